Background: an optimization exercise with open tools, aiming at small area. Do not read the settings as production practice.
Where RTL was checked, it was by simulation tests only, not by an equivalence proof against the original.
The runs stand in the order in which they began. Some may have run side by side, so a run need not build on the results above it, and the first need not be the original design.
Not every run is shown, and edits may drop behaviour that the tests do not exercise.
Function not checked in runs 1 to 4: the RTL went through the layout flow alone.
Power is estimated from default activity; no workload was simulated.

--- design/flow/config.mk ---
export PLATFORM = sky130hd
export DESIGN_NAME = top_module
export DESIGN_NICKNAME = top_module
export VERILOG_FILES = /design/flow/design.v
export SDC_FILE = /design/flow/constraint.sdc
export NUM_CORES = 4
export LEC_CHECK = 0
export CAP_MARGIN = 20
export CORE_MARGIN = 2
export CORE_UTILIZATION = 40
export PLACE_DENSITY = 0.6
export SLEW_MARGIN = 20
--- design/flow/constraint.sdc ---
create_clock -name core_clock -period 10.0 [get_ports {clk}]
set_input_delay 2.0000 -clock core_clock [delete_from_list [all_inputs] [get_ports {clk}]]
set_output_delay 2.0000 -clock core_clock [all_outputs]
set_load 0.01 [all_outputs]
--- design/flow/design.v ---
module top_module (
    input wire clk,
    input wire reset,
    input wire rx,
    input wire mode_switch,
    input wire btn_up,
    input wire btn_down,
    output wire pwm_fan,
    output wire in1,
    output wire in2,
    output wire in3,
    output wire [3:0] an,
    output wire [6:0] seg,
    output wire dp
);
    localparam [6:0] U_S0 = 7'b0011010, U_S52 = 7'b0000001, U_END = 7'b1001101;
    reg rx1, rx2;
    reg busy;
    reg [6:0] cnt;
    reg [9:0] sh;       
    reg [7:0] tdf;
    always @(posedge clk or posedge reset)
        if (reset) begin rx1 <= 1'b1; rx2 <= 1'b1; end
        else begin rx1 <= rx; rx2 <= rx1; end
    wire utick = (cnt == U_END);
    always @(posedge clk)
        cnt <= busy ? {cnt[5:0], ~(cnt[0] ^ cnt[6]) ^ utick} : U_S52;
    always @(posedge clk or posedge reset)
        if (reset) busy <= 1'b0;
        else busy <= busy ? ~(utick & sh[0]) : ~rx2;
    always @(posedge clk)
        if (!busy) sh <= 10'b1000000000;
        else if (utick & ~sh[0]) sh <= {rx2, sh[9:1]};
    wire dv = ~busy & (cnt == U_S0);
    always @(posedge clk or posedge reset)
        if (reset) tdf <= 8'd0;
        else if (dv) tdf <= sh[9:2];
    localparam [16:0] C_LIM = 17'b01001010111000001;    
    reg [6:0] usp;
    reg [16:0] count;
    wire up = btn_up & (usp != 7'd99);
    wire dn = ~up & btn_down & (usp != 7'd0);
    wire active = mode_switch & (up | dn);
    wire lim = (count == C_LIM);
    always @(posedge clk)
        count <= (active & ~lim & ~reset) ? {count[15:0], ~(count[16] ^ count[2])} : 17'd0;
    always @(posedge clk or posedge reset)
        if (reset) usp <= 7'd24;
        else if (active & lim) usp <= up ? usp + 7'd1 : usp - 7'd1;
    wire [7:0] csp = mode_switch ? {1'b0, usp} : 8'd24;
    wire [8:0] dd = {1'b0, csp} - {1'b0, tdf};
    wire [7:0] d = dd[7:0];
    wire fan_en = dd[8];
    reg [7:0] e1, e2;
    reg [11:0] fr, fr2;
    reg [13:0] ctl;
    always @(posedge clk or posedge reset)
        if (reset) e1 <= 8'd0;
        else e1 <= d;
    always @(posedge clk) begin
        e2 <= e1;
        fr <= {2'b0, d, 2'b0} - {3'b0, e1, 1'b0} + {4'b0, e2};
    end
    always @(posedge clk or posedge reset)
        if (reset) begin fr2 <= 12'd0; ctl <= 14'd0; end
        else begin fr2 <= fr; ctl <= ctl + {{2{fr2[11]}}, fr2}; end
    reg [15:0] pc;
    reg pwm;
    always @(posedge clk or posedge reset)
        if (reset) pc <= 16'd0;
        else pc <= pc + 16'd1;
    always @(posedge clk) pwm <= (pc[15:2] < ctl);
    assign pwm_fan = fan_en & pwm;
    assign in1 = ~(tdf < {1'b0, usp});
    assign in2 = (tdf > {1'b0, usp});
    assign in3 = ~in2;
    localparam [9:0] R_S0 = 10'b0111010011, R_END = 10'b1011101001;
    reg [9:0] rc;
    reg [1:0] sel;
    reg [3:0] sd;
    wire rtick = (rc == R_END);
    always @(posedge clk or posedge reset)
        if (reset) rc <= R_S0;
        else rc <= {rc[8:0], ~(rc[2] ^ rc[9]) ^ rtick};
    wire [1:0] sel_n = sel + {1'b0, rtick};
    always @(posedge clk or posedge reset)
        if (reset) sel <= 2'd0;
        else sel <= sel_n;
    wire [7:0] tin = mode_switch ? {1'b0, usp} : tdf;
    wire [3:0] tens = (tin / 8'd10) % 8'd10;
    wire [3:0] ones = tin % 8'd10;
    always @(posedge clk)
        sd <= (sel_n == 2'd0) ? tens : (sel_n == 2'd1) ? ones : 4'd0;
    assign an = (sel == 2'd0) ? 4'b0111 : (sel == 2'd1) ? 4'b1011 : (sel == 2'd2) ? 4'b1101 : 4'b1110;
    assign dp = (sel != 2'd1);
    reg [6:0] sg;
    always @(*)
        case (sd)
            4'd0: sg = 7'b1000000;
            4'd1: sg = 7'b1111001;
            4'd2: sg = 7'b0100100;
            4'd3: sg = 7'b0110000;
            4'd4: sg = 7'b0011001;
            4'd5: sg = 7'b0010010;
            4'd6: sg = 7'b0000010;
            4'd7: sg = 7'b1111000;
            4'd8: sg = 7'b0000000;
            4'd9: sg = 7'b0010000;
            default: sg = 7'b1111111;
        endcase
    assign seg = sg;
endmodule
--- design/flow/run.sh ---
#!/bin/bash
# synth_recipe.tcl (not shown) runs the flow's synth.tcl, then flattens the netlist and writes it again
# the make line also repeats each setting of config.mk as NAME=value (left out here)
make -C /OpenROAD-flow-scripts/flow DESIGN_CONFIG=/design/flow/config.mk WORK_HOME=/design/flow/orfs CLKGATE_MAP_FILE= SYNTH_SCRIPT=/design/flow/synth_recipe.tcl finish
==> results.sh, run 1 <==
export IMPL_routed_wl_mm=14.2
export IMPL_die_y_um=144
export IMPL_synthArstFlopShare_pct=56.3
export IMPL_status="finished clean"
export IMPL_syn_avg_cell_area_um2=9.94
export IMPL_skew_ps=11.3
export IMPL_cts_root_buffer="clkbuf_16"
export IMPL_top_level_ports=22
export IMPL_setup_tns_ps=0
export IMPL_synth_distinct_cells=80
export IMPL_ir_worst_vdd_mv=0.112
export IMPL_synth_edf_count=0
export IMPL_syn_to_final_growth_pct=13.5
export IMPL_grt_antenna_before_repair=0
export IMPL_power_density_nw_per_um2=184
export IMPL_n_fill_cell=1822
export IMPL_critical_path_max_fanout=25
export IMPL_cts_sinks=142
export IMPL_cp_cell_sequence="clkdlybuf4s50_1, buf_4, clkinv_1, nor2_1, ha_1, nand2_1, nand2_1, a21oi_1, o21bai_1, a21oi_1, inv_1, a21oi_1, o21a_1, clkdlybuf4s50_1"
export IMPL_viasPerCell=4.97
export IMPL_ctsHoldBuffers=0
export IMPL_maxSlewViolCount=0
export IMPL_max_stage_delay_ps=550
export IMPL_leakagePower_nw=4.09
export IMPL_clock_fmax_mhz=142
export IMPL_rsz0062_at_grt="no"
export IMPL_cts_resized=0
export IMPL_post_route_min_period_ps=7020
export IMPL_start_kind="input pin"
export IMPL_slowest_stage="clkdlybuf4s50_1"
export IMPL_required_ps=8000
export IMPL_start_util_pct=40.4
export IMPL_port_buffers=21
export IMPL_grt_usage_pct=15.0
export IMPL_syn_inst=783
export IMPL_drive_above_1_share_pct=9.44
export IMPL_crit_family="buffers and inverters"
export IMPL_hold_viol=0
export IMPL_worst_skew_pair_late_latency_ps=420
export IMPL_rows=51
export IMPL_nNetsFinal=881
export IMPL_core_area_um2=19300
export IMPL_crit_type="in -> out"
export IMPL_cp_common_cell="a21oi_1"
export IMPL_min_period_over_period_pct=70.2
export IMPL_hold_class="reg -> reg"
export IMPL_cts_htree_levels=4
export IMPL_p_total_mw=1.63
export IMPL_grt_ovfl_total=0
export IMPL_grt_pass1_wl_mm=25.0
export IMPL_grt_max_degree=81
export IMPL_clk_path_buf_depth=2
export IMPL_die_w_um=144
export IMPL_layout_common_cells="inv_1 (70), dfrtp_1 (70), ha_1 (67)"
export IMPL_post_cts_buffers=0
export IMPL_clkTransAtPathRegs_ps=60
export IMPL_tritoncts="built"
export IMPL_synth_nets=861
export IMPL_synth_area_um2=7780
export IMPL_gp_congestion=0.874
export IMPL_diodes=0
export IMPL_firstDrtPassIters=4
export IMPL_fin_ws_ps=2980
export IMPL_relSlewSlack_pct=29.4
export IMPL_numCtsBuffers=17
export IMPL_grt_pass1_vias=5340
export IMPL_synth_flop_cell="dfrtp_1"
export IMPL_fp_dieArea_um2=20600
export IMPL_synth_seq_area_share_pct=41.8
export IMPL_critPathCaptureType="output pin"
export IMPL_cp_data_arrival_time_ps=5020
export IMPL_dr_first_iter_drc_count=197
export IMPL_hold_ws_ps=325
export IMPL_ant_nets=0
export IMPL_route_vias_total=5372
export IMPL_setup_violations=0
export IMPL_yosys_warnings=1
export IMPL_dp_slack_ps=3010
export IMPL_wire_per_inst_um=13.1
export IMPL_place_hpwl_mm=10.1
export IMPL_cp_num_buf_inv=5
export IMPL_cap_violations=0
export IMPL_worst_pin_slew_ps=1050
export IMPL_drc=0
export IMPL_yosys_register_bits=142
==> Yosys cell counts (4+ instances only) <==
cell type	n	area, um^2
dfstp_2	10	263
dfrtp_1	70	1750
or2_2	4	25.0
buf_2	9	45.0
dfxtp_1	62	1240
nor2_1	34	128
a32oi_1	5	43.8
nand3_1	15	75.1
o21ai_1	4	20.0
a21o_1	20	150
nor4b_1	4	35.0
xnor2_1	37	324
a31oi_1	9	56.3
fa_1	5	100
inv_1	71	267
or3_1	4	25.0
and2_1	26	163
nand3b_1	5	37.5
nand2_1	42	158
xor2_1	18	158
o211ai_1	5	37.5
and3_1	10	62.6
o21ai_0	31	155
a21oi_1	40	200
ha_1	67	838
o21a_1	4	30.0
nand4_1	9	56.3
a211oi_1	4	30.0
o21bai_1	5	37.5
a21boi_0	4	30.0
mux2_2	12	135
nor2b_1	25	156
clkbuf_1	10	37.5
mux2i_1	14	140
nor3_1	16	80.1
nand2b_1	10	62.6
==> state kept, by name, indices dropped and copies added, names as in the netlist <==
| name | cells |
|---|---|
| rx1 | 1 |
| ctl | 14 |
| e2 | 8 |
| sh | 10 |
| pwm | 1 |
| busy | 1 |
| rc | 10 |
| count | 17 |
| sel | 2 |
| tdf | 8 |
| seg | 7 |
| cnt | 7 |
| e1 | 8 |
| pc | 16 |
| fr2 | 12 |
| usp | 7 |
| rx2 | 1 |
| fr | 12 |
==> worst register-to-register path, delay by kind of cell, from the launching register on <==
family	cells	cell delay [ps]
buffers and inverters	1	190
adders and majority gates	2	550
DFF	1	660
AOI/OAI and AO/OA	7	1550
and+or+nand+nor	6	1460
==> path summary, 6_finish.rpt <==
kind                                   from      end  slack [ps]  cells after the start
worst max-delay path            mode_switch  pwm_fan        2980                     14
min in group asynchronous             reset   tdf[0]        2190                      3
worst max register to register       tdf[7]   seg[0]        5480                     16
worst min register to register        e2[0]    fr[0]         330                      0
max in group asynchronous             reset   ctl[2]        7280                      3
worst min-delay path                  e2[0]    fr[0]         330                      0
==> power by group <==
| group | internal, mW | switching, mW | total (mW) |
|---|---|---|---|
| Sequential | 0.631 | 0.0265 | 0.657 |
| Clock | 0.363 | 0.262 | 0.625 |
| Combinational | 0.166 | 0.178 | 0.344 |
| Total | 1.16 | 0.467 | 1.63 |
==> metrics by stage <==
stage               utilization (%)  std cells  area (um^2)
CTS                            45.8       1081         8830
global placement               42.7       1049         8230
global route                   45.9       1081         8840
finish                         45.9       1081         8840
detailed placement             42.7       1049         8240
floorplan                         -        783         7780
==> cell type report <==
class | count | area [um^2] | area share [%]
Clock buffer | 20 | 489 | 5.54
Clock inverter | 12 | 108 | 1.22
Inverter | 73 | 275 | 3.12
Multi-Input combinational cell | 545 | 4140 | 46.9
Sequential cell | 142 | 3260 | 36.8
Tap cell | 265 | 332 | 3.75
Timing Repair Buffer | 24 | 236 | 2.68
==> kinds of logic (layout without fill, tap and decap cells) <==
logic type                 Yosys count  count (layout)  share of synthesized area [%]
adders and majority gates           74              74                           12.3
muxes                               28              28                           4.02
and+or+nand+nor                    220             220                           15.7
AOI/OAI and AO/OA                  168             168                           14.9
buffers and inverters               96             129                           5.06
xor gates and xnor gates            55              55                           6.19
DFF                                142             142                           41.8
==> routing by layer <==
metal	global-route usage [%]	routed length (um)	vias to the layer above
met5	0	0	-
met4	5.06	182	0
met3	2.93	295	15
met2	25.1	6850	45
met1	19.5	6880	2534
li1	-	-	2778
==> inputs of run 2 (changes only) <==
--- a/design/flow/config.mk
+++ b/design/flow/config.mk
@@ -5,8 +5,10 @@
 export SDC_FILE = /design/flow/constraint.sdc
 export NUM_CORES = 4
 export LEC_CHECK = 0
+export ABC_AREA = 1
 export CAP_MARGIN = 20
 export CORE_MARGIN = 2
 export CORE_UTILIZATION = 40
+export CTS_BUF_LIST = sky130_fd_sc_hd__clkbuf_8
 export PLACE_DENSITY = 0.6
 export SLEW_MARGIN = 20
==> run 2 against run 1 <==
Net effect: routed wire length down 14%; global-route usage down 1.3 points; clock power is 23% lower; clock-buffer cell count down 2; flip-flop and latch count stayed put; largest cell class unchanged; sequential share of layout area grew 2.6 points; register-to-register slack better by 830 ps; via count fell by 4.4%; cell count is 4.4% higher; critical endpoint unchanged; synthesized cell count grew 8.8%; non-clock buffer count down 2; still clean.
==> results.sh, run 2 <==
export IMPL_reg_largest_list="count (17), pc (16), ctl (14)"
export IMPL_place_hpwl_mm=9.08
export IMPL_top_level_ports=22
export IMPL_layout_common_cells="inv_1 (163), nand2_1 (116), dfrtp_1 (70)"
export IMPL_hold_viol=0
export IMPL_syn_avg_cell_area_um2=8.66
export IMPL_syn_to_final_growth_pct=12.0
export IMPL_internal_power_mw=1.10
export IMPL_core_area_um2=18000
export IMPL_reg2reg_depth=18
export IMPL_yosys_register_bits=142
export IMPL_ctsHoldBuffers=0
export IMPL_setup_tns_ps=0
export IMPL_required_ps=8000
export IMPL_grt_max_degree=62
export IMPL_grt_pass1_wl_mm=22.1
export IMPL_worst_pin_slew_ps=931
export IMPL_drc=0
export IMPL_cts_htree_levels=4
export IMPL_power_density_nw_per_um2=194
export IMPL_ir_worst_vdd_mv=0.154
export IMPL_synth_flop_cell="dfrtp_1"
export IMPL_rsz0062_at_grt="no"
export IMPL_post_cts_buffers=0
export IMPL_cp_startpoint="mode_switch"
export IMPL_status="finished clean"
export IMPL_gp_congestion=0.801
export IMPL_clk_path_buf_depth=2
export IMPL_ant_nets=0
export IMPL_min_from="fr[7]"
export IMPL_grt_antenna_before_repair=0
export IMPL_final_cells=1129
export IMPL_yosys_warnings=1
export IMPL_leakagePower_nw=4.11
export IMPL_port_buffers=21
export IMPL_diodes=0
export IMPL_largest_reg_flops=17
export IMPL_grt_pass1_vias=5072
export IMPL_clkTransAtPathRegs_ps=80
export IMPL_rows=49
export IMPL_critPathCaptureType="output pin"
export IMPL_viasPerCell=4.55
export IMPL_skew_ps=15.2
export IMPL_clock_power_share_pct=29.9
export IMPL_synth_nets=930
export IMPL_netlist_top_cell_by_area="dfrtp_1"
export IMPL_synth_edf_count=0
export IMPL_die_w_um=140
export IMPL_post_route_min_period_ps=6760
export IMPL_synth_area_um2=7370
export IMPL_firstDrtPassIters=4
export IMPL_synth_area_leaders="dfrtp_1 (24%), dfxtp_1 (17%), ha_1 (11%), inv_1 (8.3%), nand2_1 (5.9%)"
export IMPL_p_sw_mw=0.506
export IMPL_wire_per_inst_um=10.8
export IMPL_start_kind="input pin"
export IMPL_n_fill_cell=1749
export IMPL_comb_power_share_pct=27.3
export IMPL_synthArstFlopShare_pct=56.3
export IMPL_drive_above_1_share_pct=9.67
export IMPL_fp_dieArea_um2=19500
export IMPL_cap_violations=0
export IMPL_worst_skew_pair_late_latency_ps=440
export IMPL_tritoncts="built"
export IMPL_min_period_over_period_pct=67.6
export IMPL_maxSlewViolCount=0
export IMPL_dr_first_iter_drc_count=162
export IMPL_swShare_pct=31.5
export IMPL_setup_violations=0
export IMPL_clock_fmax_mhz=148
export IMPL_largest_register="count"
export IMPL_relSlewSlack_pct=37.7
export IMPL_synth_most_common_cell="inv_1"
export IMPL_dp_cells=1097
export IMPL_syn_inst=852
export IMPL_design_area_um2=8260
export IMPL_nNetsFinal=965
export IMPL_holdPathStages=0
export IMPL_route_vias_total=5138
export IMPL_start_util_pct=40.9
export IMPL_hold_class="reg -> reg"
export IMPL_r2r_start="usp[0]"
export IMPL_critical_path_max_fanout=13
export IMPL_pwr_share_seq_pct=42.8
export IMPL_synth_seq_area_share_pct=44.1
export IMPL_cts_root_buffer="clkbuf_8"
export IMPL_placed_area_um2=7850
export IMPL_synth_top_area_share_pct=23.8
export IMPL_synthTopCellsByCount="inv_1 (163), nand2_1 (116), dfrtp_1 (70), ha_1 (67), dfxtp_1 (62)"
export IMPL_grt_ovfl_total=0
export IMPL_cts_sinks=142
export IMPL_grt_usage_pct=13.7
export IMPL_routed_wl_mm=12.2
export IMPL_layout_commonest_cell="inv_1"
export IMPL_cts_resized=0
export IMPL_cp_data_arrival_time_ps=4760
export IMPL_die_y_um=140
export IMPL_crit_type="in -> out"
export IMPL_synth_distinct_cells=46
export IMPL_numCtsBuffers=17
[run 2: changes by cell type in the layout (fill, tap and decap cells not counted), sizes merged, moves of 25 or more]
cell | previous run | this run
inv | 80 | 171
nand2 | 42 | 142
nand3 | 15 | 45
nor2 | 35 | 60
nor2b | 25 | 0
xnor2 | 37 | 11
xor2 | 18 | 44
[run 2: critical path, stage by stage]
cell,delay [ps]
clkdlybuf4s50_1,790
nand2_1,140
ha_1,350
a21oi_1,190
inv_1,60
a31oi_1,210
o21ai_0,160
a21oi_1,160
o21a_1,150
clkdlybuf4s50_1,540
[run 2: through the flow]
step	hold WS, ps	worst slack, ps	util, %	power (mW)
finish	328	3240	45.8	1.60
global route	335	3000	45.8	1.74
CTS	331	3200	45.8	1.63
detailed placement	315	3200	43.5	1.14
global placement	311	3230	43.5	1.13
floorplan	310	4590	-	1.05
[run 2: area by class of cell]
| class | instances | area [um^2] | area share, % |
|---|---|---|---|
| Clock buffer | 18 | 248 | 3.00 |
| Sequential cell | 142 | 3260 | 39.4 |
| Inverter | 169 | 636 | 7.69 |
| Tap cell | 229 | 287 | 3.47 |
| Multi-Input combinational cell | 535 | 3450 | 41.8 |
| Clock inverter | 14 | 168 | 2.03 |
| Timing Repair Buffer | 22 | 218 | 2.64 |
[run 2: final timing paths]
kind / endpoint / slack [ps]
worst max-delay path: pwm_fan / 3240
worst min-delay path: fr2[7] / 330
worst max register to register: fr[9] / 6310
worst min register to register: fr2[7] / 330
max in group asynchronous: e1[3] / 7030
min in group asynchronous: usp[6] / 1910
[run 2: kinds of logic after synthesis]
logic type | Yosys count | share of synthesized area [%]
AO/OA/AOI/OAI | 134 | 10.4
XOR/XNOR | 55 | 6.53
adder cells (fa/ha/maj) | 72 | 12.7
buffers and inverters | 175 | 9.06
flip-flops | 142 | 44.1
multiplexers | 1 | 0.136
AND/OR/NAND/NOR | 273 | 17.0
[run 2: power groups by stage]
stage	logic [mW]	registers, mW	clock network (mW)
3_5_place_dp	0.442	0.701	0
2_1_floorplan	0.354	0.695	0
5_1_grt	0.516	0.698	0.522
4_1_cts	0.446	0.689	0.498
6_report	0.437	0.687	0.480
3_3_place_gp	0.429	0.699	0
[run 2: layer usage]
layer / part of all wire, % / wire length (um) / global-route usage, % / vias up
met5: 0 / 0 / 0 / -
met4: 1.0 / 124 / 4.11 / 0
met3: 2.3 / 286 / 3.61 / 12
met2: 46 / 5610 / 23.0 / 31
met1: 51 / 6190 / 17.5 / 2311
li1: - / - / - / 2784
==> inputs of run 3 (changes only) <==
--- a/design/flow/design.v
+++ b/design/flow/design.v
@@ -51,19 +51,20 @@
     wire [8:0] dd = {1'b0, csp} - {1'b0, tdf};
     wire [7:0] d = dd[7:0];
     wire fan_en = dd[8];
-    reg [7:0] e1, e2;
-    reg [11:0] fr, fr2;
+    reg [7:0] e1, e2, e3, e4;
+    reg f1, g;
     reg [13:0] ctl;
     always @(posedge clk or posedge reset)
-        if (reset) e1 <= 8'd0;
-        else e1 <= d;
+        if (reset) begin e1 <= 8'd0; e3 <= 8'd0; f1 <= 1'b1; g <= 1'b0; end
+        else begin e1 <= d; e3 <= e2; f1 <= 1'b0; g <= f1; end
     always @(posedge clk) begin
         e2 <= e1;
-        fr <= {2'b0, d, 2'b0} - {3'b0, e1, 1'b0} + {4'b0, e2};
+        e4 <= e3;
     end
+    wire [7:0] e2x = e2 | {3'b000, g, g, 3'b000};
     always @(posedge clk or posedge reset)
-        if (reset) begin fr2 <= 12'd0; ctl <= 14'd0; end
-        else begin fr2 <= fr; ctl <= ctl + {{2{fr2[11]}}, fr2}; end
+        if (reset) ctl <= 14'd0;
+        else ctl <= ctl + {4'b0, e2x, 2'b0} - {5'b0, e3, 1'b0} + {6'b0, e4};
     reg [15:0] pc;
     reg pwm;
     always @(posedge clk or posedge reset)
--- a/design/flow/config.mk
+++ b/design/flow/config.mk
@@ -9,6 +9,8 @@
 export CAP_MARGIN = 20
 export CORE_MARGIN = 2
 export CORE_UTILIZATION = 40
-export CTS_BUF_LIST = sky130_fd_sc_hd__clkbuf_8
+export CTS_BUF_LIST = sky130_fd_sc_hd__clkbuf_4 sky130_fd_sc_hd__clkbuf_8
+export CTS_CLUSTER_DIAMETER = 30
+export CTS_CLUSTER_SIZE = 8
 export PLACE_DENSITY = 0.6
 export SLEW_MARGIN = 20
==> run 3 against run 2 <==
Net effect: routed wire length shrank 5.7%; via count decreased by 6.7%; flip-flop and latch count fell by 6; largest power group unchanged; critical path type unchanged; still clean; synthesized area shrank 4.3%; global-route usage rose by 0.42 points; highest routed layer unchanged; maximum frequency fell by 2.2%; design area shrank 3.9%; largest cell class unchanged.
==> results.sh, run 3 <==
export IMPL_firstDrtPassIters=4
export IMPL_route_vias_total=4796
export IMPL_syn_to_final_growth_pct=12.5
export IMPL_skew_ps=16.7
export IMPL_viasPerCell=4.49
export IMPL_grt_usage_pct=14.2
export IMPL_cp_cell_sequence="clkdlybuf4s50_1, nand2_1, ha_1, fa_1, o21ai_0, a21oi_1, o21bai_1, a21oi_1, o21a_1, clkdlybuf4s50_1"
export IMPL_routed_wl_mm=11.5
export IMPL_required_ps=8000
export IMPL_n_fill_cell=1712
export IMPL_synth_area_um2=7060
export IMPL_tritoncts="built"
export IMPL_synth_distinct_cells=47
export IMPL_layout_commonest_cell="inv_1"
export IMPL_grt_pass1_wl_mm=21.1
export IMPL_yosys_warnings=1
export IMPL_netlist_top_cell_by_area="dfrtp_1"
export IMPL_final_util_pct=45.9
export IMPL_grt_ovfl_total=0
export IMPL_largest_reg_flops=17
export IMPL_ctsHoldBuffers=0
export IMPL_grt_max_degree=79
export IMPL_dr_first_iter_drc_count=146
export IMPL_synthArstFlopShare_pct=57.4
export IMPL_diodes=0
export IMPL_largest_register="count"
export IMPL_grt_antenna_before_repair=0
export IMPL_hold_ws_ps=347
export IMPL_dp_cells=1037
export IMPL_cts_resized=0
export IMPL_hold_class="reg -> reg"
export IMPL_setup_violations=0
export IMPL_post_route_min_period_ps=6920
export IMPL_rows=48
export IMPL_synth_top_area_share_pct=23.8
export IMPL_design_area_um2=7940
export IMPL_p_total_mw=1.63
export IMPL_rsz0062_at_grt="no"
export IMPL_min_period_over_period_pct=69.2
export IMPL_start_kind="input pin"
export IMPL_synth_edf_count=0
export IMPL_wire_per_inst_um=10.8
export IMPL_core_area_um2=17300
export IMPL_die_w_um=137
export IMPL_numCtsBuffers=17
export IMPL_synth_nets=878
export IMPL_ant_nets=0
export IMPL_critical_path_max_fanout=15
export IMPL_maxSlewViolCount=0
export IMPL_relSlewSlack_pct=42.4
export IMPL_layout_common_cells="inv_1 (162), nand2_1 (101), dfrtp_1 (67)"
export IMPL_port_buffers=21
export IMPL_top_level_ports=22
export IMPL_final_cells=1069
export IMPL_dp_slack_ps=3110
export IMPL_drive_above_1_share_pct=10.1
export IMPL_synth_seq_area_share_pct=44.3
export IMPL_reg_largest_list="count (17), pc (16), ctl (14)"
export IMPL_synthTopCellsByCount="inv_1 (163), nand2_1 (101), dfrtp_1 (67), nor2_1 (63), ha_1 (59)"
export IMPL_post_cts_buffers=0
export IMPL_critPathCaptureType="output pin"
export IMPL_die_y_um=137
export IMPL_clkTransAtPathRegs_ps=80
export IMPL_status="finished clean"
export IMPL_worst_pin_slew_ps=861
export IMPL_drc=0
export IMPL_slowest_stage="clkdlybuf4s50_1"
export IMPL_leakagePower_nw=3.93
export IMPL_cts_root_buffer="clkbuf_8"
export IMPL_worst_skew_pair_late_latency_ps=450
export IMPL_clock_fmax_mhz=145
export IMPL_max_stage_delay_ps=770
export IMPL_cts_htree_levels=4
export IMPL_grt_pass1_vias=4716
export IMPL_start_util_pct=40.8
export IMPL_setup_tns_ps=0
export IMPL_synth_flop_cell="dfrtp_1"
export IMPL_hold_viol=0
export IMPL_syn_avg_cell_area_um2=8.87
export IMPL_syn_inst=796
export IMPL_gp_congestion=0.840
export IMPL_crit_type="in -> out"
export IMPL_nNetsFinal=913
export IMPL_synth_area_leaders="dfrtp_1 (24%), dfxtp_1 (16%), ha_1 (10%), inv_1 (8.7%), nand2_1 (5.4%)"
export IMPL_clk_path_buf_depth=2
export IMPL_fp_dieArea_um2=18700
export IMPL_place_hpwl_mm=8.64
export IMPL_cp_data_arrival_time_ps=4920
export IMPL_synth_most_common_cell="inv_1"
export IMPL_cts_sinks=136
export IMPL_power_density_nw_per_um2=205
export IMPL_fin_ws_ps=3080
export IMPL_ir_worst_vdd_mv=0.110
export IMPL_yosys_register_bits=136
export IMPL_placed_area_um2=7530
export IMPL_cap_violations=0
## run 3: cell count changes in the layout (fill, tap and decap cells not counted), moves of 4 or more
cell        previous run  this run
xor2_1                44        32
o21ai_0               43        33
a21oi_1               59        47
ha_1                  67        59
nand3_1               43        38
fa_1                   5        17
clkinvlp_4             5         1
nand2_1              116       101
nor2_1                56        63
inv_8                  0         8
dfxtp_1               62        58
## run 3: routing by layer
layer	global-route usage, %	vias up	share of wire [%]
met3	3.59	6	2.2
met1	18.7	2190	50
li1	-	2573	-
met5	0	-	0
met4	4.75	0	0.93
met2	22.7	27	47
## run 3: worst max-delay path, delay by kind of cell
family | cells | cell delay [ps]
compound gates | 5 | 900
buf+inv | 2 | 1240
fa+ha+maj | 2 | 640
simple gates | 1 | 140
## run 3: kinds of logic (layout without fill, tap and decap cells)
family	after synthesis	after routing	share of synthesized area, %
and+or+nand+nor	262	262	17.4
xor gates and xnor gates	44	44	5.46
adders and majority gates	76	76	15.3
buffers and inverters	175	223	9.46
other	1	1	0.0531
AOI/OAI and AO/OA	102	102	8.10
DFF	136	136	44.3
## run 3: final timing paths
kind	start	to	slack, ps	depth (start not counted)
setup / recovery	mode_switch	pwm_fan	3080	10
min in group asynchronous	reset	e1[7]	2100	3
max in group asynchronous	reset	ctl[12]	7430	3
setup reg to reg	tdf[7]	seg[3]	6130	29
hold reg to reg	e1[7]	e2[7]	350	0
hold / removal	e1[7]	e2[7]	350	0
## run 3: report_power, final
group	internal (mW)	switching [mW]
Combinational	0.244	0.309
Sequential	0.606	0.0211
Clock	0.193	0.260
## run 3: final cells by class
| class | count | area [um^2] | area share (%) |
|---|---|---|---|
| Multi-Input combinational cell | 485 | 3260 | 41.1 |
| Sequential cell | 136 | 3130 | 39.4 |
| Inverter | 168 | 632 | 7.96 |
| Tap cell | 225 | 282 | 3.55 |
| Clock buffer | 17 | 234 | 2.95 |
| Timing Repair Buffer | 23 | 229 | 2.88 |
| Clock inverter | 15 | 173 | 2.17 |
==> inputs of run 4 (changes only) <==
--- a/design/flow/config.mk
+++ b/design/flow/config.mk
@@ -9,8 +9,6 @@
 export CAP_MARGIN = 20
 export CORE_MARGIN = 2
 export CORE_UTILIZATION = 40
-export CTS_BUF_LIST = sky130_fd_sc_hd__clkbuf_4 sky130_fd_sc_hd__clkbuf_8
-export CTS_CLUSTER_DIAMETER = 30
-export CTS_CLUSTER_SIZE = 8
+export CTS_BUF_LIST = sky130_fd_sc_hd__clkbuf_8
 export PLACE_DENSITY = 0.6
 export SLEW_MARGIN = 20
==> run 4 against run 3 <==
Net effect: hold slack is the same; sequential share of layout area unchanged; flip-flop and latch count unchanged; synthesized area unchanged; clock-buffer cell count unchanged; global-route usage did not move; routed wire length unchanged; largest cell class unchanged.
==> results.sh, run 4 <==
export IMPL_status="finished clean"
export IMPL_worst_pin_slew_ps=861
export IMPL_final_util_pct=45.9
export IMPL_synth_nets=878
export IMPL_viasPerCell=4.49
export IMPL_cts_htree_levels=4
export IMPL_synthXorXnorAreaFrac_pct=5.46
export IMPL_clock_power_share_pct=27.7
export IMPL_cts_resized=0
export IMPL_cp_data_arrival_time_ps=4920
export IMPL_cts_root_buffer="clkbuf_8"
export IMPL_syn_to_final_growth_pct=12.5
export IMPL_gp_congestion=0.840
export IMPL_grt_pass1_wl_mm=21.1
export IMPL_skew_ps=16.7
export IMPL_worst_skew_pair_late_latency_ps=450
export IMPL_reg_largest_list="count (17), pc (16), ctl (14)"
export IMPL_grt_ovfl_total=0
export IMPL_grt_antenna_before_repair=0
export IMPL_setup_violations=0
export IMPL_diodes=0
export IMPL_synth_most_common_cell="inv_1"
export IMPL_fin_ws_ps=3080
export IMPL_synthTopCellsByCount="inv_1 (163), nand2_1 (101), dfrtp_1 (67), nor2_1 (63), ha_1 (59)"
export IMPL_rr_endpoint="seg[3]"
export IMPL_syn_avg_cell_area_um2=8.87
export IMPL_comb_power_share_pct=33.8
export IMPL_cap_violations=0
export IMPL_power_density_nw_per_um2=205
export IMPL_largest_reg_flops=17
export IMPL_setup_tns_ps=0
export IMPL_clkTransAtPathRegs_ps=80
export IMPL_holdPathStages=0
export IMPL_start_util_pct=40.8
export IMPL_nNetsFinal=913
export IMPL_synth_distinct_cells=47
export IMPL_relSlewSlack_pct=42.4
export IMPL_numCtsBuffers=17
export IMPL_route_vias_total=4796
export IMPL_dp_slack_ps=3110
export IMPL_synth_area_um2=7060
export IMPL_synthArstFlopShare_pct=57.4
export IMPL_min_delay_worst_endpoint="e2[7]"
export IMPL_critical_path_max_fanout=15
export IMPL_start_kind="input pin"
export IMPL_die_y_um=137
export IMPL_crit_type="in -> out"
export IMPL_yosys_area_share_simple_pct=17.4
export IMPL_largest_register="count"
export IMPL_hold_class="reg -> reg"
export IMPL_grt_pass1_vias=4716
export IMPL_hold_viol=0
export IMPL_required_ps=8000
export IMPL_cts_sinks=136
export IMPL_routed_wl_mm=11.5
export IMPL_synthMuxAreaShare_pct=0
export IMPL_post_route_min_period_ps=6920
export IMPL_tritoncts="built"
export IMPL_ant_nets=0
export IMPL_reg2reg_depth=29
export IMPL_port_buffers=21
export IMPL_rsz0062_at_grt="no"
export IMPL_yosys_register_bits=136
export IMPL_fp_dieArea_um2=18700
export IMPL_rows=48
export IMPL_synth_seq_area_share_pct=44.3
export IMPL_maxSlewViolCount=0
export IMPL_grt_max_degree=79
export IMPL_layout_common_cells="inv_1 (162), nand2_1 (101), dfrtp_1 (67)"
export IMPL_post_cts_buffers=0
export IMPL_drive_above_1_share_pct=10.1
export IMPL_critPathCaptureType="output pin"
export IMPL_p_sw_mw=0.589
export IMPL_netlist_top_cell_by_area="dfrtp_1"
export IMPL_r2r_start="tdf[7]"
export IMPL_dp_cells=1037
export IMPL_leakagePower_nw=3.93
export IMPL_grt_usage_pct=14.2
export IMPL_min_from="e1[7]"
export IMPL_swShare_pct=36.1
export IMPL_place_hpwl_mm=8.64
export IMPL_ctsHoldBuffers=0
export IMPL_pwr_share_seq_pct=38.4
export IMPL_syn_inst=796
export IMPL_synth_edf_count=0
export IMPL_cp_startpoint="mode_switch"
export IMPL_firstDrtPassIters=4
export IMPL_internal_power_mw=1.04
export IMPL_min_period_over_period_pct=69.2
export IMPL_core_area_um2=17300
export IMPL_die_w_um=137
export IMPL_synth_top_family_by_area="simple AND/OR/NAND/NOR gates"
export IMPL_yosys_warnings=1
export IMPL_synth_compound_area_share_pct=8.10
export IMPL_ir_worst_vdd_mv=0.110
export IMPL_synth_top_area_share_pct=23.8
export IMPL_r2r_setup_slack_ps=6130
export IMPL_clock_fmax_mhz=145
export IMPL_wire_per_inst_um=10.8
export IMPL_synthAdderAreaFrac_pct=15.3
export IMPL_synth_flop_cell="dfrtp_1"
export IMPL_dr_first_iter_drc_count=146
export IMPL_drc=0
export IMPL_synth_area_leaders="dfrtp_1 (24%), dfxtp_1 (16%), ha_1 (10%), inv_1 (8.7%), nand2_1 (5.4%)"
export IMPL_top_level_ports=22
export IMPL_clk_path_buf_depth=2
export IMPL_layout_commonest_cell="inv_1"
export IMPL_final_cells=1069
## run 4: cell counts after synthesis
Identical to the previous run, type by type.
## run 4: cell families (layout without fill, tap and decap cells)
family | Yosys count | count (layout)
buffers and inverters | 175 | 223
AOI/OAI and AO/OA | 102 | 102
and+or+nand+nor | 262 | 262
other | 1 | 1
adders and majority gates | 76 | 76
xor gates and xnor gates | 44 | 44
DFF | 136 | 136
## run 4: area by class of cell
type | count | area (um^2)
well taps | 225 | 282
clock buffers | 17 | 234
flip-flops and latches | 136 | 3130
clock inverters | 15 | 173
repair buffers | 23 | 229
multi-input cells | 485 | 3260
fillers | 1712 | 9360
inverters | 168 | 632
## run 4: metal layers
layer | vias up | global-route usage (%) | share of wire [%]
met4 | 0 | 4.75 | 0.93
li1 | 2573 | - | -
met2 | 27 | 22.7 | 47
met1 | 2190 | 18.7 | 50
met3 | 6 | 3.59 | 2.2
met5 | - | 0 | 0
## run 4: stage by stage
stage | area [um^2] | hold WS [ps] | power (mW)
after floorplan | 7060 | 324 | 1.09
after global placement | 7530 | 326 | 1.19
after detailed placement | 7530 | 329 | 1.20
after CTS | 7940 | 349 | 1.67
after global routing | 7940 | 355 | 1.79
final | 7940 | 347 | 1.63
## run 4: worst max-delay path, cell delays in order
cell,delay [ps]
clkdlybuf4s50_1,770
nand2_1,140
ha_1,230
fa_1,410
o21ai_0,310
a21oi_1,110
o21bai_1,210
a21oi_1,90
o21a_1,180
clkdlybuf4s50_1,470
## run 4: worst max path at each step
| stage | endpoint | slack [ps] | depth (start not counted) |
|---|---|---|---|
| floorplan | pwm_fan | 4440 | 9 |
| global placement | pwm_fan | 3160 | 10 |
| detailed placement | pwm_fan | 3110 | 10 |
| CTS | pwm_fan | 3100 | 10 |
| global route | pwm_fan | 2840 | 12 |
| finish | pwm_fan | 3080 | 10 |
## run 4: power groups by stage
stage	sequential, mW	combinational, mW	clock, mW
4_1_cts	0.628	0.564	0.473
5_1_grt	0.634	0.659	0.495
3_3_place_gp	0.639	0.547	0
3_5_place_dp	0.640	0.561	0
6_report	0.627	0.552	0.453
2_1_floorplan	0.638	0.451	0
==> inputs of run 5 (changes only) <==
--- a/design/flow/design.v
+++ b/design/flow/design.v
@@ -13,28 +13,41 @@
     output wire [6:0] seg,
     output wire dp
 );
+    function [16:0] rca16(input [15:0] a, input [15:0] b, input ci);
+        integer i;
+        reg c;
+        reg [15:0] s;
+        begin
+            c = ci;
+            for (i = 0; i < 16; i = i + 1) begin
+                s[i] = a[i] ^ b[i] ^ c;
+                c = (a[i] & b[i]) | (a[i] & c) | (b[i] & c);
+            end
+            rca16 = {c, s};
+        end
+    endfunction
     localparam [6:0] U_S0 = 7'b0011010, U_S52 = 7'b0000001, U_END = 7'b1001101;
-    reg rx1, rx2;
+    reg rx1, nrx2;      
     reg busy;
     reg [6:0] cnt;
     reg [9:0] sh;       
-    reg [7:0] tdf;
+    reg [7:0] ntdf;     
     always @(posedge clk or posedge reset)
-        if (reset) begin rx1 <= 1'b1; rx2 <= 1'b1; end
-        else begin rx1 <= rx; rx2 <= rx1; end
+        if (reset) begin rx1 <= 1'b1; nrx2 <= 1'b0; end
+        else begin rx1 <= rx; nrx2 <= ~rx1; end
     wire utick = (cnt == U_END);
     always @(posedge clk)
         cnt <= busy ? {cnt[5:0], ~(cnt[0] ^ cnt[6]) ^ utick} : U_S52;
     always @(posedge clk or posedge reset)
         if (reset) busy <= 1'b0;
-        else busy <= busy ? ~(utick & sh[0]) : ~rx2;
+        else busy <= busy ? ~(utick & sh[0]) : nrx2;
     always @(posedge clk)
         if (!busy) sh <= 10'b1000000000;
-        else if (utick & ~sh[0]) sh <= {rx2, sh[9:1]};
+        else if (utick & ~sh[0]) sh <= {nrx2, sh[9:1]};
     wire dv = ~busy & (cnt == U_S0);
     always @(posedge clk or posedge reset)
-        if (reset) tdf <= 8'd0;
-        else if (dv) tdf <= sh[9:2];
+        if (reset) ntdf <= 8'hff;
+        else if (dv) ntdf <= sh[9:2];
     localparam [16:0] C_LIM = 17'b01001010111000001;    
     reg [6:0] usp;
     reg [16:0] count;
@@ -44,13 +57,19 @@
     wire lim = (count == C_LIM);
     always @(posedge clk)
         count <= (active & ~lim & ~reset) ? {count[15:0], ~(count[16] ^ count[2])} : 17'd0;
+    wire [16:0] usp_n = rca16({9'd0, usp}, {16{dn}}, up);
     always @(posedge clk or posedge reset)
         if (reset) usp <= 7'd24;
-        else if (active & lim) usp <= up ? usp + 7'd1 : usp - 7'd1;
+        else if (active & lim) usp <= usp_n[6:0];
     wire [7:0] csp = mode_switch ? {1'b0, usp} : 8'd24;
-    wire [8:0] dd = {1'b0, csp} - {1'b0, tdf};
-    wire [7:0] d = dd[7:0];
-    wire fan_en = dd[8];
+    wire [16:0] dsum = rca16({8'd0, csp}, {8'd0, ntdf}, 1'b1);    
+    wire [7:0] d = dsum[7:0];
+    wire fan_en = ~dsum[8];                                        
+    wire [16:0] c_gt = rca16({9'd0, usp}, {8'd0, ntdf}, 1'b1);     
+    wire [16:0] c_ge = rca16({9'd0, usp}, {8'd0, ntdf}, 1'b0);     
+    assign in2 = ~c_gt[8];
+    assign in3 = c_gt[8];
+    assign in1 = ~c_ge[8];
     reg [7:0] e1, e2, e3, e4;
     reg f1, g;
     reg [13:0] ctl;
@@ -62,19 +81,21 @@
         e4 <= e3;
     end
     wire [7:0] e2x = e2 | {3'b000, g, g, 3'b000};
+    wire [16:0] pa = rca16({6'd0, e2x, 2'b00}, {8'd0, e4}, 1'b0);
+    wire [16:0] pb = rca16(pa[15:0], {7'h7f, ~e3, 1'b1}, 1'b1);    
+    wire [16:0] pc_ = rca16({2'b00, ctl}, pb[15:0], 1'b0);
     always @(posedge clk or posedge reset)
         if (reset) ctl <= 14'd0;
-        else ctl <= ctl + {4'b0, e2x, 2'b0} - {5'b0, e3, 1'b0} + {6'b0, e4};
+        else ctl <= pc_[13:0];
     reg [15:0] pc;
     reg pwm;
+    wire [16:0] pc_inc = rca16(pc, 16'd0, 1'b1);
+    wire [16:0] c_lt = rca16({2'b00, ctl}, {2'b11, ~pc[15:2]}, 1'b0);   
     always @(posedge clk or posedge reset)
         if (reset) pc <= 16'd0;
-        else pc <= pc + 16'd1;
-    always @(posedge clk) pwm <= (pc[15:2] < ctl);
+        else pc <= pc_inc[15:0];
+    always @(posedge clk) pwm <= c_lt[16];
     assign pwm_fan = fan_en & pwm;
-    assign in1 = ~(tdf < {1'b0, usp});
-    assign in2 = (tdf > {1'b0, usp});
-    assign in3 = ~in2;
     localparam [9:0] R_S0 = 10'b0111010011, R_END = 10'b1011101001;
     reg [9:0] rc;
     reg [1:0] sel;
@@ -83,13 +104,26 @@
     always @(posedge clk or posedge reset)
         if (reset) rc <= R_S0;
         else rc <= {rc[8:0], ~(rc[2] ^ rc[9]) ^ rtick};
-    wire [1:0] sel_n = sel + {1'b0, rtick};
+    wire [1:0] sel_n = {sel[1] ^ (sel[0] & rtick), sel[0] ^ rtick};
     always @(posedge clk or posedge reset)
         if (reset) sel <= 2'd0;
         else sel <= sel_n;
-    wire [7:0] tin = mode_switch ? {1'b0, usp} : tdf;
-    wire [3:0] tens = (tin / 8'd10) % 8'd10;
-    wire [3:0] ones = tin % 8'd10;
+    function [3:0] a3(input [3:0] x);    
+        a3 = {x[3] | x[2] & x[0] | x[2] & x[1],
+              x[3] & x[0] | x[2] & ~x[1] & ~x[0],
+              x[3] & ~x[0] | ~x[2] & x[1] | x[1] & x[0],
+              x[3] & ~x[0] | ~x[3] & ~x[2] & x[0] | x[2] & x[1] & ~x[0]};
+    endfunction
+    wire [7:0] tin = mode_switch ? {1'b0, usp} : ~ntdf;
+    wire [3:0] b1 = a3({1'b0, tin[7:5]});
+    wire [3:0] b2 = a3({b1[2:0], tin[4]});
+    wire [3:0] b3 = a3({b2[2:0], tin[3]});
+    wire [3:0] b4 = a3({b3[2:0], tin[2]});
+    wire [3:0] b5 = a3({b4[2:0], tin[1]});
+    wire [3:0] t1 = a3({1'b0, b1[3], b2[3], b3[3]});
+    wire [3:0] t2 = a3({t1[2:0], b4[3]});
+    wire [3:0] ones = {b5[2:0], tin[0]};
+    wire [3:0] tens = {t2[2:0], b5[3]};
     always @(posedge clk)
         sd <= (sel_n == 2'd0) ? tens : (sel_n == 2'd1) ? ones : 4'd0;
     assign an = (sel == 2'd0) ? 4'b0111 : (sel == 2'd1) ? 4'b1011 : (sel == 2'd2) ? 4'b1101 : 4'b1110;
==> run 5 against run 4 <==
Net effect: cell count is 12% lower; hold slack got worse by 13 ps; die area shrank 9.5%; non-clock buffer count shrank 1; combinational power shrank 62%; clock-buffer cell count is 1 higher; global-route usage decreased by 0.34 points; clock power rose by 8.4%; first-iteration DRC count increased by 30%; highest routed layer unchanged; maximum frequency down 12%.
==> results.sh, run 5 <==
export IMPL_status="finished clean"
export IMPL_min_delay_worst_endpoint="e2[2]"
export IMPL_min_period_over_period_pct=79.0
export IMPL_yosys_register_bits=136
export IMPL_reg2reg_depth=15
export IMPL_start_kind="input pin"
export IMPL_crit_type="in -> out"
export IMPL_synth_nets=745
export IMPL_grt_pass1_vias=4377
export IMPL_grt_max_degree=79
export IMPL_cts_root_buffer="clkbuf_8"
export IMPL_p_total_mw=1.36
export IMPL_route_vias_total=4221
export IMPL_holdPathStages=0
export IMPL_n_fill_cell=1446
export IMPL_cts_htree_levels=4
export IMPL_largest_reg_flops=17
export IMPL_numCtsBuffers=17
export IMPL_drc=0
export IMPL_clkTransAtPathRegs_ps=70
export IMPL_place_hpwl_mm=7.37
export IMPL_core_area_um2=15700
export IMPL_synth_flop_cell="dfrtp_1"
export IMPL_leakagePower_nw=3.56
export IMPL_dr_first_iter_drc_count=190
export IMPL_critical_path_max_fanout=15
export IMPL_skew_ps=11.9
export IMPL_top_level_ports=22
export IMPL_post_route_min_period_ps=7900
export IMPL_clk_path_buf_depth=2
export IMPL_ant_nets=0
export IMPL_synth_area_leaders="dfrtp_1 (24%), dfxtp_1 (18%), fa_1 (11%), inv_1 (8.2%), dfstp_2 (7.4%)"
export IMPL_post_cts_buffers=0
export IMPL_grt_usage_pct=13.8
export IMPL_synth_distinct_cells=43
export IMPL_required_ps=8000
export IMPL_start_util_pct=40.5
export IMPL_rows=46
export IMPL_diodes=0
export IMPL_final_util_pct=46.2
export IMPL_synth_seq_area_share_pct=49.2
export IMPL_power_density_nw_per_um2=187
export IMPL_comb_power_share_pct=15.5
export IMPL_clock_power_share_pct=36.2
export IMPL_grt_antenna_before_repair=0
export IMPL_synthTopCellsByCount="inv_1 (140), nand2_1 (125), dfrtp_1 (60), dfxtp_1 (58), nor2_1 (54)"
export IMPL_tritoncts="built"
export IMPL_relSlewSlack_pct=36.3
export IMPL_multi_input_area_um2=2650
export IMPL_rr_endpoint="ctl[12]"
export IMPL_cap_violations=0
export IMPL_viasPerCell=4.50
export IMPL_pwr_share_seq_pct=48.3
export IMPL_nNetsFinal=779
export IMPL_placed_area_um2=6820
export IMPL_cts_sinks=136
export IMPL_r2r_start="e2[0]"
export IMPL_worst_skew_pair_late_latency_ps=430
export IMPL_syn_avg_cell_area_um2=9.45
export IMPL_hold_class="reg -> reg"
export IMPL_clock_fmax_mhz=127
export IMPL_hold_viol=0
export IMPL_design_area_um2=7260
export IMPL_min_from="e1[2]"
export IMPL_synth_area_um2=6370
export IMPL_critPathCaptureType="output pin"
export IMPL_synth_edf_count=0
export IMPL_drive_above_1_share_pct=11.4
export IMPL_setup_tns_ps=0
export IMPL_fp_dieArea_um2=17000
export IMPL_layout_commonest_cell="inv_1"
export IMPL_layout_common_cells="inv_1 (139), nand2_1 (125), dfrtp_1 (60)"
export IMPL_cp_data_arrival_time_ps=5900
export IMPL_syn_to_final_growth_pct=14.0
export IMPL_r2r_setup_slack_ps=4580
export IMPL_ir_worst_vdd_mv=0.115
export IMPL_yosys_warnings=1
export IMPL_synthArstFlopShare_pct=57.4
export IMPL_regArea_um2=3140
export IMPL_p_sw_mw=0.370
export IMPL_die_w_um=130
export IMPL_wire_per_inst_um=10.6
export IMPL_rsz0062_at_grt="no"
export IMPL_synth_most_common_cell="inv_1"
export IMPL_port_buffers=21
export IMPL_swShare_pct=27.3
export IMPL_grt_ovfl_total=0
export IMPL_routed_wl_mm=9.96
export IMPL_firstDrtPassIters=4
export IMPL_largest_register="count"
export IMPL_netlist_top_cell_by_area="dfrtp_1"
export IMPL_die_y_um=130
export IMPL_reg_largest_list="count (17), pc (16), ctl (14)"
export IMPL_synth_top_area_share_pct=23.6
export IMPL_worst_pin_slew_ps=955
export IMPL_syn_inst=674
export IMPL_internal_power_mw=0.986
export IMPL_maxSlewViolCount=0
export IMPL_ctsHoldBuffers=0
export IMPL_gp_congestion=0.844
export IMPL_grt_pass1_wl_mm=18.6
export IMPL_setup_violations=0
export IMPL_cts_resized=0
==> run 5: cells by family after synthesis <==
group	count (synthesis)	share of synthesized area (%)
DFF	136	49.2
and+or+nand+nor	245	16.8
adders and majority gates	65	17.0
xor gates and xnor gates	8	1.10
muxes	5	0.884
other	1	0.0589
AOI/OAI and AO/OA	62	5.81
buffers and inverters	152	9.15
==> run 5: through the flow <==
stage | cells | hold WS (ps) | setup WS, ps
after CTS | 937 | 335 | 2070
after floorplan | 674 | 324 | 3400
after detailed placement | 905 | 327 | 2060
after global placement | 905 | 326 | 2120
final | 937 | 334 | 2100
after global routing | 937 | 345 | 1860
==> run 5: worst max-delay path by stage <==
| stage | start | endpoint | slack [ps] | cells past startpoint |
|---|---|---|---|---|
| 2_1_floorplan | mode_switch | pwm_fan | 3400 | 14 |
| 3_3_place_gp | mode_switch | pwm_fan | 2120 | 15 |
| 3_5_place_dp | mode_switch | pwm_fan | 2060 | 15 |
| 4_1_cts | mode_switch | pwm_fan | 2070 | 15 |
| 5_1_grt | mode_switch | pwm_fan | 1860 | 15 |
| 6_report | mode_switch | pwm_fan | 2100 | 15 |
==> run 5: cell type report <==
class | instances | share of cell area [%]
Sequential cell | 136 | 43.2
Clock inverter | 14 | 2.67
Timing Repair Buffer | 22 | 3.00
Multi-Input combinational cell | 386 | 36.5
Clock buffer | 18 | 3.41
Tap cell | 216 | 3.72
Inverter | 145 | 7.51
==> run 5: routing by layer <==
layer / GRT usage (%) / part of all wire, % / up-vias
li1: - / - / 2133
met1: 15.9 / 45 / 1993
met2: 23.8 / 49 / 76
met3: 4.51 / 4.1 / 19
met4: 5.57 / 2.1 / 0
met5: 0 / 0 / -
==> run 5: critical path, cell delays in order <==
cell             delay (ps)
clkdlybuf4s50_1         680
nand2_1                 220
ha_1                    160
inv_1                    40
fa_1                    370
fa_1                    370
inv_1                    80
fa_1                    180
fa_1                    160
inv_1                    50
fa_1                    370
fa_1                    380
ha_1                    200
nor2_1                  100
clkdlybuf4s50_1         540
==> run 5: power groups by stage <==
stage | Sequential (mW) | Clock [mW] | Combinational (mW)
floorplan | 0.661 | 0 | 0.158
global placement | 0.663 | 0 | 0.203
detailed placement | 0.666 | 0 | 0.215
CTS | 0.656 | 0.509 | 0.216
global route | 0.665 | 0.532 | 0.256
finish | 0.655 | 0.491 | 0.210
==> inputs of run 6 (changes only) <==
--- a/design/flow/config.mk
+++ b/design/flow/config.mk
@@ -8,7 +8,7 @@
 export ABC_AREA = 1
 export CAP_MARGIN = 20
 export CORE_MARGIN = 2
-export CORE_UTILIZATION = 40
-export CTS_BUF_LIST = sky130_fd_sc_hd__clkbuf_8
-export PLACE_DENSITY = 0.6
+export CORE_UTILIZATION = 65
+export CTS_BUF_LIST = sky130_fd_sc_hd__clkbuf_4
+export PLACE_DENSITY = 0.75
 export SLEW_MARGIN = 20
==> run 6 against run 5 <==
Net effect: combinational power is essentially flat; critical endpoint unchanged; via count is 1.5% lower; routed wire length up 2.4%; global-route usage increased by 8.1 points.
==> results.sh, run 6 <==
export IMPL_start_util_pct=66.1
export IMPL_rsz0062_at_grt="no"
export IMPL_die_w_um=103
export IMPL_top_level_ports=22
export IMPL_synthTopCellsByCount="inv_1 (140), nand2_1 (125), dfrtp_1 (60), dfxtp_1 (58), nor2_1 (54)"
export IMPL_nNetsFinal=779
export IMPL_layout_common_cells="inv_1 (139), nand2_1 (125), dfrtp_1 (60)"
export IMPL_relSlewSlack_pct=39.5
export IMPL_required_ps=8000
export IMPL_min_period_over_period_pct=80.8
export IMPL_cts_root_buffer="clkbuf_4"
export IMPL_synth_distinct_cells=43
export IMPL_yosys_register_bits=136
export IMPL_multi_input_area_um2=2650
export IMPL_cts_htree_levels=4
export IMPL_cap_violations=0
export IMPL_core_area_um2=9640
export IMPL_hold_ws_ps=340
export IMPL_place_hpwl_mm=7.70
export IMPL_drc=0
export IMPL_firstDrtPassIters=4
export IMPL_reg_largest_list="count (17), pc (16), ctl (14)"
export IMPL_start_kind="input pin"
export IMPL_rows=36
export IMPL_clock_fmax_mhz=124
export IMPL_crit_type="in -> out"
export IMPL_comb_power_share_pct=17.2
export IMPL_worst_skew_pair_late_latency_ps=540
export IMPL_clkTransAtPathRegs_ps=110
export IMPL_synth_area_um2=6370
export IMPL_cp_data_arrival_time_ps=6080
export IMPL_largest_register="count"
export IMPL_yosys_warnings=1
export IMPL_grt_usage_pct=21.9
export IMPL_swShare_pct=28.5
export IMPL_grt_antenna_before_repair=0
export IMPL_syn_avg_cell_area_um2=9.45
export IMPL_numCtsBuffers=17
export IMPL_fp_dieArea_um2=10600
export IMPL_synth_flop_cell="dfrtp_1"
export IMPL_ant_nets=0
export IMPL_synthArstFlopShare_pct=57.4
export IMPL_power_density_nw_per_um2=176
export IMPL_grt_pass1_vias=4060
export IMPL_maxSlewViolCount=0
export IMPL_skew_ps=20.0
export IMPL_cts_resized=0
export IMPL_synth_most_common_cell="inv_1"
export IMPL_rr_endpoint="ctl[12]"
export IMPL_gp_congestion=0.912
export IMPL_syn_to_final_growth_pct=10.0
export IMPL_post_route_min_period_ps=8080
export IMPL_holdPathStages=0
export IMPL_p_sw_mw=0.351
export IMPL_layout_commonest_cell="inv_1"
export IMPL_grt_pass1_wl_mm=17.7
export IMPL_netlist_top_cell_by_area="dfrtp_1"
export IMPL_synth_seq_area_share_pct=49.2
export IMPL_clk_path_buf_depth=2
export IMPL_setup_tns_ps=0
export IMPL_grt_max_degree=73
export IMPL_internal_power_mw=0.882
export IMPL_ctsHoldBuffers=0
export IMPL_hold_class="reg -> reg"
export IMPL_min_from="e1[3]"
export IMPL_die_y_um=103
export IMPL_setup_violations=0
export IMPL_reg2reg_depth=15
export IMPL_synth_top_area_share_pct=23.6
export IMPL_port_buffers=21
export IMPL_status="finished clean"
export IMPL_tritoncts="built"
export IMPL_viasPerCell=4.87
export IMPL_diodes=0
export IMPL_routed_wl_mm=10.2
export IMPL_hold_viol=0
export IMPL_wire_per_inst_um=11.9
export IMPL_dr_first_iter_drc_count=164
export IMPL_syn_inst=674
export IMPL_pwr_share_seq_pct=53.1
export IMPL_route_vias_total=4156
export IMPL_post_cts_buffers=0
export IMPL_clock_power_share_pct=29.7
export IMPL_regArea_um2=3140
export IMPL_r2r_setup_slack_ps=4420
export IMPL_synth_nets=745
export IMPL_grt_ovfl_total=0
export IMPL_min_delay_worst_endpoint="e2[3]"
export IMPL_r2r_start="e2[0]"
export IMPL_n_fill_cell=718
export IMPL_synth_edf_count=0
export IMPL_drive_above_1_share_pct=11.0
export IMPL_critical_path_max_fanout=15
export IMPL_cts_sinks=136
export IMPL_critPathCaptureType="output pin"
export IMPL_worst_pin_slew_ps=908
export IMPL_ir_worst_vdd_mv=0.154
export IMPL_largest_reg_flops=17
export IMPL_leakagePower_nw=3.49
export IMPL_synth_area_leaders="dfrtp_1 (24%), dfxtp_1 (18%), fa_1 (11%), inv_1 (8.2%), dfstp_2 (7.4%)"
[run 6: cell count changes in the layout (fill, tap and decap cells not counted), sizes merged]
| cell | previous run | this run |
|---|---|---|
| clkinvlp | 0 | 2 |
| bufinv | 4 | 3 |
| clkbuf | 18 | 19 |
| clkinv | 7 | 6 |
| inv | 148 | 147 |
[run 6: cell families after synthesis]
group	Yosys count	synth area share (%)
buffers and inverters	152	9.15
and+or+nand+nor	245	16.8
other	1	0.0589
muxes	5	0.884
DFF	136	49.2
AOI/OAI and AO/OA	62	5.81
xor gates and xnor gates	8	1.10
adders and majority gates	65	17.0
[run 6: cell type report]
class	instances	share of cell area, %
multi-input combinational	386	37.8
sequential	136	44.7
inverter	145	7.78
clock inverter	13	2.14
timing repair buffer	22	3.11
clock buffer	19	2.03
tap	133	2.37
[run 6: critical path, cell delays in order]
cell,delay (ps)
clkdlybuf4s50_1,720
nand2_1,240
ha_1,160
inv_1,40
fa_1,370
fa_1,380
inv_1,80
fa_1,180
fa_1,180
inv_1,50
fa_1,390
fa_1,390
ha_1,220
nor2_1,110
clkdlybuf4s50_1,550
[run 6: how the worst max path moves through the flow]
| stage | from | to |
|---|---|---|
| floorplan | mode_switch | pwm_fan |
| global placement | mode_switch | pwm_fan |
| detailed placement | mode_switch | pwm_fan |
| CTS | mode_switch | pwm_fan |
| global route | mode_switch | pwm_fan |
| finish | mode_switch | pwm_fan |
[run 6: power groups by stage]
stage	Sequential [mW]	Clock, mW	Combinational [mW]
floorplan	0.661	0	0.158
global placement	0.663	0	0.202
detailed placement	0.666	0	0.215
CTS	0.655	0.377	0.217
global route	0.663	0.405	0.258
finish	0.655	0.366	0.212
[run 6: routing by layer]
metal  wire, um  GRT usage [%]  up-vias
met3        307           6.71       13
met4        155           7.29        0
met2       5100           36.6       44
met1       4640           27.5     1953
met5          0              0        -
li1           -              -     2146
[run 6: metrics by stage]
stage	utilization [%]	cells	instance area (um^2)	total power [mW]	worst slack, ps
floorplan	-	674	6370	0.819	3400
global route	72.7	854	7010	1.33	1730
detailed placement	69.7	822	6720	0.881	1940
CTS	72.7	854	7010	1.25	1930
finish	72.7	854	7010	1.23	1920
global placement	69.7	822	6720	0.865	2080
==> inputs of run 7 (changes only) <==
--- a/design/flow/design.v
+++ b/design/flow/design.v
@@ -71,21 +71,19 @@
     assign in3 = c_gt[8];
     assign in1 = ~c_ge[8];
     reg [7:0] e1, e2, e3, e4;
-    reg f1, g;
     reg [13:0] ctl;
+    always @(posedge clk) begin
+        e1 <= d;
+        e2 <= e1;
+    end
     always @(posedge clk or posedge reset)
-        if (reset) begin e1 <= 8'd0; e3 <= 8'd0; f1 <= 1'b1; g <= 1'b0; end
-        else begin e1 <= d; e3 <= e2; f1 <= 1'b0; g <= f1; end
-    always @(posedge clk) begin
-        e2 <= e1;
-        e4 <= e3;
-    end
-    wire [7:0] e2x = e2 | {3'b000, g, g, 3'b000};
-    wire [16:0] pa = rca16({6'd0, e2x, 2'b00}, {8'd0, e4}, 1'b0);
-    wire [16:0] pb = rca16(pa[15:0], {7'h7f, ~e3, 1'b1}, 1'b1);    
+        if (reset) begin e3 <= 8'd24; e4 <= 8'd24; end
+        else begin e3 <= e2; e4 <= e3; end
+    wire [16:0] pa = rca16({8'd0, e4}, {7'h7f, ~e3, 1'b1}, 1'b1);   
+    wire [16:0] pb = rca16(pa[15:0], {6'd0, e2, 2'b00}, 1'b0);      
     wire [16:0] pc_ = rca16({2'b00, ctl}, pb[15:0], 1'b0);
     always @(posedge clk or posedge reset)
-        if (reset) ctl <= 14'd0;
+        if (reset) ctl <= 14'h3fd0;     
         else ctl <= pc_[13:0];
     reg [15:0] pc;
     reg pwm;
@@ -108,40 +106,31 @@
     always @(posedge clk or posedge reset)
         if (reset) sel <= 2'd0;
         else sel <= sel_n;
-    function [3:0] a3(input [3:0] x);    
-        a3 = {x[3] | x[2] & x[0] | x[2] & x[1],
-              x[3] & x[0] | x[2] & ~x[1] & ~x[0],
-              x[3] & ~x[0] | ~x[2] & x[1] | x[1] & x[0],
-              x[3] & ~x[0] | ~x[3] & ~x[2] & x[0] | x[2] & x[1] & ~x[0]};
+    function [3:0] d5(input [2:0] r, input b);    
+        d5 = {r[2] | b & r[1] | r[0] & r[1],
+              b & r[2] | ~b & ~r[0] & r[1],
+              b & r[0] & ~r[2] | ~b & r[0] & ~r[1],
+              r[2] | (b ^ r[1])};
     endfunction
     wire [7:0] tin = mode_switch ? {1'b0, usp} : ~ntdf;
-    wire [3:0] b1 = a3({1'b0, tin[7:5]});
-    wire [3:0] b2 = a3({b1[2:0], tin[4]});
-    wire [3:0] b3 = a3({b2[2:0], tin[3]});
-    wire [3:0] b4 = a3({b3[2:0], tin[2]});
-    wire [3:0] b5 = a3({b4[2:0], tin[1]});
-    wire [3:0] t1 = a3({1'b0, b1[3], b2[3], b3[3]});
-    wire [3:0] t2 = a3({t1[2:0], b4[3]});
-    wire [3:0] ones = {b5[2:0], tin[0]};
-    wire [3:0] tens = {t2[2:0], b5[3]};
+    wire [3:0] s1 = d5({1'b0, tin[7:6]}, tin[5]);
+    wire [3:0] s2 = d5(s1[2:0], tin[4]);
+    wire [3:0] s3 = d5(s2[2:0], tin[3]);
+    wire [3:0] s4 = d5(s3[2:0], tin[2]);
+    wire [3:0] s5 = d5(s4[2:0], tin[1]);
+    wire [4:0] q = {s1[3], s2[3], s3[3], s4[3], s5[3]};    
+    wire [3:0] u1 = d5({1'b0, q[4:3]}, q[2]);
+    wire [3:0] u2 = d5(u1[2:0], q[1]);
     always @(posedge clk)
-        sd <= (sel_n == 2'd0) ? tens : (sel_n == 2'd1) ? ones : 4'd0;
-    assign an = (sel == 2'd0) ? 4'b0111 : (sel == 2'd1) ? 4'b1011 : (sel == 2'd2) ? 4'b1101 : 4'b1110;
-    assign dp = (sel != 2'd1);
-    reg [6:0] sg;
-    always @(*)
-        case (sd)
-            4'd0: sg = 7'b1000000;
-            4'd1: sg = 7'b1111001;
-            4'd2: sg = 7'b0100100;
-            4'd3: sg = 7'b0110000;
-            4'd4: sg = 7'b0011001;
-            4'd5: sg = 7'b0010010;
-            4'd6: sg = 7'b0000010;
-            4'd7: sg = 7'b1111000;
-            4'd8: sg = 7'b0000000;
-            4'd9: sg = 7'b0010000;
-            default: sg = 7'b1111111;
-        endcase
-    assign seg = sg;
+        sd <= (sel_n == 2'd0) ? {u2[2:0], q[0]} : (sel_n == 2'd1) ? {s5[2:0], tin[0]} : 4'd0;
+    assign an = {sel[1] | sel[0], sel[1] | ~sel[0], ~sel[1] | sel[0], ~(sel[1] & sel[0])};
+    assign dp = sel[1] | ~sel[0];
+    wire l = sd[0], c0 = sd[1], c1 = sd[2], c2 = sd[3];
+    assign seg[0] = l & ~c0 & ~c1 | ~l & ~c0 & c1;
+    assign seg[1] = ~l & c0 & c1 | l & ~c0 & c1;
+    assign seg[2] = ~l & c0 & ~c1 & ~c2;
+    assign seg[3] = ~l & ~c0 & c1 | l & ~c0 & ~c1 | l & c0 & c1;
+    assign seg[4] = ~c0 & c1 | l;
+    assign seg[5] = l & ~c1 & ~c2 | c0 & ~c1 & ~c2 | l & c0 & ~c2;
+    assign seg[6] = ~c0 & ~c1 | l & c0 & c1;
 endmodule
--- a/design/flow/config.mk
+++ b/design/flow/config.mk
@@ -6,9 +6,9 @@
 export NUM_CORES = 4
 export LEC_CHECK = 0
 export ABC_AREA = 1
-export CAP_MARGIN = 20
+export CAP_MARGIN = 0
 export CORE_MARGIN = 2
 export CORE_UTILIZATION = 65
 export CTS_BUF_LIST = sky130_fd_sc_hd__clkbuf_4
 export PLACE_DENSITY = 0.75
-export SLEW_MARGIN = 20
+export SLEW_MARGIN = 0
==> run 7 against run 6 <==
Net effect: core utilization rose by 1.5 points; power is 3.1% higher; sequential power is 2% lower; global-route usage down 0.081 points; die area fell by 0.99%; non-clock buffer count is 1 higher; combinational power is about 20% higher; sequential share of layout area down 0.84 points; clock skew is 5.1 ps lower; hold slack barely moved; register-to-register slack lost 860 ps.
==> results.sh, run 7 <==
export IMPL_fin_ws_ps=2260
export IMPL_clkTransAtPathRegs_ps=110
export IMPL_critPathCaptureType="output pin"
export IMPL_syn_inst=643
export IMPL_yosys_register_bits=131
export IMPL_n_fill_cell=684
export IMPL_synth_distinct_cells=41
export IMPL_ctsHoldBuffers=0
export IMPL_highest_layer="met4"
export IMPL_core_area_um2=9330
export IMPL_drc=0
export IMPL_fp_dieArea_um2=10500
export IMPL_wl_met2_mm=5.00
export IMPL_max_stage_delay_ps=550
export IMPL_die_y_um=102
export IMPL_hold_viol=0
export IMPL_drive_above_1_share_pct=15.7
export IMPL_wire_per_inst_um=12.0
export IMPL_relSlewSlack_pct=38.6
export IMPL_rows=35
export IMPL_place_hpwl_mm=7.30
export IMPL_worst_skew_pair_late_latency_ps=520
export IMPL_skew_ps=14.9
export IMPL_tritoncts="built"
export IMPL_routed_wl_mm=9.82
export IMPL_synth_edf_count=0
export IMPL_synth_most_common_cell="inv_1"
export IMPL_synthArstFlopShare_pct=58.0
export IMPL_grt_pass1_vias=4086
export IMPL_grt_pass1_wl_mm=17.7
export IMPL_cts_root_buffer="clkbuf_4"
export IMPL_numCtsBuffers=17
export IMPL_power_density_nw_per_um2=184
export IMPL_start_util_pct=67.6
export IMPL_syn_avg_cell_area_um2=9.81
export IMPL_reg2reg_depth=19
export IMPL_r2r_setup_slack_ps=3560
export IMPL_cts_resized=0
export IMPL_holdPathStages=0
export IMPL_grt_usage_pct=21.9
export IMPL_synth_flop_cell="dfxtp_1"
export IMPL_rsz0062_at_grt="no"
export IMPL_diodes=0
export IMPL_viasPerCell=4.88
export IMPL_grt_antenna_before_repair=0
export IMPL_regArea_um2=3040
export IMPL_grt_max_degree=77
export IMPL_post_cts_buffers=0
export IMPL_route_vias_total=3988
export IMPL_cp_cell_sequence="clkdlybuf4s50_1, buf_4, nand2_1, ha_1, inv_1, fa_1, fa_1, inv_1, fa_1, fa_1, inv_1, fa_1, fa_1, ha_1, nor2_1, clkdlybuf4s50_1"
export IMPL_dr_first_iter_drc_count=143
export IMPL_min_delay_worst_endpoint="e2[0]"
export IMPL_maxSlewViolCount=0
export IMPL_worst_pin_slew_ps=921
export IMPL_syn_to_final_growth_pct=9.86
export IMPL_layout_common_cells="inv_1 (153), nand2_1 (94), dfxtp_1 (55)"
export IMPL_grt_ovfl_total=0
export IMPL_cts_htree_levels=4
export IMPL_gp_congestion=0.855
export IMPL_synth_seq_area_share_pct=48.2
export IMPL_firstDrtPassIters=4
export IMPL_cp_data_arrival_time_ps=5740
export IMPL_leakagePower_nw=3.35
export IMPL_min_from="e1[0]"
export IMPL_clk_path_buf_depth=2
export IMPL_synth_nets=713
export IMPL_synth_area_leaders="dfrtp_1 (18%), dfxtp_1 (17%), dfstp_2 (13%), fa_1 (12%), inv_1 (9.2%)"
export IMPL_wl_met3_um=321
export IMPL_reg_largest_list="count (17), pc (16), ctl (14)"
export IMPL_setup_violations=0
export IMPL_port_buffers=21
export IMPL_met1Wirelength_mm=4.41
export IMPL_slowest_stage="clkdlybuf4s50_1"
export IMPL_status="finished clean"
export IMPL_ir_worst_vdd_mv=0.142
export IMPL_layout_commonest_cell="inv_1"
export IMPL_synth_top_area_share_pct=18.3
export IMPL_cts_sinks=131
export IMPL_critical_path_max_fanout=18
export IMPL_r2r_start="e4[1]"
export IMPL_top_level_ports=22
export IMPL_multi_input_area_um2=2590
export IMPL_synth_area_um2=6310
export IMPL_crit_type="in -> out"
export IMPL_min_period_over_period_pct=77.4
export IMPL_cp_common_cell="fa_1"
export IMPL_netlist_top_cell_by_area="dfrtp_1"
export IMPL_dp_slack_ps=2260
export IMPL_rr_endpoint="ctl[13]"
export IMPL_synthTopCellsByCount="inv_1 (154), nand2_1 (94), dfxtp_1 (55), dfrtp_1 (46), fa_1 (37)"
export IMPL_yosys_warnings=1
export IMPL_nNetsFinal=746
export IMPL_largest_reg_flops=17
export IMPL_setup_tns_ps=0
export IMPL_start_kind="input pin"
export IMPL_clock_fmax_mhz=129
export IMPL_required_ps=8000
export IMPL_hold_class="reg -> reg"
export IMPL_die_w_um=102
export IMPL_post_route_min_period_ps=7740
export IMPL_largest_register="count"
export IMPL_ant_nets=0
export IMPL_cap_violations=0
[run 7: changes by cell type after synthesis, moves of 5 or more]
cell,before,now
dfrtp_1,60,46
dfstp_2,18,30
inv_1,140,154
mux2_2,5,0
nand2_1,125,94
nand3_1,32,19
nor2_1,54,35
nor2_4,0,10
o21ai_0,26,31
o21ai_2,2,7
[run 7: how the worst max path moves through the flow]
stage	start	to	slack, ps
2_1_floorplan	mode_switch	pwm_fan	3200
3_3_place_gp	mode_switch	pwm_fan	2300
3_5_place_dp	mode_switch	pwm_fan	2260
4_1_cts	mode_switch	pwm_fan	2260
5_1_grt	mode_switch	pwm_fan	2050
6_report	mode_switch	pwm_fan	2260
[run 7: area by class of cell]
class                      instances  share of cell area [%]
sequential                       131                    43.9
multi-input combinational        343                    37.4
inverter                         160                    8.67
timing repair buffer              23                    3.25
clock inverter                    15                    2.60
tap                              129                    2.33
clock buffer                      17                    1.84
[run 7: metal layers]
layer,vias to the layer above,global-route usage [%]
li1,2032,-
met1,1898,27.5
met2,48,37.1
met3,10,6.44
met4,0,6.36
met5,-,0
[run 7: logic make-up after synthesis]
group / count (synthesis) / share of synthesized area (%)
flops: 131 / 48.2
compound gates: 74 / 7.06
fa+ha+maj: 64 / 17.1
simple gates: 198 / 16.0
buf+inv: 169 / 10.7
xor+xnor: 7 / 0.972
[run 7: worst max-delay path, delay by kind of cell]
kind / cells / cell delay, ps
buffers and inverters: 6 / 1350
AND/OR/NAND/NOR: 2 / 250
adder cells (fa/ha/maj): 8 / 2140
[run 7: metrics by stage]
stage	instances	cell area, um^2	utilization (%)	hold WS (ps)	power [mW]
6_report	818	6930	74.3	340	1.27
5_1_grt	818	6930	74.3	344	1.36
4_1_cts	818	6930	74.3	340	1.29
3_5_place_dp	786	6620	71.0	312	0.912
3_3_place_gp	786	6620	71.0	310	0.895
2_1_floorplan	643	6310	-	310	0.844
[run 7: power breakdown]
| group | internal [mW] | leakage (nW) | switching [mW] |
|---|---|---|---|
| clock network | 0.175 | 0.160 | 0.198 |
| logic | 0.105 | 1.84 | 0.149 |
| registers | 0.608 | 1.35 | 0.0359 |
==> inputs of run 8 (changes only) <==
--- a/design/flow/config.mk
+++ b/design/flow/config.mk
@@ -8,7 +8,7 @@
 export ABC_AREA = 1
 export CAP_MARGIN = 0
 export CORE_MARGIN = 2
-export CORE_UTILIZATION = 65
+export CORE_UTILIZATION = 75
 export CTS_BUF_LIST = sky130_fd_sc_hd__clkbuf_4
-export PLACE_DENSITY = 0.75
+export PLACE_DENSITY = 0.85
 export SLEW_MARGIN = 0
==> run 8 against run 7 <==
Net effect: register-to-register slack lost 140 ps; critical path depth shrank 1; hold slack worse by 12 ps.
==> results.sh, run 8 <==
export IMPL_largest_reg_flops=17
export IMPL_numCtsBuffers=17
export IMPL_die_w_um=95.7
export IMPL_worst_pin_slew_ps=1050
export IMPL_critical_path_max_fanout=18
export IMPL_viasPerCell=5.30
export IMPL_synth_area_leaders="dfrtp_1 (18%), dfxtp_1 (17%), dfstp_2 (13%), fa_1 (12%), inv_1 (9.2%)"
export IMPL_core_area_um2=8180
export IMPL_reg_largest_list="count (17), pc (16), ctl (14)"
export IMPL_synth_seq_area_share_pct=48.2
export IMPL_yosys_register_bits=131
export IMPL_ir_worst_vdd_mv=0.162
export IMPL_hold_viol=0
export IMPL_post_route_min_period_ps=8310
export IMPL_synthTopCellsByCount="inv_1 (154), nand2_1 (94), dfxtp_1 (55), dfrtp_1 (46), fa_1 (37)"
export IMPL_crit_type="in -> out"
export IMPL_maxSlewViolCount=0
export IMPL_rsz0062_at_grt="no"
export IMPL_min_period_over_period_pct=83.1
export IMPL_syn_avg_cell_area_um2=9.81
export IMPL_fp_dieArea_um2=9160
export IMPL_dr_first_iter_drc_count=243
export IMPL_grt_pass1_wl_mm=19.0
export IMPL_drc=0
export IMPL_n_fill_cell=433
export IMPL_grt_antenna_before_repair=0
export IMPL_worst_skew_pair_late_latency_ps=530
export IMPL_cts_resized=0
export IMPL_hold_class="reg -> reg"
export IMPL_grt_pass1_vias=4274
export IMPL_drive_above_1_share_pct=15.7
export IMPL_clock_fmax_mhz=120
export IMPL_tritoncts="built"
export IMPL_relSlewSlack_pct=29.5
export IMPL_grt_ovfl_total=0
export IMPL_netlist_top_cell_by_area="dfrtp_1"
export IMPL_grt_max_degree=77
export IMPL_synth_nets=713
export IMPL_setup_violations=0
export IMPL_diodes=0
export IMPL_power_density_nw_per_um2=191
export IMPL_start_util_pct=77.1
export IMPL_status="finished clean"
export IMPL_clkTransAtPathRegs_ps=100
export IMPL_synth_top_area_share_pct=18.3
export IMPL_largest_register="count"
export IMPL_nNetsFinal=745
export IMPL_synth_most_common_cell="inv_1"
export IMPL_synth_edf_count=0
export IMPL_syn_inst=643
export IMPL_cts_root_buffer="clkbuf_4"
export IMPL_port_buffers=21
export IMPL_yosys_warnings=1
export IMPL_synth_area_um2=6310
export IMPL_cp_data_arrival_time_ps=6310
export IMPL_layout_commonest_cell="inv_1"
export IMPL_post_cts_buffers=0
export IMPL_rows=33
export IMPL_cts_sinks=131
export IMPL_leakagePower_nw=3.35
export IMPL_gp_congestion=0.887
export IMPL_top_level_ports=22
export IMPL_wire_per_inst_um=14.3
export IMPL_layout_common_cells="inv_1 (153), nand2_1 (94), dfxtp_1 (55)"
export IMPL_synth_flop_cell="dfxtp_1"
export IMPL_grt_usage_pct=27.9
export IMPL_start_kind="input pin"
export IMPL_synthArstFlopShare_pct=58.0
export IMPL_syn_to_final_growth_pct=9.66
export IMPL_ctsHoldBuffers=0
export IMPL_cts_htree_levels=4
export IMPL_synth_distinct_cells=41
export IMPL_routed_wl_mm=11.4
export IMPL_ant_nets=0
export IMPL_route_vias_total=4205
export IMPL_place_hpwl_mm=8.04
export IMPL_firstDrtPassIters=5
export IMPL_die_y_um=95.7
export IMPL_setup_tns_ps=0
export IMPL_cap_violations=0
export IMPL_final_cells=793
export IMPL_required_ps=8000
export IMPL_clk_path_buf_depth=2
export IMPL_critPathCaptureType="output pin"
export IMPL_skew_ps=23.2
export IMPL_dp_cells=761
run 8: cell counts after synthesis:
No cell type changed its count.
run 8: final timing paths:
check / startpoint / end / slack [ps] / depth (start not counted)
max: mode_switch / pwm_fan / 1690 / 15
min: e1[5] / e2[5] / 330 / 0
max reg2reg: e4[1] / ctl[13] / 3420 / 19
min reg2reg: e1[5] / e2[5] / 330 / 0
max in group asynchronous: reset / pc[0] / 7250 / 3
min in group asynchronous: reset / usp[5] / 2120 / 3
run 8: per-layer routing:
layer	global-route usage [%]	part of all wire [%]	wire, um	up-vias
li1	-	-	-	2029
met2	48.6	53	6030	114
met5	0	0	0	-
met4	15.6	3.4	385	0
met1	32.2	40	4530	2018
met3	5.87	3.7	415	44
run 8: cell families (layout without fill, tap and decap cells):
kind of cell	count (synthesis)	count (layout)	synth area share [%]
XOR/XNOR	7	7	0.972
buffers and inverters	169	214	10.7
AO/OA/AOI/OAI	74	74	7.06
adder cells (fa/ha/maj)	64	64	17.1
flip-flops	131	131	48.2
AND/OR/NAND/NOR	198	198	16.0
run 8: metrics by stage:
| step | instance area, um^2 | utilization (%) | total power, mW | setup WS [ps] | hold WS (ps) |
|---|---|---|---|---|---|
| 2_1_floorplan | 6310 | - | 0.844 | 3200 | 310 |
| 3_3_place_gp | 6580 | 80.5 | 0.893 | 1830 | 311 |
| 3_5_place_dp | 6580 | 80.5 | 0.925 | 1720 | 312 |
| 4_1_cts | 6920 | 84.6 | 1.33 | 1720 | 323 |
| 5_1_grt | 6920 | 84.6 | 1.40 | 1500 | 338 |
| 6_report | 6920 | 84.6 | 1.32 | 1690 | 328 |
run 8: critical path, cell delays in order:
cell,delay (ps)
clkdlybuf4s50_1,940
nand2_1,290
ha_1,180
inv_1,50
fa_1,380
fa_1,380
inv_1,80
fa_1,180
fa_1,160
inv_1,50
fa_1,380
fa_1,390
ha_1,200
nor2_1,110
clkdlybuf4s50_1,540
run 8: final cells by class:
| cell class | count | area, um^2 | share of cell area [%] |
|---|---|---|---|
| flip-flops and latches | 131 | 3040 | 44.0 |
| clock buffers | 20 | 150 | 2.17 |
| well taps | 105 | 131 | 1.90 |
| repair buffers | 22 | 218 | 3.15 |
| clock inverters | 12 | 183 | 2.64 |
| inverters | 160 | 601 | 8.68 |
| multi-input cells | 343 | 2590 | 37.5 |
run 8: report_power, final:
group	switching (mW)	internal, mW
clock	0.197	0.208
combinational	0.162	0.111
sequential	0.0357	0.608
total	0.394	0.927
==> inputs of run 9 (changes only) <==
==> design/flow/flow/run.sh (new file) <==
#!/bin/bash
# Own layout flow: the standard ORFS flow (standard.sh) with three changes
#  - synthesis maps the logic with a stronger ABC area script (flow/abc_area.script);
#    the registers, their names and cells are those of the standard synthesis
#  - port buffers are sky130_fd_sc_hd__buf_1
#  - clock tree synthesis inserts no dummy loads
# Each tool's output is in orfs/logs/ (ORFS keeps one log per step); make's own
# output is in flow_make.log.
set -euo pipefail
W=$(pwd)
rm -rf "$W/scripts_own"
cp -r "$FLOW_HOME/scripts" "$W/scripts_own"
cp "$W/flow/abc_area.script" "$W/scripts_own/abc_area.script"
export SCRIPTS_DIR="$W/scripts_own"
export BUFFER_PORTS_ARGS="-buffer_cell sky130_fd_sc_hd__buf_1"
export CTS_ARGS="-sink_clustering_enable -repair_clock_nets -buf_list sky130_fd_sc_hd__clkbuf_4 -dont_use_dummy_load"
bash "$W/standard.sh" > "$W/flow_make.log" 2>&1
==> design/flow/flow/abc_area.script (new file) <==
strash
&get -n
&dch -f
&nf -R 1000
&put
strash
&get -n
&dch -f
&nf -R 1000
&put
strash
&get -n
&dch -f
&nf -R 1000
&put
strash
&get -n
&dch -f
&nf -R 1000
&put
strash
&get -n
&dch -f
&nf -R 1000
&put
strash
&get -n
&dch -f
&nf -R 1000
&put
topo
stime -c
dnsize -c
==> design/flow/standard.sh (new file) <==
#!/bin/bash
# synth_recipe.tcl (not shown) runs the flow's synth.tcl, then flattens the netlist and writes it again
# the make line also repeats each setting of config.mk as NAME=value (left out here)
make -C /OpenROAD-flow-scripts/flow DESIGN_CONFIG=/design/flow/config.mk WORK_HOME=/design/flow/orfs CLKGATE_MAP_FILE= SYNTH_SCRIPT=/design/flow/synth_recipe.tcl "${@:-finish}"
--- a/design/flow/config.mk
+++ b/design/flow/config.mk
@@ -8,7 +8,7 @@
 export ABC_AREA = 1
 export CAP_MARGIN = 0
 export CORE_MARGIN = 2
-export CORE_UTILIZATION = 75
+export CORE_UTILIZATION = 65
 export CTS_BUF_LIST = sky130_fd_sc_hd__clkbuf_4
-export PLACE_DENSITY = 0.85
+export PLACE_DENSITY = 0.75
 export SLEW_MARGIN = 0
removed: design/flow/run.sh
==> run 9 against run 8 <==
Net effect: hold slack better by 2.9 ps; power down 16%; synthesized area down 8.4%; die area up 5.5%; combinational power down about 10%; via count down 18%; clock skew up 24 ps; synthesized cell count down 23%.
==> results.sh, run 9 <==
export IMPL_status="finished clean"
export IMPL_fp_dieArea_um2=9660
export IMPL_rows=34
export IMPL_syn_inst=498
export IMPL_ir_worst_vdd_mv=0.0986
export IMPL_synth_most_common_cell="clkinv_1"
export IMPL_start_kind="input pin"
export IMPL_route_vias_total=3440
export IMPL_synth_distinct_cells=42
export IMPL_cp_num_buf_inv=5
export IMPL_grt_max_degree=77
export IMPL_cp_cell_sequence="buf_1, nand2_1, ha_1, clkinv_1, fa_1, fa_1, clkinv_1, fa_1, fa_1, clkinv_1, fa_1, fa_1, ha_1, nor2b_1, buf_1"
export IMPL_drc=0
export IMPL_clkTransAtPathRegs_ps=90
export IMPL_cap_violations=0
export IMPL_post_cts_buffers=0
export IMPL_viasPerCell=5.33
export IMPL_critPathCaptureType="output pin"
export IMPL_start_util_pct=66.6
export IMPL_yosys_register_bits=131
export IMPL_final_util_pct=70.6
export IMPL_drive_above_1_share_pct=9.31
export IMPL_cp_common_cell="fa_1"
export IMPL_slowest_stage="fa_1"
export IMPL_post_route_min_period_ps=7170
export IMPL_grt_pass1_vias=3513
export IMPL_numCtsBuffers=17
export IMPL_grt_usage_pct=20.0
export IMPL_gp_congestion=0.922
export IMPL_worst_pin_slew_ps=1180
export IMPL_crit_family="adder cells"
export IMPL_cts_root_buffer="clkbuf_4"
export IMPL_ctsHoldBuffers=0
export IMPL_grt_use_met3_pct=4.37
export IMPL_syn_to_final_growth_pct=6.04
export IMPL_multi_input_area_um2=2460
export IMPL_dp_slack_ps=2850
export IMPL_synthTopCellsByCount="clkinv_1 (71), dfxtp_1 (55), nor2_1 (48), dfrtp_1 (46), fa_1 (37)"
export IMPL_required_ps=8000
export IMPL_firstDrtPassIters=4
export IMPL_synth_nets=568
export IMPL_power_density_nw_per_um2=182
export IMPL_synth_area_leaders="dfrtp_1 (20%), dfxtp_1 (19%), dfstp_2 (14%), fa_1 (13%), ha_1 (5.8%)"
export IMPL_n_fill_cell=650
export IMPL_wire_per_inst_um=12.9
export IMPL_clk_path_buf_depth=2
export IMPL_ant_nets=0
export IMPL_routed_wl_mm=8.29
export IMPL_met2_usage_pct=33.2
export IMPL_skew_ps=46.7
export IMPL_cts_sinks=131
export IMPL_die_w_um=98.3
export IMPL_layout_commonest_cell="clkinv_1"
export IMPL_syn_avg_cell_area_um2=11.6
export IMPL_maxSlewViolCount=0
export IMPL_largest_reg_flops=17
export IMPL_leakagePower_nw=2.61
export IMPL_hold_viol=0
export IMPL_grt_ovfl_total=0
export IMPL_setup_tns_ps=0
export IMPL_max_stage_delay_ps=390
export IMPL_rsz0062_at_grt="no"
export IMPL_cts_htree_levels=4
export IMPL_cp_data_arrival_time_ps=5170
export IMPL_p_total_mw=1.12
export IMPL_hold_class="reg -> reg"
export IMPL_setup_violations=0
export IMPL_synthArstFlopShare_pct=58.0
export IMPL_nNetsFinal=609
export IMPL_layout_common_cells="clkinv_1 (70), dfxtp_1 (55), nor2_1 (48)"
export IMPL_synth_top_area_share_pct=19.9
export IMPL_worst_skew_pair_late_latency_ps=490
export IMPL_critical_path_max_fanout=13
export IMPL_relSlewSlack_pct=20.5
export IMPL_fin_ws_ps=2830
export IMPL_diodes=0
export IMPL_die_y_um=98.3
export IMPL_core_area_um2=8680
export IMPL_grt_pass1_wl_mm=15.4
export IMPL_yosys_warnings=1
export IMPL_synth_edf_count=0
export IMPL_synth_flop_cell="dfxtp_1"
export IMPL_clock_fmax_mhz=139
export IMPL_regArea_um2=3040
export IMPL_dr_first_iter_drc_count=103
export IMPL_crit_type="in -> out"
export IMPL_synth_seq_area_share_pct=52.6
export IMPL_largest_register="count"
export IMPL_reg_largest_list="count (17), pc (16), ctl (14)"
export IMPL_grt_busiest_layer="met2"
export IMPL_cts_resized=0
export IMPL_tritoncts="built"
export IMPL_place_hpwl_mm=6.26
export IMPL_grt_util_met1_pct=25.8
export IMPL_netlist_top_cell_by_area="dfrtp_1"
export IMPL_grt_antenna_before_repair=0
export IMPL_port_buffers=21
export IMPL_synth_area_um2=5780
export IMPL_min_period_over_period_pct=71.7
export IMPL_top_level_ports=22
run 9: kinds of logic (layout without fill, tap and decap cells):
family                   Yosys count  count (layout)  synth area share [%]
buffers and inverters             72             111                  4.74
flip-flops                       131             131                  52.6
multiplexers                      11              11                  2.12
adder cells (fa/ha/maj)           79              79                  21.3
AO/OA/AOI/OAI                     54              54                  5.63
XOR/XNOR                           9               9                  1.36
AND/OR/NAND/NOR                  142             142                  12.3
run 9: per-layer routing:
layer  vias up  share of wire (%)  wire, um
met1      1687                 46      3800
met4         0                1.6       134
met5         -                  0         0
met3        12                2.2       184
met2        34                 50      4170
li1       1707                  -         -
run 9: through the flow:
step                      hold WS [ps]  cells  instance area, um^2
after global routing               331    645                 6130
after global placement             310    628                 6000
after floorplan                    310    498                 5780
after detailed placement           312    628                 6000
after CTS                          328    645                 6130
final                              331    645                 6130
run 9: path summary, 6_finish.rpt:
| path | slack (ps) | depth (start not counted) | start | end |
|---|---|---|---|---|
| min in group asynchronous | 1820 | 3 | reset | nrx2 |
| max in group asynchronous | 7550 | 3 | reset | ctl[5] |
| worst max register to register | 3560 | 19 | e4[1] | ctl[13] |
| worst max-delay path | 2830 | 15 | mode_switch | pwm_fan |
| worst min-delay path | 330 | 0 | e1[5] | e2[5] |
| worst min register to register | 330 | 0 | e1[5] | e2[5] |
run 9: report_power, final:
group          switching, mW  internal, mW
clock                  0.144        0.0778
sequential            0.0382         0.611
combinational          0.136         0.108
total                  0.318         0.797
run 9: layout make-up:
| type | instances | share of cell area, % |
|---|---|---|
| Clock buffer | 17 | 2.08 |
| Inverter | 71 | 4.35 |
| Multi-Input combinational cell | 295 | 40.2 |
| Sequential cell | 131 | 49.6 |
| Tap cell | 108 | 2.21 |
| Timing Repair Buffer | 23 | 1.53 |
run 9: worst reg2reg max path, stage by stage (launching register included):
cell      delay, ps
dfrtp_1         370
clkinv_1         40
ha_1            130
clkinv_1         70
fa_1            380
fa_1            410
fa_1            400
fa_1            470
fa_1            420
fa_1            390
fa_1            400
fa_1            520
clkinv_1         70
fa_1            420
fa_1            390
fa_1            390
fa_1            380
fa_1            380
xor2_1          180
xnor2_1         150
==> inputs of run 10 (changes only) <==
==> design/flow/flow/run.sh (replaced) <==
#!/bin/bash
# Own layout flow: the standard ORFS flow (standard.sh) with these changes
#  - synthesis maps the logic with a stronger ABC area script (flow/abc_area.script);
#    the registers, their names and cells are those of the standard synthesis
#  - after synthesis, flow/polarity.py re-chooses the polarity of full adders, majority
#    gates and xor gates to need fewer inverters; the result is used only if a SAT proof
#    (yosys, flip-flops cut by flow/combcut.py) shows its logic equals the synthesised one
#  - port buffers are sky130_fd_sc_hd__buf_1
#  - clock tree synthesis inserts no dummy loads
# Logs: flow_synth.log (synthesis), polarity.log, polarity_eq.log, flow_make.log (the rest);
# ORFS also keeps one log per step in orfs/logs/.
set -euo pipefail
W=$(pwd)
rm -rf "$W/scripts_own"
cp -r "$FLOW_HOME/scripts" "$W/scripts_own"
cp "$W/flow/abc_area.script" "$W/scripts_own/abc_area.script"
export SCRIPTS_DIR="$W/scripts_own"
export BUFFER_PORTS_ARGS="-buffer_cell sky130_fd_sc_hd__buf_1"
export CTS_ARGS="-sink_clustering_enable -repair_clock_nets -buf_list sky130_fd_sc_hd__clkbuf_4 -dont_use_dummy_load"
R="$W/orfs/results/sky130hd/top_module/base"
YOSYS="$FLOW_HOME/../tools/install/yosys/bin/yosys"
LIB="$FLOW_HOME/platforms/sky130hd/lib/sky130_fd_sc_hd__tt_025C_1v80.lib"

bash "$W/standard.sh" "$R/1_2_yosys.v" > "$W/flow_synth.log" 2>&1
cp "$R/1_2_yosys.v" "$W/synth_orig.v"
ok=0
if python3 "$W/flow/polarity.py" "$W/synth_orig.v" "$W/synth_pol.v" > "$W/polarity.log" 2>&1 \
   && python3 "$W/flow/combcut.py" "$W/synth_orig.v" "$W/eq_gold.v" gold >> "$W/polarity.log" 2>&1 \
   && python3 "$W/flow/combcut.py" "$W/synth_pol.v" "$W/eq_gate.v" gate >> "$W/polarity.log" 2>&1; then
  cat > "$W/eq.ys" <<EOS
read_liberty -ignore_miss_func $LIB
read_verilog $W/eq_gold.v
read_verilog $W/eq_gate.v
flatten
opt_clean
miter -equiv -flatten -make_assert gold gate m
hierarchy -top m
sat -verify -prove-asserts m
EOS
  if "$YOSYS" -s "$W/eq.ys" > "$W/polarity_eq.log" 2>&1 && grep -q "SAT proof finished - no model found: SUCCESS" "$W/polarity_eq.log"; then
    ok=1
  fi
fi
if [[ $ok == 1 ]]; then
  cp "$W/synth_pol.v" "$R/1_2_yosys.v"
  echo "polarity: using the re-polarised netlist" >> "$W/polarity.log"
else
  echo "polarity: keeping the synthesised netlist" >> "$W/polarity.log"
fi
touch "$R/1_2_yosys.v"
bash "$W/standard.sh" > "$W/flow_make.log" 2>&1
==> design/flow/flow/combcut.py (new file) <==
#!/usr/bin/env python3
"""Cut every flip-flop out of a flat sky130hd netlist: its Q net becomes an input (ffqN) and
its D net an output (ffdN), so two netlists with the same registers can be compared as
combinational logic. usage: combcut.py IN.v OUT.v MODULE"""
import re,sys
src,dst,modname=sys.argv[1],sys.argv[2],sys.argv[3]
txt=open(src).read()
ins=[];outs=[]
def repl(m):
    typ,name,body=m.group(1),m.group(2),m.group(3)
    if '__df' not in typ and '__edf' not in typ: return m.group(0)
    pins=dict((a,b.strip()) for a,b in re.findall(r'\.(\w+)\(((?:\\\S+\s)|[^()]*?)\)',body))
    k=len(ins)
    ins.append(pins['Q']); outs.append(('ffd%d'%k,pins['D']))
    return ''
txt=re.sub(r'^\s*(sky130_fd_sc_hd__\w+)\s+(\\\S+\s|\S+)\s*\((.*?)\);',repl,txt,flags=re.M|re.S)
# add ports
hdr_end=txt.index(');')
mh=re.match(r'(\s*/\*.*?\*/\s*)?module (\w+)\((.*?)\);',txt,re.S)
ports=mh.group(3)
newports=ports+', '+', '.join('ffq%d'%i for i in range(len(ins)))+', '+', '.join(o for o,_ in outs)
txt=txt[:mh.start(2)]+modname+'('+newports+');'+txt[mh.end():]
decl='\n'.join('  input ffq%d;'%i for i in range(len(ins)))+'\n'+'\n'.join('  output %s;'%o for o,_ in outs)+'\n'
decl+='\n'.join('  assign %s = ffq%d;'%(q if not q.startswith('\\') else q+' ',i) for i,q in enumerate(ins))+'\n'
decl+='\n'.join('  assign %s = %s;'%(o,d if not d.startswith('\\') else d+' ') for o,d in outs)+'\n'
txt=txt.replace('endmodule',decl+'endmodule')
open(dst,'w').write(txt)
print(len(ins),'flops cut')
==> design/flow/flow/polarity.py (new file) <==
#!/usr/bin/env python3
"""Re-choose the polarity of self-dual cells (fa, maj3) and xor/xnor cells in a flat
Yosys netlist of sky130hd cells so that fewer inverters are needed.

A full adder and a majority gate are self-dual: f(~a,~b,~c) = ~f(a,b,c). An xor2/xnor2
absorbs an inverted input by switching to the other cell. Every inverter in the netlist is
removed, each net is written as (source signal, inversion), each flippable cell is given a
polarity, and one inverter is added per source signal whose other polarity some pin still
needs. The polarities are chosen by local search to minimise the inverters added. The
netlist keeps every register, port and register output net name.

usage: polarity.py IN.v OUT.v
"""
import re, sys, random

INV_RE = re.compile(r'sky130_fd_sc_hd__(clk)?inv(lp)?_\d+$')
FLIP = {'fa': (('A', 'B', 'CIN'), ('COUT', 'SUM')), 'maj3': (('A', 'B', 'C'), ('X',))}
PAR = {'xor2': ('X', 0), 'xnor2': ('Y', 1)}
OUTPINS = {'X', 'Y', 'Q', 'Q_N', 'SUM', 'COUT', 'HI', 'LO'}


def kind(t):
    m = re.match(r'sky130_fd_sc_hd__([a-z0-9]+?)_(\d+)$', t)
    return m.group(1) if m else t


def parse(path):
    txt = open(path).read()
    head_end = txt.index('  sky130_fd_sc_hd__')
    head = txt[:head_end]
    body = txt[head_end:]
    tail_i = body.rindex('endmodule')
    tail = body[tail_i:]
    body = body[:tail_i]
    if re.search(r'^\s*assign\b', body, re.M) or re.search(r'^\s*assign\b', head, re.M):
        raise SystemExit('netlist has assign statements: not handled')
    cells = []
    for m in re.finditer(r'^\s*(sky130_fd_sc_hd__\w+)\s+(\\\S+\s|\S+)\s*\((.*?)\);', body, re.M | re.S):
        typ, name, conns = m.group(1), m.group(2), m.group(3)
        pins = {}
        for pm in re.finditer(r'\.(\w+)\(((?:\\\S+\s)|[^()]*?)\)', conns):
            pins[pm.group(1)] = pm.group(2).strip() if not pm.group(2).startswith('\\') else pm.group(2)
        cells.append([typ, name, pins])
    rebuilt = sum(1 for _ in re.finditer(r'^\s*sky130_fd_sc_hd__', body, re.M))
    if rebuilt != len(cells):
        raise SystemExit('parse mismatch')
    return head, cells, tail


def norm(n):
    return n.strip()


def main(src, dst):
    head, cells, tail = parse(src)
    ports_out = set()
    for m in re.finditer(r'^\s*output\s+(\[(\d+):(\d+)\]\s*)?(\S+);', head, re.M):
        if m.group(1):
            hi, lo = int(m.group(2)), int(m.group(3))
            for i in range(min(hi, lo), max(hi, lo) + 1):
                ports_out.add('%s[%d]' % (m.group(4), i))
        else:
            ports_out.add(m.group(4))
    # literal of every net: (base, parity)
    invs = {}
    for c in cells:
        if INV_RE.match(c[0]):
            invs[norm(c[2]['Y'])] = norm(c[2]['A'])
    lit = {}

    def L(n):
        n = norm(n)
        if n in lit:
            return lit[n]
        if n in invs:
            b, p = L(invs[n])
            r = (b, p ^ 1)
        else:
            r = (n, 0)
        lit[n] = r
        return r
    # output port nets driven by inverters: keep that net name for the literal
    keep_name = {}
    for c in cells:
        if INV_RE.match(c[0]):
            y = norm(c[2]['Y'])
            if y in ports_out:
                l = L(y)
                if l in keep_name:
                    raise SystemExit('two output ports on one literal')
                keep_name[l] = y
    others = [c for c in cells if not INV_RE.match(c[0])]
    driver = {}
    for i, c in enumerate(others):
        for p, n in c[2].items():
            if p in OUTPINS:
                driver[norm(n)] = i
    var = {}   # cell index -> variable index
    for i, c in enumerate(others):
        k = kind(c[0])
        if k in FLIP or k in PAR:
            var[i] = len(var)
    fixed0 = set()
    for i, c in enumerate(others):
        if i in var:
            for p, n in c[2].items():
                if p in OUTPINS and norm(n) in ports_out:
                    fixed0.add(var[i])
    # loads: for every base, list of (required parity, load var or None); parity-cell inputs need nothing
    loads = {}
    for i, c in enumerate(others):
        k = kind(c[0])
        for p, n in c[2].items():
            if p in OUTPINS or p == 'CLK':
                continue
            n = norm(n)
            if re.match(r"^\d+'[bh]", n):
                continue
            b, r = L(n)
            if k in PAR:
                continue
            v = var.get(i) if k in FLIP else None
            loads.setdefault(b, []).append((r, v))
    for pn in ports_out:
        if pn in lit or pn in invs or pn in driver:
            b, r = L(pn)
            loads.setdefault(b, []).append((r, None))
    base_var = {}
    for b, i in driver.items():
        if i in var:
            base_var[b] = var[i]
    nv = len(var)
    dep = [[] for _ in range(nv)]
    for b, ls in loads.items():
        vs = set(v for _, v in ls if v is not None)
        if b in base_var:
            vs.add(base_var[b])
        for v in vs:
            dep[v].append(b)

    def bcost(b, x):
        q = x[base_var[b]] if b in base_var else 0
        need = set(r ^ (x[v] if v is not None else 0) for r, v in loads[b])
        return 1 if (q ^ 1) in need else 0

    def total(x):
        return sum(bcost(b, x) for b in loads)
    for b in base_var:
        loads.setdefault(b, [])
    best = None
    rnd = random.Random(1)
    for restart in range(30):
        x = [0] * nv if restart == 0 else [rnd.randint(0, 1) for _ in range(nv)]
        for v in fixed0:
            x[v] = 0
        improved = True
        while improved:
            improved = False
            order = list(range(nv))
            rnd.shuffle(order)
            for v in order:
                if v in fixed0:
                    continue
                bs = set(dep[v])
                before = sum(bcost(b, x) for b in bs)
                x[v] ^= 1
                after = sum(bcost(b, x) for b in bs)
                if after < before:
                    improved = True
                else:
                    x[v] ^= 1
        t = total(x)
        if best is None or t < best[0]:
            best = (t, x[:])
    t, x = best
    n_inv_before = sum(1 for c in cells if INV_RE.match(c[0]))
    # names
    name = {}
    fresh = [0]

    def N(b, r):
        if (b, r) in name:
            return name[(b, r)]
        if (b, r) in keep_name:
            nm = keep_name[(b, r)]
        elif r == 0:
            nm = b
        else:
            fresh[0] += 1
            nm = '_pol%d_' % fresh[0]
        name[(b, r)] = nm
        return nm
    for pn in ports_out:
        if pn in lit or pn in invs or pn in driver:
            N(*L(pn))
    out = []
    newwires = []
    for i, c in enumerate(others):
        typ, inst, pins = c
        k = kind(typ)
        np = {}
        if k in FLIP:
            p = x[var[i]]
            for pn, n in pins.items():
                nn = norm(n)
                if pn in OUTPINS:
                    np[pn] = N(nn, p)
                else:
                    if re.match(r"^\d+'[bh]", nn):
                        raise SystemExit('constant on flippable cell')
                    b, r = L(nn)
                    np[pn] = N(b, r ^ p)
        elif k in PAR:
            outpin, k0 = PAR[k]
            q = x[var[i]]
            par = k0 ^ q
            for pn, n in pins.items():
                nn = norm(n)
                if pn == outpin:
                    continue
                b, r = L(nn)
                qb = x[base_var[b]] if b in base_var else 0
                par ^= r ^ qb
                np[pn] = N(b, qb)
            if par:
                typ = 'sky130_fd_sc_hd__xnor2_1'; np['Y'] = N(norm(pins[outpin]), q)
            else:
                typ = 'sky130_fd_sc_hd__xor2_1'; np['X'] = N(norm(pins[outpin]), q)
        else:
            for pn, n in pins.items():
                nn = norm(n)
                if pn in OUTPINS:
                    np[pn] = N(nn, 0)
                elif pn == 'CLK' or re.match(r"^\d+'[bh]", nn):
                    np[pn] = nn
                else:
                    b, r = L(nn)
                    np[pn] = N(b, r)
        out.append((typ, inst, np))
    # inverters for every base whose other polarity is used
    used = {}
    for typ, inst, np in out:
        for pn, n in np.items():
            if pn not in OUTPINS:
                used[n] = True
    for pn in ports_out:
        used[pn] = True
    k = 0
    for (b, r), nm in list(name.items()):
        q = x[base_var[b]] if b in base_var else 0
        if r != q and nm in used:
            k += 1
            out.append(('sky130_fd_sc_hd__inv_1', '_polinv%d_' % k, {'A': N(b, q), 'Y': nm}))
    for (b, r), nm in name.items():
        if nm.startswith('_pol'):
            newwires.append(nm)

    def fmt(n):
        return n if not n.startswith('\\') else n + ' '
    lines = [head.rstrip('\n')]
    for w in newwires:
        lines.append('  wire %s;' % w)
    for typ, inst, np in out:
        lines.append('  %s %s (' % (typ, inst.strip() + (' ' if inst.startswith('\\') else '')))
        items = sorted(np.items())
        lines.append(',\n'.join('    .%s(%s)' % (p, fmt(n)) for p, n in items))
        lines.append('  );')
    lines.append(tail)
    open(dst, 'w').write('\n'.join(lines))
    sys.stderr.write('polarity: %d inverters before, %d after (%d flippable cells, %d flipped)\n'
                     % (n_inv_before, k, nv, sum(x)))


if __name__ == '__main__':
    main(sys.argv[1], sys.argv[2])
==> run 10 against run 9 <==
Net effect: sequential share of layout area up 0.77 points; still clean; routed wire length rose by 1.5%; global-route usage grew 0.32 points; register-to-register slack gained 110 ps; critical path type unchanged; sequential power rose by 2%; critical endpoint unchanged; setup slack lost 270 ps.
==> results.sh, run 10 <==
export IMPL_status="finished clean"
export IMPL_final_cells=620
export IMPL_place_hpwl_mm=6.19
export IMPL_cts_htree_levels=4
export IMPL_setup_violations=0
export IMPL_start_util_pct=66.1
export IMPL_required_ps=8000
export IMPL_leakagePower_nw=2.73
export IMPL_min_period_over_period_pct=74.4
export IMPL_slowest_stage="fa_1"
export IMPL_die_y_um=97.5
export IMPL_grt_pass1_wl_mm=15.5
export IMPL_port_buffers=21
export IMPL_cp_common_cell="fa_1"
export IMPL_drc=0
export IMPL_comb_power_share_pct=18.4
export IMPL_cp_num_buf_inv=3
export IMPL_pwr_share_seq_pct=60.9
export IMPL_clock_power_share_pct=20.7
export IMPL_wire_per_inst_um=13.6
export IMPL_max_stage_delay_ps=410
export IMPL_design_area_um2=6030
export IMPL_gp_congestion=0.812
export IMPL_skew_ps=42.5
export IMPL_diodes=0
export IMPL_fin_ws_ps=2560
export IMPL_viasPerCell=5.45
export IMPL_final_util_pct=70.2
export IMPL_critPathCaptureType="output pin"
export IMPL_ctsHoldBuffers=0
export IMPL_synth_nets=543
export IMPL_cts_root_buffer="clkbuf_4"
export IMPL_dp_slack_ps=2550
export IMPL_tritoncts="built"
export IMPL_fp_dieArea_um2=9510
export IMPL_highest_layer="met4"
export IMPL_multi_input_area_um2=2460
export IMPL_crit_family="adder cells"
export IMPL_syn_inst=473
export IMPL_layout_common_cells="dfxtp_1 (55), nor2_1 (48), dfrtp_1 (46)"
export IMPL_rows=34
export IMPL_die_w_um=97.5
export IMPL_route_vias_total=3379
export IMPL_cp_cell_sequence="buf_1, nand2_1, ha_1, inv_1, fa_1, fa_1, fa_1, fa_1, fa_1, fa_1, ha_1, nor2b_1, buf_1"
export IMPL_setup_tns_ps=0
export IMPL_internal_power_mw=0.787
export IMPL_cts_resized=0
export IMPL_regArea_um2=3040
export IMPL_grt_max_degree=77
export IMPL_routed_wl_mm=8.42
export IMPL_placed_area_um2=5910
export IMPL_largest_register="count"
export IMPL_worst_skew_pair_late_latency_ps=500
export IMPL_nNetsFinal=584
export IMPL_yosys_warnings=1
export IMPL_worst_pin_slew_ps=1190
export IMPL_synth_area_um2=5680
export IMPL_largest_reg_flops=17
export IMPL_cts_sinks=131
export IMPL_start_kind="input pin"
export IMPL_relSlewSlack_pct=19.8
export IMPL_firstDrtPassIters=5
export IMPL_cap_violations=0
export IMPL_p_total_mw=1.09
export IMPL_crit_type="in -> out"
export IMPL_power_density_nw_per_um2=181
export IMPL_dr_first_iter_drc_count=128
export IMPL_ir_worst_vdd_mv=0.123
export IMPL_maxSlewViolCount=0
export IMPL_n_fill_cell=629
export IMPL_critical_path_max_fanout=13
export IMPL_post_cts_buffers=0
export IMPL_ant_nets=0
export IMPL_dp_cells=603
export IMPL_clock_fmax_mhz=134
export IMPL_reg_largest_list="count (17), pc (16), ctl (14)"
export IMPL_met1Wirelength_mm=3.73
export IMPL_hold_viol=0
export IMPL_grt_antenna_before_repair=0
export IMPL_swShare_pct=27.8
export IMPL_cp_data_arrival_time_ps=5440
export IMPL_numCtsBuffers=17
export IMPL_clk_path_buf_depth=2
export IMPL_drive_above_1_share_pct=9.77
export IMPL_grt_usage_pct=20.4
export IMPL_core_area_um2=8590
export IMPL_top_level_ports=22
export IMPL_post_route_min_period_ps=7440
export IMPL_layout_commonest_cell="dfxtp_1"
export IMPL_clkTransAtPathRegs_ps=80
export IMPL_grt_ovfl_total=0
export IMPL_hold_ws_ps=320
export IMPL_grt_pass1_vias=3569
export IMPL_wl_met3_um=307
export IMPL_syn_avg_cell_area_um2=12.0
export IMPL_rsz0062_at_grt="no"
export IMPL_wl_met2_mm=4.20
export IMPL_syn_to_final_growth_pct=6.14
export IMPL_p_sw_mw=0.303
export IMPL_hold_class="reg -> reg"
## run 10: cell types whose count changed in the layout (fill, tap and decap cells not counted), sizes merged
cell / before / now
xor2: 5 / 4
inv: 1 / 46
xnor2: 4 / 5
clkinv: 70 / 0
## run 10: area by class of cell
class,count,share of cell area [%]
flip-flops and latches,131,50.4
multi-input cells,295,40.8
inverters,46,2.86
well taps,108,2.24
clock buffers,17,2.12
repair buffers,23,1.56
## run 10: power by group through the flow
stage,combinational [mW],sequential [mW],clock (mW)
5_1_grt,0.241,0.677,0.258
6_report,0.201,0.664,0.225
3_5_place_dp,0.205,0.676,0
4_1_cts,0.208,0.665,0.236
2_1_floorplan,0.162,0.662,0
3_3_place_gp,0.189,0.672,0
## run 10: metal layers
layer / vias up / track usage [%]
met4: 0 / 8.65
li1: 1641 / -
met2: 65 / 33.3
met1: 1649 / 25.7
met5: - / 0
met3: 24 / 5.61
## run 10: path summary, 6_finish.rpt
path / from / to / slack, ps / depth (start not counted)
min in group asynchronous: reset / usp[1] / 1800 / 3
max in group asynchronous: reset / e4[5] / 7580 / 3
worst max register to register: e3[0] / ctl[13] / 3670 / 17
worst min-delay path: e1[3] / e2[3] / 320 / 0
worst max-delay path: mode_switch / pwm_fan / 2560 / 13
worst min register to register: e1[3] / e2[3] / 320 / 0
==> inputs of run 11 (changes only) <==
--- a/design/flow/flow/run.sh
+++ b/design/flow/flow/run.sh
@@ -16,7 +16,7 @@
 cp "$W/flow/abc_area.script" "$W/scripts_own/abc_area.script"
 export SCRIPTS_DIR="$W/scripts_own"
 export BUFFER_PORTS_ARGS="-buffer_cell sky130_fd_sc_hd__buf_1"
-export CTS_ARGS="-sink_clustering_enable -repair_clock_nets -buf_list sky130_fd_sc_hd__clkbuf_4 -dont_use_dummy_load"
+export CTS_ARGS="-repair_clock_nets -buf_list sky130_fd_sc_hd__clkbuf_4 -dont_use_dummy_load"
 R="$W/orfs/results/sky130hd/top_module/base"
 YOSYS="$FLOW_HOME/../tools/install/yosys/bin/yosys"
 LIB="$FLOW_HOME/platforms/sky130hd/lib/sky130_fd_sc_hd__tt_025C_1v80.lib"
==> run 11 against run 10 <==
Net effect: largest power group unchanged; routed wire length is the same; maximum frequency unchanged; design area unchanged; non-clock buffer count stayed put; die area is the same; sequential share of layout area is the same; combinational power is essentially flat; setup slack did not move; hold slack did not move.
==> results.sh, run 11 <==
export IMPL_critPathCaptureType="output pin"
export IMPL_rsz0062_at_grt="no"
export IMPL_wire_per_inst_um=13.6
export IMPL_cts_sinks=131
export IMPL_grt_antenna_before_repair=0
export IMPL_syn_avg_cell_area_um2=12.0
export IMPL_clk_path_buf_depth=2
export IMPL_drive_above_1_share_pct=9.77
export IMPL_ir_worst_vdd_mv=0.123
export IMPL_status="finished clean"
export IMPL_syn_inst=473
export IMPL_cp_cell_sequence="buf_1, nand2_1, ha_1, inv_1, fa_1, fa_1, fa_1, fa_1, fa_1, fa_1, ha_1, nor2b_1, buf_1"
export IMPL_clock_fmax_mhz=134
export IMPL_crit_family="adder cells"
export IMPL_layout_commonest_cell="dfxtp_1"
export IMPL_largest_register="count"
export IMPL_diodes=0
export IMPL_synth_area_um2=5680
export IMPL_post_cts_buffers=0
export IMPL_routed_wl_mm=8.42
export IMPL_grt_pass1_vias=3569
export IMPL_cp_common_cell="fa_1"
export IMPL_worst_skew_pair_late_latency_ps=500
export IMPL_place_hpwl_mm=6.19
export IMPL_required_ps=8000
export IMPL_synth_nets=543
export IMPL_cp_data_arrival_time_ps=5440
export IMPL_min_period_over_period_pct=74.4
export IMPL_critical_path_max_fanout=13
export IMPL_grt_pass1_wl_mm=15.5
export IMPL_start_util_pct=66.1
export IMPL_grt_usage_pct=20.4
export IMPL_yosys_warnings=1
export IMPL_clkTransAtPathRegs_ps=80
export IMPL_layout_common_cells="dfxtp_1 (55), nor2_1 (48), dfrtp_1 (46)"
export IMPL_relSlewSlack_pct=19.8
export IMPL_hold_class="reg -> reg"
export IMPL_fp_dieArea_um2=9510
export IMPL_port_buffers=21
export IMPL_r2r_setup_slack_ps=3670
export IMPL_viasPerCell=5.45
export IMPL_die_y_um=97.5
export IMPL_drc=0
export IMPL_maxSlewViolCount=0
export IMPL_crit_type="in -> out"
export IMPL_setup_tns_ps=0
export IMPL_tritoncts="built"
export IMPL_cts_resized=0
export IMPL_slowest_stage="fa_1"
export IMPL_numCtsBuffers=17
export IMPL_grt_max_degree=77
export IMPL_ctsHoldBuffers=0
export IMPL_max_stage_delay_ps=410
export IMPL_cp_num_buf_inv=3
export IMPL_leakagePower_nw=2.73
export IMPL_largest_reg_flops=17
export IMPL_worst_pin_slew_ps=1190
export IMPL_post_route_min_period_ps=7440
export IMPL_rows=34
export IMPL_cap_violations=0
export IMPL_dr_first_iter_drc_count=128
export IMPL_skew_ps=42.5
export IMPL_nNetsFinal=584
export IMPL_syn_to_final_growth_pct=6.14
export IMPL_top_level_ports=22
export IMPL_n_fill_cell=629
export IMPL_hold_viol=0
export IMPL_setup_violations=0
export IMPL_firstDrtPassIters=5
export IMPL_reg_largest_list="count (17), pc (16), ctl (14)"
export IMPL_die_w_um=97.5
export IMPL_core_area_um2=8590
export IMPL_cts_htree_levels=4
export IMPL_gp_congestion=0.812
export IMPL_hold_ws_ps=320
export IMPL_grt_ovfl_total=0
export IMPL_cts_root_buffer="clkbuf_4"
export IMPL_route_vias_total=3379
export IMPL_start_kind="input pin"
export IMPL_ant_nets=0
export IMPL_power_density_nw_per_um2=181
run 11: report_power, final:
part	leakage (nW)	internal, mW	switching, mW	total, mW
combinational	1.30	0.0974	0.104	0.201
clock	0.0782	0.0778	0.148	0.225
sequential	1.35	0.612	0.0520	0.664
total	2.73	0.787	0.303	1.09
run 11: worst paths after layout:
check,end,cells after the start,startpoint
worst max-delay path,pwm_fan,13,mode_switch
worst min-delay path,e2[3],0,e1[3]
worst max register to register,ctl[13],17,e3[0]
worst min register to register,e2[3],0,e1[3]
max in group asynchronous,e4[5],3,reset
min in group asynchronous,usp[1],3,reset
run 11: stage by stage:
| step | power, mW | utilization (%) | cell area (um^2) | setup slack (ps) | instances |
|---|---|---|---|---|---|
| 2_1_floorplan | 0.824 | - | 5680 | 3150 | 473 |
| 5_1_grt | 1.18 | 70.2 | 6030 | 2360 | 620 |
| 6_report | 1.09 | 70.2 | 6030 | 2560 | 620 |
| 3_3_place_gp | 0.861 | 68.7 | 5910 | 2680 | 603 |
| 4_1_cts | 1.11 | 70.2 | 6030 | 2550 | 620 |
| 3_5_place_dp | 0.881 | 68.7 | 5910 | 2550 | 603 |
run 11: area by class of cell:
type / instances / area (um^2) / area share (%)
flip-flops and latches: 131 / 3040 / 50.4
multi-input cells: 295 / 2460 / 40.8
inverters: 46 / 173 / 2.86
well taps: 108 / 135 / 2.24
clock buffers: 17 / 128 / 2.12
repair buffers: 23 / 93.8 / 1.56
run 11: layer usage:
metal | part of all wire [%] | GRT usage [%] | wire length [um] | vias to the layer above
met3 | 3.6 | 5.61 | 307 | 24
li1 | - | - | - | 1641
met1 | 44 | 25.7 | 3730 | 1649
met5 | 0 | 0 | 0 | -
met2 | 50 | 33.3 | 4200 | 65
met4 | 2.0 | 8.65 | 171 | 0
==> inputs of run 12 (changes only) <==
--- a/design/flow/flow/run.sh
+++ b/design/flow/flow/run.sh
@@ -16,7 +16,7 @@
 cp "$W/flow/abc_area.script" "$W/scripts_own/abc_area.script"
 export SCRIPTS_DIR="$W/scripts_own"
 export BUFFER_PORTS_ARGS="-buffer_cell sky130_fd_sc_hd__buf_1"
-export CTS_ARGS="-repair_clock_nets -buf_list sky130_fd_sc_hd__clkbuf_4 -dont_use_dummy_load"
+export CTS_ARGS="-sink_clustering_enable -repair_clock_nets -buf_list sky130_fd_sc_hd__clkbuf_4 -dont_use_dummy_load -sink_clustering_size 30"
 R="$W/orfs/results/sky130hd/top_module/base"
 YOSYS="$FLOW_HOME/../tools/install/yosys/bin/yosys"
 LIB="$FLOW_HOME/platforms/sky130hd/lib/sky130_fd_sc_hd__tt_025C_1v80.lib"
==> run 12 against run 11 <==
Net effect: setup slack did not move; highest routed layer unchanged; clock-buffer cell count stayed put; non-clock buffer count is the same; synthesized cell count stayed put; via count is the same; sequential power about the same; flip-flop and latch count stayed put; core utilization did not move; maximum frequency unchanged; global-route usage did not move; critical path type unchanged.
==> results.sh, run 12 <==
export IMPL_synth_area_um2=5680
export IMPL_tritoncts="built"
export IMPL_dp_cells=603
export IMPL_dr_first_iter_drc_count=128
export IMPL_r2r_setup_slack_ps=3670
export IMPL_critical_path_max_fanout=13
export IMPL_routed_wl_mm=8.42
export IMPL_ctsHoldBuffers=0
export IMPL_viasPerCell=5.45
export IMPL_relSlewSlack_pct=19.8
export IMPL_grt_usage_pct=20.4
export IMPL_cap_violations=0
export IMPL_grt_pass1_vias=3569
export IMPL_route_vias_total=3379
export IMPL_cts_htree_levels=4
export IMPL_nNetsFinal=584
export IMPL_worst_pin_slew_ps=1190
export IMPL_fp_dieArea_um2=9510
export IMPL_power_density_nw_per_um2=181
export IMPL_r2r_start="e3[0]"
export IMPL_p_total_mw=1.09
export IMPL_layout_commonest_cell="dfxtp_1"
export IMPL_clk_path_buf_depth=2
export IMPL_wl_met3_um=307
export IMPL_reg_largest_list="count (17), pc (16), ctl (14)"
export IMPL_min_period_over_period_pct=74.4
export IMPL_highest_layer="met4"
export IMPL_holdPathStages=0
export IMPL_grt_ovfl_total=0
export IMPL_setup_tns_ps=0
export IMPL_cts_sinks=131
export IMPL_place_hpwl_mm=6.19
export IMPL_grt_pass1_wl_mm=15.5
export IMPL_maxSlewViolCount=0
export IMPL_drive_above_1_share_pct=9.77
export IMPL_hold_ws_ps=320
export IMPL_min_delay_worst_endpoint="e2[3]"
export IMPL_required_ps=8000
export IMPL_cp_startpoint="mode_switch"
export IMPL_port_buffers=21
export IMPL_diodes=0
export IMPL_syn_avg_cell_area_um2=12.0
export IMPL_die_w_um=97.5
export IMPL_syn_to_final_growth_pct=6.14
export IMPL_reg2reg_depth=17
export IMPL_leakagePower_nw=2.73
export IMPL_wl_met2_mm=4.20
export IMPL_layout_common_cells="dfxtp_1 (55), nor2_1 (48), dfrtp_1 (46)"
export IMPL_clock_fmax_mhz=134
export IMPL_hold_viol=0
export IMPL_setup_violations=0
export IMPL_critPathCaptureType="output pin"
export IMPL_post_cts_buffers=0
export IMPL_cts_resized=0
export IMPL_skew_ps=42.5
export IMPL_die_y_um=97.5
export IMPL_top_level_ports=22
export IMPL_met1Wirelength_mm=3.73
export IMPL_gp_congestion=0.812
export IMPL_start_kind="input pin"
export IMPL_numCtsBuffers=17
export IMPL_rows=34
export IMPL_status="finished clean"
export IMPL_min_from="e1[3]"
export IMPL_firstDrtPassIters=5
export IMPL_ir_worst_vdd_mv=0.123
export IMPL_drc=0
export IMPL_hold_class="reg -> reg"
export IMPL_crit_type="in -> out"
export IMPL_rsz0062_at_grt="no"
export IMPL_grt_antenna_before_repair=0
export IMPL_final_util_pct=70.2
export IMPL_cp_data_arrival_time_ps=5440
export IMPL_ant_nets=0
export IMPL_worst_skew_pair_late_latency_ps=500
export IMPL_rr_endpoint="ctl[13]"
export IMPL_yosys_warnings=1
export IMPL_wire_per_inst_um=13.6
export IMPL_clkTransAtPathRegs_ps=80
export IMPL_cts_root_buffer="clkbuf_4"
export IMPL_largest_register="count"
export IMPL_core_area_um2=8590
export IMPL_grt_max_degree=77
export IMPL_post_route_min_period_ps=7440
export IMPL_start_util_pct=66.1
export IMPL_final_cells=620
export IMPL_synth_nets=543
export IMPL_syn_inst=473
export IMPL_largest_reg_flops=17
run 12: power breakdown:
| part | total, mW | leakage (nW) | internal, mW | switching (mW) |
|---|---|---|---|---|
| Sequential | 0.664 | 1.35 | 0.612 | 0.0520 |
| Combinational | 0.201 | 1.30 | 0.0974 | 0.104 |
| Clock | 0.225 | 0.0782 | 0.0778 | 0.148 |
| Total | 1.09 | 2.73 | 0.787 | 0.303 |
run 12: worst max path at each step:
stage | slack, ps | to
floorplan | 3150 | pwm_fan
global placement | 2680 | pwm_fan
detailed placement | 2550 | pwm_fan
CTS | 2550 | pwm_fan
global route | 2360 | pwm_fan
finish | 2560 | pwm_fan
run 12: routing by layer:
| metal | vias up | track usage [%] |
|---|---|---|
| li1 | 1641 | - |
| met2 | 65 | 33.3 |
| met5 | - | 0 |
| met3 | 24 | 5.61 |
| met1 | 1649 | 25.7 |
| met4 | 0 | 8.65 |
run 12: cell type report:
cell class / instances / area [um^2]
timing repair buffer: 23 / 93.8
fill: 629 / 2560
clock buffer: 17 / 128
tap: 108 / 135
inverter: 46 / 173
sequential: 131 / 3040
multi-input combinational: 295 / 2460
run 12: worst max-delay path, stage by stage:
cell,delay [ps]
buf_1,220
nand2_1,180
ha_1,160
inv_1,50
fa_1,390
fa_1,410
fa_1,400
fa_1,390
fa_1,400
fa_1,380
ha_1,200
nor2b_1,110
buf_1,160
run 12: per-stage QoR:
step	instance area, um^2	worst slack [ps]
floorplan	5680	3150
global placement	5910	2680
detailed placement	5910	2550
CTS	6030	2550
global route	6030	2360
finish	6030	2560
==> inputs of run 13 (changes only) <==
--- a/design/flow/flow/run.sh
+++ b/design/flow/flow/run.sh
@@ -16,7 +16,7 @@
 cp "$W/flow/abc_area.script" "$W/scripts_own/abc_area.script"
 export SCRIPTS_DIR="$W/scripts_own"
 export BUFFER_PORTS_ARGS="-buffer_cell sky130_fd_sc_hd__buf_1"
-export CTS_ARGS="-sink_clustering_enable -repair_clock_nets -buf_list sky130_fd_sc_hd__clkbuf_4 -dont_use_dummy_load -sink_clustering_size 30"
+export CTS_ARGS="-sink_clustering_enable -repair_clock_nets -buf_list sky130_fd_sc_hd__clkbuf_4 -dont_use_dummy_load -sink_clustering_size 25 -sink_clustering_max_diameter 100"
 R="$W/orfs/results/sky130hd/top_module/base"
 YOSYS="$FLOW_HOME/../tools/install/yosys/bin/yosys"
 LIB="$FLOW_HOME/platforms/sky130hd/lib/sky130_fd_sc_hd__tt_025C_1v80.lib"
==> run 13 against run 12 <==
Net effect: still clean on timing, DRC and antenna; via count is the same; flip-flop and latch count is the same; clock skew is the same; synthesized cell count is the same; clock-buffer cell count is the same; critical endpoint unchanged; largest cell class unchanged; highest routed layer unchanged.
==> results.sh, run 13 <==
export IMPL_min_period_over_period_pct=74.4
export IMPL_ctsHoldBuffers=0
export IMPL_dp_cells=603
export IMPL_cp_startpoint="mode_switch"
export IMPL_die_y_um=97.5
export IMPL_yosys_warnings=1
export IMPL_place_hpwl_mm=6.19
export IMPL_ant_nets=0
export IMPL_rows=34
export IMPL_final_cells=620
export IMPL_largest_reg_flops=17
export IMPL_nNetsFinal=584
export IMPL_grt_antenna_before_repair=0
export IMPL_layout_common_cells="dfxtp_1 (55), nor2_1 (48), dfrtp_1 (46)"
export IMPL_core_area_um2=8590
export IMPL_rsz0062_at_grt="no"
export IMPL_required_ps=8000
export IMPL_syn_inst=473
export IMPL_placed_area_um2=5910
export IMPL_drive_above_1_share_pct=9.77
export IMPL_top_level_ports=22
export IMPL_slowest_stage="fa_1"
export IMPL_start_kind="input pin"
export IMPL_clock_fmax_mhz=134
export IMPL_cts_sinks=131
export IMPL_grt_usage_pct=20.4
export IMPL_dp_slack_ps=2550
export IMPL_cp_cell_sequence="buf_1, nand2_1, ha_1, inv_1, fa_1, fa_1, fa_1, fa_1, fa_1, fa_1, ha_1, nor2b_1, buf_1"
export IMPL_start_util_pct=66.1
export IMPL_cp_num_buf_inv=3
export IMPL_tritoncts="built"
export IMPL_design_area_um2=6030
export IMPL_diodes=0
export IMPL_r2r_setup_slack_ps=3670
export IMPL_fin_ws_ps=2560
export IMPL_post_route_min_period_ps=7440
export IMPL_fp_dieArea_um2=9510
export IMPL_r2r_start="e3[0]"
export IMPL_setup_violations=0
export IMPL_cp_data_arrival_time_ps=5440
export IMPL_p_total_mw=1.09
export IMPL_routed_wl_mm=8.42
export IMPL_syn_to_final_growth_pct=6.14
export IMPL_grt_pass1_wl_mm=15.5
export IMPL_critPathCaptureType="output pin"
export IMPL_clk_path_buf_depth=2
export IMPL_dr_first_iter_drc_count=128
export IMPL_largest_register="count"
export IMPL_gp_congestion=0.812
export IMPL_synth_nets=543
export IMPL_grt_pass1_vias=3569
export IMPL_hold_ws_ps=320
export IMPL_clkTransAtPathRegs_ps=80
export IMPL_wire_per_inst_um=13.6
export IMPL_cts_root_buffer="clkbuf_4"
export IMPL_max_stage_delay_ps=410
export IMPL_ir_worst_vdd_mv=0.123
export IMPL_worst_pin_slew_ps=1190
export IMPL_synth_area_um2=5680
export IMPL_crit_family="adder cells"
export IMPL_layout_commonest_cell="dfxtp_1"
export IMPL_post_cts_buffers=0
export IMPL_maxSlewViolCount=0
export IMPL_cp_common_cell="fa_1"
export IMPL_numCtsBuffers=17
export IMPL_min_from="e1[3]"
export IMPL_cts_resized=0
export IMPL_crit_type="in -> out"
export IMPL_cts_htree_levels=4
export IMPL_relSlewSlack_pct=19.8
export IMPL_port_buffers=21
export IMPL_cap_violations=0
export IMPL_grt_ovfl_total=0
export IMPL_worst_skew_pair_late_latency_ps=500
export IMPL_power_density_nw_per_um2=181
export IMPL_syn_avg_cell_area_um2=12.0
export IMPL_setup_tns_ps=0
export IMPL_leakagePower_nw=2.73
export IMPL_route_vias_total=3379
export IMPL_die_w_um=97.5
export IMPL_final_util_pct=70.2
export IMPL_hold_class="reg -> reg"
export IMPL_reg_largest_list="count (17), pc (16), ctl (14)"
export IMPL_drc=0
export IMPL_skew_ps=42.5
export IMPL_firstDrtPassIters=5
export IMPL_viasPerCell=5.45
export IMPL_critical_path_max_fanout=13
export IMPL_hold_viol=0
export IMPL_status="finished clean"
export IMPL_grt_max_degree=77
-- run 13: cell type report --
cell class / instances / area, um^2
inverters: 46 / 173
fillers: 629 / 2560
well taps: 108 / 135
multi-input cells: 295 / 2460
flip-flops and latches: 131 / 3040
repair buffers: 23 / 93.8
clock buffers: 17 / 128
-- run 13: routing by layer --
| metal | up-vias | wire [um] | global-route usage (%) |
|---|---|---|---|
| met5 | - | 0 | 0 |
| met1 | 1649 | 3730 | 25.7 |
| li1 | 1641 | - | - |
| met3 | 24 | 307 | 5.61 |
| met2 | 65 | 4200 | 33.3 |
| met4 | 0 | 171 | 8.65 |
-- run 13: final timing paths --
check	cells after the start	to
max	13	pwm_fan
min	0	e2[3]
max reg2reg	17	ctl[13]
min reg2reg	0	e2[3]
max in group asynchronous	3	e4[5]
min in group asynchronous	3	usp[1]
-- run 13: report_power, final --
part | leakage, nW | switching, mW | internal, mW | total [mW]
Sequential | 1.35 | 0.0520 | 0.612 | 0.664
Clock | 0.0782 | 0.148 | 0.0778 | 0.225
Combinational | 1.30 | 0.104 | 0.0974 | 0.201
Total | 2.73 | 0.303 | 0.787 | 1.09
==> inputs of run 14 (changes only) <==
--- a/design/flow/flow/run.sh
+++ b/design/flow/flow/run.sh
@@ -16,7 +16,7 @@
 cp "$W/flow/abc_area.script" "$W/scripts_own/abc_area.script"
 export SCRIPTS_DIR="$W/scripts_own"
 export BUFFER_PORTS_ARGS="-buffer_cell sky130_fd_sc_hd__buf_1"
-export CTS_ARGS="-sink_clustering_enable -repair_clock_nets -buf_list sky130_fd_sc_hd__clkbuf_4 -dont_use_dummy_load -sink_clustering_size 25 -sink_clustering_max_diameter 100"
+export CTS_ARGS="-sink_clustering_enable -repair_clock_nets -buf_list sky130_fd_sc_hd__clkbuf_8 -dont_use_dummy_load -sink_clustering_size 30 -sink_clustering_max_diameter 200"
 R="$W/orfs/results/sky130hd/top_module/base"
 YOSYS="$FLOW_HOME/../tools/install/yosys/bin/yosys"
 LIB="$FLOW_HOME/platforms/sky130hd/lib/sky130_fd_sc_hd__tt_025C_1v80.lib"
==> run 14 against run 13 <==
Net effect: still clean; routed wire length increased by 1.1%; clock power is 37% higher; design area is 1.8% higher; non-clock buffer count unchanged; highest routed layer unchanged.
==> results.sh, run 14 <==
export IMPL_dr_first_iter_drc_count=120
export IMPL_hold_ws_ps=318
export IMPL_setup_violations=0
export IMPL_cp_common_cell="fa_1"
export IMPL_cts_htree_levels=4
export IMPL_layout_commonest_cell="dfxtp_1"
export IMPL_min_period_over_period_pct=74.3
export IMPL_power_density_nw_per_um2=191
export IMPL_drc=0
export IMPL_wire_per_inst_um=13.7
export IMPL_max_stage_delay_ps=410
export IMPL_die_y_um=97.5
export IMPL_dp_cells=603
export IMPL_ctsHoldBuffers=0
export IMPL_route_vias_total=3422
export IMPL_routed_wl_mm=8.51
export IMPL_start_util_pct=66.1
export IMPL_maxSlewViolCount=0
export IMPL_grt_antenna_before_repair=0
export IMPL_diodes=0
export IMPL_cts_sinks=131
export IMPL_rsz0062_at_grt="no"
export IMPL_start_kind="input pin"
export IMPL_worst_pin_slew_ps=1170
export IMPL_post_route_min_period_ps=7430
export IMPL_holdPathStages=0
export IMPL_cts_root_buffer="clkbuf_8"
export IMPL_top_level_ports=22
export IMPL_reg_largest_list="count (17), pc (16), ctl (14)"
export IMPL_critical_path_max_fanout=13
export IMPL_synth_area_um2=5680
export IMPL_fp_dieArea_um2=9510
export IMPL_hold_viol=0
export IMPL_skew_ps=24.8
export IMPL_reg2reg_depth=18
export IMPL_syn_inst=473
export IMPL_r2r_setup_slack_ps=3680
export IMPL_cp_cell_sequence="buf_1, nand2_1, ha_1, inv_1, fa_1, fa_1, fa_1, fa_1, fa_1, fa_1, ha_1, nor2b_1, buf_1"
export IMPL_tritoncts="built"
export IMPL_grt_pass1_vias=3609
export IMPL_grt_ovfl_total=0
export IMPL_hold_class="reg -> reg"
export IMPL_grt_pass1_wl_mm=15.7
export IMPL_post_cts_buffers=0
export IMPL_status="finished clean"
export IMPL_largest_register="count"
export IMPL_worst_skew_pair_late_latency_ps=410
export IMPL_drive_above_1_share_pct=9.77
export IMPL_relSlewSlack_pct=21.6
export IMPL_slowest_stage="fa_1"
export IMPL_ant_nets=0
export IMPL_ir_worst_vdd_mv=0.153
export IMPL_clkTransAtPathRegs_ps=60
export IMPL_crit_type="in -> out"
export IMPL_port_buffers=21
export IMPL_firstDrtPassIters=5
export IMPL_layout_common_cells="dfxtp_1 (55), nor2_1 (48), dfrtp_1 (46)"
export IMPL_core_area_um2=8590
export IMPL_nNetsFinal=584
export IMPL_synth_nets=543
export IMPL_grt_max_degree=77
export IMPL_syn_avg_cell_area_um2=12.0
export IMPL_syn_to_final_growth_pct=8.01
export IMPL_die_w_um=97.5
export IMPL_viasPerCell=5.52
export IMPL_leakagePower_nw=2.77
export IMPL_critPathCaptureType="output pin"
export IMPL_gp_congestion=0.812
export IMPL_largest_reg_flops=17
export IMPL_cts_resized=0
export IMPL_rows=34
export IMPL_clock_fmax_mhz=135
export IMPL_yosys_warnings=1
export IMPL_clk_path_buf_depth=2
export IMPL_setup_tns_ps=0
export IMPL_required_ps=8000
export IMPL_place_hpwl_mm=6.19
export IMPL_cap_violations=0
export IMPL_final_cells=620
export IMPL_numCtsBuffers=17
export IMPL_cp_data_arrival_time_ps=5430
export IMPL_grt_usage_pct=20.6
## run 14: cell count changes in the layout (fill, tap and decap cells not counted)
cell / change
clkbuf_8: +17
clkbuf_4: -17
## run 14: area by class of cell
type / count / area (um^2)
Multi-Input combinational cell: 295 / 2460
Inverter: 46 / 173
Tap cell: 108 / 135
Sequential cell: 131 / 3040
Fill cell: 623 / 2450
Timing Repair Buffer: 23 / 93.8
Clock buffer: 17 / 234
## run 14: path summary, 6_finish.rpt
| kind | startpoint | end |
|---|---|---|
| max | mode_switch | pwm_fan |
| min | e1[3] | e2[3] |
| max in group asynchronous | reset | e3[2] |
| max reg2reg | e4[1] | ctl[13] |
| min reg2reg | e1[3] | e2[3] |
| min in group asynchronous | reset | usp[1] |
## run 14: power breakdown
| part | switching [mW] | internal [mW] | leakage, nW | total (mW) |
|---|---|---|---|---|
| clock | 0.158 | 0.149 | 0.122 | 0.308 |
| sequential | 0.0520 | 0.613 | 1.35 | 0.665 |
| combinational | 0.104 | 0.0975 | 1.30 | 0.201 |
| total | 0.314 | 0.860 | 2.77 | 1.17 |
## run 14: worst max-delay path, delay by kind of cell
kind | cells | cell delay (ps)
fa+ha+maj | 8 | 2730
buf+inv | 3 | 430
simple gates | 2 | 280
## run 14: routing by layer
metal / vias up / wire length [um] / track usage [%]
met5: - / 0 / 0
met4: 0 / 141 / 8.87
met3: 13 / 269 / 5.25
met2: 61 / 4310 / 33.6
met1: 1704 / 3790 / 26.3
li1: 1644 / - / -
## run 14: metrics by stage
step / util (%) / power, mW / setup WS (ps) / cell area (um^2)
2_1_floorplan: - / 0.824 / 3150 / 5680
3_3_place_gp: 68.7 / 0.861 / 2680 / 5910
5_1_grt: 71.4 / 1.26 / 2380 / 6140
6_report: 71.4 / 1.17 / 2570 / 6140
3_5_place_dp: 68.7 / 0.881 / 2550 / 5910
4_1_cts: 71.4 / 1.19 / 2570 / 6140
==> inputs of run 15 (changes only) <==
--- a/design/flow/flow/run.sh
+++ b/design/flow/flow/run.sh
@@ -16,7 +16,7 @@
 cp "$W/flow/abc_area.script" "$W/scripts_own/abc_area.script"
 export SCRIPTS_DIR="$W/scripts_own"
 export BUFFER_PORTS_ARGS="-buffer_cell sky130_fd_sc_hd__buf_1"
-export CTS_ARGS="-sink_clustering_enable -repair_clock_nets -buf_list sky130_fd_sc_hd__clkbuf_8 -dont_use_dummy_load -sink_clustering_size 30 -sink_clustering_max_diameter 200"
+export CTS_ARGS="-sink_clustering_enable -repair_clock_nets -buf_list sky130_fd_sc_hd__clkbuf_4 -dont_use_dummy_load -sink_buffer_max_cap_derate 1.0"
 R="$W/orfs/results/sky130hd/top_module/base"
 YOSYS="$FLOW_HOME/../tools/install/yosys/bin/yosys"
 LIB="$FLOW_HOME/platforms/sky130hd/lib/sky130_fd_sc_hd__tt_025C_1v80.lib"
==> run 15 against run 14 <==
Net effect: sequential share of layout area increased by 0.87 points; largest power group unchanged; still clean; clock power decreased by 27%; via count decreased by 1.3%; critical endpoint unchanged.
==> results.sh, run 15 <==
export IMPL_grt_antenna_before_repair=0
export IMPL_dr_first_iter_drc_count=128
export IMPL_grt_pass1_wl_mm=15.5
export IMPL_layout_commonest_cell="dfxtp_1"
export IMPL_skew_ps=42.5
export IMPL_die_w_um=97.5
export IMPL_drive_above_1_share_pct=9.77
export IMPL_cap_violations=0
export IMPL_firstDrtPassIters=5
export IMPL_synth_nets=543
export IMPL_hold_viol=0
export IMPL_worst_skew_pair_late_latency_ps=500
export IMPL_clock_power_share_pct=20.7
export IMPL_crit_type="in -> out"
export IMPL_wire_per_inst_um=13.6
export IMPL_post_route_min_period_ps=7440
export IMPL_grt_max_degree=77
export IMPL_port_buffers=21
export IMPL_nNetsFinal=584
export IMPL_critical_path_max_fanout=13
export IMPL_ir_worst_vdd_mv=0.123
export IMPL_cts_sinks=131
export IMPL_slowest_stage="fa_1"
export IMPL_setup_tns_ps=0
export IMPL_setup_violations=0
export IMPL_syn_inst=473
export IMPL_power_density_nw_per_um2=181
export IMPL_status="finished clean"
export IMPL_diodes=0
export IMPL_start_kind="input pin"
export IMPL_swShare_pct=27.8
export IMPL_worst_pin_slew_ps=1190
export IMPL_n_fill_cell=629
export IMPL_final_util_pct=70.2
export IMPL_cts_root_buffer="clkbuf_4"
export IMPL_cts_htree_levels=4
export IMPL_clk_path_buf_depth=2
export IMPL_cts_resized=0
export IMPL_die_y_um=97.5
export IMPL_rows=34
export IMPL_top_level_ports=22
export IMPL_cp_common_cell="fa_1"
export IMPL_grt_usage_pct=20.4
export IMPL_gp_congestion=0.812
export IMPL_reg_largest_list="count (17), pc (16), ctl (14)"
export IMPL_p_sw_mw=0.303
export IMPL_comb_power_share_pct=18.4
export IMPL_route_vias_total=3379
export IMPL_rsz0062_at_grt="no"
export IMPL_ant_nets=0
export IMPL_hold_class="reg -> reg"
export IMPL_pwr_share_seq_pct=60.9
export IMPL_routed_wl_mm=8.42
export IMPL_post_cts_buffers=0
export IMPL_layout_common_cells="dfxtp_1 (55), nor2_1 (48), dfrtp_1 (46)"
export IMPL_clock_fmax_mhz=134
export IMPL_ctsHoldBuffers=0
export IMPL_largest_reg_flops=17
export IMPL_grt_ovfl_total=0
export IMPL_syn_to_final_growth_pct=6.14
export IMPL_synth_area_um2=5680
export IMPL_min_period_over_period_pct=74.4
export IMPL_viasPerCell=5.45
export IMPL_max_stage_delay_ps=410
export IMPL_maxSlewViolCount=0
export IMPL_internal_power_mw=0.787
export IMPL_tritoncts="built"
export IMPL_relSlewSlack_pct=19.8
export IMPL_drc=0
export IMPL_cp_cell_sequence="buf_1, nand2_1, ha_1, inv_1, fa_1, fa_1, fa_1, fa_1, fa_1, fa_1, ha_1, nor2b_1, buf_1"
export IMPL_grt_pass1_vias=3569
export IMPL_leakagePower_nw=2.73
export IMPL_required_ps=8000
export IMPL_yosys_warnings=1
export IMPL_largest_register="count"
export IMPL_core_area_um2=8590
export IMPL_clkTransAtPathRegs_ps=80
export IMPL_numCtsBuffers=17
export IMPL_syn_avg_cell_area_um2=12.0
export IMPL_critPathCaptureType="output pin"
export IMPL_fp_dieArea_um2=9510
export IMPL_place_hpwl_mm=6.19
export IMPL_cp_data_arrival_time_ps=5440
export IMPL_start_util_pct=66.1
-- run 15: cell types whose count changed in the layout (fill, tap and decap cells not counted) --
| cell | change |
|---|---|
| clkbuf_4 | +17 |
| clkbuf_8 | -17 |
-- run 15: layout make-up --
type	count	area, um^2	share of cell area (%)
Multi-Input combinational cell	295	2460	40.8
Tap cell	108	135	2.24
Sequential cell	131	3040	50.4
Clock buffer	17	128	2.12
Inverter	46	173	2.86
Timing Repair Buffer	23	93.8	1.56
-- run 15: metal layers --
metal	vias to the layer above	track usage [%]	wire (um)
met5	-	0	0
met4	0	8.65	171
met3	24	5.61	307
met2	65	33.3	4200
met1	1649	25.7	3730
li1	1641	-	-
-- run 15: worst max-delay path, delay by kind of cell --
family        cells  cell delay, ps
simple gates      2             290
buf+inv           3             430
fa+ha+maj         8            2730
-- run 15: stage by stage --
step                hold WS [ps]  cell area [um^2]  total power [mW]  std cells  setup WS [ps]
global placement             310              5910             0.861        603           2680
detailed placement           312              5910             0.881        603           2550
global route                 331              6030              1.18        620           2360
CTS                          324              6030              1.11        620           2550
floorplan                    310              5680             0.824        473           3150
finish                       320              6030              1.09        620           2560
-- run 15: worst paths after layout --
path	from	end	slack (ps)	cells after the start
worst max-delay path	mode_switch	pwm_fan	2560	13
worst min-delay path	e1[3]	e2[3]	320	0
worst max register to register	e3[0]	ctl[13]	3670	17
worst min register to register	e1[3]	e2[3]	320	0
max in group asynchronous	reset	e4[5]	7580	3
min in group asynchronous	reset	usp[1]	1800	3
-- run 15: power by group through the flow --
stage               sequential, mW  clock [mW]  combinational (mW)
floorplan                    0.662           0               0.162
global placement             0.672           0               0.189
detailed placement           0.676           0               0.205
CTS                          0.665       0.236               0.208
global route                 0.677       0.258               0.241
finish                       0.664       0.225               0.201
==> inputs of run 16 (changes only) <==
--- a/design/flow/design.v
+++ b/design/flow/design.v
@@ -55,8 +55,11 @@
     wire dn = ~up & btn_down & (usp != 7'd0);
     wire active = mode_switch & (up | dn);
     wire lim = (count == C_LIM);
+    localparam [16:0] C_INV = 17'b01010101010101010;
+    reg [16:0] count_s;
+    always @(*) count = count_s ^ C_INV;
     always @(posedge clk)
-        count <= (active & ~lim & ~reset) ? {count[15:0], ~(count[16] ^ count[2])} : 17'd0;
+        count_s <= ((active & ~lim & ~reset) ? {count[15:0], ~(count[16] ^ count[2])} : 17'd0) ^ C_INV;
     wire [16:0] usp_n = rca16({9'd0, usp}, {16{dn}}, up);
     always @(posedge clk or posedge reset)
         if (reset) usp <= 7'd24;
@@ -77,13 +80,13 @@
         e2 <= e1;
     end
     always @(posedge clk or posedge reset)
-        if (reset) begin e3 <= 8'd24; e4 <= 8'd24; end
+        if (reset) begin e3 <= 8'd48; e4 <= 8'd0; end
         else begin e3 <= e2; e4 <= e3; end
     wire [16:0] pa = rca16({8'd0, e4}, {7'h7f, ~e3, 1'b1}, 1'b1);   
     wire [16:0] pb = rca16(pa[15:0], {6'd0, e2, 2'b00}, 1'b0);      
     wire [16:0] pc_ = rca16({2'b00, ctl}, pb[15:0], 1'b0);
     always @(posedge clk or posedge reset)
-        if (reset) ctl <= 14'h3fd0;     
+        if (reset) ctl <= 14'd0;
         else ctl <= pc_[13:0];
     reg [15:0] pc;
     reg pwm;
--- a/design/flow/flow/run.sh
+++ b/design/flow/flow/run.sh
@@ -16,7 +16,7 @@
 cp "$W/flow/abc_area.script" "$W/scripts_own/abc_area.script"
 export SCRIPTS_DIR="$W/scripts_own"
 export BUFFER_PORTS_ARGS="-buffer_cell sky130_fd_sc_hd__buf_1"
-export CTS_ARGS="-sink_clustering_enable -repair_clock_nets -buf_list sky130_fd_sc_hd__clkbuf_4 -dont_use_dummy_load -sink_buffer_max_cap_derate 1.0"
+export CTS_ARGS="-sink_clustering_enable -repair_clock_nets -buf_list sky130_fd_sc_hd__clkbuf_4 -dont_use_dummy_load"
 R="$W/orfs/results/sky130hd/top_module/base"
 YOSYS="$FLOW_HOME/../tools/install/yosys/bin/yosys"
 LIB="$FLOW_HOME/platforms/sky130hd/lib/sky130_fd_sc_hd__tt_025C_1v80.lib"
==> run 16 against run 15 <==
Net effect: design area down 0.85%; combinational power grew 36%; largest cell class unchanged; first-iteration DRC count is 11% higher.
==> results.sh, run 16 <==
export IMPL_largest_reg_flops=17
export IMPL_p_sw_mw=0.350
export IMPL_fp_dieArea_um2=9440
export IMPL_grt_pass1_wl_mm=15.9
export IMPL_internal_power_mw=0.819
export IMPL_diodes=0
export IMPL_ant_nets=0
export IMPL_clock_fmax_mhz=136
export IMPL_syn_inst=473
export IMPL_comb_power_share_pct=23.4
export IMPL_drive_above_1_share_pct=7.44
export IMPL_cp_common_cell="fa_1"
export IMPL_top_level_ports=22
export IMPL_die_y_um=97.2
export IMPL_layout_common_cells="dfrtp_1 (57), dfxtp_1 (55), nor2_1 (51)"
export IMPL_cts_htree_levels=4
export IMPL_synth_nets=543
export IMPL_nNetsFinal=583
export IMPL_p_total_mw=1.17
export IMPL_grt_ovfl_total=0
export IMPL_crit_type="in -> out"
export IMPL_layout_commonest_cell="dfrtp_1"
export IMPL_ir_worst_vdd_mv=0.113
export IMPL_design_area_um2=5980
export IMPL_dr_first_iter_drc_count=142
export IMPL_grt_pass1_vias=3467
export IMPL_skew_ps=40.1
export IMPL_tritoncts="built"
export IMPL_viasPerCell=5.46
export IMPL_setup_violations=0
export IMPL_swShare_pct=29.9
export IMPL_worst_pin_slew_ps=946
export IMPL_grt_usage_pct=20.9
export IMPL_min_period_over_period_pct=73.4
export IMPL_post_route_min_period_ps=7340
export IMPL_firstDrtPassIters=6
export IMPL_grt_antenna_before_repair=0
export IMPL_clk_path_buf_depth=2
export IMPL_pwr_share_seq_pct=57.2
export IMPL_post_cts_buffers=0
export IMPL_cts_root_buffer="clkbuf_4"
export IMPL_cp_cell_sequence="buf_1, nand2_1, ha_1, inv_1, fa_1, fa_1, fa_1, fa_1, fa_1, fa_1, ha_1, nor2b_1, buf_1"
export IMPL_setup_tns_ps=0
export IMPL_slowest_stage="fa_1"
export IMPL_start_kind="input pin"
export IMPL_status="finished clean"
export IMPL_hold_class="reg -> reg"
export IMPL_max_stage_delay_ps=400
export IMPL_leakagePower_nw=2.73
export IMPL_maxSlewViolCount=0
export IMPL_place_hpwl_mm=6.33
export IMPL_route_vias_total=3364
export IMPL_syn_avg_cell_area_um2=11.9
export IMPL_rsz0062_at_grt="no"
export IMPL_ctsHoldBuffers=0
export IMPL_placed_area_um2=5850
export IMPL_cap_violations=0
export IMPL_wire_per_inst_um=13.9
export IMPL_reg_largest_list="count_s (17), pc (16), ctl (14)"
export IMPL_cts_sinks=131
export IMPL_cts_resized=0
export IMPL_final_util_pct=72.1
export IMPL_gp_congestion=0.791
export IMPL_critical_path_max_fanout=13
export IMPL_clock_power_share_pct=19.4
export IMPL_largest_register="count_s"
export IMPL_worst_skew_pair_late_latency_ps=490
export IMPL_core_area_um2=8300
export IMPL_required_ps=8000
export IMPL_crit_family="adder cells"
export IMPL_synth_area_um2=5640
export IMPL_grt_max_degree=77
export IMPL_cp_num_buf_inv=3
export IMPL_routed_wl_mm=8.55
export IMPL_n_fill_cell=604
export IMPL_start_util_pct=68.0
export IMPL_clkTransAtPathRegs_ps=80
export IMPL_port_buffers=21
export IMPL_syn_to_final_growth_pct=5.99
export IMPL_hold_viol=0
export IMPL_critPathCaptureType="output pin"
export IMPL_drc=0
export IMPL_die_w_um=97.2
export IMPL_power_density_nw_per_um2=195
export IMPL_numCtsBuffers=17
export IMPL_rows=33
export IMPL_relSlewSlack_pct=37.0
export IMPL_yosys_warnings=1
export IMPL_cp_data_arrival_time_ps=5340
run 16: area by class of cell:
| type | count | area, um^2 | area share (%) |
|---|---|---|---|
| clock buffer | 17 | 128 | 2.13 |
| inverter | 45 | 169 | 2.82 |
| multi-input combinational | 296 | 2440 | 40.8 |
| sequential | 131 | 3030 | 50.6 |
| tap | 105 | 131 | 2.20 |
| timing repair buffer | 22 | 86.3 | 1.44 |
run 16: final timing paths:
check                           depth (start not counted)  slack (ps)   startpoint  endpoint
worst min-delay path                                    0         330        e1[6]     e2[6]
worst max-delay path                                   13        2660  mode_switch   pwm_fan
worst min register to register                          0         330        e1[6]     e2[6]
worst max register to register                         18        3680        e4[1]   ctl[13]
max in group asynchronous                               3        7560        reset    sel[1]
min in group asynchronous                               3        1790        reset      nrx2
run 16: metal layers:
metal,GRT usage (%),wire length [um]
met1,27.5,3880
met2,34.2,4280
met3,6.33,277
met4,5.31,110
met5,0,0
run 16: worst register-to-register path: stages (launching register included):
cell and delay (ps):
dfrtp_1 360, inv_1 60, ha_1 140, inv_1 50, fa_1 370, fa_1 470, fa_1 430, fa_1 410
fa_1 400, fa_1 400, fa_1 390, fa_1 400, fa_1 490, fa_1 430, fa_1 390, fa_1 380
fa_1 380, xnor2_1 180, xnor2_1 140
run 16: power by group through the flow:
stage	Combinational [mW]	Sequential [mW]	Clock [mW]
after floorplan	0.214	0.665	0
after global routing	0.326	0.684	0.260
after detailed placement	0.280	0.681	0
after global placement	0.250	0.677	0
final	0.274	0.669	0.226
after CTS	0.283	0.671	0.236
run 16: metrics by stage:
stage | std cells | hold WS, ps | worst slack (ps)
2_1_floorplan | 473 | 310 | 3160
3_3_place_gp | 599 | 310 | 2700
3_5_place_dp | 599 | 315 | 2660
4_1_cts | 616 | 335 | 2660
5_1_grt | 616 | 335 | 2500
6_report | 616 | 331 | 2660

static timing again, ports no longer ideal:
No port has a modelled driver above. Below, the same layouts with a new extraction and two added sets of constraints.
Step 1, drivers: a clkbuf_16 drives clk and a buf_2 each remaining input, both assumed.
Step 2 moves the port delays by t, midway between the first and last clock arrival at a register: inputs arrive t later, outputs are due t later. That takes back most of the time a late clock gives input paths.
Three values: ideal, step 1, step 2; two values: the first two.
run	t, ns	setup slack, ns	hold WS [ns]	slew at the worst register clock pin (ns)
run 1	0.456	2.976 / 2.954 / 2.954	0.325 / 0.325 / 0.325	0.07 / 0.07
run 2	0.470	3.236 / 3.202 / 3.202	0.328 / 0.328 / 0.328	0.09 / 0.09
run 3	0.477	3.083 / 3.061 / 3.061	0.347 / 0.347 / 0.347	0.10 / 0.10
run 4	0.477	3.083 / 3.061 / 3.061	0.347 / 0.347 / 0.347	0.10 / 0.10
run 5	0.458	2.097 / 2.066 / 2.066	0.334 / 0.334 / 0.334	0.08 / 0.08
run 6	0.559	1.918 / 1.897 / 1.897	0.340 / 0.340 / 0.340	0.12 / 0.12
run 7	0.544	2.258 / 2.226 / 2.226	0.340 / 0.340 / 0.340	0.12 / 0.12
run 8	0.550	1.694 / 1.667 / 1.667	0.328 / 0.328 / 0.328	0.13 / 0.13
run 9	0.499	2.828 / 2.808 / 2.808	0.331 / 0.331 / 0.331	0.12 / 0.12
run 10	0.510	2.562 / 2.538 / 2.538	0.320 / 0.320 / 0.320	0.12 / 0.12
run 11	0.510	2.562 / 2.538 / 2.538	0.320 / 0.320 / 0.320	0.12 / 0.12
run 12	0.510	2.562 / 2.538 / 2.538	0.320 / 0.320 / 0.320	0.12 / 0.12
run 13	0.510	2.562 / 2.538 / 2.538	0.320 / 0.320 / 0.320	0.12 / 0.12
run 14	0.438	2.567 / 2.544 / 2.544	0.318 / 0.318 / 0.318	0.08 / 0.08
run 15	0.510	2.562 / 2.538 / 2.538	0.320 / 0.320 / 0.320	0.12 / 0.12
run 16	0.501	2.663 / 2.642 / 2.642	0.331 / 0.331 / 0.331	0.11 / 0.11
After both steps every run listed still meets setup and hold. The setup slack of run 2, which loses most, moves by -0.034 ns with the drivers and by -0.034 ns with both steps.
